Context: an optimization exercise on an open-source flow, tuned for small area. The choices shown serve that exercise and are no tape-out recipe.
At most, simulation tests tie the RTL to the original design; equivalence was not proved.
Runs are listed by start time; runs that overlapped did not see each other's results, and the first one shown may already differ from the original design.
Some runs may be left out. An edit can pass the tests and still lose a function that they never use.
Only the layout flow was run in run 4; the RTL was not checked for function there.
No activity file was given, so power comes from the tool's default toggle rates.

$ cat flow/config.mk
export PLATFORM = sky130hd
export DESIGN_NAME = censor_rtl
export DESIGN_NICKNAME = censor_rtl
export VERILOG_FILES = /design/flow/design.v
export SDC_FILE = /design/flow/constraint.sdc
export NUM_CORES = 4
export LEC_CHECK = 0
export CAP_MARGIN = 20
export CORE_MARGIN = 2
export CORE_UTILIZATION = 45
export PLACE_DENSITY = 0.6
export SLEW_MARGIN = 20
$ cat flow/constraint.sdc
create_clock -name core_clock -period 10.0 [get_ports {clock}]
set_input_delay 2.0000 -clock core_clock [delete_from_list [all_inputs] [get_ports {clock}]]
set_output_delay 2.0000 -clock core_clock [all_outputs]
set_load 0.01 [all_outputs]
$ cat flow/design.v
`timescale 1ns / 1ps
module crc8_rtl(
    input clock,
    input reset,
    input enable,
    input init,
    input [7:0] char_in,
    output [7:0] crc_out);
    reg [7:0]   crc_reg;
    wire [7:0]  next_crc;
    assign crc_out = crc_reg;
    always @ (posedge clock)
    if(reset) begin
        crc_reg <= 8'h00;
    end
    else if(enable) begin
        if(init) begin
            crc_reg <= 8'h00;
        end
        else begin
            crc_reg <= next_crc;
        end
    end
    assign next_crc[0] = (char_in[2] ^ char_in[4] ^ char_in[5] ^ crc_reg[2] ^ crc_reg[4] ^ crc_reg[5]);
    assign next_crc[1] = (char_in[0] ^ char_in[3] ^ char_in[5] ^ char_in[6] ^ crc_reg[0] ^ crc_reg[3] ^ crc_reg[5] ^ crc_reg[6]);
    assign next_crc[2] = (char_in[0] ^ char_in[1] ^ char_in[4] ^ char_in[6] ^ char_in[7] ^ crc_reg[0] ^ crc_reg[1] ^ crc_reg[4] ^ crc_reg[6] ^ crc_reg[7]);
    assign next_crc[3] = (char_in[0] ^ char_in[1] ^ char_in[4] ^ char_in[7] ^ crc_reg[0] ^ crc_reg[1] ^ crc_reg[4] ^ crc_reg[7]);
    assign next_crc[4] = (char_in[0] ^ char_in[1] ^ char_in[4] ^ crc_reg[0] ^ crc_reg[1] ^ crc_reg[4]);
    assign next_crc[5] = (char_in[1] ^ char_in[2] ^ char_in[5] ^ crc_reg[1] ^ crc_reg[2] ^ crc_reg[5]);
    assign next_crc[6] = (char_in[0] ^ char_in[2] ^ char_in[3] ^ char_in[6] ^ crc_reg[0] ^ crc_reg[2] ^ crc_reg[3] ^ crc_reg[6]);
    assign next_crc[7] = (char_in[1] ^ char_in[3] ^ char_in[4] ^ char_in[7] ^ crc_reg[1] ^ crc_reg[3] ^ crc_reg[4] ^ crc_reg[7]);
endmodule
`timescale 1ns / 1ps
module pearson8_rtl(
    input clock,
    input reset,
    input enable,
    input init,
    input [7:0] char_in,
    output reg [7:0] hash_out
);
    localparam [2047:0] lut = {8'hd6, 8'h50, 8'h0f, 8'h0b, 8'h76, 8'hb5, 8'h5f, 8'h94, 8'h57, 8'h4a, 8'hef, 8'h25, 8'h8a, 8'h13, 8'hed, 8'h9b,
                            8'hbd, 8'haf, 8'hd2, 8'h6e, 8'h8f, 8'h74, 8'h0a, 8'had, 8'h23, 8'h92, 8'h7b, 8'h40, 8'hee, 8'h90, 8'h97, 8'h30,
                            8'h59, 8'h64, 8'hc8, 8'hb7, 8'h3d, 8'h8d, 8'h73, 8'hcc, 8'hd8, 8'hc7, 8'h00, 8'h85, 8'h14, 8'h2c, 8'h7c, 8'h81,
                            8'h1b, 8'hdd, 8'h55, 8'he3, 8'h93, 8'h87, 8'hab, 8'h19, 8'h16, 8'hf7, 8'h56, 8'h05, 8'hf0, 8'h39, 8'h04, 8'h0e,
                            8'hae, 8'h79, 8'h08, 8'h09, 8'h47, 8'h75, 8'h53, 8'he2, 8'h7d, 8'ha1, 8'h29, 8'h72, 8'hb4, 8'h5c, 8'h32, 8'h51,
                            8'hba, 8'hb9, 8'h4e, 8'h3f, 8'hc1, 8'h49, 8'h02, 8'h44, 8'hc4, 8'h4f, 8'h5a, 8'h70, 8'hec, 8'h5e, 8'h3a, 8'h67,
                            8'hf2, 8'h5d, 8'h95, 8'hac, 8'he6, 8'h83, 8'h9e, 8'h22, 8'h8c, 8'h99, 8'he9, 8'hb6, 8'h69, 8'ha4, 8'hd1, 8'hf9,
                            8'h9f, 8'h5b, 8'hbf, 8'h1c, 8'hc2, 8'h48, 8'h01, 8'h8e, 8'h06, 8'h86, 8'h63, 8'hb2, 8'h91, 8'haa, 8'he4, 8'hb3,
                            8'h7f, 8'ha8, 8'h2e, 8'hce, 8'hbb, 8'h4b, 8'h0c, 8'hda, 8'h6f, 8'hcf, 8'h36, 8'ha3, 8'h12, 8'h41, 8'hdb, 8'h28,
                            8'h80, 8'hf6, 8'hca, 8'h4d, 8'h66, 8'h0d, 8'h38, 8'hd0, 8'he7, 8'h78, 8'h34, 8'h1f, 8'h96, 8'h20, 8'hfb, 8'h27,
                            8'hff, 8'hbc, 8'hfa, 8'h26, 8'h3e, 8'h9c, 8'h7a, 8'h84, 8'h6b, 8'hc6, 8'h9d, 8'h54, 8'h2b, 8'hdf, 8'h6a, 8'hf4,
                            8'hf3, 8'hd5, 8'h07, 8'ha7, 8'hbe, 8'h68, 8'h15, 8'h42, 8'h52, 8'h24, 8'he0, 8'h77, 8'hf8, 8'hc9, 8'h37, 8'hb0,
                            8'hd9, 8'h2d, 8'h1d, 8'h60, 8'heb, 8'hd7, 8'h2f, 8'h03, 8'hcb, 8'h11, 8'h88, 8'h45, 8'h62, 8'h21, 8'h58, 8'hfc,
                            8'hb1, 8'hf1, 8'h6d, 8'ha2, 8'h6c, 8'h98, 8'h71, 8'h35, 8'hde, 8'ha9, 8'hfd, 8'ha0, 8'h7e, 8'h2a, 8'ha5, 8'h65,
                            8'hc5, 8'h31, 8'h46, 8'hd3, 8'h8b, 8'ha6, 8'hd4, 8'he8, 8'h1e, 8'h10, 8'h43, 8'h89, 8'hfe, 8'h33, 8'h61, 8'h1a,
                            8'h17, 8'hdc, 8'hc3, 8'h18, 8'he5, 8'hcd, 8'hb8, 8'h3c, 8'h4c, 8'hc0, 8'h3b, 8'hf5, 8'h9a, 8'he1, 8'h82, 8'hea};
    reg [7:0]   hash_reg;
    wire [7:0]  next_hash;
    assign hash_out = hash_reg;
    always @ (posedge clock)
    if(reset) begin
        hash_reg <= 8'h00;
    end
    else if(enable) begin
        if(init) begin
            hash_reg <= 8'h00;
        end
        else begin
            hash_reg <= next_hash;
        end
    end
    wire [7:0]  lut_index;
    assign lut_index = hash_reg ^ char_in;
    assign next_hash = lut[(8'd255 - lut_index)*8 +: 8];
endmodule
`timescale 1ns / 1ps
module bloom_filter_rtl(
    input clock, 
    input reset,
    input enable,
    input write,
    input check,
    input reg[7:0] hash1,
    input reg[7:0] hash2,
    output reg word_detected
);   
    reg [511:0] filter;
    always @(posedge clock)
    if(reset) begin
        filter <= 512'h0;
        word_detected <= 1'b0;
    end
    else if(enable) begin
        if(write) begin
            filter[hash1] <= 1'b1;
            filter[hash2 + 9'hff] <= 1'b1;
        end
        else if(check) begin
            if(filter[hash1] == 1'b1) begin
                if(filter[hash2 + 9'hff] == 1'b1) begin
                    word_detected <= 1'b1;
                end
                else begin
                word_detected <= 1'b0;
                end
            end
            else begin
                word_detected <= 1'b0;
            end
        end
        else begin
            word_detected <= 1'b0;
        end
    end
endmodule
`timescale 1ns / 1ps
module fifo_rtl(
    input clock, 
    input reset,
    input enable, 
    input write_en, 
    input read_en,
    input [7:0] data_in,
    output reg [7:0] data_out,
    output full, 
    output empty
);
  reg [5:0] wptr, rptr;  
  reg [7:0] memory [63:0];  
  assign full = ( (wptr == 6'b111111) & (rptr == 6'b000000) ? 1 : 0 );
  assign empty = (wptr == rptr) ? 1 : 0;
  always @(posedge clock)
    if (reset) begin
        memory[0] <= 0; memory[1] <= 0; memory[2] <= 0; memory[3] <= 0;
        memory[4] <= 0; memory[5] <= 0; memory[6] <= 0; memory[7] <= 0;
        memory[8] <= 0; memory[9] <= 0; memory[10] <= 0; memory[11] <= 0;
        memory[12] <= 0; memory[13] <= 0; memory[14] <= 0; memory[15] <= 0;
        memory[16] <= 0; memory[17] <= 0; memory[18] <= 0; memory[19] <= 0;
        memory[20] <= 0; memory[21] <= 0; memory[22] <= 0; memory[23] <= 0;
        memory[24] <= 0; memory[25] <= 0; memory[26] <= 0; memory[27] <= 0;
        memory[28] <= 0; memory[29] <= 0; memory[30] <= 0; memory[31] <= 0;
        memory[32] <= 0; memory[33] <= 0; memory[34] <= 0; memory[35] <= 0;
        memory[36] <= 0; memory[37] <= 0; memory[38] <= 0; memory[39] <= 0;
        memory[40] <= 0; memory[41] <= 0; memory[42] <= 0; memory[43] <= 0;
        memory[44] <= 0; memory[45] <= 0; memory[46] <= 0; memory[47] <= 0;
        memory[48] <= 0; memory[49] <= 0; memory[50] <= 0; memory[51] <= 0;
        memory[52] <= 0; memory[53] <= 0; memory[54] <= 0; memory[55] <= 0;
        memory[56] <= 0; memory[57] <= 0; memory[58] <= 0; memory[59] <= 0;
        memory[60] <= 0; memory[61] <= 0; memory[62] <= 0; memory[63] <= 0;
        data_out <= 0; wptr <= 0; rptr <= 0;
    end
    else begin
        if (write_en & !full & enable) begin
            memory[wptr] <= data_in;
            wptr <= wptr + 1;
        end
        if (read_en & !empty & enable) begin
            data_out <= memory[rptr];
            rptr <= rptr + 1;
        end
    end
endmodule
`timescale 1ns / 1ps
module censor_rtl(
    input clock,
    input reset,
    input enable,
    input bloom_write,
    input [7:0] char_in,
    output [7:0] char_out,
    output reg data_ready
    );
    reg prev_fifo_read;
    reg prev_space_detect_in;
    reg write;
    reg check;
    reg word_detected;
    reg space_detect_in;
    reg space_detect_out;
    reg censor_en;
    reg fifo_write;
    reg fifo_read;
    reg fifo2_read_int;
    reg [7:0] char_int;
    reg [7:0] crc_out;
    reg [7:0] hash_out;
    reg [7:0] crc_in;
    reg [7:0] hash_in;
    reg [7:0] char_in_count;
    reg [7:0] censor_in;
    reg [7:0] censor_out;
    wire fifo_full, fifo_empty, fifo2_full, fifo2_empty;
    wire [7:0] char_in_count_inc;
    wire [7:0] char_in_count_now;
    assign char_in_count_inc = char_in_count + 8'h01;
    assign char_in_count_now = fifo_write ? char_in_count_inc : char_in_count;
    assign space_detect_in = ~char_in[0] & ~char_in[1] & ~char_in[2] & ~char_in[3] & ~char_in[4] & char_in[5] & ~char_in[6] & ~char_in[7];
    assign space_detect_out = ~char_int[0] & ~char_int[1] & ~char_int[2] & ~char_int[3] & ~char_int[4] & char_int[5] & ~char_int[6] & ~char_int[7];
    assign write = bloom_write & space_detect_in;
    assign check = ~bloom_write & space_detect_in;
    assign fifo_write = ~bloom_write;
    assign crc_in = crc_out;
    assign hash_in = hash_out;
    assign censor_en = censor_out[0]&~space_detect_out;
    assign censor_in[0] = word_detected;
    assign censor_in[7:1] = 7'b0000000;
    assign char_out = ( (censor_en == 1'b1) ? 8'h2A : char_int );
    assign fifo2_read_int = ( (((prev_fifo_read == 1'b0) && (fifo_read==1'b1))|| space_detect_out) ? 1'b1 : 1'b0 );
    crc8_rtl crc8(clock, reset, enable, space_detect_in, char_in, crc_out);
    pearson8_rtl pearson8(clock, reset, enable, space_detect_in, char_in, hash_out);
    bloom_filter_rtl bloom_filter(clock, reset, enable, write, check, crc_in, hash_in, word_detected);
    fifo_rtl fifo(clock, reset, enable, fifo_write, fifo_read, char_in, char_int, fifo_full, fifo_empty);
    fifo_rtl fifo_to_censor(clock, reset, enable, prev_space_detect_in, fifo2_read_int, censor_in, censor_out, fifo2_full, fifo2_empty);         
    always @ (posedge clock) begin
        if(reset) begin
            data_ready <= 1'b0;
            fifo_read <= 1'b0;       
            char_in_count <= 8'h00;
            prev_fifo_read <= 1'b0;
            prev_space_detect_in <= 1'b0;
        end
        else if(enable) begin
            if(fifo_write) begin
                char_in_count <= char_in_count_inc;
            end
            else begin
                fifo_read <= 1'b0;
                data_ready <= 1'b0;
                char_in_count <= 8'h00;
            end
            if(char_in_count_now == 8'h2B) begin
                fifo_read <= 1'b1;
            end
            if(char_in_count_now == 8'h2C) begin
                data_ready <= 1'b1;
            end
            prev_fifo_read <= fifo_read;
            prev_space_detect_in <= (space_detect_in & ~bloom_write);
        end
    end
endmodule
$ cat flow/run.sh
#!/bin/bash
# synth_recipe.tcl (not shown) runs the flow's synth.tcl, then flattens the netlist and writes it again
# the make line also repeats each setting of config.mk as NAME=value (left out here)
make -C /OpenROAD-flow-scripts/flow DESIGN_CONFIG=/design/flow/config.mk WORK_HOME=/design/flow/orfs CLKGATE_MAP_FILE= SYNTH_SCRIPT=/design/flow/synth_recipe.tcl finish
==> results of run 1 <==
[metal layers]
metal	vias up	track usage [%]	part of all wire [%]
met5	-	0	0
met4	0	6.55	2.7
met3	281	3.74	6.8
met2	1495	38.9	47
met1	19113	33.8	43
li1	17449	-	-
[logic make-up (layout without fill, tap and decap cells)]
logic type      after synthesis  count (layout)  share of synthesized area, %
mux                         389             389                          14.4
fa+ha+maj                    27              27                         0.621
other cells                   0               1                             0
simple gates               1821            1821                          16.2
compound gates              974             974                          10.8
flops                      1149            1149                          52.9
xor+xnor                     81              81                          1.40
buf+inv                     484             357                          3.73
[path summary, 6_finish.rpt]
kind / start / slack (ns) / cells past startpoint / end
worst max register to register: pearson8.hash_reg[1]$_SDFFE_PP0P_ / 5.41 / 11 / pearson8.hash_reg[1]$_SDFFE_PP0P_
worst max-delay path: char_in[1] / 4.25 / 13 / pearson8.hash_reg[1]$_SDFFE_PP0P_
worst min register to register: bloom_filter.filter[125]$_SDFFE_PP0P_ / 0.46 / 2 / bloom_filter.filter[125]$_SDFFE_PP0P_
worst min-delay path: bloom_filter.filter[125]$_SDFFE_PP0P_ / 0.46 / 2 / bloom_filter.filter[125]$_SDFFE_PP0P_
[cell usage in the layout, fill, tap and decap left out, types with 32 or more instances in the layout]
cell type and instances:
dfxtp_1 561, nor2_1 811, or2_2 67, mux2i_1 71, clkbuf_16 120, edfxtp_1 576
o21bai_1 65, buf_4 85, o21ai_0 71, nand3_1 40, xnor2_1 41, and2_1 415
nor3_1 139, nand2_1 161, a21oi_1 579, clkbuf_1 32, mux4_2 314
[metrics by stage]
| stage | power, mW | instances |
|---|---|---|
| after floorplan | 7.61 | 4925 |
| after global routing | 13.7 | 6410 |
| final | 13.2 | 6411 |
| after detailed placement | 8.65 | 6191 |
| after global placement | 8.67 | 6191 |
| after CTS | 13.2 | 6408 |
[critical path: stages]
cell             delay [ns]
clkdlybuf4s50_1        0.46
buf_4                  0.23
xor2_2                 0.08
buf_4                  0.24
inv_2                  0.53
ha_1                   0.72
or2_2                  0.35
nor2_1                 0.10
o311a_1                0.32
a211oi_1               0.20
a211oi_1               0.08
a2111oi_0              0.88
a221o_1                0.20
[area by class of cell]
class,count,share of cell area [%]
repair buffers,107,1.46
clock buffers,161,5.45
multi-input cells,3292,39.9
flip-flops and latches,1149,48.3
well taps,1612,3.39
diodes,1,0.00420
clock inverters,56,1.23
inverters,33,0.208
[power breakdown]
part	internal, mW	total, mW	switching [mW]
combinational	1.09	3.41	2.32
sequential	5.07	5.27	0.195
clock	2.66	4.55	1.89
total	8.83	13.2	4.40
==> results.cfg, run 1 <==
[job]
drv_cap = 0

[yosys]
synth_area_um2 = 54400
synth_nets = 4964
synth_commonest_cells = nor2_1 (818), a21oi_1 (579), edfxtp_1 (576)
netlist_instances = 4925
ys_seq_area_share_pct = 52.9
synth_edf_count = 576
synthArstFlopShare_pct = 0
synth_area_leaders = edfxtp_1 (32%), dfxtp_1 (21%), mux4_2 (13%)
synth-seq-cells = 1149
yosys.area.top_type = edfxtp_1
postSynthAreaPerCell_um2 = 11.0
yosys_warnings = 17
dominantRegCellSynth = edfxtp_1
synth.distinct_cells = 85
synth.top_cell.area_share_pct = 31.8
synth_most_common_cell = nor2_1

[routing]
dr_total_vias = 38338
antenna_left = 0
wl_per_cell_um = 23.4
drtIter0Drc = 4306
routed_wl_um = 150000
via_per_inst = 5.98
drc = 0
drtPass1Iterations = 8

[clock_network]
cts_tree = done
post_cts_resized = 0
cts_buffer_depth = 3
insertion_delay_ns = 0.74
ctsRootBufferMaster = clkbuf_16
cts_buffers = 118
cts.sinks = 1149
htreeDepth = 3
post_cts_buffers = 0
clk_pin_slew_worst_paths_ns = 0.06
cts_hold_buf = 0

[timing]
setup_viol = 0
whs_ns = 0.458
rsz0062_at_grt = false
timing.final.max_slew_violations = 0
tns_ns = 0
slew-limit-headroom_pct = 20.7
post-route-period-util_pct = 57.5
finClkSkew_ns = 0.0229
hold_viol_final = 0
worst_slew_pin_slew_ns = 1.19
fin_crit_ns = 5.75
worst_slack_ns = 4.25
fmax_mhz = 174

[outcome]
status = no timing/DRC/antenna violations

[global_route]
grt_max_degree = 107
grt_pass1_wl_um = 230000
grt_use_total_pct = 24.1
antenna_found_initial = 0
grt_pass1_vias = 36558
grt-ovfl-total = 0

[finish]
seqCellArea_um2 = 28800
reg.largest.list = fifo.memory (512), bloom_filter.filter (511), fifo_to_censor.memory (64)
nets = 4740
multi_input_area_um2 = 23800
final_area_um2 = 59600
synthToLayoutAreaGrowth_pct = 9.48
regMostFlops = fifo.memory
post-route-util_pct = 49.6
drive_gt1_share_pct = 15.1
fillCellCount = 10646
largest_register_ff_count = 512

[worst_setup_path]
worstSetupStartpointType = input pin
path_class = input pin to register
arrival_ns = 6.41
path_max_fanout = 32
cp-end-kind = register
worstPathRequired_ns = 10.66

[hold_path]
hp-class = register to register

[floorplan]
coreArea_um2 = 120000
die-width_um = 352
die_area_um2 = 124000
io_pins = 21
die_y_um = 352
start_util_pct = 45.4
rows = 127

[place]
gp_congestion = 0.966
hpwl_um = 92200
placed_cell_area_um2 = 55500
port_buffers = 20
place_ws_ns = 3.67

[power_and_ir_drop]
peakVddDrop_mv = 0.197
powerDensity_nw_per_um2 = 222
p_leak_nw = 19.8
==> run 2: changes to the inputs <==
==> flow/design.v (replaced) <==
`timescale 1ns / 1ps
module crc8_rtl(
    input clock,
    input reset,
    input enable,
    input init,
    input [7:0] char_in,
    output [7:0] crc_out);
    reg [7:0]   crc_reg;
    wire [7:0]  next_crc;
    assign crc_out = crc_reg;
    always @ (posedge clock)
    if(reset) begin
        crc_reg <= 8'h00;
    end
    else if(enable) begin
        if(init) begin
            crc_reg <= 8'h00;
        end
        else begin
            crc_reg <= next_crc;
        end
    end
    assign next_crc[0] = (char_in[2] ^ char_in[4] ^ char_in[5] ^ crc_reg[2] ^ crc_reg[4] ^ crc_reg[5]);
    assign next_crc[1] = (char_in[0] ^ char_in[3] ^ char_in[5] ^ char_in[6] ^ crc_reg[0] ^ crc_reg[3] ^ crc_reg[5] ^ crc_reg[6]);
    assign next_crc[2] = (char_in[0] ^ char_in[1] ^ char_in[4] ^ char_in[6] ^ char_in[7] ^ crc_reg[0] ^ crc_reg[1] ^ crc_reg[4] ^ crc_reg[6] ^ crc_reg[7]);
    assign next_crc[3] = (char_in[0] ^ char_in[1] ^ char_in[4] ^ char_in[7] ^ crc_reg[0] ^ crc_reg[1] ^ crc_reg[4] ^ crc_reg[7]);
    assign next_crc[4] = (char_in[0] ^ char_in[1] ^ char_in[4] ^ crc_reg[0] ^ crc_reg[1] ^ crc_reg[4]);
    assign next_crc[5] = (char_in[1] ^ char_in[2] ^ char_in[5] ^ crc_reg[1] ^ crc_reg[2] ^ crc_reg[5]);
    assign next_crc[6] = (char_in[0] ^ char_in[2] ^ char_in[3] ^ char_in[6] ^ crc_reg[0] ^ crc_reg[2] ^ crc_reg[3] ^ crc_reg[6]);
    assign next_crc[7] = (char_in[1] ^ char_in[3] ^ char_in[4] ^ char_in[7] ^ crc_reg[1] ^ crc_reg[3] ^ crc_reg[4] ^ crc_reg[7]);
endmodule
`timescale 1ns / 1ps
module pearson8_rtl(
    input clock,
    input reset,
    input enable,
    input init,
    input [7:0] char_in,
    output reg [7:0] hash_out
);
    localparam [2047:0] lut = {8'hd6, 8'h50, 8'h0f, 8'h0b, 8'h76, 8'hb5, 8'h5f, 8'h94, 8'h57, 8'h4a, 8'hef, 8'h25, 8'h8a, 8'h13, 8'hed, 8'h9b,
                            8'hbd, 8'haf, 8'hd2, 8'h6e, 8'h8f, 8'h74, 8'h0a, 8'had, 8'h23, 8'h92, 8'h7b, 8'h40, 8'hee, 8'h90, 8'h97, 8'h30,
                            8'h59, 8'h64, 8'hc8, 8'hb7, 8'h3d, 8'h8d, 8'h73, 8'hcc, 8'hd8, 8'hc7, 8'h00, 8'h85, 8'h14, 8'h2c, 8'h7c, 8'h81,
                            8'h1b, 8'hdd, 8'h55, 8'he3, 8'h93, 8'h87, 8'hab, 8'h19, 8'h16, 8'hf7, 8'h56, 8'h05, 8'hf0, 8'h39, 8'h04, 8'h0e,
                            8'hae, 8'h79, 8'h08, 8'h09, 8'h47, 8'h75, 8'h53, 8'he2, 8'h7d, 8'ha1, 8'h29, 8'h72, 8'hb4, 8'h5c, 8'h32, 8'h51,
                            8'hba, 8'hb9, 8'h4e, 8'h3f, 8'hc1, 8'h49, 8'h02, 8'h44, 8'hc4, 8'h4f, 8'h5a, 8'h70, 8'hec, 8'h5e, 8'h3a, 8'h67,
                            8'hf2, 8'h5d, 8'h95, 8'hac, 8'he6, 8'h83, 8'h9e, 8'h22, 8'h8c, 8'h99, 8'he9, 8'hb6, 8'h69, 8'ha4, 8'hd1, 8'hf9,
                            8'h9f, 8'h5b, 8'hbf, 8'h1c, 8'hc2, 8'h48, 8'h01, 8'h8e, 8'h06, 8'h86, 8'h63, 8'hb2, 8'h91, 8'haa, 8'he4, 8'hb3,
                            8'h7f, 8'ha8, 8'h2e, 8'hce, 8'hbb, 8'h4b, 8'h0c, 8'hda, 8'h6f, 8'hcf, 8'h36, 8'ha3, 8'h12, 8'h41, 8'hdb, 8'h28,
                            8'h80, 8'hf6, 8'hca, 8'h4d, 8'h66, 8'h0d, 8'h38, 8'hd0, 8'he7, 8'h78, 8'h34, 8'h1f, 8'h96, 8'h20, 8'hfb, 8'h27,
                            8'hff, 8'hbc, 8'hfa, 8'h26, 8'h3e, 8'h9c, 8'h7a, 8'h84, 8'h6b, 8'hc6, 8'h9d, 8'h54, 8'h2b, 8'hdf, 8'h6a, 8'hf4,
                            8'hf3, 8'hd5, 8'h07, 8'ha7, 8'hbe, 8'h68, 8'h15, 8'h42, 8'h52, 8'h24, 8'he0, 8'h77, 8'hf8, 8'hc9, 8'h37, 8'hb0,
                            8'hd9, 8'h2d, 8'h1d, 8'h60, 8'heb, 8'hd7, 8'h2f, 8'h03, 8'hcb, 8'h11, 8'h88, 8'h45, 8'h62, 8'h21, 8'h58, 8'hfc,
                            8'hb1, 8'hf1, 8'h6d, 8'ha2, 8'h6c, 8'h98, 8'h71, 8'h35, 8'hde, 8'ha9, 8'hfd, 8'ha0, 8'h7e, 8'h2a, 8'ha5, 8'h65,
                            8'hc5, 8'h31, 8'h46, 8'hd3, 8'h8b, 8'ha6, 8'hd4, 8'he8, 8'h1e, 8'h10, 8'h43, 8'h89, 8'hfe, 8'h33, 8'h61, 8'h1a,
                            8'h17, 8'hdc, 8'hc3, 8'h18, 8'he5, 8'hcd, 8'hb8, 8'h3c, 8'h4c, 8'hc0, 8'h3b, 8'hf5, 8'h9a, 8'he1, 8'h82, 8'hea};
    reg [7:0]   hash_reg;
    wire [7:0]  next_hash;
    assign hash_out = hash_reg;
    always @ (posedge clock)
    if(reset) begin
        hash_reg <= 8'h00;
    end
    else if(enable) begin
        if(init) begin
            hash_reg <= 8'h00;
        end
        else begin
            hash_reg <= next_hash;
        end
    end
    wire [7:0]  lut_index;
    assign lut_index = hash_reg ^ char_in;
    assign next_hash = lut[(8'd255 - lut_index)*8 +: 8];
endmodule
`timescale 1ns / 1ps
module bloom_filter_rtl(
    input clock,
    input reset,
    input write,             
    input [7:0] hash1,       
    input [7:0] hash2,       
    output hit               
);
    reg  [254:0] fa;         
    reg  [255:1] fb;         
    reg          fs;         
    wire [15:0] a_lo, a_hi, b_lo, b_hi;
    genvar i;
    generate
        for (i = 0; i < 16; i = i + 1) begin : g_pre
            assign a_lo[i] = write & (hash1[3:0] == i);
            assign a_hi[i] = (hash1[7:4] == i);
            assign b_lo[i] = write & (hash2[3:0] == i);
            assign b_hi[i] = (hash2[7:4] == i);
        end
        for (i = 0; i < 255; i = i + 1) begin : g_a
            always @(posedge clock)
                fa[i] <= (fa[i] & ~reset) | (a_lo[i % 16] & a_hi[i / 16]);
        end
        for (i = 1; i < 256; i = i + 1) begin : g_b
            always @(posedge clock)
                fb[i] <= (fb[i] & ~reset) | (b_lo[i % 16] & b_hi[i / 16]);
        end
    endgenerate
    always @(posedge clock)
        fs <= (fs & ~reset) | (a_lo[15] & a_hi[15]) | (b_lo[0] & b_hi[0]);
    wire [255:0] va = {fs, fa};
    wire [255:0] vb = {fb, fs};
    assign hit = va[hash1] & vb[hash2];
endmodule
`timescale 1ns / 1ps
module fifo_rtl #(parameter DEPTH = 44) (
    input clock,
    input shift,
    input [7:0] data_in,
    output [7:0] q,
    output [7:0] q_next
);
    reg [8*DEPTH-1:0] line;
    always @(posedge clock)
        if (shift) line <= {line[8*DEPTH-9:0], data_in};
    assign q = line[8*DEPTH-1 -: 8];
    assign q_next = line[8*DEPTH-9 -: 8];
endmodule
`timescale 1ns / 1ps
module censor_rtl(
    input clock,
    input reset,
    input enable,
    input bloom_write,
    input [7:0] char_in,
    output [7:0] char_out,
    output data_ready
    );
    localparam NFLAG = 22;       
    wire space_in = (char_in == 8'h20);
    wire take_text = enable & ~bloom_write;
    wire [7:0] crc, hash;
    wire hit;
    wire [7:0] oldest, next_oldest;
    crc8_rtl crc8(clock, reset, enable, space_in, char_in, crc);
    pearson8_rtl pearson8(clock, reset, enable, space_in, char_in, hash);
    bloom_filter_rtl bloom_filter(clock, reset, ~reset & enable & bloom_write & space_in, crc, hash, hit);
    fifo_rtl #(.DEPTH(44)) line(clock, take_text, char_in, oldest, next_oldest);
    reg [5:0] count;
    assign data_ready = count[5] & count[3] & count[2];
    always @(posedge clock)
        if (reset) count <= 6'd0;
        else if (take_text & ~data_ready) count <= count + 6'd1;
    reg in_word;
    always @(posedge clock)
        if (reset) in_word <= 1'b0;
        else if (enable) in_word <= space_in ? 1'b0 : (in_word | ~bloom_write);
    wire push = take_text & space_in & in_word;
    wire out_space = (oldest == 8'h20);
    wire next_space = (next_oldest == 8'h20);
    wire pop = take_text & data_ready & ~out_space & next_space;
    reg [NFLAG-1:0] flags;
    reg [4:0] nflags;
    always @(posedge clock)
        if (push) flags <= {flags[NFLAG-2:0], hit};
    always @(posedge clock)
        if (reset) nflags <= 5'd0;
        else if (push & ~pop) nflags <= nflags + 5'd1;
        else if (pop & ~push) nflags <= nflags - 5'd1;
    wire [4:0] head_idx = nflags - 5'd1;
    wire head = flags[head_idx];
    wire censor = head & ~out_space;
    assign char_out = censor ? 8'h2A : oldest;
endmodule
==> run 2 against run 1 <==
Compared with the run above:
- worst setup slack worse by 0.0090 ns
- global-route usage down 2.0 points
- power down 23%
- sequential power down 23%
- register-to-register slack better by 0.59 ns
- clock skew up 0.012 ns
- cell count down 34%
- clock power down 25%
- sequential share of layout area up 5.6 points
- first-iteration DRC count down 42%
- via count down 35%
- largest cell class unchanged
==> results.cfg, run 2 <==
[global_route]
grt_pass1_wl_um = 146000
grt_max_degree = 272
grt_use_total_pct = 22.1
grt_pass1_vias = 24692
grt-ovfl-total = 0
antenna_found_initial = 3

[finish]
final_cell_mix = dfxtp_1 (533), inv_1 (523), o22ai_1 (518)
largest_register_ff_count = 352
final_area_um2 = 40800
post-route-util_pct = 50.5
synthToLayoutAreaGrowth_pct = 10.7
reg.largest.list = line.line (352), bloom_filter.fa (255), bloom_filter.fb (255)
nets = 3110
mostFrequentLayoutCell = dfxtp_1
fin_cells = 4218
drive_gt1_share_pct = 11.6
n_antenna_cell = 0
regMostFlops = line.line

[routing]
dr_total_vias = 24968
antenna_left = 0
drtIter0Drc = 2519
routed_wl_um = 94600
via_per_inst = 5.92
drtPass1Iterations = 6
drc = 0
wl_per_cell_um = 22.4

[timing]
tns_ns = 0
timing.final.max_slew_violations = 0
setup_viol = 0
post-route-period-util_pct = 57.6
whs_ns = 0.395
rsz0062_at_grt = false
hold_viol_final = 0
worst_slack_ns = 4.24
worst_slew_pin_slew_ns = 1.13
slew-limit-headroom_pct = 24.6
fmax_mhz = 174
finClkSkew_ns = 0.0353
fin_crit_ns = 5.76

[worst_setup_path]
cp-end-kind = output pin
path_class = register to output pin
rr_startpoint = pearson8.hash_reg[0]$_SDFFE_PP0P_
timing.rr.end = pearson8.hash_reg[2]$_SDFFE_PP0P_
ff2ff_setup_slack_ns = 6.00
path_max_fanout = 12
worstSetupStartpointType = register
arrival_ns = 3.76
r2r_cells = 10
crit_start = nflags[0]$_SDFFE_PP0P_
worstPathRequired_ns = 8.00

[job]
drv_cap = 0

[hold_path]
hp-class = register to register
whs_path_depth = 0
min_from = line.line[9]$_DFFE_PP_
hold_end = line.line[17]$_DFFE_PP_

[yosys]
yosys.area.top_type = edfxtp_1
synth_commonest_cells = dfxtp_1 (539), inv_1 (523), o22ai_1 (518)
synth.top_cell.area_share_pct = 30.5
synth_area_leaders = edfxtp_1 (30%), dfxtp_1 (29%), mux4_2 (9.3%)
synth-seq-cells = 913
netlist_instances = 3183
yosys_warnings = 6
synth_nets = 3213
postSynthAreaPerCell_um2 = 11.6
synth_area_um2 = 36900
ys_seq_area_share_pct = 59.7
synth_edf_count = 374
synth.distinct_cells = 75
dominantRegCellSynth = dfxtp_1
synthArstFlopShare_pct = 0
synth_most_common_cell = dfxtp_1

[power_and_ir_drop]
clkPwrFrac_pct = 33.6
power.share.switching_pct = 33.3
powerDensity_nw_per_um2 = 249
p_comb_share_pct = 26.2
power_mw = 10.1
p_int_mw = 6.77
p_leak_nw = 12.8
p_sw_mw = 3.38
peakVddDrop_mv = 0.140
share_seq_of_total_power_pct = 40.2

[floorplan]
coreArea_um2 = 80800
die_y_um = 290
start_util_pct = 45.6
die_area_um2 = 84200
io_pins = 21
rows = 104
die-width_um = 290

[clock_network]
ctsRootBufferMaster = clkbuf_16
clk_pin_slew_worst_paths_ns = 0.06
cts_buffer_depth = 3
insertion_delay_ns = 0.66
cts_buffers = 92
cts_tree = done
cts.sinks = 913
htreeDepth = 3
post_cts_buffers = 0
cts_hold_buf = 0
post_cts_resized = 0

[outcome]
status = no timing/DRC/antenna violations

[place]
gp_congestion = 0.911
placed_cells = 4045
port_buffers = 20
placed_cell_area_um2 = 37800
place_ws_ns = 3.98
hpwl_um = 55300
run 2: changes by cell type after synthesis, moves of 46 or more:
cell      change
mux2i_1      -46
edfxtp_1    -202
o22ai_1     +498
nor3_1      -109
a21oi_1     -519
and2_1      -399
inv_1       +498
clkbuf_1     -93
buf_2        -74
nor2_1      -736
or2_2        -66
mux4_2      -161
o21bai_1     -65
run 2: cells by family (layout without fill, tap and decap cells):
family | count (synthesis) | after routing | synth area share [%]
flops | 913 | 913 | 59.7
buf+inv | 790 | 765 | 8.37
compound gates | 820 | 820 | 14.5
xor+xnor | 55 | 55 | 1.42
simple gates | 406 | 406 | 5.27
fa+ha+maj | 18 | 18 | 0.611
mux | 181 | 181 | 10.1
run 2: cell type report:
type / instances / area [um2]
clock buffer: 127 / 2580
clock inverter: 45 / 450
fill: 6928 / 40000
inverter: 526 / 1980
multi-input combinational: 1480 / 11900
sequential: 913 / 22000
tap: 1060 / 1330
timing repair buffer: 67 / 594
run 2: layer usage:
layer / GRT usage [%] / routed length [um] / vias to the layer above
li1: - / - / 11440
met1: 29.9 / 40500 / 12347
met2: 34.9 / 44000 / 959
met3: 4.86 / 7080 / 216
met4: 7.96 / 2980 / 6
met5: 0 / 34 / -
run 2: worst max-delay path: stages (launching register included):
cell             delay (ns)
dfxtp_1                0.71
inv_1                  0.10
ha_1                   0.27
xor2_1                 0.38
mux4_2                 0.28
a21oi_1                0.07
o31ai_1                0.42
nand2_1                0.22
and2_1                 0.22
clkdlybuf4s50_1        0.47
run 2: worst max path at each step:
stage,slack (ns),cells after the start,end
after floorplan,0.22,7,nflags[2]$_SDFFE_PP0P_
after global placement,3.93,12,pearson8.hash_reg[3]$_SDFFE_PP0P_
after detailed placement,3.98,6,line.line[130]$_DFFE_PP_
after CTS,4.12,9,char_out[7]
after global routing,3.87,9,char_out[6]
final,4.24,9,char_out[7]
run 2: power groups by stage:
stage	combinational (mW)	clock (mW)	sequential [mW]
CTS	2.59	3.49	4.09
global route	2.81	3.64	4.10
floorplan	1.89	0	4.07
finish	2.66	3.41	4.08
global placement	2.64	0	4.17
detailed placement	2.58	0	4.17
==> run 3: changes to the inputs <==
==> flow/design.v (replaced) <==
`timescale 1ns / 1ps
module crc8_rtl(
    input clock,
    input reset,
    input enable,
    input init,
    input [7:0] char_in,
    output [7:0] crc_out);
    reg [7:0]   crc_reg;
    wire [7:0]  next_crc;
    assign crc_out = crc_reg;
    always @ (posedge clock)
    if(reset) begin
        crc_reg <= 8'h00;
    end
    else if(enable) begin
        if(init) begin
            crc_reg <= 8'h00;
        end
        else begin
            crc_reg <= next_crc;
        end
    end
    assign next_crc[0] = (char_in[2] ^ char_in[4] ^ char_in[5] ^ crc_reg[2] ^ crc_reg[4] ^ crc_reg[5]);
    assign next_crc[1] = (char_in[0] ^ char_in[3] ^ char_in[5] ^ char_in[6] ^ crc_reg[0] ^ crc_reg[3] ^ crc_reg[5] ^ crc_reg[6]);
    assign next_crc[2] = (char_in[0] ^ char_in[1] ^ char_in[4] ^ char_in[6] ^ char_in[7] ^ crc_reg[0] ^ crc_reg[1] ^ crc_reg[4] ^ crc_reg[6] ^ crc_reg[7]);
    assign next_crc[3] = (char_in[0] ^ char_in[1] ^ char_in[4] ^ char_in[7] ^ crc_reg[0] ^ crc_reg[1] ^ crc_reg[4] ^ crc_reg[7]);
    assign next_crc[4] = (char_in[0] ^ char_in[1] ^ char_in[4] ^ crc_reg[0] ^ crc_reg[1] ^ crc_reg[4]);
    assign next_crc[5] = (char_in[1] ^ char_in[2] ^ char_in[5] ^ crc_reg[1] ^ crc_reg[2] ^ crc_reg[5]);
    assign next_crc[6] = (char_in[0] ^ char_in[2] ^ char_in[3] ^ char_in[6] ^ crc_reg[0] ^ crc_reg[2] ^ crc_reg[3] ^ crc_reg[6]);
    assign next_crc[7] = (char_in[1] ^ char_in[3] ^ char_in[4] ^ char_in[7] ^ crc_reg[1] ^ crc_reg[3] ^ crc_reg[4] ^ crc_reg[7]);
endmodule
`timescale 1ns / 1ps
module pearson8_rtl(
    input clock,
    input reset,
    input enable,
    input init,
    input [7:0] char_in,
    output [7:0] hash_out
);
    reg  [7:0] hash_reg;
    wire [7:0] next_hash;
    assign hash_out = hash_reg;
    pearson8_lut lut(.x(hash_reg ^ char_in), .y(next_hash));
    always @(posedge clock)
        if (reset) hash_reg <= 8'h00;
        else if (enable) hash_reg <= init ? 8'h00 : next_hash;
endmodule
module pearson8_lut(x, y);
  input [7:0] x;
  wire [7:0] x;
  output [7:0] y;
  wire [7:0] y;
  wire _000_;
  wire _001_;
  wire _002_;
  wire _003_;
  wire _004_;
  wire _005_;
  wire _006_;
  wire _007_;
  wire _008_;
  wire _009_;
  wire _010_;
  wire _011_;
  wire _012_;
  wire _013_;
  wire _014_;
  wire _015_;
  wire _016_;
  wire _017_;
  wire _018_;
  wire _019_;
  wire _020_;
  wire _021_;
  wire _022_;
  wire _023_;
  wire _024_;
  wire _025_;
  wire _026_;
  wire _027_;
  wire _028_;
  wire _029_;
  wire _030_;
  wire _031_;
  wire _032_;
  wire _033_;
  wire _034_;
  wire _035_;
  wire _036_;
  wire _037_;
  wire _038_;
  wire _039_;
  wire _040_;
  wire _041_;
  wire _042_;
  wire _043_;
  wire _044_;
  wire _045_;
  wire _046_;
  wire _047_;
  wire _048_;
  wire _049_;
  wire _050_;
  wire _051_;
  wire _052_;
  wire _053_;
  wire _054_;
  wire _055_;
  wire _056_;
  wire _057_;
  wire _058_;
  wire _059_;
  wire _060_;
  wire _061_;
  wire _062_;
  wire _063_;
  wire _064_;
  wire _065_;
  wire _066_;
  wire _067_;
  wire _068_;
  wire _069_;
  wire _070_;
  wire _071_;
  wire _072_;
  wire _073_;
  wire _074_;
  wire _075_;
  wire _076_;
  wire _077_;
  wire _078_;
  wire _079_;
  wire _080_;
  wire _081_;
  wire _082_;
  wire _083_;
  wire _084_;
  wire _085_;
  wire _086_;
  wire _087_;
  wire _088_;
  wire _089_;
  wire _090_;
  wire _091_;
  wire _092_;
  wire _093_;
  wire _094_;
  wire _095_;
  wire _096_;
  wire _097_;
  wire _098_;
  wire _099_;
  wire _100_;
  wire _101_;
  wire _102_;
  wire _103_;
  wire _104_;
  wire _105_;
  wire _106_;
  wire _107_;
  wire _108_;
  wire _109_;
  wire _110_;
  wire _111_;
  wire _112_;
  wire _113_;
  wire _114_;
  wire _115_;
  wire _116_;
  wire _117_;
  wire _118_;
  wire _119_;
  wire _120_;
  wire _121_;
  wire _122_;
  wire _123_;
  wire _124_;
  wire _125_;
  wire _126_;
  wire _127_;
  wire _128_;
  wire _129_;
  wire _130_;
  wire _131_;
  wire _132_;
  wire _133_;
  wire _134_;
  wire _135_;
  wire _136_;
  wire _137_;
  wire _138_;
  wire _139_;
  wire _140_;
  wire _141_;
  wire _142_;
  wire _143_;
  wire _144_;
  wire _145_;
  wire _146_;
  wire _147_;
  wire _148_;
  wire _149_;
  wire _150_;
  wire _151_;
  wire _152_;
  wire _153_;
  wire _154_;
  wire _155_;
  wire _156_;
  wire _157_;
  wire _158_;
  wire _159_;
  wire _160_;
  wire _161_;
  wire _162_;
  wire _163_;
  wire _164_;
  wire _165_;
  wire _166_;
  wire _167_;
  wire _168_;
  wire _169_;
  wire _170_;
  wire _171_;
  wire _172_;
  wire _173_;
  wire _174_;
  wire _175_;
  wire _176_;
  wire _177_;
  wire _178_;
  wire _179_;
  wire _180_;
  wire _181_;
  wire _182_;
  wire _183_;
  wire _184_;
  wire _185_;
  wire _186_;
  wire _187_;
  wire _188_;
  wire _189_;
  wire _190_;
  wire _191_;
  wire _192_;
  wire _193_;
  wire _194_;
  wire _195_;
  wire _196_;
  wire _197_;
  wire _198_;
  wire _199_;
  wire _200_;
  wire _201_;
  wire _202_;
  wire _203_;
  wire _204_;
  wire _205_;
  wire _206_;
  wire _207_;
  wire _208_;
  wire _209_;
  wire _210_;
  wire _211_;
  wire _212_;
  wire _213_;
  wire _214_;
  wire _215_;
  wire _216_;
  wire _217_;
  wire _218_;
  wire _219_;
  wire _220_;
  wire _221_;
  wire _222_;
  wire _223_;
  wire _224_;
  wire _225_;
  wire _226_;
  wire _227_;
  wire _228_;
  wire _229_;
  wire _230_;
  wire _231_;
  wire _232_;
  wire _233_;
  wire _234_;
  wire _235_;
  wire _236_;
  wire _237_;
  wire _238_;
  wire _239_;
  wire _240_;
  wire _241_;
  wire _242_;
  wire _243_;
  wire _244_;
  wire _245_;
  wire _246_;
  wire _247_;
  wire _248_;
  wire _249_;
  wire _250_;
  wire _251_;
  wire _252_;
  wire _253_;
  wire _254_;
  wire _255_;
  wire _256_;
  wire _257_;
  wire _258_;
  wire _259_;
  wire _260_;
  wire _261_;
  wire _262_;
  wire _263_;
  wire _264_;
  wire _265_;
  wire _266_;
  wire _267_;
  wire _268_;
  wire _269_;
  wire _270_;
  wire _271_;
  wire _272_;
  wire _273_;
  wire _274_;
  wire _275_;
  wire _276_;
  wire _277_;
  wire _278_;
  wire _279_;
  wire _280_;
  wire _281_;
  wire _282_;
  wire _283_;
  wire _284_;
  wire _285_;
  wire _286_;
  wire _287_;
  wire _288_;
  wire _289_;
  wire _290_;
  wire _291_;
  wire _292_;
  wire _293_;
  wire _294_;
  wire _295_;
  wire _296_;
  wire _297_;
  wire _298_;
  wire _299_;
  wire _300_;
  wire _301_;
  wire _302_;
  wire _303_;
  wire _304_;
  wire _305_;
  wire _306_;
  wire _307_;
  wire _308_;
  wire _309_;
  wire _310_;
  wire _311_;
  wire _312_;
  wire _313_;
  wire _314_;
  wire _315_;
  wire _316_;
  wire _317_;
  wire _318_;
  wire _319_;
  wire _320_;
  wire _321_;
  wire _322_;
  wire _323_;
  wire _324_;
  wire _325_;
  wire _326_;
  wire _327_;
  wire _328_;
  wire _329_;
  wire _330_;
  wire _331_;
  wire _332_;
  wire _333_;
  wire _334_;
  wire _335_;
  wire _336_;
  wire _337_;
  wire _338_;
  wire _339_;
  wire _340_;
  wire _341_;
  wire _342_;
  wire _343_;
  wire _344_;
  wire _345_;
  wire _346_;
  wire _347_;
  wire _348_;
  wire _349_;
  wire _350_;
  wire _351_;
  wire _352_;
  wire _353_;
  wire _354_;
  wire _355_;
  wire _356_;
  wire _357_;
  wire _358_;
  wire _359_;
  wire _360_;
  wire _361_;
  wire _362_;
  wire _363_;
  wire _364_;
  wire _365_;
  wire _366_;
  wire _367_;
  wire _368_;
  wire _369_;
  wire _370_;
  wire _371_;
  wire _372_;
  wire _373_;
  wire _374_;
  wire _375_;
  wire _376_;
  wire _377_;
  wire _378_;
  wire _379_;
  wire _380_;
  wire _381_;
  wire _382_;
  wire _383_;
  wire _384_;
  wire _385_;
  wire _386_;
  wire _387_;
  wire _388_;
  wire _389_;
  wire _390_;
  wire _391_;
  wire _392_;
  wire _393_;
  wire _394_;
  wire _395_;
  wire _396_;
  wire _397_;
  wire _398_;
  wire _399_;
  wire _400_;
  wire _401_;
  wire _402_;
  wire _403_;
  wire _404_;
  wire _405_;
  wire _406_;
  wire _407_;
  wire _408_;
  wire _409_;
  wire _410_;
  wire _411_;
  wire _412_;
  wire _413_;
  wire _414_;
  wire _415_;
  wire _416_;
  wire _417_;
  wire _418_;
  wire _419_;
  wire _420_;
  wire _421_;
  wire _422_;
  wire _423_;
  wire _424_;
  wire _425_;
  wire _426_;
  wire _427_;
  wire _428_;
  wire _429_;
  wire _430_;
  wire _431_;
  wire _432_;
  c_inv _433_ (
    .A(x[6]),
    .Y(_069_)
  );
  c_inv _434_ (
    .A(x[5]),
    .Y(_080_)
  );
  c_inv _435_ (
    .A(x[4]),
    .Y(_091_)
  );
  c_inv _436_ (
    .A(x[2]),
    .Y(_101_)
  );
  c_inv _437_ (
    .A(x[0]),
    .Y(_112_)
  );
  c_nor2 _438_ (
    .A(_101_),
    .B(_112_),
    .Y(_123_)
  );
  c_inv _439_ (
    .A(_123_),
    .Y(_134_)
  );
  c_inv _440_ (
    .A(x[1]),
    .Y(_145_)
  );
  c_nor2 _441_ (
    .A(x[2]),
    .B(_145_),
    .Y(_156_)
  );
  c_nor2 _442_ (
    .A(x[3]),
    .B(_156_),
    .Y(_166_)
  );
  c_nand2 _443_ (
    .A(_166_),
    .B(_134_),
    .Y(_177_)
  );
  c_nor2 _444_ (
    .A(_145_),
    .B(_112_),
    .Y(_188_)
  );
  c_nor2 _445_ (
    .A(x[1]),
    .B(x[0]),
    .Y(_199_)
  );
  c_nor2 _446_ (
    .A(_199_),
    .B(_188_),
    .Y(_209_)
  );
  c_nor2 _447_ (
    .A(_101_),
    .B(_209_),
    .Y(_220_)
  );
  c_inv _448_ (
    .A(_220_),
    .Y(_231_)
  );
  c_nor2 _449_ (
    .A(x[1]),
    .B(x[2]),
    .Y(_242_)
  );
  c_nor2 _450_ (
    .A(x[3]),
    .B(_242_),
    .Y(_252_)
  );
  c_and2 _451_ (
    .A(_231_),
    .B(_252_),
    .X(_263_)
  );
  c_nand2 _452_ (
    .A(_263_),
    .B(_177_),
    .Y(_274_)
  );
  c_nor2 _453_ (
    .A(x[1]),
    .B(_101_),
    .Y(_285_)
  );
  c_nor2 _454_ (
    .A(_156_),
    .B(_285_),
    .Y(_295_)
  );
  c_inv _455_ (
    .A(_295_),
    .Y(_306_)
  );
  c_a31oi _456_ (
    .A1(_306_),
    .A2(x[3]),
    .A3(_134_),
    .B1(_091_),
    .Y(_317_)
  );
  c_inv _457_ (
    .A(_188_),
    .Y(_328_)
  );
  c_inv _458_ (
    .A(x[3]),
    .Y(_339_)
  );
  c_nor2 _459_ (
    .A(_339_),
    .B(_285_),
    .Y(_349_)
  );
  c_nand2 _460_ (
    .A(_349_),
    .B(_328_),
    .Y(_360_)
  );
  c_a32o _461_ (
    .A1(_091_),
    .A2(_177_),
    .A3(_360_),
    .B1(_274_),
    .B2(_317_),
    .X(_371_)
  );
  c_nand2 _462_ (
    .A(_371_),
    .B(_080_),
    .Y(_379_)
  );
  c_nor2 _463_ (
    .A(x[2]),
    .B(x[0]),
    .Y(_380_)
  );
  c_nor2 _464_ (
    .A(_242_),
    .B(_380_),
    .Y(_381_)
  );
  c_nor2 _465_ (
    .A(_199_),
    .B(_381_),
    .Y(_382_)
  );
  c_inv _466_ (
    .A(_199_),
    .Y(_383_)
  );
  c_nor2 _467_ (
    .A(_101_),
    .B(_383_),
    .Y(_384_)
  );
  c_nor2 _468_ (
    .A(_339_),
    .B(_384_),
    .Y(_385_)
  );
  c_inv _469_ (
    .A(_385_),
    .Y(_386_)
  );
  c_nor2 _470_ (
    .A(_382_),
    .B(_386_),
    .Y(_387_)
  );
  c_nor2 _471_ (
    .A(x[2]),
    .B(_112_),
    .Y(_388_)
  );
  c_nor2 _472_ (
    .A(x[3]),
    .B(_388_),
    .Y(_389_)
  );
  c_inv _473_ (
    .A(_389_),
    .Y(_390_)
  );
  c_nor2 _474_ (
    .A(_156_),
    .B(_390_),
    .Y(_391_)
  );
  c_nor2 _475_ (
    .A(_339_),
    .B(_188_),
    .Y(_392_)
  );
  c_nand2 _476_ (
    .A(_295_),
    .B(_392_),
    .Y(_393_)
  );
  c_nor2 _477_ (
    .A(x[3]),
    .B(_285_),
    .Y(_394_)
  );
  c_inv _478_ (
    .A(_394_),
    .Y(_395_)
  );
  c_inv _479_ (
    .A(_156_),
    .Y(_396_)
  );
  c_nor2 _480_ (
    .A(_112_),
    .B(_396_),
    .Y(_397_)
  );
  c_o21ai _481_ (
    .A1(_395_),
    .A2(_397_),
    .B1(_393_),
    .Y(_398_)
  );
  c_nand2 _482_ (
    .A(_398_),
    .B(_091_),
    .Y(_399_)
  );
  c_o311ai _483_ (
    .A1(_091_),
    .A2(_391_),
    .A3(_387_),
    .B1(x[5]),
    .C1(_399_),
    .Y(_400_)
  );
  c_nand3 _484_ (
    .A(_379_),
    .B(_069_),
    .C(_400_),
    .Y(_401_)
  );
  c_nor2 _485_ (
    .A(x[0]),
    .B(_145_),
    .Y(_402_)
  );
  c_nor2 _486_ (
    .A(_339_),
    .B(_402_),
    .Y(_403_)
  );
  c_nor2 _487_ (
    .A(x[1]),
    .B(_112_),
    .Y(_404_)
  );
  c_nor2 _488_ (
    .A(_404_),
    .B(_395_),
    .Y(_405_)
  );
  c_nor2 _489_ (
    .A(x[3]),
    .B(_123_),
    .Y(_406_)
  );
  c_inv _490_ (
    .A(_406_),
    .Y(_407_)
  );
  c_nor2 _491_ (
    .A(x[1]),
    .B(_407_),
    .Y(_408_)
  );
  c_nor2 _492_ (
    .A(_145_),
    .B(_101_),
    .Y(_409_)
  );
  c_inv _493_ (
    .A(_242_),
    .Y(_410_)
  );
  c_nand2 _494_ (
    .A(_410_),
    .B(_112_),
    .Y(_411_)
  );
  c_inv _495_ (
    .A(_411_),
    .Y(_412_)
  );
  c_nor2 _496_ (
    .A(_409_),
    .B(_412_),
    .Y(_413_)
  );
  c_nor2 _497_ (
    .A(_339_),
    .B(_413_),
    .Y(_414_)
  );
  c_o21ai _498_ (
    .A1(_408_),
    .A2(_414_),
    .B1(_091_),
    .Y(_415_)
  );
  c_o311ai _499_ (
    .A1(_091_),
    .A2(_403_),
    .A3(_405_),
    .B1(x[5]),
    .C1(_415_),
    .Y(_416_)
  );
  c_nor2 _500_ (
    .A(x[2]),
    .B(_383_),
    .Y(_417_)
  );
  c_inv _501_ (
    .A(_417_),
    .Y(_418_)
  );
  c_nor2 _502_ (
    .A(_339_),
    .B(_123_),
    .Y(_419_)
  );
  c_inv _503_ (
    .A(_419_),
    .Y(_420_)
  );
  c_nor2 _504_ (
    .A(_188_),
    .B(_420_),
    .Y(_421_)
  );
  c_nand2 _505_ (
    .A(_421_),
    .B(_418_),
    .Y(_422_)
  );
  c_inv _506_ (
    .A(_404_),
    .Y(_423_)
  );
  c_a31oi _507_ (
    .A1(_423_),
    .A2(_101_),
    .A3(_339_),
    .B1(x[4]),
    .Y(_424_)
  );
  c_nand2 _508_ (
    .A(_422_),
    .B(_424_),
    .Y(_425_)
  );
  c_inv _509_ (
    .A(_402_),
    .Y(_426_)
  );
  c_nor2 _510_ (
    .A(_101_),
    .B(_426_),
    .Y(_427_)
  );
  c_inv _511_ (
    .A(_427_),
    .Y(_428_)
  );
  c_a31oi _512_ (
    .A1(_426_),
    .A2(_101_),
    .A3(_339_),
    .B1(_091_),
    .Y(_429_)
  );
  c_nand2 _513_ (
    .A(_428_),
    .B(_429_),
    .Y(_430_)
  );
  c_nand3 _514_ (
    .A(_425_),
    .B(_080_),
    .C(_430_),
    .Y(_431_)
  );
  c_a31oi _515_ (
    .A1(_416_),
    .A2(x[6]),
    .A3(_431_),
    .B1(x[7]),
    .Y(_432_)
  );
  c_nor2 _516_ (
    .A(_382_),
    .B(_395_),
    .Y(_000_)
  );
  c_nor2 _517_ (
    .A(_339_),
    .B(_411_),
    .Y(_001_)
  );
  c_o21ai _518_ (
    .A1(_001_),
    .A2(_405_),
    .B1(_091_),
    .Y(_002_)
  );
  c_o311ai _519_ (
    .A1(_091_),
    .A2(_001_),
    .A3(_000_),
    .B1(x[5]),
    .C1(_002_),
    .Y(_003_)
  );
  c_nand2 _520_ (
    .A(_418_),
    .B(_406_),
    .Y(_004_)
  );
  c_inv _521_ (
    .A(_004_),
    .Y(_005_)
  );
  c_nand2 _522_ (
    .A(_005_),
    .B(_328_),
    .Y(_006_)
  );
  c_inv _523_ (
    .A(_285_),
    .Y(_007_)
  );
  c_nor2 _524_ (
    .A(_112_),
    .B(_007_),
    .Y(_008_)
  );
  c_inv _525_ (
    .A(_008_),
    .Y(_009_)
  );
  c_nor2 _526_ (
    .A(_339_),
    .B(_388_),
    .Y(_010_)
  );
  c_a31oi _527_ (
    .A1(_428_),
    .A2(_010_),
    .A3(_009_),
    .B1(_091_),
    .Y(_011_)
  );
  c_inv _528_ (
    .A(_382_),
    .Y(_012_)
  );
  c_nor2 _529_ (
    .A(x[3]),
    .B(_409_),
    .Y(_013_)
  );
  c_nand2 _530_ (
    .A(_012_),
    .B(_013_),
    .Y(_014_)
  );
  c_inv _531_ (
    .A(_209_),
    .Y(_015_)
  );
  c_o21ai _532_ (
    .A1(_409_),
    .A2(_015_),
    .B1(x[3]),
    .Y(_016_)
  );
  c_a32o _533_ (
    .A1(_091_),
    .A2(_014_),
    .A3(_016_),
    .B1(_011_),
    .B2(_006_),
    .X(_017_)
  );
  c_nand2 _534_ (
    .A(_017_),
    .B(_080_),
    .Y(_018_)
  );
  c_nand3 _535_ (
    .A(_018_),
    .B(x[6]),
    .C(_003_),
    .Y(_019_)
  );
  c_inv _536_ (
    .A(_166_),
    .Y(_020_)
  );
  c_nor2 _537_ (
    .A(x[0]),
    .B(_101_),
    .Y(_021_)
  );
  c_nor2 _538_ (
    .A(_021_),
    .B(_020_),
    .Y(_022_)
  );
  c_inv _539_ (
    .A(_380_),
    .Y(_023_)
  );
  c_a31oi _540_ (
    .A1(_396_),
    .A2(_023_),
    .A3(_007_),
    .B1(_339_),
    .Y(_024_)
  );
  c_o21ai _541_ (
    .A1(_024_),
    .A2(_022_),
    .B1(x[4]),
    .Y(_025_)
  );
  c_nand2 _542_ (
    .A(_421_),
    .B(_306_),
    .Y(_026_)
  );
  c_a31oi _543_ (
    .A1(_426_),
    .A2(_339_),
    .A3(_023_),
    .B1(x[4]),
    .Y(_027_)
  );
  c_nand2 _544_ (
    .A(_026_),
    .B(_027_),
    .Y(_028_)
  );
  c_nand3 _545_ (
    .A(_028_),
    .B(x[5]),
    .C(_025_),
    .Y(_029_)
  );
  c_nor2 _546_ (
    .A(_339_),
    .B(_242_),
    .Y(_030_)
  );
  c_inv _547_ (
    .A(_030_),
    .Y(_031_)
  );
  c_nor2 _548_ (
    .A(_031_),
    .B(_427_),
    .Y(_032_)
  );
  c_nand2 _549_ (
    .A(_032_),
    .B(_009_),
    .Y(_033_)
  );
  c_nand3 _550_ (
    .A(_006_),
    .B(_091_),
    .C(_033_),
    .Y(_034_)
  );
  c_and2 _551_ (
    .A(_231_),
    .B(_391_),
    .X(_035_)
  );
  c_o311ai _552_ (
    .A1(_091_),
    .A2(_032_),
    .A3(_035_),
    .B1(_080_),
    .C1(_034_),
    .Y(_036_)
  );
  c_nand3 _553_ (
    .A(_036_),
    .B(_069_),
    .C(_029_),
    .Y(_037_)
  );
  c_a32oi _554_ (
    .A1(_019_),
    .A2(x[7]),
    .A3(_037_),
    .B1(_401_),
    .B2(_432_),
    .Y(y[6])
  );
  c_a31oi _555_ (
    .A1(_406_),
    .A2(_328_),
    .A3(_023_),
    .B1(_091_),
    .Y(_038_)
  );
  c_o21ai _556_ (
    .A1(_397_),
    .A2(_386_),
    .B1(_038_),
    .Y(_039_)
  );
  c_nor2 _557_ (
    .A(x[3]),
    .B(_380_),
    .Y(_040_)
  );
  c_inv _558_ (
    .A(_040_),
    .Y(_041_)
  );
  c_nor2 _559_ (
    .A(_339_),
    .B(_380_),
    .Y(_042_)
  );
  c_inv _560_ (
    .A(_042_),
    .Y(_043_)
  );
  c_nand2 _561_ (
    .A(_383_),
    .B(_410_),
    .Y(_044_)
  );
  c_o22ai _562_ (
    .A1(_188_),
    .A2(_043_),
    .B1(_041_),
    .B2(_044_),
    .Y(_045_)
  );
  c_nand2 _563_ (
    .A(_045_),
    .B(_091_),
    .Y(_046_)
  );
  c_nand3 _564_ (
    .A(_039_),
    .B(_080_),
    .C(_046_),
    .Y(_047_)
  );
  c_nand2 _565_ (
    .A(_418_),
    .B(x[3]),
    .Y(_048_)
  );
  c_o21ai _566_ (
    .A1(_008_),
    .A2(_048_),
    .B1(_014_),
    .Y(_049_)
  );
  c_nor2 _567_ (
    .A(_091_),
    .B(_049_),
    .Y(_050_)
  );
  c_a311oi _568_ (
    .A1(_396_),
    .A2(_423_),
    .A3(x[3]),
    .B1(x[4]),
    .C1(_406_),
    .Y(_051_)
  );
  c_o311ai _569_ (
    .A1(_080_),
    .A2(_051_),
    .A3(_050_),
    .B1(_069_),
    .C1(_047_),
    .Y(_052_)
  );
  c_inv _570_ (
    .A(_388_),
    .Y(_053_)
  );
  c_nor2 _571_ (
    .A(x[1]),
    .B(_053_),
    .Y(_054_)
  );
  c_nor2 _572_ (
    .A(_054_),
    .B(_407_),
    .Y(_055_)
  );
  c_inv _573_ (
    .A(_021_),
    .Y(_056_)
  );
  c_nand2 _574_ (
    .A(_056_),
    .B(x[3]),
    .Y(_057_)
  );
  c_nor2 _575_ (
    .A(_285_),
    .B(_057_),
    .Y(_058_)
  );
  c_o21ai _576_ (
    .A1(_058_),
    .A2(_055_),
    .B1(_091_),
    .Y(_059_)
  );
  c_a31oi _577_ (
    .A1(_423_),
    .A2(x[2]),
    .A3(_339_),
    .B1(_091_),
    .Y(_060_)
  );
  c_nand2 _578_ (
    .A(_056_),
    .B(_030_),
    .Y(_061_)
  );
  c_nand2 _579_ (
    .A(_060_),
    .B(_061_),
    .Y(_062_)
  );
  c_nand3 _580_ (
    .A(_059_),
    .B(x[5]),
    .C(_062_),
    .Y(_063_)
  );
  c_nor2 _581_ (
    .A(_388_),
    .B(_021_),
    .Y(_064_)
  );
  c_o21ai _582_ (
    .A1(x[3]),
    .A2(_064_),
    .B1(_091_),
    .Y(_065_)
  );
  c_nor2 _583_ (
    .A(_285_),
    .B(_123_),
    .Y(_066_)
  );
  c_nor2 _584_ (
    .A(_339_),
    .B(_066_),
    .Y(_067_)
  );
  c_nor2 _585_ (
    .A(_067_),
    .B(_065_),
    .Y(_068_)
  );
  c_nand2 _586_ (
    .A(_009_),
    .B(_339_),
    .Y(_070_)
  );
  c_and2 _587_ (
    .A(_070_),
    .B(_048_),
    .X(_071_)
  );
  c_o311ai _588_ (
    .A1(x[5]),
    .A2(_068_),
    .A3(_071_),
    .B1(x[6]),
    .C1(_063_),
    .Y(_072_)
  );
  c_nand2 _589_ (
    .A(_041_),
    .B(x[4]),
    .Y(_073_)
  );
  c_nor2 _590_ (
    .A(x[3]),
    .B(_209_),
    .Y(_074_)
  );
  c_nor2 _591_ (
    .A(_074_),
    .B(_032_),
    .Y(_075_)
  );
  c_o22ai _592_ (
    .A1(_044_),
    .A2(_073_),
    .B1(x[4]),
    .B2(_075_),
    .Y(_076_)
  );
  c_nand2 _593_ (
    .A(_076_),
    .B(x[6]),
    .Y(_077_)
  );
  c_o21ai _594_ (
    .A1(_156_),
    .A2(_402_),
    .B1(_040_),
    .Y(_078_)
  );
  c_o21ai _595_ (
    .A1(x[1]),
    .A2(_043_),
    .B1(_078_),
    .Y(_079_)
  );
  c_nor2 _596_ (
    .A(_091_),
    .B(_079_),
    .Y(_081_)
  );
  c_nor2 _597_ (
    .A(_101_),
    .B(_015_),
    .Y(_082_)
  );
  c_inv _598_ (
    .A(_082_),
    .Y(_083_)
  );
  c_nor2 _599_ (
    .A(_339_),
    .B(_083_),
    .Y(_084_)
  );
  c_nor2 _600_ (
    .A(_065_),
    .B(_084_),
    .Y(_085_)
  );
  c_o311ai _601_ (
    .A1(x[6]),
    .A2(_081_),
    .A3(_085_),
    .B1(x[5]),
    .C1(_077_),
    .Y(_086_)
  );
  c_o21ai _602_ (
    .A1(x[3]),
    .A2(_412_),
    .B1(_011_),
    .Y(_087_)
  );
  c_inv _603_ (
    .A(_403_),
    .Y(_088_)
  );
  c_nor2 _604_ (
    .A(_156_),
    .B(_088_),
    .Y(_089_)
  );
  c_o21ai _605_ (
    .A1(_394_),
    .A2(_089_),
    .B1(_091_),
    .Y(_090_)
  );
  c_nand3 _606_ (
    .A(_087_),
    .B(_069_),
    .C(_090_),
    .Y(_092_)
  );
  c_inv _607_ (
    .A(_022_),
    .Y(_093_)
  );
  c_nor2 _608_ (
    .A(x[4]),
    .B(_419_),
    .Y(_094_)
  );
  c_nand2 _609_ (
    .A(_093_),
    .B(_094_),
    .Y(_095_)
  );
  c_o21ai _610_ (
    .A1(_404_),
    .A2(_043_),
    .B1(_429_),
    .Y(_096_)
  );
  c_nand3 _611_ (
    .A(_095_),
    .B(_096_),
    .C(x[6]),
    .Y(_097_)
  );
  c_a31oi _612_ (
    .A1(_092_),
    .A2(_080_),
    .A3(_097_),
    .B1(x[7]),
    .Y(_098_)
  );
  c_a32o _613_ (
    .A1(_052_),
    .A2(x[7]),
    .A3(_072_),
    .B1(_086_),
    .B2(_098_),
    .X(y[5])
  );
  c_inv _614_ (
    .A(x[7]),
    .Y(_099_)
  );
  c_inv _615_ (
    .A(_392_),
    .Y(_100_)
  );
  c_inv _616_ (
    .A(_397_),
    .Y(_102_)
  );
  c_a31oi _617_ (
    .A1(_083_),
    .A2(_339_),
    .A3(_102_),
    .B1(_091_),
    .Y(_103_)
  );
  c_o21a _618_ (
    .A1(_100_),
    .A2(_409_),
    .B1(_103_),
    .X(_104_)
  );
  c_nor2 _619_ (
    .A(_339_),
    .B(_199_),
    .Y(_105_)
  );
  c_nand2 _620_ (
    .A(_056_),
    .B(_105_),
    .Y(_106_)
  );
  c_a31oi _621_ (
    .A1(_012_),
    .A2(_134_),
    .A3(_106_),
    .B1(x[4]),
    .Y(_107_)
  );
  c_nor2 _622_ (
    .A(x[2]),
    .B(x[3]),
    .Y(_108_)
  );
  c_nor2 _623_ (
    .A(x[3]),
    .B(_188_),
    .Y(_109_)
  );
  c_nor2 _624_ (
    .A(_042_),
    .B(_109_),
    .Y(_110_)
  );
  c_o21ai _625_ (
    .A1(_285_),
    .A2(_110_),
    .B1(_091_),
    .Y(_111_)
  );
  c_nor2 _626_ (
    .A(_043_),
    .B(_209_),
    .Y(_113_)
  );
  c_o311ai _627_ (
    .A1(_091_),
    .A2(_108_),
    .A3(_113_),
    .B1(x[6]),
    .C1(_111_),
    .Y(_114_)
  );
  c_o311ai _628_ (
    .A1(x[6]),
    .A2(_107_),
    .A3(_104_),
    .B1(x[5]),
    .C1(_114_),
    .Y(_115_)
  );
  c_nor2 _629_ (
    .A(x[3]),
    .B(_404_),
    .Y(_116_)
  );
  c_nand2 _630_ (
    .A(_428_),
    .B(_116_),
    .Y(_117_)
  );
  c_o21ai _631_ (
    .A1(_339_),
    .A2(_012_),
    .B1(_117_),
    .Y(_118_)
  );
  c_nand2 _632_ (
    .A(_118_),
    .B(_091_),
    .Y(_119_)
  );
  c_o21ai _633_ (
    .A1(_031_),
    .A2(_220_),
    .B1(_429_),
    .Y(_120_)
  );
  c_nand3 _634_ (
    .A(_119_),
    .B(_120_),
    .C(x[6]),
    .Y(_121_)
  );
  c_nand2 _635_ (
    .A(_102_),
    .B(_105_),
    .Y(_122_)
  );
  c_inv _636_ (
    .A(_064_),
    .Y(_124_)
  );
  c_inv _637_ (
    .A(_109_),
    .Y(_125_)
  );
  c_nor2 _638_ (
    .A(_125_),
    .B(_124_),
    .Y(_126_)
  );
  c_nor2 _639_ (
    .A(_091_),
    .B(_126_),
    .Y(_127_)
  );
  c_nand2 _640_ (
    .A(_127_),
    .B(_122_),
    .Y(_128_)
  );
  c_nor2 _641_ (
    .A(_088_),
    .B(_124_),
    .Y(_129_)
  );
  c_o311ai _642_ (
    .A1(x[4]),
    .A2(_166_),
    .A3(_129_),
    .B1(_069_),
    .C1(_128_),
    .Y(_130_)
  );
  c_nand3 _643_ (
    .A(_130_),
    .B(_121_),
    .C(_080_),
    .Y(_131_)
  );
  c_nand3 _644_ (
    .A(_115_),
    .B(_099_),
    .C(_131_),
    .Y(_132_)
  );
  c_inv _645_ (
    .A(_013_),
    .Y(_133_)
  );
  c_o22ai _646_ (
    .A1(_088_),
    .A2(_124_),
    .B1(_133_),
    .B2(_054_),
    .Y(_135_)
  );
  c_nor2 _647_ (
    .A(_209_),
    .B(_390_),
    .Y(_136_)
  );
  c_o21ai _648_ (
    .A1(_001_),
    .A2(_136_),
    .B1(_091_),
    .Y(_137_)
  );
  c_o21ai _649_ (
    .A1(_091_),
    .A2(_135_),
    .B1(_137_),
    .Y(_138_)
  );
  c_nor2 _650_ (
    .A(x[6]),
    .B(_138_),
    .Y(_139_)
  );
  c_inv _651_ (
    .A(_409_),
    .Y(_140_)
  );
  c_a31oi _652_ (
    .A1(_140_),
    .A2(x[3]),
    .A3(_410_),
    .B1(x[4]),
    .Y(_141_)
  );
  c_o21ai _653_ (
    .A1(_042_),
    .A2(_126_),
    .B1(_141_),
    .Y(_142_)
  );
  c_o21ai _654_ (
    .A1(_199_),
    .A2(_380_),
    .B1(x[3]),
    .Y(_143_)
  );
  c_o21ai _655_ (
    .A1(_384_),
    .A2(_020_),
    .B1(_143_),
    .Y(_144_)
  );
  c_nand2 _656_ (
    .A(_144_),
    .B(x[4]),
    .Y(_146_)
  );
  c_a31oi _657_ (
    .A1(x[6]),
    .A2(_142_),
    .A3(_146_),
    .B1(_139_),
    .Y(_147_)
  );
  c_inv _658_ (
    .A(_089_),
    .Y(_148_)
  );
  c_nor2 _659_ (
    .A(_064_),
    .B(_395_),
    .Y(_149_)
  );
  c_nor2 _660_ (
    .A(x[4]),
    .B(_149_),
    .Y(_150_)
  );
  c_nand2 _661_ (
    .A(_150_),
    .B(_148_),
    .Y(_151_)
  );
  c_nor2 _662_ (
    .A(_145_),
    .B(_023_),
    .Y(_152_)
  );
  c_o21ai _663_ (
    .A1(_395_),
    .A2(_152_),
    .B1(_317_),
    .Y(_153_)
  );
  c_nand3 _664_ (
    .A(_151_),
    .B(x[6]),
    .C(_153_),
    .Y(_154_)
  );
  c_and2 _665_ (
    .A(_016_),
    .B(x[4]),
    .X(_155_)
  );
  c_nand2 _666_ (
    .A(_155_),
    .B(_177_),
    .Y(_157_)
  );
  c_nand3 _667_ (
    .A(_125_),
    .B(_091_),
    .C(_061_),
    .Y(_158_)
  );
  c_nand3 _668_ (
    .A(_157_),
    .B(_069_),
    .C(_158_),
    .Y(_159_)
  );
  c_a31oi _669_ (
    .A1(_159_),
    .A2(x[5]),
    .A3(_154_),
    .B1(_099_),
    .Y(_160_)
  );
  c_o21ai _670_ (
    .A1(x[5]),
    .A2(_147_),
    .B1(_160_),
    .Y(_161_)
  );
  c_nand2 _671_ (
    .A(_132_),
    .B(_161_),
    .Y(y[4])
  );
  c_o21ai _672_ (
    .A1(_152_),
    .A2(_070_),
    .B1(_026_),
    .Y(_162_)
  );
  c_nand2 _673_ (
    .A(_162_),
    .B(x[4]),
    .Y(_163_)
  );
  c_nand2 _674_ (
    .A(_166_),
    .B(_426_),
    .Y(_164_)
  );
  c_nand2 _675_ (
    .A(_102_),
    .B(_418_),
    .Y(_165_)
  );
  c_o21ai _676_ (
    .A1(_008_),
    .A2(_165_),
    .B1(x[3]),
    .Y(_167_)
  );
  c_nand3 _677_ (
    .A(_167_),
    .B(_091_),
    .C(_164_),
    .Y(_168_)
  );
  c_nand3 _678_ (
    .A(_168_),
    .B(_163_),
    .C(_080_),
    .Y(_169_)
  );
  c_o21ai _679_ (
    .A1(_082_),
    .A2(_048_),
    .B1(_150_),
    .Y(_170_)
  );
  c_nor2 _680_ (
    .A(x[3]),
    .B(_295_),
    .Y(_171_)
  );
  c_o311ai _681_ (
    .A1(_091_),
    .A2(_419_),
    .A3(_171_),
    .B1(x[5]),
    .C1(_170_),
    .Y(_172_)
  );
  c_inv _682_ (
    .A(_349_),
    .Y(_173_)
  );
  c_nor2 _683_ (
    .A(_112_),
    .B(_173_),
    .Y(_174_)
  );
  c_nand2 _684_ (
    .A(_174_),
    .B(_396_),
    .Y(_175_)
  );
  c_nand2 _685_ (
    .A(_175_),
    .B(_143_),
    .Y(_176_)
  );
  c_o21ai _686_ (
    .A1(_149_),
    .A2(_176_),
    .B1(_091_),
    .Y(_178_)
  );
  c_o311ai _687_ (
    .A1(_091_),
    .A2(_349_),
    .A3(_021_),
    .B1(x[5]),
    .C1(_178_),
    .Y(_179_)
  );
  c_nor2 _688_ (
    .A(x[3]),
    .B(_101_),
    .Y(_180_)
  );
  c_nor2 _689_ (
    .A(x[4]),
    .B(_180_),
    .Y(_181_)
  );
  c_o21ai _690_ (
    .A1(_043_),
    .A2(_008_),
    .B1(_181_),
    .Y(_182_)
  );
  c_o21ai _691_ (
    .A1(_057_),
    .A2(_209_),
    .B1(_060_),
    .Y(_183_)
  );
  c_a31oi _692_ (
    .A1(_183_),
    .A2(_080_),
    .A3(_182_),
    .B1(_069_),
    .Y(_184_)
  );
  c_a32oi _693_ (
    .A1(_169_),
    .A2(_069_),
    .A3(_172_),
    .B1(_179_),
    .B2(_184_),
    .Y(_185_)
  );
  c_o21ai _694_ (
    .A1(_199_),
    .A2(_041_),
    .B1(_011_),
    .Y(_186_)
  );
  c_o21ai _695_ (
    .A1(_108_),
    .A2(_209_),
    .B1(_091_),
    .Y(_187_)
  );
  c_nor2 _696_ (
    .A(x[1]),
    .B(_339_),
    .Y(_189_)
  );
  c_a31oi _697_ (
    .A1(_134_),
    .A2(_339_),
    .A3(_328_),
    .B1(x[4]),
    .Y(_190_)
  );
  c_o21ai _698_ (
    .A1(_173_),
    .A2(_388_),
    .B1(_190_),
    .Y(_191_)
  );
  c_nand2 _699_ (
    .A(_007_),
    .B(x[4]),
    .Y(_192_)
  );
  c_o311ai _700_ (
    .A1(_189_),
    .A2(_152_),
    .A3(_192_),
    .B1(_080_),
    .C1(_191_),
    .Y(_193_)
  );
  c_nand2 _701_ (
    .A(_193_),
    .B(x[6]),
    .Y(_194_)
  );
  c_a31oi _702_ (
    .A1(_186_),
    .A2(x[5]),
    .A3(_187_),
    .B1(_194_),
    .Y(_195_)
  );
  c_nor2 _703_ (
    .A(_064_),
    .B(_173_),
    .Y(_196_)
  );
  c_o21ai _704_ (
    .A1(_196_),
    .A2(_263_),
    .B1(x[4]),
    .Y(_197_)
  );
  c_nor2 _705_ (
    .A(x[5]),
    .B(_141_),
    .Y(_198_)
  );
  c_nand2 _706_ (
    .A(_388_),
    .B(x[3]),
    .Y(_200_)
  );
  c_nand3 _707_ (
    .A(_200_),
    .B(_328_),
    .C(_091_),
    .Y(_201_)
  );
  c_a32oi _708_ (
    .A1(x[5]),
    .A2(_007_),
    .A3(_201_),
    .B1(_197_),
    .B2(_198_),
    .Y(_202_)
  );
  c_o21ai _709_ (
    .A1(x[6]),
    .A2(_202_),
    .B1(x[7]),
    .Y(_203_)
  );
  c_o22ai _710_ (
    .A1(x[7]),
    .A2(_185_),
    .B1(_195_),
    .B2(_203_),
    .Y(y[3])
  );
  c_o311ai _711_ (
    .A1(_145_),
    .A2(x[3]),
    .A3(_021_),
    .B1(x[4]),
    .C1(_148_),
    .Y(_204_)
  );
  c_o311ai _712_ (
    .A1(x[4]),
    .A2(_285_),
    .A3(_417_),
    .B1(_080_),
    .C1(_204_),
    .Y(_205_)
  );
  c_nand3 _713_ (
    .A(_167_),
    .B(_091_),
    .C(_004_),
    .Y(_206_)
  );
  c_nand2 _714_ (
    .A(_116_),
    .B(_056_),
    .Y(_207_)
  );
  c_nand3 _715_ (
    .A(_393_),
    .B(x[4]),
    .C(_207_),
    .Y(_208_)
  );
  c_nand3 _716_ (
    .A(_206_),
    .B(x[5]),
    .C(_208_),
    .Y(_210_)
  );
  c_nand3 _717_ (
    .A(_210_),
    .B(x[6]),
    .C(_205_),
    .Y(_211_)
  );
  c_nor2 _718_ (
    .A(_285_),
    .B(_124_),
    .Y(_212_)
  );
  c_o21ai _719_ (
    .A1(_339_),
    .A2(_212_),
    .B1(_027_),
    .Y(_213_)
  );
  c_o311ai _720_ (
    .A1(x[3]),
    .A2(_409_),
    .A3(_015_),
    .B1(x[4]),
    .C1(_173_),
    .Y(_214_)
  );
  c_nand3 _721_ (
    .A(_213_),
    .B(_214_),
    .C(x[5]),
    .Y(_215_)
  );
  c_nand2 _722_ (
    .A(_402_),
    .B(_339_),
    .Y(_216_)
  );
  c_nand3 _723_ (
    .A(_057_),
    .B(x[4]),
    .C(_216_),
    .Y(_217_)
  );
  c_nor2 _724_ (
    .A(x[2]),
    .B(_404_),
    .Y(_218_)
  );
  c_nor2 _725_ (
    .A(_218_),
    .B(_088_),
    .Y(_219_)
  );
  c_o21ai _726_ (
    .A1(x[3]),
    .A2(_053_),
    .B1(_091_),
    .Y(_221_)
  );
  c_o21ai _727_ (
    .A1(_221_),
    .A2(_219_),
    .B1(_217_),
    .Y(_222_)
  );
  c_nand2 _728_ (
    .A(_222_),
    .B(_080_),
    .Y(_223_)
  );
  c_nand3 _729_ (
    .A(_215_),
    .B(_069_),
    .C(_223_),
    .Y(_224_)
  );
  c_a31oi _730_ (
    .A1(_231_),
    .A2(_339_),
    .A3(_053_),
    .B1(x[4]),
    .Y(_225_)
  );
  c_o21ai _731_ (
    .A1(_339_),
    .A2(_383_),
    .B1(_225_),
    .Y(_226_)
  );
  c_nand2 _732_ (
    .A(_403_),
    .B(_218_),
    .Y(_227_)
  );
  c_nand3 _733_ (
    .A(_227_),
    .B(_164_),
    .C(x[4]),
    .Y(_228_)
  );
  c_nand3 _734_ (
    .A(_226_),
    .B(x[5]),
    .C(_228_),
    .Y(_229_)
  );
  c_a31oi _735_ (
    .A1(_009_),
    .A2(x[3]),
    .A3(_053_),
    .B1(_091_),
    .Y(_230_)
  );
  c_nor2 _736_ (
    .A(_152_),
    .B(_220_),
    .Y(_232_)
  );
  c_nand2 _737_ (
    .A(_230_),
    .B(_232_),
    .Y(_233_)
  );
  c_o21ai _738_ (
    .A1(_392_),
    .A2(_074_),
    .B1(_091_),
    .Y(_234_)
  );
  c_nand3 _739_ (
    .A(_233_),
    .B(_080_),
    .C(_234_),
    .Y(_235_)
  );
  c_nand3 _740_ (
    .A(_229_),
    .B(x[6]),
    .C(_235_),
    .Y(_236_)
  );
  c_nand2 _741_ (
    .A(_392_),
    .B(_101_),
    .Y(_237_)
  );
  c_nand3 _742_ (
    .A(_424_),
    .B(_237_),
    .C(_216_),
    .Y(_238_)
  );
  c_nand2 _743_ (
    .A(_140_),
    .B(_040_),
    .Y(_239_)
  );
  c_o311ai _744_ (
    .A1(_339_),
    .A2(_404_),
    .A3(_427_),
    .B1(x[4]),
    .C1(_239_),
    .Y(_240_)
  );
  c_nand3 _745_ (
    .A(_240_),
    .B(_080_),
    .C(_238_),
    .Y(_241_)
  );
  c_nor2 _746_ (
    .A(x[3]),
    .B(_402_),
    .Y(_243_)
  );
  c_nor2 _747_ (
    .A(x[4]),
    .B(_243_),
    .Y(_244_)
  );
  c_nand2 _748_ (
    .A(_244_),
    .B(_106_),
    .Y(_245_)
  );
  c_o311ai _749_ (
    .A1(_091_),
    .A2(_196_),
    .A3(_005_),
    .B1(x[5]),
    .C1(_245_),
    .Y(_246_)
  );
  c_a31oi _750_ (
    .A1(_246_),
    .A2(_069_),
    .A3(_241_),
    .B1(_099_),
    .Y(_247_)
  );
  c_a32o _751_ (
    .A1(_211_),
    .A2(_099_),
    .A3(_224_),
    .B1(_236_),
    .B2(_247_),
    .X(y[2])
  );
  c_nor2 _752_ (
    .A(x[4]),
    .B(_055_),
    .Y(_248_)
  );
  c_o21ai _753_ (
    .A1(_145_),
    .A2(_021_),
    .B1(x[3]),
    .Y(_249_)
  );
  c_o21ai _754_ (
    .A1(_427_),
    .A2(_165_),
    .B1(x[3]),
    .Y(_250_)
  );
  c_a32oi _755_ (
    .A1(_250_),
    .A2(x[4]),
    .A3(_117_),
    .B1(_248_),
    .B2(_249_),
    .Y(_251_)
  );
  c_nand2 _756_ (
    .A(_428_),
    .B(_010_),
    .Y(_253_)
  );
  c_o21ai _757_ (
    .A1(x[3]),
    .A2(_295_),
    .B1(_253_),
    .Y(_254_)
  );
  c_nand2 _758_ (
    .A(_254_),
    .B(_091_),
    .Y(_255_)
  );
  c_nand2 _759_ (
    .A(_413_),
    .B(x[3]),
    .Y(_256_)
  );
  c_nand3 _760_ (
    .A(_256_),
    .B(x[4]),
    .C(_041_),
    .Y(_257_)
  );
  c_a31oi _761_ (
    .A1(_255_),
    .A2(x[6]),
    .A3(_257_),
    .B1(_080_),
    .Y(_258_)
  );
  c_o21ai _762_ (
    .A1(x[6]),
    .A2(_251_),
    .B1(_258_),
    .Y(_259_)
  );
  c_o21ai _763_ (
    .A1(_384_),
    .A2(_382_),
    .B1(_339_),
    .Y(_260_)
  );
  c_nand2 _764_ (
    .A(_056_),
    .B(_252_),
    .Y(_261_)
  );
  c_a32oi _765_ (
    .A1(_383_),
    .A2(_094_),
    .A3(_261_),
    .B1(_155_),
    .B2(_260_),
    .Y(_262_)
  );
  c_nor2 _766_ (
    .A(_180_),
    .B(_109_),
    .Y(_264_)
  );
  c_nand2 _767_ (
    .A(_007_),
    .B(_105_),
    .Y(_265_)
  );
  c_nand3 _768_ (
    .A(_264_),
    .B(x[4]),
    .C(_265_),
    .Y(_266_)
  );
  c_o311ai _769_ (
    .A1(x[4]),
    .A2(_108_),
    .A3(_105_),
    .B1(x[6]),
    .C1(_266_),
    .Y(_267_)
  );
  c_o21ai _770_ (
    .A1(x[6]),
    .A2(_262_),
    .B1(_267_),
    .Y(_268_)
  );
  c_o21ai _771_ (
    .A1(x[5]),
    .A2(_268_),
    .B1(_259_),
    .Y(_269_)
  );
  c_nor2 _772_ (
    .A(x[4]),
    .B(_079_),
    .Y(_270_)
  );
  c_o21ai _773_ (
    .A1(_112_),
    .A2(_306_),
    .B1(_339_),
    .Y(_271_)
  );
  c_o21ai _774_ (
    .A1(_145_),
    .A2(_064_),
    .B1(_349_),
    .Y(_272_)
  );
  c_o21a _775_ (
    .A1(_152_),
    .A2(_271_),
    .B1(_272_),
    .X(_273_)
  );
  c_o21ai _776_ (
    .A1(_145_),
    .A2(_064_),
    .B1(x[3]),
    .Y(_275_)
  );
  c_nand2 _777_ (
    .A(_248_),
    .B(_275_),
    .Y(_276_)
  );
  c_o311ai _778_ (
    .A1(_091_),
    .A2(_421_),
    .A3(_005_),
    .B1(_080_),
    .C1(_276_),
    .Y(_277_)
  );
  c_o311ai _779_ (
    .A1(_080_),
    .A2(_270_),
    .A3(_273_),
    .B1(_069_),
    .C1(_277_),
    .Y(_278_)
  );
  c_o21ai _780_ (
    .A1(_199_),
    .A2(_133_),
    .B1(_275_),
    .Y(_279_)
  );
  c_nand2 _781_ (
    .A(_279_),
    .B(_091_),
    .Y(_280_)
  );
  c_o21ai _782_ (
    .A1(_402_),
    .A2(_218_),
    .B1(_339_),
    .Y(_281_)
  );
  c_nand3 _783_ (
    .A(_122_),
    .B(x[4]),
    .C(_281_),
    .Y(_282_)
  );
  c_nand3 _784_ (
    .A(_280_),
    .B(_282_),
    .C(_080_),
    .Y(_283_)
  );
  c_nand2 _785_ (
    .A(_103_),
    .B(_057_),
    .Y(_284_)
  );
  c_nor2 _786_ (
    .A(x[4]),
    .B(_391_),
    .Y(_286_)
  );
  c_o21ai _787_ (
    .A1(_339_),
    .A2(_102_),
    .B1(_286_),
    .Y(_287_)
  );
  c_nand3 _788_ (
    .A(_284_),
    .B(x[5]),
    .C(_287_),
    .Y(_288_)
  );
  c_a31oi _789_ (
    .A1(_288_),
    .A2(x[6]),
    .A3(_283_),
    .B1(x[7]),
    .Y(_289_)
  );
  c_a22o _790_ (
    .A1(_278_),
    .A2(_289_),
    .B1(_269_),
    .B2(x[7]),
    .X(y[1])
  );
  c_nand2 _791_ (
    .A(_124_),
    .B(_189_),
    .Y(_290_)
  );
  c_nand2 _792_ (
    .A(_290_),
    .B(_091_),
    .Y(_291_)
  );
  c_nand2 _793_ (
    .A(_083_),
    .B(_166_),
    .Y(_292_)
  );
  c_nand2 _794_ (
    .A(_349_),
    .B(_112_),
    .Y(_293_)
  );
  c_nand3 _795_ (
    .A(_292_),
    .B(_291_),
    .C(_293_),
    .Y(_294_)
  );
  c_o21ai _796_ (
    .A1(_291_),
    .A2(_292_),
    .B1(_294_),
    .Y(_296_)
  );
  c_nand2 _797_ (
    .A(_296_),
    .B(_080_),
    .Y(_297_)
  );
  c_nor2 _798_ (
    .A(_152_),
    .B(_271_),
    .Y(_298_)
  );
  c_o21ai _799_ (
    .A1(_174_),
    .A2(_298_),
    .B1(_091_),
    .Y(_299_)
  );
  c_nand2 _800_ (
    .A(_299_),
    .B(x[5]),
    .Y(_300_)
  );
  c_o21ai _801_ (
    .A1(_230_),
    .A2(_300_),
    .B1(_297_),
    .Y(_301_)
  );
  c_nand2 _802_ (
    .A(_301_),
    .B(_069_),
    .Y(_302_)
  );
  c_o21ai _803_ (
    .A1(_145_),
    .A2(_023_),
    .B1(_116_),
    .Y(_303_)
  );
  c_nand2 _804_ (
    .A(_167_),
    .B(_303_),
    .Y(_304_)
  );
  c_nand2 _805_ (
    .A(_304_),
    .B(_091_),
    .Y(_305_)
  );
  c_a31oi _806_ (
    .A1(_328_),
    .A2(_339_),
    .A3(_007_),
    .B1(_091_),
    .Y(_307_)
  );
  c_o21ai _807_ (
    .A1(_339_),
    .A2(_232_),
    .B1(_307_),
    .Y(_308_)
  );
  c_nand3 _808_ (
    .A(_305_),
    .B(x[5]),
    .C(_308_),
    .Y(_309_)
  );
  c_nand3 _809_ (
    .A(_175_),
    .B(x[4]),
    .C(_239_),
    .Y(_310_)
  );
  c_inv _810_ (
    .A(_212_),
    .Y(_311_)
  );
  c_nand2 _811_ (
    .A(_311_),
    .B(_339_),
    .Y(_312_)
  );
  c_nand2 _812_ (
    .A(_312_),
    .B(_272_),
    .Y(_313_)
  );
  c_nand3 _813_ (
    .A(_313_),
    .B(_080_),
    .C(_310_),
    .Y(_314_)
  );
  c_a31oi _814_ (
    .A1(_309_),
    .A2(x[6]),
    .A3(_314_),
    .B1(x[7]),
    .Y(_315_)
  );
  c_inv _815_ (
    .A(_084_),
    .Y(_316_)
  );
  c_nand2 _816_ (
    .A(_389_),
    .B(_145_),
    .Y(_318_)
  );
  c_nand2 _817_ (
    .A(_403_),
    .B(_101_),
    .Y(_319_)
  );
  c_a31oi _818_ (
    .A1(_316_),
    .A2(_318_),
    .A3(_319_),
    .B1(x[4]),
    .Y(_320_)
  );
  c_nand2 _819_ (
    .A(_218_),
    .B(_426_),
    .Y(_321_)
  );
  c_o21ai _820_ (
    .A1(_008_),
    .A2(_264_),
    .B1(x[4]),
    .Y(_322_)
  );
  c_a31oi _821_ (
    .A1(x[3]),
    .A2(_140_),
    .A3(_321_),
    .B1(_322_),
    .Y(_323_)
  );
  c_o21ai _822_ (
    .A1(_323_),
    .A2(_320_),
    .B1(_080_),
    .Y(_324_)
  );
  c_nand2 _823_ (
    .A(_100_),
    .B(_066_),
    .Y(_325_)
  );
  c_nand3 _824_ (
    .A(_316_),
    .B(x[4]),
    .C(_325_),
    .Y(_326_)
  );
  c_nor2 _825_ (
    .A(_380_),
    .B(_285_),
    .Y(_327_)
  );
  c_o21ai _826_ (
    .A1(_252_),
    .A2(_327_),
    .B1(_091_),
    .Y(_329_)
  );
  c_nand3 _827_ (
    .A(_326_),
    .B(x[5]),
    .C(_329_),
    .Y(_330_)
  );
  c_nand3 _828_ (
    .A(_324_),
    .B(_069_),
    .C(_330_),
    .Y(_331_)
  );
  c_nand3 _829_ (
    .A(_256_),
    .B(_091_),
    .C(_264_),
    .Y(_332_)
  );
  c_nor2 _830_ (
    .A(_339_),
    .B(_383_),
    .Y(_333_)
  );
  c_nor2 _831_ (
    .A(_091_),
    .B(_409_),
    .Y(_334_)
  );
  c_o21ai _832_ (
    .A1(_381_),
    .A2(_333_),
    .B1(_334_),
    .Y(_335_)
  );
  c_nand2 _833_ (
    .A(_332_),
    .B(_335_),
    .Y(_336_)
  );
  c_o22ai _834_ (
    .A1(_402_),
    .A2(_407_),
    .B1(_031_),
    .B2(_220_),
    .Y(_337_)
  );
  c_nand2 _835_ (
    .A(_337_),
    .B(_091_),
    .Y(_338_)
  );
  c_nand2 _836_ (
    .A(_390_),
    .B(_061_),
    .Y(_340_)
  );
  c_a31oi _837_ (
    .A1(_340_),
    .A2(x[4]),
    .A3(_140_),
    .B1(_080_),
    .Y(_341_)
  );
  c_a22o _838_ (
    .A1(_338_),
    .A2(_341_),
    .B1(_336_),
    .B2(_080_),
    .X(_342_)
  );
  c_nand2 _839_ (
    .A(_342_),
    .B(x[6]),
    .Y(_343_)
  );
  c_a32o _840_ (
    .A1(_331_),
    .A2(x[7]),
    .A3(_343_),
    .B1(_302_),
    .B2(_315_),
    .X(y[0])
  );
  c_nand2 _841_ (
    .A(_311_),
    .B(_252_),
    .Y(_344_)
  );
  c_a32oi _842_ (
    .A1(_344_),
    .A2(x[4]),
    .A3(_106_),
    .B1(_253_),
    .B2(_225_),
    .Y(_345_)
  );
  c_nand4 _843_ (
    .A(_093_),
    .B(_091_),
    .C(_134_),
    .D(_012_),
    .Y(_346_)
  );
  c_o21ai _844_ (
    .A1(_152_),
    .A2(_406_),
    .B1(_216_),
    .Y(_347_)
  );
  c_nor2 _845_ (
    .A(_091_),
    .B(_067_),
    .Y(_348_)
  );
  c_nand2 _846_ (
    .A(_348_),
    .B(_347_),
    .Y(_350_)
  );
  c_a31oi _847_ (
    .A1(_346_),
    .A2(x[5]),
    .A3(_350_),
    .B1(x[6]),
    .Y(_351_)
  );
  c_o21ai _848_ (
    .A1(x[5]),
    .A2(_345_),
    .B1(_351_),
    .Y(_352_)
  );
  c_o21ai _849_ (
    .A1(_339_),
    .A2(_311_),
    .B1(_318_),
    .Y(_353_)
  );
  c_o21ai _850_ (
    .A1(x[2]),
    .A2(_402_),
    .B1(_116_),
    .Y(_354_)
  );
  c_a22o _851_ (
    .A1(_348_),
    .A2(_354_),
    .B1(_353_),
    .B2(_091_),
    .X(_355_)
  );
  c_nand2 _852_ (
    .A(_355_),
    .B(_080_),
    .Y(_356_)
  );
  c_nor2 _853_ (
    .A(_384_),
    .B(_397_),
    .Y(_357_)
  );
  c_nand2 _854_ (
    .A(_286_),
    .B(_357_),
    .Y(_358_)
  );
  c_o21ai _855_ (
    .A1(_417_),
    .A2(_110_),
    .B1(x[4]),
    .Y(_359_)
  );
  c_nand3 _856_ (
    .A(_358_),
    .B(x[5]),
    .C(_359_),
    .Y(_361_)
  );
  c_nand3 _857_ (
    .A(_356_),
    .B(x[6]),
    .C(_361_),
    .Y(_362_)
  );
  c_nor2 _858_ (
    .A(_390_),
    .B(_082_),
    .Y(_363_)
  );
  c_nand3 _859_ (
    .A(_271_),
    .B(_091_),
    .C(_386_),
    .Y(_364_)
  );
  c_o311ai _860_ (
    .A1(_091_),
    .A2(_042_),
    .A3(_363_),
    .B1(x[5]),
    .C1(_364_),
    .Y(_365_)
  );
  c_a21o _861_ (
    .A1(_166_),
    .A2(_212_),
    .B1(_291_),
    .X(_366_)
  );
  c_o311ai _862_ (
    .A1(_091_),
    .A2(_408_),
    .A3(_333_),
    .B1(_080_),
    .C1(_366_),
    .Y(_367_)
  );
  c_nand3 _863_ (
    .A(_365_),
    .B(_367_),
    .C(x[6]),
    .Y(_368_)
  );
  c_a31oi _864_ (
    .A1(_339_),
    .A2(_053_),
    .A3(_411_),
    .B1(_414_),
    .Y(_369_)
  );
  c_nand2 _865_ (
    .A(_369_),
    .B(_091_),
    .Y(_370_)
  );
  c_o21ai _866_ (
    .A1(_188_),
    .A2(_043_),
    .B1(_103_),
    .Y(_372_)
  );
  c_nand3 _867_ (
    .A(_372_),
    .B(_080_),
    .C(_370_),
    .Y(_373_)
  );
  c_nand3 _868_ (
    .A(_312_),
    .B(x[4]),
    .C(_290_),
    .Y(_374_)
  );
  c_nand2 _869_ (
    .A(_349_),
    .B(_426_),
    .Y(_375_)
  );
  c_nand3 _870_ (
    .A(_375_),
    .B(_091_),
    .C(_261_),
    .Y(_376_)
  );
  c_nand3 _871_ (
    .A(_374_),
    .B(x[5]),
    .C(_376_),
    .Y(_377_)
  );
  c_a31oi _872_ (
    .A1(_373_),
    .A2(_069_),
    .A3(_377_),
    .B1(x[7]),
    .Y(_378_)
  );
  c_a32o _873_ (
    .A1(_362_),
    .A2(x[7]),
    .A3(_352_),
    .B1(_368_),
    .B2(_378_),
    .X(y[7])
  );
endmodule
`timescale 1ns / 1ps
module bloom_filter_rtl(
    input clock,
    input reset,
    input write,             
    input [7:0] hash1,       
    input [7:0] hash2,       
    output hit               
);
    reg  [254:0] fa_n;       
    reg  [255:1] fb_n;       
    reg          fs_n;       
    wire [15:0] a_lo_n, a_hi_n, b_lo_n, b_hi_n;
    bf_dec4n da_lo(hash1[3:0], a_lo_n);
    bf_dec4n da_hi(hash1[7:4], a_hi_n);
    bf_dec4n db_lo(hash2[3:0], b_lo_n);
    bf_dec4n db_hi(hash2[7:4], b_hi_n);
    wire write_n;
    c_inv iw(write, write_n);
    wire [15:0] wa_lo_n, wb_lo_n;
    genvar i;
    generate
        for (i = 0; i < 16; i = i + 1) begin : g_w
            c_or2 ua(a_lo_n[i], write_n, wa_lo_n[i]);
            c_or2 ub(b_lo_n[i], write_n, wb_lo_n[i]);
        end
    endgenerate
    wire [254:0] fa_d;
    wire [255:1] fb_d;
    generate
        for (i = 0; i < 255; i = i + 1) begin : g_a
            c_o22a u(fa_n[i], reset, wa_lo_n[i % 16], a_hi_n[i / 16], fa_d[i]);
        end
        for (i = 1; i < 256; i = i + 1) begin : g_b
            c_o22a u(fb_n[i], reset, wb_lo_n[i % 16], b_hi_n[i / 16], fb_d[i]);
        end
    endgenerate
    wire fs_a, fs_d;
    c_o22a us0(fs_n, reset, wa_lo_n[15], a_hi_n[15], fs_a);
    c_o21a us1(wb_lo_n[0], b_hi_n[0], fs_a, fs_d);
    always @(posedge clock) begin
        fa_n <= fa_d;
        fb_n <= fb_d;
        fs_n <= fs_d;
    end
    wire ha, hb;
    bf_rd256 ra({fs_n, fa_n}, a_lo_n, a_hi_n, ha);
    bf_rd256 rb({fb_n, fs_n}, b_lo_n, b_hi_n, hb);
    c_and2 uh(ha, hb, hit);
endmodule
module bf_dec4n(input [3:0] x, output [15:0] y);
    wire [3:0] xn;
    genvar i;
    generate
        for (i = 0; i < 4; i = i + 1) begin : g_n
            c_inv u(x[i], xn[i]);
        end
        for (i = 0; i < 16; i = i + 1) begin : g
            c_nand4 u(i & 1 ? x[0] : xn[0], i & 2 ? x[1] : xn[1],
                      i & 4 ? x[2] : xn[2], i & 8 ? x[3] : xn[3], y[i]);
        end
    endgenerate
endmodule
module bf_ao16n(input [15:0] v_n, input [15:0] sel_n, output y_n);
    wire [7:0] p;        
    wire [3:0] q;
    genvar i;
    generate
        for (i = 0; i < 8; i = i + 1) begin : g_p
            c_o22ai u(v_n[2*i], sel_n[2*i], v_n[2*i+1], sel_n[2*i+1], p[i]);
        end
        for (i = 0; i < 4; i = i + 1) begin : g_q
            c_nor2 u(p[2*i], p[2*i+1], q[i]);
        end
    endgenerate
    c_and4 ua(q[0], q[1], q[2], q[3], y_n);
endmodule
module bf_rd256(input [255:0] v_n, input [15:0] lo_n, input [15:0] hi_n, output y);
    wire [15:0] g_n;
    genvar k;
    generate
        for (k = 0; k < 16; k = k + 1) begin : g_grp
            bf_ao16n u(v_n[16*k +: 16], lo_n, g_n[k]);
        end
    endgenerate
    wire y_n;
    bf_ao16n top(g_n, hi_n, y_n);
    c_inv ui(y_n, y);
endmodule
module c_inv(input A, output Y); assign Y = ~A; endmodule
module c_and2(input A, input B, output X); assign X = A & B; endmodule
module c_or2(input A, input B, output X); assign X = A | B; endmodule
module c_nand2(input A, input B, output Y); assign Y = ~(A & B); endmodule
module c_nor2(input A, input B, output Y); assign Y = ~(A | B); endmodule
module c_nand3(input A, input B, input C, output Y); assign Y = ~(A & B & C); endmodule
module c_nand4(input A, input B, input C, input D, output Y); assign Y = ~(A & B & C & D); endmodule
module c_and4(input A, input B, input C, input D, output X); assign X = A & B & C & D; endmodule
module c_xor2(input A, input B, output X); assign X = A ^ B; endmodule
module c_a21o(input A1, input A2, input B1, output X); assign X = (A1 & A2) | B1; endmodule
module c_a22o(input A1, input A2, input B1, input B2, output X); assign X = (A1 & A2) | (B1 & B2); endmodule
module c_a31oi(input A1, input A2, input A3, input B1, output Y); assign Y = ~((A1 & A2 & A3) | B1); endmodule
module c_a32o(input A1, input A2, input A3, input B1, input B2, output X); assign X = (A1 & A2 & A3) | (B1 & B2); endmodule
module c_a32oi(input A1, input A2, input A3, input B1, input B2, output Y); assign Y = ~((A1 & A2 & A3) | (B1 & B2)); endmodule
module c_a311oi(input A1, input A2, input A3, input B1, input C1, output Y); assign Y = ~((A1 & A2 & A3) | B1 | C1); endmodule
module c_o21a(input A1, input A2, input B1, output X); assign X = (A1 | A2) & B1; endmodule
module c_o21ai(input A1, input A2, input B1, output Y); assign Y = ~((A1 | A2) & B1); endmodule
module c_o22a(input A1, input A2, input B1, input B2, output X); assign X = (A1 | A2) & (B1 | B2); endmodule
module c_o22ai(input A1, input A2, input B1, input B2, output Y); assign Y = ~((A1 | A2) & (B1 | B2)); endmodule
module c_o311ai(input A1, input A2, input A3, input B1, input C1, output Y); assign Y = ~((A1 | A2 | A3) & B1 & C1); endmodule
`timescale 1ns / 1ps
module fifo_rtl #(parameter DEPTH = 44) (
    input clock,
    input shift,
    input [7:0] data_in,
    output [7:0] q,
    output [7:0] q_next
);
    reg [8*DEPTH-1:0] line;
    always @(posedge clock)
        if (shift) line <= {line[8*DEPTH-9:0], data_in};
    assign q = line[8*DEPTH-1 -: 8];
    assign q_next = line[8*DEPTH-9 -: 8];
endmodule
`timescale 1ns / 1ps
module censor_rtl(
    input clock,
    input reset,
    input enable,
    input bloom_write,
    input [7:0] char_in,
    output [7:0] char_out,
    output data_ready
    );
    localparam NFLAG = 22;       
    wire space_in = (char_in == 8'h20);
    wire take_text = enable & ~bloom_write;
    wire [7:0] crc, hash;
    wire hit;
    wire [7:0] oldest, next_oldest;
    crc8_rtl crc8(clock, reset, enable, space_in, char_in, crc);
    pearson8_rtl pearson8(clock, reset, enable, space_in, char_in, hash);
    bloom_filter_rtl bloom_filter(clock, reset, ~reset & enable & bloom_write & space_in, crc, hash, hit);
    fifo_rtl #(.DEPTH(44)) line(clock, take_text, char_in, oldest, next_oldest);
    reg [5:0] count;
    assign data_ready = count[5] & count[3] & count[2];
    always @(posedge clock)
        if (reset) count <= 6'd0;
        else if (take_text & ~data_ready) count <= count + 6'd1;
    reg in_word;
    always @(posedge clock)
        if (reset) in_word <= 1'b0;
        else if (enable) in_word <= space_in ? 1'b0 : (in_word | ~bloom_write);
    wire push = take_text & space_in & in_word;
    wire out_space = (oldest == 8'h20);
    wire next_space = (next_oldest == 8'h20);
    wire pop = take_text & data_ready & ~out_space & next_space;
    reg [NFLAG-1:0] flags;
    reg [4:0] nflags;
    always @(posedge clock)
        if (push) flags <= {flags[NFLAG-2:0], hit};
    always @(posedge clock)
        if (reset) nflags <= 5'd0;
        else if (push & ~pop) nflags <= nflags + 5'd1;
        else if (pop & ~push) nflags <= nflags - 5'd1;
    wire [4:0] head_idx = nflags - 5'd1;
    wire head = flags[head_idx];
    wire censor = head & ~out_space;
    assign char_out = censor ? 8'h2A : oldest;
endmodule
--- a/flow/config.mk
+++ b/flow/config.mk
@@ -8,5 +8,8 @@
 export CAP_MARGIN = 20
 export CORE_MARGIN = 2
-export CORE_UTILIZATION = 45
-export PLACE_DENSITY = 0.6
+export CORE_UTILIZATION = 70
+export CTS_CLUSTER_DIAMETER = 100
+export CTS_CLUSTER_SIZE = 20
+export PLACE_DENSITY = 0.8
 export SLEW_MARGIN = 20
+export SYNTH_HIERARCHICAL = 1
==> run 3 against run 2 <==
Compared with the run above:
- largest power group unchanged
- register-to-register slack lost 0.59 ns
- synthesized cell count is 18% lower
- clock skew grew 0.013 ns
- sequential share of layout area rose by 6.9 points
- die area down 41%
- final area shrank 11%
- area after synthesis decreased by 9.4%
- non-clock buffer count grew 7
- core utilization rose by 26 points
- combinational power fell by 36%
- hold slack lost 0.0062 ns
==> results.cfg, run 3 <==
[outcome]
status = no timing/DRC/antenna violations

[finish]
mostFrequentLayoutCell = dfxtp_1
drive_gt1_share_pct = 4.73
synthToLayoutAreaGrowth_pct = 8.35
final_area_um2 = 36200
largest_register_ff_count = 352
final_cell_mix = dfxtp_1 (539), o22a_1 (511), edfxtp_1 (374)
regMostFlops = line.line
nets = 2735
reg.largest.list = line.line (352), bloom_filter.fa_n (255), bloom_filter.fb_n (255)

[timing]
whs_ns = 0.389
worst_slew_pin_slew_ns = 1.33
timing.final.max_slew_violations = 0
fmax_mhz = 171
setup_viol = 0
tns_ns = 0
rsz0062_at_grt = false
slew-limit-headroom_pct = 11.1
finClkSkew_ns = 0.0484
post-route-period-util_pct = 58.6
hold_viol_final = 0
fin_crit_ns = 5.86

[floorplan]
coreArea_um2 = 47400
rows = 80
die_area_um2 = 49500
start_util_pct = 70.4
die-width_um = 222
die_y_um = 222
io_pins = 21

[place]
port_buffers = 20
gp_congestion = 0.983
hpwl_um = 61800
placed_cell_area_um2 = 34700

[global_route]
gr-usage-met2_pct = 66.5
grt.met3_usage_pct = 12.4
grt-busiest-layer = met2
grt_use_total_pct = 43.2
antenna_found_initial = 18
grt.met1_usage_pct = 54.4
grt_max_degree = 230
grt_pass1_vias = 25201
grt_pass1_wl_um = 159000
grt-ovfl-total = 0

[clock_network]
cts_hold_buf = 0
post_cts_resized = 0
insertion_delay_ns = 0.67
cts_buffers = 51
cts.sinks = 913
cts_tree = done
ctsRootBufferMaster = clkbuf_16
clk_pin_slew_worst_paths_ns = 0.09
htreeDepth = 2
post_cts_buffers = 0
cts_buffer_depth = 3

[worst_setup_path]
ff2ff_setup_slack_ns = 5.41
r2r_cells = 14
cp-end-kind = output pin
rr_startpoint = pearson8.hash_reg[2]$_SDFFE_PP0P_
worstSetupStartpointType = register
worstPathRequired_ns = 8.00
path_max_fanout = 12
arrival_ns = 3.86
timing.rr.end = pearson8.hash_reg[2]$_SDFFE_PP0P_
path_class = register to output pin

[yosys]
postSynthAreaPerCell_um2 = 12.8
synth_most_common_cell = dfxtp_1
synthMuxAreaShare_pct = 0.524
synthArstFlopShare_pct = 0
synthXorXnorAreaFrac_pct = 1.33
synth-seq-cells = 913
netlist_instances = 2616
synth_nets = 2632
synth.top_cell.area_share_pct = 33.6
synth_top_family_by_area = compound AO/OA/AOI/OAI gates
synth_area_um2 = 33400
yosys_warnings = 11
ys_seq_area_share_pct = 65.9
dominantRegCellSynth = dfxtp_1
synth_edf_count = 374
synth_area_leaders = edfxtp_1 (34%), dfxtp_1 (32%), o22a_1 (13%)
yosys.area.top_type = edfxtp_1
synthAdderAreaFrac_pct = 0.150
synth_compound_area_share_pct = 21.8
yosys.area_share.simple_pct = 8.98
synth_commonest_cells = dfxtp_1 (539), o22a_1 (511), edfxtp_1 (374)
synth.distinct_cells = 59

[routing]
via_per_inst = 7.86
antenna_left = 0
drc = 0
drtPass1Iterations = 12
drtIter0Drc = 4455
routed_wl_um = 108000
wl_per_cell_um = 32.1
dr_total_vias = 26533

[hold_path]
hold_end = line.line[30]$_DFFE_PP_
hp-class = register to register
min_from = line.line[22]$_DFFE_PP_
whs_path_depth = 0

[power_and_ir_drop]
p_leak_nw = 11.2
power_mw = 7.97
powerDensity_nw_per_um2 = 220
peakVddDrop_mv = 0.147

[job]
drv_cap = 0
==> run 3: cell count changes after synthesis, sizes merged, moves of 34 or more <==
| cell | change |
|---|---|
| and4 | +34 |
| nor2 | +170 |
| buf | -58 |
| o22a | +511 |
| inv | -452 |
| mux4 | -148 |
| nand2 | -45 |
| a21oi | -47 |
| o22ai | -241 |
| nand4 | +53 |
| clkbuf | -182 |
==> run 3: worst max-delay path, stage by stage, from the launching register on <==
cell and delay, ns:
dfxtp_1 0.73, inv_1 0.11, ha_1 0.30, xor2_2 0.30, mux4_2 0.36, a211oi_1 0.41
nor4_4 0.15, nor2b_1 0.24, clkdlybuf4s50_1 0.59
==> run 3: final cells by class <==
cell class                 instances  area [um2]
antenna                            8        20.0
clock buffer                      83        1430
clock inverter                     2        36.3
multi-input combinational       1606       11000
sequential                       913       22000
timing repair buffer              74         651
tap                              615         769
inverter                          73         274
fill                            2583       11300
==> run 3: cells by family (layout without fill, tap and decap cells) <==
| logic type | Yosys count | after routing |
|---|---|---|
| buffers and inverters | 97 | 232 |
| muxes | 10 | 10 |
| other | 0 | 8 |
| xor gates and xnor gates | 36 | 36 |
| AOI/OAI and AO/OA | 955 | 955 |
| adders and majority gates | 4 | 4 |
| and+or+nand+nor | 601 | 601 |
| DFF | 913 | 913 |
==> run 3: worst max path at each step <==
stage | startpoint | end | slack, ns | depth (start not counted)
2_1_floorplan | enable | nflags[2]$_SDFFE_PP0P_ | 0.69 | 5
3_3_place_gp | char_in[2] | pearson8.hash_reg[2]$_SDFFE_PP0P_ | 3.64 | 15
3_5_place_dp | char_in[2] | pearson8.hash_reg[2]$_SDFFE_PP0P_ | 3.79 | 15
4_1_cts | nflags[0]$_SDFFE_PP0P_ | char_out[6] | 4.22 | 8
5_1_grt | char_in[2] | pearson8.hash_reg[2]$_SDFFE_PP0P_ | 4.00 | 15
6_report | nflags[0]$_SDFFE_PP0P_ | char_out[6] | 4.14 | 8
==> run 3: report_power, final <==
part | total, mW | internal, mW | switching (mW)
Sequential | 4.07 | 3.95 | 0.119
Combinational | 1.70 | 0.448 | 1.25
Clock | 2.20 | 0.983 | 1.22
==> run 3: metrics by stage <==
stage          utilization [%]  std cells  setup WS, ns
6_report                  76.3       3374          4.14
3_3_place_gp              73.1       3278          3.64
3_5_place_dp              73.1       3278          3.79
4_1_cts                   76.2       3363          4.22
5_1_grt                   76.2       3367          4.00
2_1_floorplan                -       2616         0.694
==> run 3: metal layers <==
metal  up-vias  part of all wire [%]
met5         -                 0.082
met4        12                   8.5
met3       758                    13
met2      2519                    44
met1     12554                    34
li1      10690                     -
==> run 3: Yosys stat by module (local to each module, per instance), a selection <==
module | flops+latches | cells
c_o311ai | 0 | 1
c_inv | 0 | 1
censor_rtl | 34 | 126
c_nand4 | 0 | 1
c_nand3 | 0 | 1
c_a22o | 0 | 1
c_a311oi | 0 | 1
c_or2 | 0 | 1
c_a21o | 0 | 1
c_o22ai | 0 | 1
c_o21ai | 0 | 1
c_a32o | 0 | 1
==> run 4: changes to the inputs <==
--- a/flow/design.v
+++ b/flow/design.v
@@ -2,49 +2,63 @@
 module crc8_rtl(
     input clock,
-    input reset,
-    input enable,
-    input init,
+    input load,
+    input hold,
     input [7:0] char_in,
     output [7:0] crc_out);
-    reg [7:0]   crc_reg;
-    wire [7:0]  next_crc;
+    reg  [7:0] crc_reg;
+    wire [7:0] x, n, d;
     assign crc_out = crc_reg;
-    always @ (posedge clock)
-    if(reset) begin
-        crc_reg <= 8'h00;
-    end
-    else if(enable) begin
-        if(init) begin
-            crc_reg <= 8'h00;
+    genvar i;
+    generate
+        for (i = 0; i < 8; i = i + 1) begin : g_x
+            c_xor2 u(crc_reg[i], char_in[i], x[i]);
         end
-        else begin
-            crc_reg <= next_crc;
+    endgenerate
+    wire x01, x47, x13, x25, x36, x036;
+    c_xor2 s0(x[0], x[1], x01);
+    c_xor2 s1(x[4], x[7], x47);
+    c_xor2 s2(x[1], x[3], x13);
+    c_xor2 s3(x[2], x[5], x25);
+    c_xor2 s4(x[3], x[6], x36);
+    c_xor2 s5(x36, x[0], x036);
+    c_xor2 o0(x25, x[4], n[0]);          
+    c_xor2 o1(x036, x[5], n[1]);         
+    c_xor2 o2(n[3], x[6], n[2]);         
+    c_xor2 o3(x01, x47, n[3]);           
+    c_xor2 o4(x01, x[4], n[4]);          
+    c_xor2 o5(x25, x[1], n[5]);          
+    c_xor2 o6(x036, x[2], n[6]);         
+    c_xor2 o7(x13, x47, n[7]);           
+    generate
+        for (i = 0; i < 8; i = i + 1) begin : g_d
+            c_a22o u(n[i], load, crc_reg[i], hold, d[i]);
         end
-    end
-    assign next_crc[0] = (char_in[2] ^ char_in[4] ^ char_in[5] ^ crc_reg[2] ^ crc_reg[4] ^ crc_reg[5]);
-    assign next_crc[1] = (char_in[0] ^ char_in[3] ^ char_in[5] ^ char_in[6] ^ crc_reg[0] ^ crc_reg[3] ^ crc_reg[5] ^ crc_reg[6]);
-    assign next_crc[2] = (char_in[0] ^ char_in[1] ^ char_in[4] ^ char_in[6] ^ char_in[7] ^ crc_reg[0] ^ crc_reg[1] ^ crc_reg[4] ^ crc_reg[6] ^ crc_reg[7]);
-    assign next_crc[3] = (char_in[0] ^ char_in[1] ^ char_in[4] ^ char_in[7] ^ crc_reg[0] ^ crc_reg[1] ^ crc_reg[4] ^ crc_reg[7]);
-    assign next_crc[4] = (char_in[0] ^ char_in[1] ^ char_in[4] ^ crc_reg[0] ^ crc_reg[1] ^ crc_reg[4]);
-    assign next_crc[5] = (char_in[1] ^ char_in[2] ^ char_in[5] ^ crc_reg[1] ^ crc_reg[2] ^ crc_reg[5]);
-    assign next_crc[6] = (char_in[0] ^ char_in[2] ^ char_in[3] ^ char_in[6] ^ crc_reg[0] ^ crc_reg[2] ^ crc_reg[3] ^ crc_reg[6]);
-    assign next_crc[7] = (char_in[1] ^ char_in[3] ^ char_in[4] ^ char_in[7] ^ crc_reg[1] ^ crc_reg[3] ^ crc_reg[4] ^ crc_reg[7]);
+    endgenerate
+    always @(posedge clock) crc_reg <= d;
 endmodule
 `timescale 1ns / 1ps
 module pearson8_rtl(
     input clock,
-    input reset,
-    input enable,
-    input init,
+    input load,              
+    input hold,              
     input [7:0] char_in,
     output [7:0] hash_out
 );
     reg  [7:0] hash_reg;
-    wire [7:0] next_hash;
+    wire [7:0] x, next_hash, d;
     assign hash_out = hash_reg;
-    pearson8_lut lut(.x(hash_reg ^ char_in), .y(next_hash));
-    always @(posedge clock)
-        if (reset) hash_reg <= 8'h00;
-        else if (enable) hash_reg <= init ? 8'h00 : next_hash;
+    genvar i;
+    generate
+        for (i = 0; i < 8; i = i + 1) begin : g_x
+            c_xor2 u(hash_reg[i], char_in[i], x[i]);
+        end
+    endgenerate
+    pearson8_lut lut(.x(x), .y(next_hash));
+    generate
+        for (i = 0; i < 8; i = i + 1) begin : g_d
+            c_a22o u(next_hash[i], load, hash_reg[i], hold, d[i]);
+        end
+    endgenerate
+    always @(posedge clock) hash_reg <= d;
 endmodule
 module pearson8_lut(x, y);
@@ -3093,6 +3107,8 @@
     wire hit;
     wire [7:0] oldest, next_oldest;
-    crc8_rtl crc8(clock, reset, enable, space_in, char_in, crc);
-    pearson8_rtl pearson8(clock, reset, enable, space_in, char_in, hash);
+    wire hash_load = enable & ~reset & ~space_in;
+    wire hash_hold = ~enable & ~reset;
+    crc8_rtl crc8(clock, hash_load, hash_hold, char_in, crc);
+    pearson8_rtl pearson8(clock, hash_load, hash_hold, char_in, hash);
     bloom_filter_rtl bloom_filter(clock, reset, ~reset & enable & bloom_write & space_in, crc, hash, hit);
     fifo_rtl #(.DEPTH(44)) line(clock, take_text, char_in, oldest, next_oldest);
--- a/flow/config.mk
+++ b/flow/config.mk
@@ -8,8 +8,8 @@
 export CAP_MARGIN = 20
 export CORE_MARGIN = 2
-export CORE_UTILIZATION = 70
+export CORE_UTILIZATION = 60
 export CTS_CLUSTER_DIAMETER = 100
 export CTS_CLUSTER_SIZE = 20
-export PLACE_DENSITY = 0.8
+export PLACE_DENSITY = 0.75
 export SLEW_MARGIN = 20
 export SYNTH_HIERARCHICAL = 1
==> run 4 against run 3 <==
Compared with the run above:
- flip-flop and latch count stayed put
- worst setup slack worse by 0.27 ns
- power increased by 3.8%
- combinational power is 19% higher
==> results.cfg, run 4 <==
[yosys]
synth_edf_count = 374
synth_area_leaders = edfxtp_1 (34%), dfxtp_1 (33%), o22a_1 (14%)
synth.top_cell.area_share_pct = 33.9
synthArstFlopShare_pct = 0
yosys_warnings = 11
synth_nets = 2596
dominantRegCellSynth = dfxtp_1
postSynthAreaPerCell_um2 = 12.8
ys_seq_area_share_pct = 66.6
synth_area_um2 = 33100
synth_commonest_cells = dfxtp_1 (539), o22a_1 (511), edfxtp_1 (374)
synth.distinct_cells = 50
netlist_instances = 2580
synth_most_common_cell = dfxtp_1
yosys.area.top_type = edfxtp_1
synth-seq-cells = 913

[floorplan]
rows = 86
start_util_pct = 60.4
die_y_um = 239
io_pins = 21
coreArea_um2 = 54800
die-width_um = 239
die_area_um2 = 57000

[clock_network]
ctsRootBufferMaster = clkbuf_16
insertion_delay_ns = 0.65
cts_hold_buf = 0
cts.sinks = 913
post_cts_buffers = 0
clk_pin_slew_worst_paths_ns = 0.08
cts_buffers = 52
htreeDepth = 2
cts_buffer_depth = 3
post_cts_resized = 0
cts_tree = done

[place]
placed_cell_area_um2 = 34300
gp_congestion = 0.964
place_ws_ns = 3.47
hpwl_um = 55700
port_buffers = 20

[power_and_ir_drop]
powerDensity_nw_per_um2 = 231
power_mw = 8.27
peakVddDrop_mv = 0.186
p_leak_nw = 11.0

[routing]
dr_wl_met2_um = 41000
antenna_left = 0
drtIter0Drc = 2746
drc = 0
wirelength_met1_um = 37800
wl_per_cell_um = 26.2
routed_wl_um = 89100
highest_layer = met5
dr_total_vias = 23547
drtPass1Iterations = 7
via_per_inst = 6.93
wl_met3_um = 6550

[global_route]
grt_max_degree = 269
grt_pass1_wl_um = 135000
grt_pass1_vias = 22224
grt_use_total_pct = 30.7
antenna_found_initial = 2
grt-ovfl-total = 0

[worst_setup_path]
cpMostUsedCell = inv_1
r2r_cells = 12
cp_slowest_cell = nor2_1
path_class = input pin to register
worstPathRequired_ns = 10.52
ff2ff_setup_slack_ns = 5.13
path_max_fanout = 13
crit_end = pearson8.hash_reg[3]$_DFF_P_
rr_startpoint = pearson8.hash_reg[2]$_DFF_P_
arrival_ns = 6.64
cp-end-kind = register
timing.rr.end = pearson8.hash_reg[3]$_DFF_P_
worstSetupStartpointType = input pin
worstPathCellList = clkdlybuf4s50_1 -> xor2_1 -> buf_4 -> inv_1 -> nor2_1 -> inv_1 -> nor2_1 -> inv_1 -> a31oi_1 -> o21ai_1 -> a31oi_1 -> o22ai_1 -> a22o_1
max_stage_delay_ns = 1.08
crit_start = char_in[2]

[finish]
final_area_um2 = 35900
largest_register_ff_count = 352
drive_gt1_share_pct = 3.93
mostFrequentLayoutCell = dfxtp_1
regMostFlops = line.line
synthToLayoutAreaGrowth_pct = 8.43
reg.largest.list = line.line (352), bloom_filter.fa_n (255), bloom_filter.fb_n (255)
final_cell_mix = dfxtp_1 (539), o22a_1 (511), edfxtp_1 (374)
nets = 2679
post-route-util_pct = 65.5

[outcome]
status = no timing/DRC/antenna violations

[job]
drv_cap = 0

[timing]
timing.final.max_slew_violations = 0
fmax_mhz = 163
finClkSkew_ns = 0.0359
setup_viol = 0
rsz0062_at_grt = false
tns_ns = 0
worst_slew_pin_slew_ns = 1.30
slew-limit-headroom_pct = 13.0
worst_slack_ns = 3.88
fin_crit_ns = 6.12
post-route-period-util_pct = 61.2
hold_viol_final = 0

[hold_path]
hp-class = register to register
## run 4: cell type report
cell class	instances	area [um2]
Sequential cell	913	22000
Fill cell	4016	18900
Multi-Input combinational cell	1574	10700
Clock buffer	80	1410
Tap cell	704	881
Timing Repair Buffer	50	483
Inverter	72	270
Clock inverter	6	81.3
Antenna cell	1	2.50
## run 4: worst min path at each step
stage | startpoint | end | slack (ns) | cells after the start
detailed placement | line.line[92]$_DFFE_PP_ | line.line[100]$_DFFE_PP_ | 0.40 | 0
finish | line.line[57]$_DFFE_PP_ | line.line[65]$_DFFE_PP_ | 0.40 | 0
floorplan | line.line[92]$_DFFE_PP_ | line.line[100]$_DFFE_PP_ | 0.40 | 0
global placement | line.line[74]$_DFFE_PP_ | line.line[82]$_DFFE_PP_ | 0.40 | 0
CTS | line.line[57]$_DFFE_PP_ | line.line[65]$_DFFE_PP_ | 0.42 | 0
global route | line.line[322]$_DFFE_PP_ | line.line[330]$_DFFE_PP_ | 0.43 | 0
## run 4: cells by family (layout without fill, tap and decap cells)
| family | Yosys count | in the layout | share of synthesized area [%] |
|---|---|---|---|
| flip-flops | 913 | 913 | 66.6 |
| adder cells (fa/ha/maj) | 4 | 4 | 0.151 |
| multiplexers | 10 | 10 | 0.529 |
| buffers and inverters | 93 | 208 | 1.26 |
| AO/OA/AOI/OAI | 955 | 955 | 22.1 |
| XOR/XNOR | 41 | 41 | 1.11 |
| AND/OR/NAND/NOR | 564 | 564 | 8.28 |
| other | 0 | 1 | 0 |
## run 4: Yosys stat by module (local to each module, per instance), excerpt
module	copies in the design	flops+latches	cell area, um2	cells inside
c_xor2	30	0	8.76	1
c_o22ai	277	0	6.26	1
c_and4	34	0	8.76	1
c_nand2	85	0	3.75	1
c_a32oi	6	0	8.76	1
c_o21ai	68	0	5.00	1
c_o311ai	23	0	8.76	1
c_inv	69	0	3.75	1
c_a31oi	31	0	6.26	1
bloom_filter_rtl	1	511	10200	511
## run 4: worst max-delay path, delay by kind of cell
family	cells	cell delay (ns)
and+or+nand+nor	2	1.50
buffers and inverters	5	1.72
xor gates and xnor gates	1	0.18
AOI/OAI and AO/OA	5	1.22
## run 4: metrics by stage
step	hold WS, ns	cells
after floorplan	0.400	2580
after global placement	0.400	3311
after detailed placement	0.405	3311
after CTS	0.416	3397
after global routing	0.428	3400
final	0.402	3400
## run 4: metal layers
layer	vias up	global-route usage (%)
li1	10522	-
met1	11792	42.9
met2	1015	48.4
met3	216	4.33
met4	2	12.5
met5	-	0
## run 4: report_power, final
part	switching, mW	internal, mW	total [mW]
sequential	0.129	3.95	4.08
combinational	1.53	0.494	2.02
clock	1.19	0.982	2.17
==> run 5: changes to the inputs <==
--- a/flow/design.v
+++ b/flow/design.v
@@ -3013,8 +3013,8 @@
         fs_n <= fs_d;
     end
-    wire ha, hb;
-    bf_rd256 ra({fs_n, fa_n}, a_lo_n, a_hi_n, ha);
-    bf_rd256 rb({fb_n, fs_n}, b_lo_n, b_hi_n, hb);
-    c_and2 uh(ha, hb, hit);
+    wire ha_n, hb_n;
+    bf_rd256 ra({fs_n, fa_n}, a_lo_n, a_hi_n, ha_n);
+    bf_rd256 rb({fb_n, fs_n}, b_lo_n, b_hi_n, hb_n);
+    c_nor2 uh(ha_n, hb_n, hit);
 endmodule
 module bf_dec4n(input [3:0] x, output [15:0] y);
@@ -3033,5 +3033,5 @@
 module bf_ao16n(input [15:0] v_n, input [15:0] sel_n, output y_n);
     wire [7:0] p;        
-    wire [3:0] q;
+    wire [1:0] q;
     genvar i;
     generate
@@ -3039,11 +3039,10 @@
             c_o22ai u(v_n[2*i], sel_n[2*i], v_n[2*i+1], sel_n[2*i+1], p[i]);
         end
-        for (i = 0; i < 4; i = i + 1) begin : g_q
-            c_nor2 u(p[2*i], p[2*i+1], q[i]);
-        end
     endgenerate
-    c_and4 ua(q[0], q[1], q[2], q[3], y_n);
+    c_or4 u0(p[0], p[1], p[2], p[3], q[0]);
+    c_or4 u1(p[4], p[5], p[6], p[7], q[1]);
+    c_nor2 un(q[0], q[1], y_n);
 endmodule
-module bf_rd256(input [255:0] v_n, input [15:0] lo_n, input [15:0] hi_n, output y);
+module bf_rd256(input [255:0] v_n, input [15:0] lo_n, input [15:0] hi_n, output y_n);
     wire [15:0] g_n;
     genvar k;
@@ -3053,7 +3052,5 @@
         end
     endgenerate
-    wire y_n;
     bf_ao16n top(g_n, hi_n, y_n);
-    c_inv ui(y_n, y);
 endmodule
 module c_inv(input A, output Y); assign Y = ~A; endmodule
@@ -3062,4 +3059,5 @@
 module c_nand2(input A, input B, output Y); assign Y = ~(A & B); endmodule
 module c_nor2(input A, input B, output Y); assign Y = ~(A | B); endmodule
+module c_or4(input A, input B, input C, input D, output X); assign X = A | B | C | D; endmodule
 module c_nand3(input A, input B, input C, output Y); assign Y = ~(A & B & C); endmodule
 module c_nand4(input A, input B, input C, input D, output Y); assign Y = ~(A & B & C & D); endmodule
--- a/flow/config.mk
+++ b/flow/config.mk
@@ -8,8 +8,9 @@
 export CAP_MARGIN = 20
 export CORE_MARGIN = 2
-export CORE_UTILIZATION = 60
-export CTS_CLUSTER_DIAMETER = 100
-export CTS_CLUSTER_SIZE = 20
-export PLACE_DENSITY = 0.75
+export CORE_UTILIZATION = 70
+export CTS_BUF_LIST = sky130_fd_sc_hd__clkbuf_8
+export CTS_CLUSTER_DIAMETER = 80
+export CTS_CLUSTER_SIZE = 16
+export PLACE_DENSITY = 0.8
 export SLEW_MARGIN = 20
 export SYNTH_HIERARCHICAL = 1
==> run 5 against run 4 <==
Compared with the run above:
- still clean on timing, DRC and antenna
- maximum frequency grew 2.2%
- sequential power is essentially flat
- power shrank 3.6%
- flip-flop and latch count is the same
- combinational power is essentially flat
- clock power shrank 15%
- register-to-register slack gained 0.21 ns
- sequential share of layout area grew 1.1 points
- worst setup slack gained 0.13 ns
- clock skew grew 0.011 ns
- first-iteration DRC count grew 41%
- largest cell class unchanged
==> results.cfg, run 5 <==
[yosys]
synth.distinct_cells = 49
synthArstFlopShare_pct = 0
yosys.area.top_type = edfxtp_1
dominantRegCellSynth = dfxtp_1
postSynthAreaPerCell_um2 = 13.1
synth_edf_count = 374
yosys_warnings = 11
ys_seq_area_share_pct = 66.9
synth_area_leaders = edfxtp_1 (34%), dfxtp_1 (33%), o22a_1 (14%)
netlist_instances = 2510
synth_most_common_cell = dfxtp_1
synth_nets = 2526
synth_commonest_cells = dfxtp_1 (539), o22a_1 (511), edfxtp_1 (374)
synth.top_cell.area_share_pct = 34.1
synth_area_um2 = 32900
synth-seq-cells = 913

[job]
drv_cap = 0

[finish]
synthToLayoutAreaGrowth_pct = 7.06
regMostFlops = line.line
reg.largest.list = line.line (352), bloom_filter.fa_n (255), bloom_filter.fb_n (255)
n_antenna_cell = 0
mostFrequentLayoutCell = dfxtp_1
largest_register_ff_count = 352
final_cell_mix = dfxtp_1 (539), o22a_1 (511), edfxtp_1 (374)
nets = 2624
drive_gt1_share_pct = 4.60
fillCellCount = 2697

[clock_network]
cts_buffers = 68
htreeDepth = 3
post_cts_buffers = 0
cts_tree = done
post_cts_resized = 0
cts_hold_buf = 0
clk_pin_slew_worst_paths_ns = 0.10
ctsRootBufferMaster = clkbuf_8
cts.sinks = 913
insertion_delay_ns = 0.69
cts_buffer_depth = 3

[routing]
wl_per_cell_um = 28.1
drc = 0
drtPass1Iterations = 8
routed_wl_um = 91500
drtIter0Drc = 3881
dr_total_vias = 24451
via_per_inst = 7.50
antenna_left = 0

[timing]
worst_slew_pin_slew_ns = 1.17
setup_viol = 0
post-route-period-util_pct = 59.9
finClkSkew_ns = 0.0470
slew-limit-headroom_pct = 22.2
hold_viol_final = 0
timing.final.max_slew_violations = 0
fin_crit_ns = 5.99
tns_ns = 0
fmax_mhz = 167
rsz0062_at_grt = false

[power_and_ir_drop]
p_int_mw = 5.14
power.share.switching_pct = 35.5
share_seq_of_total_power_pct = 51.4
p_comb_share_pct = 25.5
peakVddDrop_mv = 0.243
clkPwrFrac_pct = 23.2
p_leak_nw = 11.4
power_mw = 7.97
powerDensity_nw_per_um2 = 226
p_sw_mw = 2.83

[floorplan]
coreArea_um2 = 46500
rows = 79
start_util_pct = 70.8
die-width_um = 221
die_y_um = 221
io_pins = 21
die_area_um2 = 48800

[worst_setup_path]
ff2ff_setup_slack_ns = 5.34
cp-end-kind = output pin
worstPathRequired_ns = 8.00
cp_slowest_cell = dfxtp_1
path_max_fanout = 12
arrival_ns = 3.99
worstPathCellList = inv_1 -> ha_1 -> xor2_2 -> mux4_2 -> a211oi_1 -> nor4_4 -> or2_1 -> clkdlybuf4s50_1
path_class = register to output pin
max_stage_delay_ns = 0.78
worstSetupStartpointType = register

[place]
hpwl_um = 55800
port_buffers = 20
gp_congestion = 0.955

[global_route]
grt_max_degree = 182
antenna_found_initial = 0
grt-ovfl-total = 0
grt_pass1_wl_um = 138000
grt_pass1_vias = 23437
grt_use_total_pct = 36.3

[outcome]
status = no timing/DRC/antenna violations

[hold_path]
hp-class = register to register
==> run 5: final timing paths <==
kind / endpoint / cells past startpoint / startpoint
max reg2reg: pearson8.hash_reg[5]$_DFF_P_ / 13 / pearson8.hash_reg[2]$_DFF_P_
max: char_out[3] / 8 / nflags[0]$_SDFFE_PP0P_
min: line.line[91]$_DFFE_PP_ / 0 / line.line[83]$_DFFE_PP_
min reg2reg: line.line[91]$_DFFE_PP_ / 0 / line.line[83]$_DFFE_PP_
==> run 5: metrics by stage <==
step	cells	hold slack (ns)	area, um2	worst slack [ns]	utilization [%]
3_5_place_dp	3142	0.405	34000	3.76	73.1
5_1_grt	3259	0.426	35200	3.80	75.8
2_1_floorplan	2510	0.400	32900	0.694	-
6_report	3259	0.412	35200	4.01	75.8
3_3_place_gp	3142	0.400	34000	3.75	73.1
4_1_cts	3256	0.419	35200	3.94	75.7
==> run 5: kinds of logic (layout without fill, tap and decap cells) <==
kind of cell | after synthesis | count (layout) | share of synthesized area [%]
flip-flops | 913 | 913 | 66.9
multiplexers | 10 | 10 | 0.532
AO/OA/AOI/OAI | 955 | 955 | 22.2
XOR/XNOR | 41 | 41 | 1.11
buffers and inverters | 91 | 233 | 1.25
AND/OR/NAND/NOR | 496 | 496 | 7.80
adder cells (fa/ha/maj) | 4 | 4 | 0.152
==> run 5: per-layer routing <==
metal	share of wire [%]	global-route usage (%)	vias up
li1	-	-	10417
met1	38	50.0	11884
met2	46	57.4	1748
met3	10	5.60	402
met4	5.0	17.1	0
met5	0	0	-
==> run 5: cell type report <==
class / count / area, um2 / area share (%)
Timing Repair Buffer: 49 / 474 / 1.35
Inverter: 70 / 263 / 0.746
Multi-Input combinational cell: 1506 / 10500 / 29.8
Sequential cell: 913 / 22000 / 62.5
Clock inverter: 41 / 198 / 0.561
Tap cell: 607 / 759 / 2.16
Clock buffer: 73 / 1000 / 2.85
==> run 5: modules after synthesis, one instance, submodules excluded, a selection <==
module | times used | cells inside
c_o22ai | 277 | 1
c_a32o | 6 | 1
crc8_rtl | 1 | 8
c_a32oi | 6 | 1
c_nand3 | 53 | 1
c_nand4 | 65 | 1
==> run 5: power groups by stage <==
stage	sequential (mW)	clock, mW	combinational, mW
final	4.09	1.85	2.03
after CTS	4.08	1.84	1.91
after global routing	4.10	1.98	2.12
after detailed placement	4.17	0	1.91
after floorplan	4.11	0	1.18
after global placement	4.16	0	1.94
==> run 5: worst max-delay path: cells and delay by family (launching register included) <==
kind	cells	cell delay, ns
and+or+nand+nor	2	0.39
buffers and inverters	2	0.62
DFF	1	0.78
AOI/OAI and AO/OA	1	0.43
muxes	1	0.40
xor gates and xnor gates	1	0.36
adders and majority gates	1	0.32
==> run 6: changes to the inputs <==
==> flow/flow/run.sh (new file) <==
#!/bin/bash
# The standard layout (standard.sh: ORFS synthesis through finish), with
# two changes passed to ORFS through its own variables:
#  - clock tree synthesis with clkbuf_8 buffers, clusters of at most 16 sinks
#    within 80 um, and no dummy loads;
#  - input and output ports are buffered with buf_1 cells (repair may still
#    resize them).
# make's full output goes to standard.log here; ORFS writes each step's log
# under orfs/logs/.
set -euo pipefail
export CTS_ARGS="-sink_clustering_enable -repair_clock_nets -sink_clustering_size 16 -sink_clustering_max_diameter 80 -buf_list sky130_fd_sc_hd__clkbuf_8 -dont_use_dummy_load"
export BUFFER_PORTS_ARGS="-buffer_cell sky130_fd_sc_hd__buf_1"
bash standard.sh > standard.log 2>&1
==> flow/standard.sh (new file) <==
#!/bin/bash
# synth_recipe.tcl (not shown) runs the flow's synth.tcl, then flattens the netlist and writes it again
# the make line also repeats each setting of config.mk as NAME=value (left out here)
make -C /OpenROAD-flow-scripts/flow DESIGN_CONFIG=/design/flow/config.mk WORK_HOME=/design/flow/orfs CLKGATE_MAP_FILE= SYNTH_SCRIPT=/design/flow/synth_recipe.tcl "${@:-finish}"
--- a/flow/config.mk
+++ b/flow/config.mk
@@ -8,9 +8,9 @@
 export CAP_MARGIN = 20
 export CORE_MARGIN = 2
-export CORE_UTILIZATION = 70
+export CORE_UTILIZATION = 55
 export CTS_BUF_LIST = sky130_fd_sc_hd__clkbuf_8
 export CTS_CLUSTER_DIAMETER = 80
 export CTS_CLUSTER_SIZE = 16
-export PLACE_DENSITY = 0.8
+export PLACE_DENSITY = 0.7
 export SLEW_MARGIN = 20
 export SYNTH_HIERARCHICAL = 1
removed: flow/run.sh
==> run 6 against run 5 <==
Compared with the run above:
- sequential power is essentially flat
- still clean
- maximum frequency up 11%
- flip-flop and latch count unchanged
- first-iteration DRC count down 33%
- non-clock buffer count grew 1
- critical path depth is 5 higher
==> results.cfg, run 6 <==
[worst_setup_path]
cp_num_buf_inv = 4
cp_slowest_cell = xor2_1
arrival_ns = 5.91
worstPathCellList = buf_1 -> xor2_1 -> inv_1 -> nor2_1 -> inv_1 -> nor2_1 -> inv_1 -> a31oi_1 -> o21ai_1 -> nand3_1 -> a31oi_1 -> a32o_1 -> a22o_1
path_max_fanout = 13
max_stage_delay_ns = 0.76
crit_family = buffers and inverters
ff2ff_setup_slack_ns = 5.69
cpMostUsedCell = inv_1
cp-end-kind = register
worstPathRequired_ns = 10.53
path_class = input pin to register
worstSetupStartpointType = input pin

[floorplan]
die_y_um = 249
die-width_um = 249
coreArea_um2 = 59100
io_pins = 21
rows = 89
start_util_pct = 55.7
die_area_um2 = 61800

[timing]
fmax_mhz = 186
fin_crit_ns = 5.38
whs_ns = 0.348
hold_viol_final = 0
rsz0062_at_grt = false
worst_slew_pin_slew_ns = 1.23
slew-limit-headroom_pct = 17.8
post-route-period-util_pct = 53.8
setup_viol = 0
worst_slack_ns = 4.62
tns_ns = 0
finClkSkew_ns = 0.0755
timing.final.max_slew_violations = 0

[yosys]
synth_nets = 2526
synth-seq-cells = 913
synth.distinct_cells = 49
synthArstFlopShare_pct = 0
yosys_warnings = 11
synth_area_um2 = 32900
postSynthAreaPerCell_um2 = 13.1
synth_commonest_cells = dfxtp_1 (539), o22a_1 (511), edfxtp_1 (374)
dominantRegCellSynth = dfxtp_1
synth.top_cell.area_share_pct = 34.1
synth_edf_count = 374
yosys.area.top_type = edfxtp_1
synth_area_leaders = edfxtp_1 (34%), dfxtp_1 (33%), o22a_1 (14%)
ys_seq_area_share_pct = 66.9
synth_most_common_cell = dfxtp_1
netlist_instances = 2510

[place]
placed_cell_area_um2 = 34100
place_ws_ns = 4.19
hpwl_um = 51400
placed_cells = 3309
gp_congestion = 0.974
port_buffers = 20

[finish]
n_antenna_cell = 0
final_cell_mix = dfxtp_1 (539), o22a_1 (511), edfxtp_1 (374)
multi_input_area_um2 = 10500
final_area_um2 = 35000
synthToLayoutAreaGrowth_pct = 6.51
reg.largest.list = line.line (352), bloom_filter.fa_n (255), bloom_filter.fb_n (255)
regMostFlops = line.line
fin_cells = 3379
post-route-util_pct = 59.3
drive_gt1_share_pct = 4.30
seqCellArea_um2 = 22000
fillCellCount = 4805
largest_register_ff_count = 352
mostFrequentLayoutCell = dfxtp_1
nets = 2624

[clock_network]
post_cts_resized = 0
htreeDepth = 3
cts_buffer_depth = 3
cts_tree = done
ctsRootBufferMaster = clkbuf_8
cts.sinks = 913
cts_buffers = 67
clk_pin_slew_worst_paths_ns = 0.10
cts_hold_buf = 0
insertion_delay_ns = 0.68
post_cts_buffers = 0

[routing]
antenna_left = 0
drtPass1Iterations = 6
dr_total_vias = 22877
routed_wl_um = 83900
via_per_inst = 6.77
drc = 0
drtIter0Drc = 2586
wl_per_cell_um = 24.8

[outcome]
status = no timing/DRC/antenna violations

[global_route]
grt_pass1_vias = 22255
antenna_found_initial = 0
grt_max_degree = 233
grt_use_total_pct = 26.6
grt-ovfl-total = 0
grt_pass1_wl_um = 129000

[power_and_ir_drop]
power_mw = 7.76
p_leak_nw = 11.1
powerDensity_nw_per_um2 = 221
peakVddDrop_mv = 0.153

[hold_path]
hp-class = register to register

[job]
drv_cap = 0
run 6: cell counts after synthesis:
Identical to the previous run, type by type.
run 6: final cells by class:
cell class                      count  share of cell area, %
Timing Repair Buffer               50                  0.982
Inverter                           70                  0.750
Clock buffer                       67                   2.63
Sequential cell                   913                   62.8
Multi-Input combinational cell   1506                   30.0
Tap cell                          773                   2.76
run 6: modules after synthesis, one instance, submodules excluded, excerpt:
module / flip-flops and latches / cell area (um2) / cells
crc8_rtl: 8 / 160 / 8
c_a22o: 0 / 8.76 / 1
c_or4: 0 / 7.51 / 1
c_and2: 0 / 6.26 / 1
c_o21ai: 0 / 5.00 / 1
c_nor2: 0 / 3.75 / 1
run 6: path summary, 6_finish.rpt:
| check | start | cells after the start | to |
|---|---|---|---|
| hold reg to reg | line.line[161]$_DFFE_PP_ | 0 | line.line[169]$_DFFE_PP_ |
| setup reg to reg | pearson8.hash_reg[2]$_DFF_P_ | 12 | pearson8.hash_reg[5]$_DFF_P_ |
| setup / recovery | char_in[2] | 13 | pearson8.hash_reg[5]$_DFF_P_ |
| hold / removal | line.line[161]$_DFFE_PP_ | 0 | line.line[169]$_DFFE_PP_ |
run 6: power by group:
part	switching (mW)	leakage [nW]	internal [mW]
Combinational	1.53	2.70	0.490
Sequential	0.105	7.87	3.95
Clock	1.07	0.482	0.604
Total	2.71	11.1	5.05
run 6: cells by family after synthesis:
logic type                 after synthesis  synth area share (%)
AOI/OAI and AO/OA                      955                  22.2
xor gates and xnor gates                41                  1.11
adders and majority gates                4                 0.152
buffers and inverters                   91                  1.25
DFF                                    913                  66.9
muxes                                   10                 0.532
and+or+nand+nor                        496                  7.80
run 6: routing by layer:
| layer | vias to the layer above | global-route usage, % | share of wire [%] |
|---|---|---|---|
| met5 | - | 0 | 0 |
| met2 | 865 | 41.3 | 46 |
| met4 | 0 | 10.8 | 3.8 |
| met1 | 11458 | 37.1 | 43 |
| li1 | 10339 | - | - |
| met3 | 215 | 4.84 | 7.0 |
==> run 7: changes to the inputs <==
--- a/flow/design.v
+++ b/flow/design.v
@@ -2981,18 +2981,8 @@
     reg          fs_n;       
     wire [15:0] a_lo_n, a_hi_n, b_lo_n, b_hi_n;
-    bf_dec4n da_lo(hash1[3:0], a_lo_n);
-    bf_dec4n da_hi(hash1[7:4], a_hi_n);
-    bf_dec4n db_lo(hash2[3:0], b_lo_n);
-    bf_dec4n db_hi(hash2[7:4], b_hi_n);
-    wire write_n;
-    c_inv iw(write, write_n);
     wire [15:0] wa_lo_n, wb_lo_n;
+    bf_dec8n da(hash1, write, a_lo_n, wa_lo_n, a_hi_n);
+    bf_dec8n db(hash2, write, b_lo_n, wb_lo_n, b_hi_n);
     genvar i;
-    generate
-        for (i = 0; i < 16; i = i + 1) begin : g_w
-            c_or2 ua(a_lo_n[i], write_n, wa_lo_n[i]);
-            c_or2 ub(b_lo_n[i], write_n, wb_lo_n[i]);
-        end
-    endgenerate
     wire [254:0] fa_d;
     wire [255:1] fb_d;
@@ -3018,14 +3008,23 @@
     c_nor2 uh(ha_n, hb_n, hit);
 endmodule
-module bf_dec4n(input [3:0] x, output [15:0] y);
-    wire [3:0] xn;
+module bf_dec8n(input [7:0] x, input w, output [15:0] lo_n, output [15:0] wlo_n, output [15:0] hi_n);
+    wire [7:0] xn;
+    wire [3:0] p, q, wq, r, s;       
     genvar i;
     generate
-        for (i = 0; i < 4; i = i + 1) begin : g_n
+        for (i = 0; i < 8; i = i + 1) begin : g_n
             c_inv u(x[i], xn[i]);
         end
-        for (i = 0; i < 16; i = i + 1) begin : g
-            c_nand4 u(i & 1 ? x[0] : xn[0], i & 2 ? x[1] : xn[1],
-                      i & 4 ? x[2] : xn[2], i & 8 ? x[3] : xn[3], y[i]);
+        for (i = 0; i < 4; i = i + 1) begin : g_p
+            c_nor2 up(i & 1 ? xn[0] : x[0], i & 2 ? xn[1] : x[1], p[i]);
+            c_nor2 uq(i & 1 ? xn[2] : x[2], i & 2 ? xn[3] : x[3], q[i]);
+            c_and3 uw(w, i & 1 ? x[2] : xn[2], i & 2 ? x[3] : xn[3], wq[i]);
+            c_nor2 ur(i & 1 ? xn[4] : x[4], i & 2 ? xn[5] : x[5], r[i]);
+            c_nor2 us(i & 1 ? xn[6] : x[6], i & 2 ? xn[7] : x[7], s[i]);
+        end
+        for (i = 0; i < 16; i = i + 1) begin : g_o
+            c_nand2 ul(p[i % 4], q[i / 4], lo_n[i]);
+            c_nand2 uw(p[i % 4], wq[i / 4], wlo_n[i]);
+            c_nand2 uh(r[i % 4], s[i / 4], hi_n[i]);
         end
     endgenerate
@@ -3060,4 +3059,5 @@
 module c_nor2(input A, input B, output Y); assign Y = ~(A | B); endmodule
 module c_or4(input A, input B, input C, input D, output X); assign X = A | B | C | D; endmodule
+module c_and3(input A, input B, input C, output X); assign X = A & B & C; endmodule
 module c_nand3(input A, input B, input C, output Y); assign Y = ~(A & B & C); endmodule
 module c_nand4(input A, input B, input C, input D, output Y); assign Y = ~(A & B & C & D); endmodule
==> flow/run.sh (new file) <==
#!/bin/bash
# synth_recipe.tcl (not shown) runs the flow's synth.tcl, then flattens the netlist and writes it again
# the make line also repeats each setting of config.mk as NAME=value (left out here)
make -C /OpenROAD-flow-scripts/flow DESIGN_CONFIG=/design/flow/config.mk WORK_HOME=/design/flow/orfs CLKGATE_MAP_FILE= SYNTH_SCRIPT=/design/flow/synth_recipe.tcl finish
removed: flow/flow/run.sh
removed: flow/standard.sh
==> run 7 against run 6 <==
Compared with the run above:
- area after synthesis shrank 0.22%
- die area fell by 0.22%
- sequential share of layout area shrank 0.37 points
- worst setup slack got worse by 0.28 ns
- combinational power about the same
- clock skew decreased by 0.044 ns
- highest routed layer unchanged
==> results.cfg, run 7 <==
[hold_path]
hp-class = register to register

[outcome]
status = no timing/DRC/antenna violations

[floorplan]
start_util_pct = 55.6
rows = 89
io_pins = 21
die-width_um = 248
die_area_um2 = 61700
coreArea_um2 = 59000
die_y_um = 248

[clock_network]
cts_tree = done
post_cts_buffers = 0
cts_buffers = 67
clk_pin_slew_worst_paths_ns = 0.10
ctsRootBufferMaster = clkbuf_8
insertion_delay_ns = 0.68
post_cts_resized = 0
cts.sinks = 913
cts_hold_buf = 0
htreeDepth = 3
cts_buffer_depth = 3

[global_route]
grt_max_degree = 206
antenna_found_initial = 1
grt-ovfl-total = 0
grt_use_total_pct = 27.1
grt_pass1_wl_um = 128000
grt_pass1_vias = 22146

[finish]
reg.largest.list = line.line (352), bloom_filter.fa_n (255), bloom_filter.fb_n (255)
fin_cells = 3452
largest_register_ff_count = 352
final_cell_mix = dfxtp_1 (539), o22a_1 (511), edfxtp_1 (374)
synthToLayoutAreaGrowth_pct = 7.37
regMostFlops = line.line
mostFrequentLayoutCell = dfxtp_1
nets = 2660
drive_gt1_share_pct = 4.33

[yosys]
synth_compound_area_share_pct = 22.3
synth_most_common_cell = dfxtp_1
synthAdderAreaFrac_pct = 0.152
synth.top_cell.area_share_pct = 34.2
ys_seq_area_share_pct = 67.1
yosys_warnings = 11
synth_top_family_by_area = compound AO/OA/AOI/OAI gates
synth_nets = 2565
synth.distinct_cells = 49
netlist_instances = 2549
synthMuxAreaShare_pct = 0.534
yosys.area.top_type = edfxtp_1
synth-seq-cells = 913
synth_edf_count = 374
yosys.area_share.simple_pct = 7.61
postSynthAreaPerCell_um2 = 12.9
dominantRegCellSynth = dfxtp_1
synthXorXnorAreaFrac_pct = 1.12
synth_commonest_cells = dfxtp_1 (539), o22a_1 (511), edfxtp_1 (374)
synthArstFlopShare_pct = 0
synth_area_um2 = 32800
synth_area_leaders = edfxtp_1 (34%), dfxtp_1 (33%), o22a_1 (14%)

[power_and_ir_drop]
powerDensity_nw_per_um2 = 222
peakVddDrop_mv = 0.154
p_leak_nw = 11.4

[routing]
via_per_inst = 6.63
wl_per_cell_um = 24.8
antenna_left = 0
drc = 0
drtIter0Drc = 2396
drtPass1Iterations = 6
dr_total_vias = 22878
routed_wl_um = 85500

[worst_setup_path]
worstPathRequired_ns = 8.00
arrival_ns = 3.67
worstSetupStartpointType = register
path_max_fanout = 12
path_class = register to output pin
cp-end-kind = output pin

[timing]
hold_viol_final = 0
post-route-period-util_pct = 56.7
slew-limit-headroom_pct = 26.7
fin_crit_ns = 5.67
worst_slew_pin_slew_ns = 1.10
finClkSkew_ns = 0.0320
rsz0062_at_grt = false
setup_viol = 0
fmax_mhz = 176
tns_ns = 0
timing.final.max_slew_violations = 0

[job]
drv_cap = 0

[place]
gp_congestion = 0.972
placed_cells = 3348
hpwl_um = 52500
port_buffers = 20
-- run 7: path summary, 6_finish.rpt --
path / start / end / slack, ns / depth (start not counted)
worst max-delay path: nflags[0]$_SDFFE_PP0P_ / char_out[7] / 4.33 / 8
worst min-delay path: line.line[55]$_DFFE_PP_ / line.line[63]$_DFFE_PP_ / 0.41 / 0
worst max register to register: pearson8.hash_reg[2]$_DFF_P_ / pearson8.hash_reg[5]$_DFF_P_ / 5.69 / 12
worst min register to register: line.line[55]$_DFFE_PP_ / line.line[63]$_DFFE_PP_ / 0.41 / 0
-- run 7: cell families (layout without fill, tap and decap cells) --
group                      after synthesis  count (layout)
and+or+nand+nor                        536             536
other                                    0               1
adders and majority gates                4               4
xor gates and xnor gates                41              41
muxes                                   10              10
AOI/OAI and AO/OA                      955             955
buffers and inverters                   90             219
DFF                                    913             913
-- run 7: routing by layer --
layer | GRT usage, % | part of all wire (%) | wire length (um)
met1 | 36.3 | 43 | 36400
met2 | 42.9 | 46 | 39600
met3 | 4.33 | 6.3 | 5370
met4 | 14.0 | 4.8 | 4070
met5 | 0 | 0 | 0
-- run 7: cell type report --
class                      count  area (um2)
fill                        4692       23800
sequential                   913       22000
multi-input combinational   1546       10500
tap                          773         967
clock buffer                  68         936
timing repair buffer          47         437
inverter                      69         259
clock inverter                35         169
antenna                        1        2.50
-- run 7: power by group --
part / total [mW] / switching [mW] / internal, mW / leakage (nW)
combinational: 2.03 / 1.53 / 0.503 / 2.85
sequential: 4.04 / 0.0864 / 3.95 / 7.87
clock: 1.77 / 1.13 / 0.641 / 0.671
-- run 7: stage by stage --
stage | hold slack (ns) | setup WS (ns) | instance area, um2 | util, % | total power, mW
3_5_place_dp | 0.405 | 3.94 | 34100 | 57.9 | 6.07
5_1_grt | 0.416 | 4.06 | 35300 | 59.7 | 8.15
2_1_floorplan | 0.400 | 0.694 | 32800 | - | 5.28
3_3_place_gp | 0.401 | 3.89 | 34100 | 57.9 | 6.14
6_report | 0.406 | 4.33 | 35300 | 59.7 | 7.84
4_1_cts | 0.403 | 4.26 | 35200 | 59.7 | 7.82
-- run 7: per-module statistics from Yosys (local to each module, per instance), excerpt --
module / copies in the design / cells inside
bloom_filter_rtl: 1 / 511
c_a21o: 1 / 1
c_a22o: 19 / 1
c_a311oi: 1 / 1
c_a31oi: 31 / 1
c_a32o: 6 / 1
c_a32oi: 6 / 1
c_and2: 4 / 1
c_and3: 8 / 1
c_inv: 66 / 1
c_nand2: 181 / 1
c_o22ai: 277 / 1
c_o311ai: 23 / 1
censor_rtl: 1 / 128
pearson8_rtl: 1 / 8
-- run 7: critical path, stage by stage (launching register included) --
cell             delay (ns)
dfxtp_1                0.70
inv_1                  0.10
ha_1                   0.28
xor2_2                 0.29
mux4_2                 0.36
a211oi_1               0.39
nor4_4                 0.14
nor2b_1                0.18
clkdlybuf4s50_1        0.56
==> run 8: changes to the inputs <==
==> flow/flow/run.sh (new file) <==
#!/bin/bash
# The standard layout (standard.sh: ORFS synthesis through finish), with
# two changes passed to ORFS through its own variables:
#  - clock tree synthesis with clkbuf_8 buffers, clusters of at most 16 sinks
#    within 80 um, and no dummy loads;
#  - input and output ports are buffered with buf_1 cells (repair may still
#    resize them).
# make's full output goes to standard.log here; ORFS writes each step's log
# under orfs/logs/.
set -euo pipefail
export CTS_ARGS="-sink_clustering_enable -repair_clock_nets -sink_clustering_size 16 -sink_clustering_max_diameter 80 -buf_list sky130_fd_sc_hd__clkbuf_8 -dont_use_dummy_load"
export BUFFER_PORTS_ARGS="-buffer_cell sky130_fd_sc_hd__buf_1"
bash standard.sh > standard.log 2>&1
==> flow/standard.sh (new file) <==
#!/bin/bash
# synth_recipe.tcl (not shown) runs the flow's synth.tcl, then flattens the netlist and writes it again
# the make line also repeats each setting of config.mk as NAME=value (left out here)
make -C /OpenROAD-flow-scripts/flow DESIGN_CONFIG=/design/flow/config.mk WORK_HOME=/design/flow/orfs CLKGATE_MAP_FILE= SYNTH_SCRIPT=/design/flow/synth_recipe.tcl "${@:-finish}"
removed: flow/run.sh
==> run 8 against run 7 <==
Compared with the run above:
- synthesized cell count stayed put
- worst setup slack improved by 0.35 ns
- register-to-register slack improved by 0.25 ns
- count of clock-buffer cells in the layout shrank 1
- the layout now fails its checks (max-slew violations)
==> results.cfg, run 8 <==
[worst_setup_path]
crit_start = nflags[0]$_SDFFE_PP0P_
max_stage_delay_ns = 0.70
worstPathRequired_ns = 8.00
arrival_ns = 3.32
path_class = register to output pin
cp-end-kind = output pin
ff2ff_setup_slack_ns = 5.94
timing.rr.end = pearson8.hash_reg[3]$_DFF_P_
cp_slowest_cell = dfxtp_1
r2r_cells = 14
worstSetupStartpointType = register
path_max_fanout = 12
worstPathCellList = inv_1 -> ha_1 -> xor2_2 -> mux4_2 -> a211oi_1 -> nor4_4 -> or2_1 -> buf_1
rr_startpoint = pearson8.hash_reg[3]$_DFF_P_

[yosys]
yosys.area.top_type = edfxtp_1
synthArstFlopShare_pct = 0
synthMuxAreaShare_pct = 0.534
synthXorXnorAreaFrac_pct = 1.12
synth_commonest_cells = dfxtp_1 (539), o22a_1 (511), edfxtp_1 (374)
yosys.area_share.simple_pct = 7.61
dominantRegCellSynth = dfxtp_1
synth_edf_count = 374
synth.top_cell.area_share_pct = 34.2
netlist_instances = 2549
ys_seq_area_share_pct = 67.1
synth.distinct_cells = 49
synth_compound_area_share_pct = 22.3
synth-seq-cells = 913
synth_area_um2 = 32800
synth_top_family_by_area = compound AO/OA/AOI/OAI gates
postSynthAreaPerCell_um2 = 12.9
synth_area_leaders = edfxtp_1 (34%), dfxtp_1 (33%), o22a_1 (14%)
synthAdderAreaFrac_pct = 0.152
yosys_warnings = 11
synth_nets = 2565
synth_most_common_cell = dfxtp_1

[timing]
worst_slack_ns = 4.68
finClkSkew_ns = 0.0858
fmax_mhz = 188
hold_viol_final = 0
worst_slew_pin_slew_ns = 1.53
whs_ns = 0.369
tns_ns = 0
setup_viol = 0
post-route-period-util_pct = 53.2
rsz0062_at_grt = false
timing.final.max_slew_violations = 61
fin_crit_ns = 5.32
slew-limit-headroom_pct = -1.81

[floorplan]
die_area_um2 = 61700
coreArea_um2 = 59000
rows = 89
start_util_pct = 55.6
io_pins = 21
die_y_um = 248
die-width_um = 248

[routing]
via_per_inst = 6.72
drc = 0
drtIter0Drc = 2344
wl_per_cell_um = 25.0
dr_total_vias = 22972
antenna_left = 0
routed_wl_um = 85400
drtPass1Iterations = 8

[power_and_ir_drop]
p_comb_share_pct = 25.9
p_int_mw = 5.05
share_seq_of_total_power_pct = 52.3
p_leak_nw = 11.1
power.share.switching_pct = 34.6
clkPwrFrac_pct = 21.8
peakVddDrop_mv = 0.152
powerDensity_nw_per_um2 = 221
p_sw_mw = 2.67

[global_route]
grt_max_degree = 259
grt_pass1_vias = 22302
grt_pass1_wl_um = 129000
grt_use_total_pct = 27.4
antenna_found_initial = 3
grt-ovfl-total = 0

[finish]
largest_register_ff_count = 352
fin_cells = 3416
regMostFlops = line.line
mostFrequentLayoutCell = dfxtp_1
multi_input_area_um2 = 10500
nets = 2659
synthToLayoutAreaGrowth_pct = 6.38
drive_gt1_share_pct = 4.09
fillCellCount = 4721
post-route-util_pct = 59.2
reg.largest.list = line.line (352), bloom_filter.fa_n (255), bloom_filter.fb_n (255)
final_cell_mix = dfxtp_1 (539), o22a_1 (511), edfxtp_1 (374)
seqCellArea_um2 = 22000

[place]
hpwl_um = 51800
port_buffers = 20
gp_congestion = 0.944
place_ws_ns = 4.26
placed_cells = 3347

[clock_network]
cts_tree = done
cts_buffer_depth = 3
post_cts_resized = 0
ctsRootBufferMaster = clkbuf_8
cts.sinks = 913
clk_pin_slew_worst_paths_ns = 0.10
cts_buffers = 67
post_cts_buffers = 0
cts_hold_buf = 0
htreeDepth = 3
insertion_delay_ns = 0.67

[hold_path]
hold_end = line.line[56]$_DFFE_PP_
whs_path_depth = 0
hp-class = register to register
min_from = line.line[48]$_DFFE_PP_

[outcome]
status = finished with violations
check.faults = max-slew violations

[job]
drv_cap = 0
==> run 8: cell counts after synthesis <==
No cell type changed its count.
==> run 8: worst max-delay path, delay by kind of cell, from the launching register on <==
kind,cells,cell delay (ns)
buffers and inverters,2,0.23
flip-flops,1,0.70
XOR/XNOR,1,0.31
AND/OR/NAND/NOR,2,0.38
multiplexers,1,0.37
adder cells (fa/ha/maj),1,0.28
AO/OA/AOI/OAI,1,0.40
==> run 8: stage by stage <==
step | power [mW] | cell area (um2)
global route | 8.03 | 34900
finish | 7.72 | 34900
CTS | 7.70 | 34900
global placement | 6.11 | 34000
floorplan | 5.28 | 32800
detailed placement | 6.04 | 34000
==> run 8: power groups by stage <==
stage / combinational, mW / clock (mW) / sequential (mW)
2_1_floorplan: 1.20 / 0 / 4.08
4_1_cts: 1.92 / 1.74 / 4.04
5_1_grt: 2.11 / 1.87 / 4.05
6_report: 2.00 / 1.68 / 4.04
3_5_place_dp: 1.91 / 0 / 4.12
3_3_place_gp: 1.99 / 0 / 4.12
==> run 8: area by class of cell <==
type / instances / share of cell area [%]
clock buffer: 67 / 2.64
antenna: 2 / 0.0143
tap: 773 / 2.77
sequential: 913 / 63.0
inverter: 69 / 0.742
timing repair buffer: 46 / 0.831
multi-input combinational: 1546 / 30.0
==> run 8: per-module statistics from Yosys (local to each module, per instance), excerpt <==
module	cells	flops+latches	area (um2)	times used
c_a21o	1	0	7.51	1
c_a22o	1	0	8.76	19
c_a32o	1	0	10.0	6
c_a32oi	1	0	8.76	6
c_and3	1	0	6.26	8
c_inv	1	0	3.75	66
==> run 8: logic make-up (layout without fill, tap and decap cells) <==
logic type | Yosys count | count (layout)
AOI/OAI and AO/OA | 955 | 955
DFF | 913 | 913
and+or+nand+nor | 536 | 536
buffers and inverters | 90 | 182
xor gates and xnor gates | 41 | 41
muxes | 10 | 10
adders and majority gates | 4 | 4
other | 0 | 2
==> run 8: worst max-delay path by stage <==
stage,slack [ns],end
after global placement,4.06,pearson8.hash_reg[3]$_DFF_P_
after floorplan,0.69,nflags[2]$_SDFFE_PP0P_
after detailed placement,4.26,pearson8.hash_reg[3]$_DFF_P_
after CTS,4.61,char_out[3]
final,4.68,char_out[3]
after global routing,4.50,char_out[3]
==> run 8: layer usage <==
layer	part of all wire [%]	track usage, %	vias up
li1	-	-	10328
met3	6.5	3.91	233
met1	42	36.7	11445
met5	0.018	0	-
met4	4.7	14.0	2
met2	47	43.5	964
==> run 9: changes to the inputs <==
--- a/flow/config.mk
+++ b/flow/config.mk
@@ -13,4 +13,4 @@
 export CTS_CLUSTER_SIZE = 16
 export PLACE_DENSITY = 0.7
-export SLEW_MARGIN = 20
+export SLEW_MARGIN = 40
 export SYNTH_HIERARCHICAL = 1
==> run 9 against run 8 <==
Compared with the run above:
- the run now finishes clean
- non-clock buffer count grew 3
- global-route usage is essentially flat
- sequential power is essentially flat
- die area is the same
- worst setup slack gained 0.032 ns
- routed wire length grew 0.48%
- power grew 0.24%
- via count grew 0.55%
- flip-flop and latch count is the same
- area after synthesis is the same
- first-iteration DRC count grew 6.8%
- largest cell class unchanged
==> results.cfg, run 9 <==
[yosys]
synth.distinct_cells = 49
netlist_instances = 2549
synth_area_um2 = 32800
synth.top_cell.area_share_pct = 34.2
synth_most_common_cell = dfxtp_1
synth_edf_count = 374
dominantRegCellSynth = dfxtp_1
ys_seq_area_share_pct = 67.1
synth_commonest_cells = dfxtp_1 (539), o22a_1 (511), edfxtp_1 (374)
postSynthAreaPerCell_um2 = 12.9
synth-seq-cells = 913
yosys.area.top_type = edfxtp_1
yosys_warnings = 11
synth_area_leaders = edfxtp_1 (34%), dfxtp_1 (33%), o22a_1 (14%)
synthArstFlopShare_pct = 0
synth_nets = 2565

[clock_network]
clk_pin_slew_worst_paths_ns = 0.09
cts_buffers = 67
cts_buffer_depth = 3
cts.sinks = 913
post_cts_buffers = 0
htreeDepth = 3
cts_hold_buf = 0
ctsRootBufferMaster = clkbuf_8
insertion_delay_ns = 0.69
cts_tree = done
post_cts_resized = 0

[power_and_ir_drop]
peakVddDrop_mv = 0.143
p_leak_nw = 11.2
power_mw = 7.74
powerDensity_nw_per_um2 = 221

[floorplan]
die-width_um = 248
die_y_um = 248
rows = 89
die_area_um2 = 61700
start_util_pct = 55.6
io_pins = 21
coreArea_um2 = 59000

[place]
hpwl_um = 52200
gp_congestion = 0.944
place_ws_ns = 4.29
port_buffers = 20

[worst_setup_path]
cp-end-kind = output pin
r2r_cells = 14
rr_startpoint = pearson8.hash_reg[3]$_DFF_P_
worstPathRequired_ns = 8.00
ff2ff_setup_slack_ns = 5.98
worstSetupStartpointType = register
crit_family = flip-flops
path_max_fanout = 12
timing.rr.end = pearson8.hash_reg[3]$_DFF_P_
cp_slowest_cell = dfxtp_1
path_class = register to output pin
worstPathCellList = inv_1 -> ha_1 -> mux4_1 -> mux2_4 -> nor3b_4 -> nor4_4 -> or2_1 -> buf_1
cp_num_buf_inv = 2
max_stage_delay_ns = 0.69
arrival_ns = 3.29

[timing]
finClkSkew_ns = 0.0751
fin_crit_ns = 5.29
hold_viol_final = 0
timing.final.max_slew_violations = 0
rsz0062_at_grt = false
setup_viol = 0
worst_slew_pin_slew_ns = 0.904
whs_ns = 0.369
slew-limit-headroom_pct = 39.5
worst_slack_ns = 4.71
fmax_mhz = 189
post-route-period-util_pct = 52.9
tns_ns = 0

[routing]
dr_total_vias = 23099
wl_per_cell_um = 25.1
antenna_left = 0
drtIter0Drc = 2504
drc = 0
via_per_inst = 6.76
routed_wl_um = 85800
drtPass1Iterations = 8

[finish]
reg.largest.list = line.line (352), bloom_filter.fa_n (255), bloom_filter.fb_n (255)
final_cell_mix = dfxtp_1 (539), o22a_1 (511), edfxtp_1 (374)
largest_register_ff_count = 352
post-route-util_pct = 59.3
nets = 2662
regMostFlops = line.line
drive_gt1_share_pct = 4.39
synthToLayoutAreaGrowth_pct = 6.68
mostFrequentLayoutCell = dfxtp_1
fillCellCount = 4701

[global_route]
grt_pass1_wl_um = 130000
grt_use_total_pct = 27.4
antenna_found_initial = 3
grt_max_degree = 156
grt-ovfl-total = 0
grt_pass1_vias = 22371

[hold_path]
min_from = line.line[31]$_DFFE_PP_
hp-class = register to register
hold_end = line.line[39]$_DFFE_PP_
whs_path_depth = 0

[outcome]
status = no timing/DRC/antenna violations

[job]
drv_cap = 0
run 9: cell count changes in the layout (fill, tap and decap cells not counted):
cell,delta
buf_12,+1
buf_16,+2
buf_4,-3
buf_6,+2
clkbuf_8,+1
diode_2,-1
nand2_1,-5
nand2_2,+5
run 9: logic make-up after synthesis:
group / after synthesis / synth area share [%]
buffers and inverters: 90 / 1.24
muxes: 10 / 0.533
xor gates and xnor gates: 41 / 1.12
and+or+nand+nor: 536 / 7.61
DFF: 913 / 67.1
adders and majority gates: 4 / 0.152
AOI/OAI and AO/OA: 955 / 22.3
run 9: report_power, final:
| group | switching (mW) | internal, mW |
|---|---|---|
| clock network | 1.09 | 0.604 |
| registers | 0.0858 | 3.95 |
| logic | 1.52 | 0.494 |
| total | 2.69 | 5.05 |
run 9: per-module statistics from Yosys (local to each module, per instance), excerpt:
module,flops+latches,copies in the design,cells,area [um2]
c_o21ai,0,68,1,5.00
pearson8_rtl,8,1,8,160
c_nand4,0,1,1,6.26
bloom_filter_rtl,511,1,511,10200
c_o21a,0,3,1,7.51
c_or4,0,68,1,7.51
c_a31oi,0,31,1,6.26
censor_rtl,34,1,128,1650
c_a22o,0,19,1,8.76
c_o311ai,0,23,1,8.76
c_inv,0,66,1,3.75
c_nand3,0,53,1,5.00
c_a32oi,0,6,1,8.76
c_nor2,0,169,1,3.75
c_a32o,0,6,1,10.0
run 9: how the worst max path moves through the flow:
| stage | start | endpoint | depth (start not counted) |
|---|---|---|---|
| finish | nflags[0]$_SDFFE_PP0P_ | char_out[3] | 8 |
| global route | nflags[0]$_SDFFE_PP0P_ | char_out[3] | 8 |
| CTS | nflags[0]$_SDFFE_PP0P_ | char_out[3] | 8 |
| detailed placement | char_in[3] | pearson8.hash_reg[3]$_DFF_P_ | 15 |
| global placement | char_in[3] | pearson8.hash_reg[3]$_DFF_P_ | 15 |
| floorplan | enable | nflags[2]$_SDFFE_PP0P_ | 5 |
run 9: area by class of cell:
type                       count  area [um2]  area share, %
sequential                   913       22000           62.9
multi-input combinational   1546       10500           29.9
tap                          773         967           2.76
clock buffer                  67         922           2.63
timing repair buffer          49         379           1.08
inverter                      69         259          0.739
antenna                        1        2.50        0.00714
run 9: stage by stage:
| stage | std cells | cell area, um2 |
|---|---|---|
| 2_1_floorplan | 2549 | 32800 |
| 3_3_place_gp | 3347 | 34000 |
| 3_5_place_dp | 3350 | 34100 |
| 4_1_cts | 3417 | 35000 |
| 5_1_grt | 3418 | 35000 |
| 6_report | 3418 | 35000 |
run 9: metal layers:
layer / vias up / share of wire [%] / track usage [%]
li1: 10354 / - / -
met1: 11487 / 41 / 36.4
met2: 984 / 47 / 43.9
met3: 272 / 6.7 / 4.34
met4: 2 / 5.1 / 13.5
met5: - / 0.016 / 0
==> run 10: changes to the inputs <==
--- a/flow/config.mk
+++ b/flow/config.mk
@@ -8,9 +8,9 @@
 export CAP_MARGIN = 20
 export CORE_MARGIN = 2
-export CORE_UTILIZATION = 55
+export CORE_UTILIZATION = 60
 export CTS_BUF_LIST = sky130_fd_sc_hd__clkbuf_8
 export CTS_CLUSTER_DIAMETER = 80
 export CTS_CLUSTER_SIZE = 16
-export PLACE_DENSITY = 0.7
+export PLACE_DENSITY = 0.75
 export SLEW_MARGIN = 40
 export SYNTH_HIERARCHICAL = 1
==> run 10 against run 9 <==
Compared with the run above:
- clock power barely moved
- combinational power barely moved
- cell count fell by 2.3%
- area after synthesis did not move
- power fell by 0.43%
- clock skew barely moved
- sequential power barely moved
- maximum frequency fell by 4.5%
- synthesized cell count did not move
- count of clock-buffer cells in the layout did not move
- critical endpoint is now pearson8.hash_reg[5]$_DFF_P_
==> results.cfg, run 10 <==
[outcome]
status = no timing/DRC/antenna violations

[yosys]
synth_nets = 2565
yosys.area.top_type = edfxtp_1
synth.distinct_cells = 49
ys_seq_area_share_pct = 67.1
synth_commonest_cells = dfxtp_1 (539), o22a_1 (511), edfxtp_1 (374)
yosys_warnings = 11
synth_area_um2 = 32800
synth.top_cell.area_share_pct = 34.2
synthArstFlopShare_pct = 0
postSynthAreaPerCell_um2 = 12.9
synth_edf_count = 374
synth-seq-cells = 913
synth_most_common_cell = dfxtp_1
synth_area_leaders = edfxtp_1 (34%), dfxtp_1 (33%), o22a_1 (14%)
dominantRegCellSynth = dfxtp_1
netlist_instances = 2549

[timing]
timing.final.max_slew_violations = 0
worst_slack_ns = 4.47
setup_viol = 0
worst_slew_pin_slew_ns = 0.930
rsz0062_at_grt = false
tns_ns = 0
hold_viol_final = 0
finClkSkew_ns = 0.0749
whs_ns = 0.384
slew-limit-headroom_pct = 37.8
post-route-period-util_pct = 55.3
fmax_mhz = 181
fin_crit_ns = 5.53

[clock_network]
cts_hold_buf = 0
ctsRootBufferMaster = clkbuf_8
htreeDepth = 3
insertion_delay_ns = 0.67
post_cts_resized = 0
cts.sinks = 913
cts_buffers = 67
clk_pin_slew_worst_paths_ns = 0.09
cts_buffer_depth = 3
cts_tree = done
post_cts_buffers = 0

[worst_setup_path]
worstPathCellList = buf_1 -> xor2_1 -> inv_1 -> nor2_1 -> inv_1 -> nor2_1 -> inv_1 -> a31oi_1 -> o21ai_1 -> nand3_1 -> a31oi_1 -> a32o_1 -> a22o_1
cp_slowest_cell = nor2_1
cpMostUsedCell = inv_1
worstPathRequired_ns = 10.49
path_max_fanout = 13
crit_family = simple AND/OR/NAND/NOR gates
path_class = input pin to register
max_stage_delay_ns = 0.68
cp-end-kind = register
arrival_ns = 6.02
r2r_cells = 12
rr_startpoint = pearson8.hash_reg[2]$_DFF_P_
cp_num_buf_inv = 4
timing.rr.end = pearson8.hash_reg[5]$_DFF_P_
worstSetupStartpointType = input pin
ff2ff_setup_slack_ns = 5.45

[place]
port_buffers = 20
gp_congestion = 0.954
placed_cell_area_um2 = 33900
hpwl_um = 50200
place_ws_ns = 4.00

[power_and_ir_drop]
power_mw = 7.71
power.share.switching_pct = 34.5
share_seq_of_total_power_pct = 52.3
powerDensity_nw_per_um2 = 221
peakVddDrop_mv = 0.130
clkPwrFrac_pct = 21.7
p_leak_nw = 11.1
p_comb_share_pct = 26.0
p_int_mw = 5.05
p_sw_mw = 2.66

[global_route]
grt_pass1_vias = 22084
grt_max_degree = 110
grt_pass1_wl_um = 125000
grt-ovfl-total = 0
grt_use_total_pct = 28.3
antenna_found_initial = 2

[floorplan]
start_util_pct = 60.9
io_pins = 21
coreArea_um2 = 53900
die_y_um = 238
die_area_um2 = 56600
rows = 85
die-width_um = 238

[hold_path]
hold_end = line.line[27]$_DFFE_PP_
hp-class = register to register
min_from = line.line[19]$_DFFE_PP_
whs_path_depth = 0

[finish]
final_area_um2 = 34900
mostFrequentLayoutCell = dfxtp_1
synthToLayoutAreaGrowth_pct = 6.17
nets = 2659
regMostFlops = line.line
final_cell_mix = dfxtp_1 (539), o22a_1 (511), edfxtp_1 (374)
drive_gt1_share_pct = 4.13
fillCellCount = 4086
largest_register_ff_count = 352
reg.largest.list = line.line (352), bloom_filter.fa_n (255), bloom_filter.fb_n (255)

[routing]
drtIter0Drc = 2680
routed_wl_um = 81000
drtPass1Iterations = 8
antenna_left = 0
wl_per_cell_um = 24.3
drc = 0
via_per_inst = 6.90
dr_total_vias = 23018

[job]
drv_cap = 0
[run 10: layer usage]
layer / track usage (%) / share of wire [%] / vias up
met5: 0 / 0.014 / -
met4: 12.4 / 4.1 / 2
met3: 5.02 / 7.7 / 242
met2: 43.4 / 45 / 1021
met1: 39.9 / 43 / 11409
li1: - / - / 10344
[run 10: worst max path at each step]
stage | cells after the start | endpoint | from
3_5_place_dp | 13 | pearson8.hash_reg[2]$_DFF_P_ | char_in[2]
3_3_place_gp | 13 | pearson8.hash_reg[5]$_DFF_P_ | char_in[2]
6_report | 13 | pearson8.hash_reg[5]$_DFF_P_ | char_in[2]
4_1_cts | 8 | char_out[1] | nflags[0]$_SDFFE_PP0P_
2_1_floorplan | 5 | nflags[2]$_SDFFE_PP0P_ | enable
5_1_grt | 13 | pearson8.hash_reg[5]$_DFF_P_ | char_in[2]
[run 10: kinds of logic after synthesis]
family	count (synthesis)	synth area share, %
compound gates	955	22.3
fa+ha+maj	4	0.152
xor+xnor	41	1.12
buf+inv	90	1.24
flops	913	67.1
mux	10	0.533
simple gates	536	7.61
[run 10: power by group through the flow]
stage               Clock [mW]  Combinational [mW]  Sequential (mW)
finish                    1.67                2.00             4.03
detailed placement           0                1.90             4.12
global route              1.85                2.10             4.04
floorplan                    0                1.20             4.08
global placement             0                1.96             4.12
CTS                       1.73                1.90             4.03
[run 10: cell type report]
class,instances,area (um2),share of cell area (%)
Sequential cell,913,22000,63.2
Antenna cell,1,2.50,0.00718
Inverter,69,259,0.743
Tap cell,696,871,2.50
Timing Repair Buffer,46,318,0.912
Clock buffer,67,922,2.65
Multi-Input combinational cell,1546,10500,30.0
[run 10: stage by stage]
step / cells / utilization [%]
after global routing: 3338 / 64.6
after CTS: 3337 / 64.6
after floorplan: 2549 / -
final: 3338 / 64.6
after detailed placement: 3270 / 62.9
after global placement: 3269 / 62.8
[run 10: modules after synthesis, one instance, submodules excluded, a selection]
module	copies in the design	cells inside	flops+latches	cell area, um2
c_a311oi	1	1	0	8.76
c_nand3	53	1	0	5.00
c_o22ai	277	1	0	6.26
c_a31oi	31	1	0	6.26
c_and3	8	1	0	6.26
c_a22o	19	1	0	8.76
bloom_filter_rtl	1	511	511	10200
c_or4	68	1	0	7.51
c_and2	4	1	0	6.26
censor_rtl	1	128	34	1650
crc8_rtl	1	8	8	160
c_o22a	511	1	0	8.76
c_o21ai	68	1	0	5.00
c_o311ai	23	1	0	8.76
==> run 11: changes to the inputs <==
==> flow/flow/run.sh (replaced) <==
#!/bin/bash
# The standard layout (standard.sh: ORFS synthesis through finish), with
# two changes passed to ORFS through its own variables:
#  - clock tree synthesis with clkbuf_8 buffers, clusters of at most 18 sinks
#    within 80 um, and no dummy loads;
#  - input and output ports are buffered with buf_1 cells (repair may still
#    resize them).
# make's full output goes to standard.log here; ORFS writes each step's log
# under orfs/logs/.
set -euo pipefail
export CTS_ARGS="-sink_clustering_enable -repair_clock_nets -sink_clustering_size 18 -sink_clustering_max_diameter 80 -buf_list sky130_fd_sc_hd__clkbuf_8 -dont_use_dummy_load"
export BUFFER_PORTS_ARGS="-buffer_cell sky130_fd_sc_hd__buf_1"
bash standard.sh > standard.log 2>&1
--- a/flow/config.mk
+++ b/flow/config.mk
@@ -8,9 +8,9 @@
 export CAP_MARGIN = 20
 export CORE_MARGIN = 2
-export CORE_UTILIZATION = 60
+export CORE_UTILIZATION = 55
 export CTS_BUF_LIST = sky130_fd_sc_hd__clkbuf_8
 export CTS_CLUSTER_DIAMETER = 80
-export CTS_CLUSTER_SIZE = 16
-export PLACE_DENSITY = 0.75
+export CTS_CLUSTER_SIZE = 18
+export PLACE_DENSITY = 0.7
 export SLEW_MARGIN = 40
 export SYNTH_HIERARCHICAL = 1
==> run 11 against run 10 <==
Compared with the run above:
- clock skew is 0.029 ns higher
- maximum frequency is 4.3% higher
- global-route usage is 1.2 points lower
- via count stayed put
- count of clock-buffer cells in the layout is 10 lower
- highest routed layer unchanged
- clock power is 7% lower
- worst setup slack better by 0.23 ns
- hold slack worse by 0.036 ns
- die area is 8.9% higher
- critical path depth is 5 lower
- core utilization is 5.5 points lower
==> results.cfg, run 11 <==
[global_route]
grt_pass1_vias = 22338
grt_use_total_pct = 27.1
antenna_found_initial = 2
grt-ovfl-total = 0
grt_max_degree = 156
grt_pass1_wl_um = 129000

[clock_network]
cts.sinks = 913
cts_tree = done
clk_pin_slew_worst_paths_ns = 0.11
insertion_delay_ns = 0.72
cts_buffer_depth = 3
post_cts_resized = 0
htreeDepth = 2
post_cts_buffers = 0
cts_buffers = 57
cts_hold_buf = 0
ctsRootBufferMaster = clkbuf_8

[worst_setup_path]
worstPathCellList = inv_1 -> ha_1 -> mux4_1 -> mux2_4 -> nor3b_4 -> nor4_4 -> or2_1 -> buf_1
worstSetupStartpointType = register
arrival_ns = 3.31
timing.rr.end = pearson8.hash_reg[3]$_DFF_P_
worstPathRequired_ns = 8.00
r2r_cells = 14
path_class = register to output pin
path_max_fanout = 12
cp_slowest_cell = dfxtp_1
crit_start = nflags[0]$_SDFFE_PP0P_
ff2ff_setup_slack_ns = 5.98
crit_end = char_out[3]
rr_startpoint = pearson8.hash_reg[3]$_DFF_P_
cp-end-kind = output pin
max_stage_delay_ns = 0.69

[timing]
rsz0062_at_grt = false
fin_crit_ns = 5.31
fmax_mhz = 188
post-route-period-util_pct = 53.1
slew-limit-headroom_pct = 40.9
whs_ns = 0.348
tns_ns = 0
timing.final.max_slew_violations = 0
hold_viol_final = 0
setup_viol = 0
finClkSkew_ns = 0.104
worst_slew_pin_slew_ns = 0.884

[power_and_ir_drop]
clkPwrFrac_pct = 20.5
p_int_mw = 4.96
peakVddDrop_mv = 0.153
p_leak_nw = 11.1
powerDensity_nw_per_um2 = 218
power.share.switching_pct = 34.9
p_sw_mw = 2.66
share_seq_of_total_power_pct = 53.0
p_comb_share_pct = 26.4

[finish]
largest_register_ff_count = 352
nets = 2652
synthToLayoutAreaGrowth_pct = 6.27
fin_cells = 3408
final_cell_mix = dfxtp_1 (539), o22a_1 (511), edfxtp_1 (374)
reg.largest.list = line.line (352), bloom_filter.fa_n (255), bloom_filter.fb_n (255)
regMostFlops = line.line
mostFrequentLayoutCell = dfxtp_1
final_area_um2 = 34900
drive_gt1_share_pct = 4.06

[yosys]
synth.top_cell.area_share_pct = 34.2
synthXorXnorAreaFrac_pct = 1.12
yosys.area.top_type = edfxtp_1
netlist_instances = 2549
synth_nets = 2565
synth_most_common_cell = dfxtp_1
synth_compound_area_share_pct = 22.3
yosys.area_share.simple_pct = 7.61
dominantRegCellSynth = dfxtp_1
synth.distinct_cells = 49
postSynthAreaPerCell_um2 = 12.9
synthArstFlopShare_pct = 0
yosys_warnings = 11
ys_seq_area_share_pct = 67.1
synth_area_leaders = edfxtp_1 (34%), dfxtp_1 (33%), o22a_1 (14%)
synth_area_um2 = 32800
synth_top_family_by_area = compound AO/OA/AOI/OAI gates
synthMuxAreaShare_pct = 0.534
synth_commonest_cells = dfxtp_1 (539), o22a_1 (511), edfxtp_1 (374)
synth_edf_count = 374
synthAdderAreaFrac_pct = 0.152
synth-seq-cells = 913

[place]
port_buffers = 20
placed_cells = 3350
gp_congestion = 0.944
hpwl_um = 52200
placed_cell_area_um2 = 34100

[floorplan]
coreArea_um2 = 59000
start_util_pct = 55.6
rows = 89
die_area_um2 = 61700
io_pins = 21
die-width_um = 248
die_y_um = 248

[routing]
dr_total_vias = 23018
dr_wl_met2_um = 39900
wl_per_cell_um = 25.0
via_per_inst = 6.75
highest_layer = met5
wirelength_met1_um = 35200
drtIter0Drc = 2332
antenna_left = 0
drtPass1Iterations = 8
drc = 0
wl_met3_um = 6000
routed_wl_um = 85300

[hold_path]
hp-class = register to register
min_from = line.line[21]$_DFFE_PP_

[outcome]
status = no timing/DRC/antenna violations

[job]
drv_cap = 0
[run 11: cell count changes in the layout (fill, tap and decap cells not counted), sizes merged]
cell    delta
buf        +2
clkbuf     -9
[run 11: modules after synthesis (local to each module, per instance), a selection]
module,times used,area [um2]
c_nor2,169,3.75
bloom_filter_rtl,1,10200
c_nand2,181,3.75
c_and2,4,6.26
c_xor2,30,8.76
censor_rtl,1,1650
c_a22o,19,8.76
c_a311oi,1,8.76
c_a31oi,31,6.26
c_o22a,511,8.76
c_and3,8,6.26
c_nand4,1,6.26
c_o21a,3,7.51
crc8_rtl,1,160
[run 11: per-layer routing]
layer / GRT usage [%] / vias to the layer above
li1: - / 10319
met1: 36.2 / 11424
met2: 44.0 / 1001
met3: 3.76 / 272
met4: 13.0 / 2
met5: 0 / -
[run 11: per-stage QoR]
| stage | setup slack [ns] | utilization, % | total power, mW |
|---|---|---|---|
| global placement | 4.06 | 57.6 | 6.11 |
| detailed placement | 4.29 | 57.7 | 6.04 |
| global route | 4.48 | 59.1 | 7.90 |
| floorplan | 0.694 | - | 5.28 |
| CTS | 4.61 | 59.1 | 7.58 |
| finish | 4.69 | 59.1 | 7.61 |
[run 11: area by class of cell]
cell class	count	area, um2
antenna	1	2.50
clock buffer	57	785
fill	4713	24100
inverter	69	259
multi-input combinational	1546	10500
sequential	913	22000
tap	773	967
timing repair buffer	49	379
[run 11: critical path: cells and delay by family, from the launching register on]
kind	cells	cell delay, ns
multiplexers	2	0.67
flip-flops	1	0.69
adder cells (fa/ha/maj)	1	0.47
buffers and inverters	2	0.23
AND/OR/NAND/NOR	3	0.56
[run 11: cells by family after synthesis]
| family | after synthesis |
|---|---|
| AOI/OAI and AO/OA | 955 |
| DFF | 913 |
| and+or+nand+nor | 536 |
| buffers and inverters | 90 |
| xor gates and xnor gates | 41 |
| muxes | 10 |
| adders and majority gates | 4 |
[run 11: worst min path at each step]
stage                     cells past startpoint                  endpoint  slack, ns
after floorplan                               0  line.line[100]$_DFFE_PP_       0.40
after global placement                        0  line.line[174]$_DFFE_PP_       0.40
after detailed placement                      0  line.line[111]$_DFFE_PP_       0.40
after CTS                                     0   line.line[29]$_DFFE_PP_       0.35
after global routing                          0   line.line[98]$_DFFE_PP_       0.35
final                                         0   line.line[29]$_DFFE_PP_       0.35
[run 11: power by group through the flow]
stage / Clock [mW] / Combinational [mW] / Sequential, mW
2_1_floorplan: 0 / 1.20 / 4.08
3_3_place_gp: 0 / 1.99 / 4.12
3_5_place_dp: 0 / 1.92 / 4.12
4_1_cts: 1.61 / 1.93 / 4.04
5_1_grt: 1.74 / 2.12 / 4.05
6_report: 1.56 / 2.01 / 4.04
==> run 12: changes to the inputs <==
--- a/flow/config.mk
+++ b/flow/config.mk
@@ -8,9 +8,9 @@
 export CAP_MARGIN = 20
 export CORE_MARGIN = 2
-export CORE_UTILIZATION = 55
+export CORE_UTILIZATION = 60
 export CTS_BUF_LIST = sky130_fd_sc_hd__clkbuf_8
 export CTS_CLUSTER_DIAMETER = 80
 export CTS_CLUSTER_SIZE = 18
-export PLACE_DENSITY = 0.7
+export PLACE_DENSITY = 0.75
 export SLEW_MARGIN = 40
 export SYNTH_HIERARCHICAL = 1
==> run 12 against run 11 <==
Compared with the run above:
- combinational power about the same
- via count fell by 0.37%
- synthesized cell count did not move
- die area fell by 8.2%
- hold slack improved by 0.013 ns
- power fell by 0.53%
- core utilization rose by 5.3 points
- maximum frequency fell by 4.0%
- final area down 0.52%
- worst setup slack got worse by 0.22 ns
- first-iteration DRC count increased by 14%
- critical path type is now input pin to register
- critical endpoint is now pearson8.hash_reg[2]$_DFF_P_
- largest cell class unchanged
==> results.cfg, run 12 <==
[timing]
finClkSkew_ns = 0.0963
worst_slew_pin_slew_ns = 0.894
post-route-period-util_pct = 55.3
rsz0062_at_grt = false
setup_viol = 0
timing.final.max_slew_violations = 0
tns_ns = 0
hold_viol_final = 0
slew-limit-headroom_pct = 40.2
fin_crit_ns = 5.53
fmax_mhz = 181

[routing]
drtPass1Iterations = 6
dr_total_vias = 22933
wl_per_cell_um = 24.3
drc = 0
drtIter0Drc = 2656
antenna_left = 0
routed_wl_um = 80700
via_per_inst = 6.89

[yosys]
dominantRegCellSynth = dfxtp_1
yosys.area.top_type = edfxtp_1
yosys_warnings = 11
synth.top_cell.area_share_pct = 34.2
synth_most_common_cell = dfxtp_1
netlist_instances = 2549
synth.distinct_cells = 49
synth_edf_count = 374
synth_area_leaders = edfxtp_1 (34%), dfxtp_1 (33%), o22a_1 (14%)
synthArstFlopShare_pct = 0
synth-seq-cells = 913
synth_commonest_cells = dfxtp_1 (539), o22a_1 (511), edfxtp_1 (374)
postSynthAreaPerCell_um2 = 12.9
synth_area_um2 = 32800
synth_nets = 2565
ys_seq_area_share_pct = 67.1

[floorplan]
die_area_um2 = 56600
die-width_um = 238
start_util_pct = 60.9
io_pins = 21
coreArea_um2 = 53900
die_y_um = 238
rows = 85

[worst_setup_path]
cp_num_buf_inv = 4
worstSetupStartpointType = input pin
crit_family = simple AND/OR/NAND/NOR gates
worstPathRequired_ns = 10.55
path_class = input pin to register
cp_slowest_cell = nor2_1
cpMostUsedCell = inv_1
max_stage_delay_ns = 0.70
cp-end-kind = register
path_max_fanout = 13
arrival_ns = 6.08
worstPathCellList = buf_1 -> xor2_1 -> inv_1 -> nor2_1 -> inv_1 -> nor2_1 -> inv_1 -> a31oi_1 -> nand2_1 -> nand3_1 -> nand3_1 -> a32o_1 -> a22o_1

[outcome]
status = no timing/DRC/antenna violations

[clock_network]
post_cts_buffers = 0
clk_pin_slew_worst_paths_ns = 0.11
cts_buffers = 56
cts_tree = done
insertion_delay_ns = 0.72
ctsRootBufferMaster = clkbuf_8
cts_buffer_depth = 3
htreeDepth = 2
cts.sinks = 913
cts_hold_buf = 0
post_cts_resized = 0

[power_and_ir_drop]
powerDensity_nw_per_um2 = 218
p_leak_nw = 11.1
power_mw = 7.57
peakVddDrop_mv = 0.130

[global_route]
antenna_found_initial = 2
grt_max_degree = 110
grt_pass1_vias = 22085
grt_pass1_wl_um = 124000
grt_use_total_pct = 28.1
grt-ovfl-total = 0

[place]
port_buffers = 20
gp_congestion = 0.954
hpwl_um = 50200

[finish]
regMostFlops = line.line
final_cell_mix = dfxtp_1 (539), o22a_1 (511), edfxtp_1 (374)
synthToLayoutAreaGrowth_pct = 5.72
nets = 2648
multi_input_area_um2 = 10500
seqCellArea_um2 = 22000
fillCellCount = 4118
drive_gt1_share_pct = 3.76
mostFrequentLayoutCell = dfxtp_1
post-route-util_pct = 64.4
reg.largest.list = line.line (352), bloom_filter.fa_n (255), bloom_filter.fb_n (255)
largest_register_ff_count = 352

[job]
drv_cap = 0

[hold_path]
hp-class = register to register
run 12: per-stage QoR:
step	area [um2]	instances	setup slack [ns]	hold slack [ns]
2_1_floorplan	32800	2549	0.694	0.400
3_3_place_gp	33900	3269	4.12	0.401
3_5_place_dp	33900	3270	4.00	0.405
4_1_cts	34700	3326	4.55	0.367
5_1_grt	34700	3327	4.22	0.382
6_report	34700	3327	4.47	0.361
run 12: layer usage:
| metal | vias up | part of all wire (%) | GRT usage, % |
|---|---|---|---|
| met3 | 254 | 7.7 | 4.48 |
| met2 | 987 | 45 | 43.3 |
| li1 | 10324 | - | - |
| met1 | 11366 | 43 | 39.7 |
| met4 | 2 | 4.3 | 12.4 |
| met5 | - | 0.016 | 0 |
run 12: modules after synthesis, one instance, submodules excluded, a selection:
module | copies in the design | cells inside
pearson8_rtl | 1 | 8
c_a32o | 6 | 1
c_nor2 | 169 | 1
c_or4 | 68 | 1
c_o21ai | 68 | 1
c_and2 | 4 | 1
censor_rtl | 1 | 128
c_a21o | 1 | 1
c_nand3 | 53 | 1
c_nand4 | 1 | 1
crc8_rtl | 1 | 8
c_o311ai | 23 | 1
c_nand2 | 181 | 1
c_and3 | 8 | 1
run 12: worst paths after layout:
check                               startpoint  slack [ns]  cells after the start                            to
setup / recovery                    char_in[2]        4.47                     13  pearson8.hash_reg[2]$_DFF_P_
hold / removal        line.line[132]$_DFFE_PP_        0.36                      0      line.line[140]$_DFFE_PP_
setup reg to reg  pearson8.hash_reg[2]$_DFF_P_        5.46                     12  pearson8.hash_reg[2]$_DFF_P_
hold reg to reg       line.line[132]$_DFFE_PP_        0.36                      0      line.line[140]$_DFFE_PP_
run 12: layout make-up:
class                      instances  area share, %
inverter                          69          0.746
multi-input combinational       1546           30.2
tap                              696           2.51
antenna                            1        0.00721
sequential                       913           63.4
timing repair buffer              46          0.916
clock buffer                      56           2.22
run 12: cell families after synthesis:
logic type | after synthesis | share of synthesized area, %
AOI/OAI and AO/OA | 955 | 22.3
xor gates and xnor gates | 41 | 1.12
adders and majority gates | 4 | 0.152
buffers and inverters | 90 | 1.24
DFF | 913 | 67.1
muxes | 10 | 0.533
and+or+nand+nor | 536 | 7.61
run 12: power by group:
| part | switching (mW) | internal, mW | leakage, nW | total (mW) |
|---|---|---|---|---|
| Clock | 1.04 | 0.502 | 0.403 | 1.54 |
| Combinational | 1.51 | 0.489 | 2.80 | 2.00 |
| Sequential | 0.0821 | 3.95 | 7.87 | 4.03 |
==> run 13: changes to the inputs <==
==> flow/flow/run.sh (replaced) <==
#!/bin/bash
# The standard layout (standard.sh: ORFS synthesis through finish), with
# two changes passed to ORFS through its own variables:
#  - clock tree synthesis with clkbuf_8 buffers, clusters of at most 16 sinks
#    within 80 um, and no dummy loads;
#  - input and output ports are buffered with buf_1 cells (repair may still
#    resize them).
# make's full output goes to standard.log here; ORFS writes each step's log
# under orfs/logs/.
set -euo pipefail
export CTS_ARGS="-sink_clustering_enable -repair_clock_nets -sink_clustering_size 16 -sink_clustering_max_diameter 80 -buf_list sky130_fd_sc_hd__clkbuf_8 -dont_use_dummy_load"
export BUFFER_PORTS_ARGS="-buffer_cell sky130_fd_sc_hd__buf_1"
bash standard.sh > standard.log 2>&1
--- a/flow/config.mk
+++ b/flow/config.mk
@@ -8,9 +8,9 @@
 export CAP_MARGIN = 20
 export CORE_MARGIN = 2
-export CORE_UTILIZATION = 60
+export CORE_UTILIZATION = 65
 export CTS_BUF_LIST = sky130_fd_sc_hd__clkbuf_8
 export CTS_CLUSTER_DIAMETER = 80
-export CTS_CLUSTER_SIZE = 18
-export PLACE_DENSITY = 0.75
+export CTS_CLUSTER_SIZE = 16
+export PLACE_DENSITY = 0.8
 export SLEW_MARGIN = 40
 export SYNTH_HIERARCHICAL = 1
==> run 13 against run 12 <==
Compared with the run above:
- non-clock buffer count increased by 2
- flip-flop and latch count unchanged
- global-route usage increased by 3.5 points
- area after synthesis unchanged
- highest routed layer is now met4
- largest power group unchanged
==> results.cfg, run 13 <==
[yosys]
postSynthAreaPerCell_um2 = 12.9
synthMuxAreaShare_pct = 0.534
synth_area_um2 = 32800
synth_area_leaders = edfxtp_1 (34%), dfxtp_1 (33%), o22a_1 (14%)
ys_seq_area_share_pct = 67.1
synth_commonest_cells = dfxtp_1 (539), o22a_1 (511), edfxtp_1 (374)
synthAdderAreaFrac_pct = 0.152
yosys.area_share.simple_pct = 7.61
dominantRegCellSynth = dfxtp_1
yosys_warnings = 11
synth.top_cell.area_share_pct = 34.2
synth-seq-cells = 913
synthXorXnorAreaFrac_pct = 1.12
synthArstFlopShare_pct = 0
netlist_instances = 2549
synth_top_family_by_area = compound AO/OA/AOI/OAI gates
synth_nets = 2565
synth_compound_area_share_pct = 22.3
synth.distinct_cells = 49
synth_most_common_cell = dfxtp_1
yosys.area.top_type = edfxtp_1
synth_edf_count = 374

[power_and_ir_drop]
peakVddDrop_mv = 0.141
powerDensity_nw_per_um2 = 223
p_leak_nw = 11.2

[floorplan]
die_y_um = 229
die-width_um = 229
rows = 82
io_pins = 21
die_area_um2 = 52300
start_util_pct = 65.7
coreArea_um2 = 50000

[clock_network]
clk_pin_slew_worst_paths_ns = 0.10
cts.sinks = 913
insertion_delay_ns = 0.70
cts_buffer_depth = 3
htreeDepth = 3
cts_buffers = 68
cts_hold_buf = 0
post_cts_resized = 0
cts_tree = done
ctsRootBufferMaster = clkbuf_8
post_cts_buffers = 0

[timing]
worst_slew_pin_slew_ns = 0.922
hold_viol_final = 0
tns_ns = 0
setup_viol = 0
fin_crit_ns = 5.58
slew-limit-headroom_pct = 38.3
timing.final.max_slew_violations = 0
fmax_mhz = 179
rsz0062_at_grt = false
finClkSkew_ns = 0.0971
post-route-period-util_pct = 55.8

[finish]
synthToLayoutAreaGrowth_pct = 6.28
drive_gt1_share_pct = 4.27
largest_register_ff_count = 352
fillCellCount = 3408
final_cell_mix = dfxtp_1 (539), o22a_1 (511), edfxtp_1 (374)
regMostFlops = line.line
n_antenna_cell = 0
fin_cells = 3316
mostFrequentLayoutCell = dfxtp_1
reg.largest.list = line.line (352), bloom_filter.fa_n (255), bloom_filter.fb_n (255)
nets = 2662

[worst_setup_path]
arrival_ns = 6.13
worstPathCellList = buf_1 -> xor2_1 -> inv_1 -> nor2_1 -> inv_1 -> nor2_1 -> inv_1 -> a31oi_1 -> o21ai_1 -> nand3_1 -> a31oi_1 -> a32o_1 -> a22o_1
worstSetupStartpointType = input pin
cp-end-kind = register
crit_family = buffers and inverters
max_stage_delay_ns = 0.70
cpMostUsedCell = inv_1
cp_slowest_cell = nor2_1
path_max_fanout = 13
path_class = input pin to register
worstPathRequired_ns = 10.55
cp_num_buf_inv = 4

[global_route]
grt-ovfl-total = 0
grt_pass1_wl_um = 128000
grt_max_degree = 178
grt_pass1_vias = 22699
antenna_found_initial = 0
grt_use_total_pct = 31.6

[routing]
dr_total_vias = 23381
routed_wl_um = 84600
wl_per_cell_um = 25.5
drc = 0
drtIter0Drc = 2915
antenna_left = 0
drtPass1Iterations = 7
via_per_inst = 7.05

[hold_path]
hp-class = register to register

[job]
drv_cap = 0

[place]
hpwl_um = 53200
placed_cells = 3246
port_buffers = 20
gp_congestion = 0.973

[outcome]
status = no timing/DRC/antenna violations
-- run 13: cell counts after synthesis --
No cell type changed its count.
-- run 13: cell type report --
class	instances	area [um2]	share of cell area, %
Sequential cell	913	22000	63.1
Tap cell	672	841	2.41
Multi-Input combinational cell	1546	10500	30.0
Inverter	69	259	0.742
Clock buffer	68	936	2.68
Timing Repair Buffer	48	369	1.06
-- run 13: cells by family after synthesis --
family | count (synthesis)
DFF | 913
AOI/OAI and AO/OA | 955
adders and majority gates | 4
and+or+nand+nor | 536
xor gates and xnor gates | 41
muxes | 10
buffers and inverters | 90
-- run 13: final timing paths --
check                               startpoint                            to  slack (ns)  depth (start not counted)
setup / recovery                    char_in[2]  pearson8.hash_reg[5]$_DFF_P_        4.42                         13
hold / removal         line.line[31]$_DFFE_PP_       line.line[39]$_DFFE_PP_        0.35                          0
setup reg to reg  pearson8.hash_reg[2]$_DFF_P_  pearson8.hash_reg[5]$_DFF_P_        5.41                         12
hold reg to reg        line.line[31]$_DFFE_PP_       line.line[39]$_DFFE_PP_        0.35                          0
-- run 13: per-module statistics from Yosys, one instance, submodules excluded, excerpt --
module    cells  times used  area [um2]  flip-flops and latches
crc8_rtl      8           1         160                       8
c_o22ai       1         277        6.26                       0
c_nand4       1           1        6.26                       0
c_a22o        1          19        8.76                       0
c_a31oi       1          31        6.26                       0
c_a32oi       1           6        8.76                       0
c_inv         1          66        3.75                       0
c_xor2        1          30        8.76                       0
c_nand3       1          53        5.00                       0
c_and3        1           8        6.26                       0
c_o21a        1           3        7.51                       0
c_nor2        1         169        3.75                       0
-- run 13: per-layer routing --
metal  routed length (um)  vias up  part of all wire [%]  track usage, %
met5                    0        -                     0               0
met3                 7310      272                   8.6            5.99
met1                34600    11481                    41            43.3
met4                 3850        0                   4.6            14.6
li1                     -    10343                     -               -
met2                38800     1285                    46            49.3
-- run 13: power breakdown --
group | internal (mW) | total [mW] | switching [mW] | leakage, nW
clock network | 0.612 | 1.68 | 1.06 | 0.489
logic | 0.501 | 2.05 | 1.55 | 2.82
registers | 3.95 | 4.04 | 0.0909 | 7.87
total | 5.06 | 7.77 | 2.70 | 11.2
-- run 13: stage by stage --
step	setup WS [ns]	hold WS, ns	area (um2)	util, %	total power [mW]
after floorplan	0.694	0.400	32800	-	5.28
after global placement	3.93	0.400	33900	67.8	6.13
after detailed placement	3.92	0.405	33900	67.8	6.07
after CTS	4.48	0.355	34800	69.7	7.71
after global routing	4.24	0.353	34900	69.8	8.04
final	4.42	0.346	34900	69.8	7.77
==> run 14: changes to the inputs <==
==> flow/design.v (replaced) <==
`timescale 1ns / 1ps
module crc8_rtl(
    input clock,
    input load,
    input hold,
    input [7:0] char_in,
    output [7:0] crc_out);
    reg  [7:0] crc_reg;
    wire [7:0] x, n, d;
    assign crc_out = crc_reg;
    genvar i;
    generate
        for (i = 0; i < 8; i = i + 1) begin : g_x
            c_xor2 u(crc_reg[i], char_in[i], x[i]);
        end
    endgenerate
    wire x01, x47, x13, x25, x36, x036;
    c_xor2 s0(x[0], x[1], x01);
    c_xor2 s1(x[4], x[7], x47);
    c_xor2 s2(x[1], x[3], x13);
    c_xor2 s3(x[2], x[5], x25);
    c_xor2 s4(x[3], x[6], x36);
    c_xor2 s5(x36, x[0], x036);
    c_xor2 o0(x25, x[4], n[0]);          
    c_xor2 o1(x036, x[5], n[1]);         
    c_xor2 o2(n[3], x[6], n[2]);         
    c_xor2 o3(x01, x47, n[3]);           
    c_xor2 o4(x01, x[4], n[4]);          
    c_xor2 o5(x25, x[1], n[5]);          
    c_xor2 o6(x036, x[2], n[6]);         
    c_xor2 o7(x13, x47, n[7]);           
    generate
        for (i = 0; i < 8; i = i + 1) begin : g_d
            c_a22o u(n[i], load, crc_reg[i], hold, d[i]);
        end
    endgenerate
    always @(posedge clock) crc_reg <= d;
endmodule
`timescale 1ns / 1ps
module pearson8_rtl(
    input clock,
    input load,              
    input hold,              
    input [7:0] char_in,
    output [7:0] hash_out
);
    reg  [7:0] hash_reg;
    wire [7:0] x, next_hash, d;
    assign hash_out = hash_reg;
    genvar i;
    generate
        for (i = 0; i < 8; i = i + 1) begin : g_x
            c_xor2 u(hash_reg[i], char_in[i], x[i]);
        end
    endgenerate
    pearson8_lut lut(.x(x), .y(next_hash));
    generate
        for (i = 0; i < 8; i = i + 1) begin : g_d
            c_a22o u(next_hash[i], load, hash_reg[i], hold, d[i]);
        end
    endgenerate
    always @(posedge clock) hash_reg <= d;
endmodule
module pearson8_lut(input [7:0] x, output [7:0] y);
    pearson8_lut_p u(.x({x[3], x[4], x[6], x[1], x[2], x[7], x[5], x[0]}), .y(y));
endmodule
module pearson8_lut_p(x, y);
  input [7:0] x;
  wire [7:0] x;
  output [7:0] y;
  wire [7:0] y;
  wire _000_;
  wire _001_;
  wire _002_;
  wire _003_;
  wire _004_;
  wire _005_;
  wire _006_;
  wire _007_;
  wire _008_;
  wire _009_;
  wire _010_;
  wire _011_;
  wire _012_;
  wire _013_;
  wire _014_;
  wire _015_;
  wire _016_;
  wire _017_;
  wire _018_;
  wire _019_;
  wire _020_;
  wire _021_;
  wire _022_;
  wire _023_;
  wire _024_;
  wire _025_;
  wire _026_;
  wire _027_;
  wire _028_;
  wire _029_;
  wire _030_;
  wire _031_;
  wire _032_;
  wire _033_;
  wire _034_;
  wire _035_;
  wire _036_;
  wire _037_;
  wire _038_;
  wire _039_;
  wire _040_;
  wire _041_;
  wire _042_;
  wire _043_;
  wire _044_;
  wire _045_;
  wire _046_;
  wire _047_;
  wire _048_;
  wire _049_;
  wire _050_;
  wire _051_;
  wire _052_;
  wire _053_;
  wire _054_;
  wire _055_;
  wire _056_;
  wire _057_;
  wire _058_;
  wire _059_;
  wire _060_;
  wire _061_;
  wire _062_;
  wire _063_;
  wire _064_;
  wire _065_;
  wire _066_;
  wire _067_;
  wire _068_;
  wire _069_;
  wire _070_;
  wire _071_;
  wire _072_;
  wire _073_;
  wire _074_;
  wire _075_;
  wire _076_;
  wire _077_;
  wire _078_;
  wire _079_;
  wire _080_;
  wire _081_;
  wire _082_;
  wire _083_;
  wire _084_;
  wire _085_;
  wire _086_;
  wire _087_;
  wire _088_;
  wire _089_;
  wire _090_;
  wire _091_;
  wire _092_;
  wire _093_;
  wire _094_;
  wire _095_;
  wire _096_;
  wire _097_;
  wire _098_;
  wire _099_;
  wire _100_;
  wire _101_;
  wire _102_;
  wire _103_;
  wire _104_;
  wire _105_;
  wire _106_;
  wire _107_;
  wire _108_;
  wire _109_;
  wire _110_;
  wire _111_;
  wire _112_;
  wire _113_;
  wire _114_;
  wire _115_;
  wire _116_;
  wire _117_;
  wire _118_;
  wire _119_;
  wire _120_;
  wire _121_;
  wire _122_;
  wire _123_;
  wire _124_;
  wire _125_;
  wire _126_;
  wire _127_;
  wire _128_;
  wire _129_;
  wire _130_;
  wire _131_;
  wire _132_;
  wire _133_;
  wire _134_;
  wire _135_;
  wire _136_;
  wire _137_;
  wire _138_;
  wire _139_;
  wire _140_;
  wire _141_;
  wire _142_;
  wire _143_;
  wire _144_;
  wire _145_;
  wire _146_;
  wire _147_;
  wire _148_;
  wire _149_;
  wire _150_;
  wire _151_;
  wire _152_;
  wire _153_;
  wire _154_;
  wire _155_;
  wire _156_;
  wire _157_;
  wire _158_;
  wire _159_;
  wire _160_;
  wire _161_;
  wire _162_;
  wire _163_;
  wire _164_;
  wire _165_;
  wire _166_;
  wire _167_;
  wire _168_;
  wire _169_;
  wire _170_;
  wire _171_;
  wire _172_;
  wire _173_;
  wire _174_;
  wire _175_;
  wire _176_;
  wire _177_;
  wire _178_;
  wire _179_;
  wire _180_;
  wire _181_;
  wire _182_;
  wire _183_;
  wire _184_;
  wire _185_;
  wire _186_;
  wire _187_;
  wire _188_;
  wire _189_;
  wire _190_;
  wire _191_;
  wire _192_;
  wire _193_;
  wire _194_;
  wire _195_;
  wire _196_;
  wire _197_;
  wire _198_;
  wire _199_;
  wire _200_;
  wire _201_;
  wire _202_;
  wire _203_;
  wire _204_;
  wire _205_;
  wire _206_;
  wire _207_;
  wire _208_;
  wire _209_;
  wire _210_;
  wire _211_;
  wire _212_;
  wire _213_;
  wire _214_;
  wire _215_;
  wire _216_;
  wire _217_;
  wire _218_;
  wire _219_;
  wire _220_;
  wire _221_;
  wire _222_;
  wire _223_;
  wire _224_;
  wire _225_;
  wire _226_;
  wire _227_;
  wire _228_;
  wire _229_;
  wire _230_;
  wire _231_;
  wire _232_;
  wire _233_;
  wire _234_;
  wire _235_;
  wire _236_;
  wire _237_;
  wire _238_;
  wire _239_;
  wire _240_;
  wire _241_;
  wire _242_;
  wire _243_;
  wire _244_;
  wire _245_;
  wire _246_;
  wire _247_;
  wire _248_;
  wire _249_;
  wire _250_;
  wire _251_;
  wire _252_;
  wire _253_;
  wire _254_;
  wire _255_;
  wire _256_;
  wire _257_;
  wire _258_;
  wire _259_;
  wire _260_;
  wire _261_;
  wire _262_;
  wire _263_;
  wire _264_;
  wire _265_;
  wire _266_;
  wire _267_;
  wire _268_;
  wire _269_;
  wire _270_;
  wire _271_;
  wire _272_;
  wire _273_;
  wire _274_;
  wire _275_;
  wire _276_;
  wire _277_;
  wire _278_;
  wire _279_;
  wire _280_;
  wire _281_;
  wire _282_;
  wire _283_;
  wire _284_;
  wire _285_;
  wire _286_;
  wire _287_;
  wire _288_;
  wire _289_;
  wire _290_;
  wire _291_;
  wire _292_;
  wire _293_;
  wire _294_;
  wire _295_;
  wire _296_;
  wire _297_;
  wire _298_;
  wire _299_;
  wire _300_;
  wire _301_;
  wire _302_;
  wire _303_;
  wire _304_;
  wire _305_;
  wire _306_;
  wire _307_;
  wire _308_;
  wire _309_;
  wire _310_;
  wire _311_;
  wire _312_;
  wire _313_;
  wire _314_;
  wire _315_;
  wire _316_;
  wire _317_;
  wire _318_;
  wire _319_;
  wire _320_;
  wire _321_;
  wire _322_;
  wire _323_;
  wire _324_;
  wire _325_;
  wire _326_;
  wire _327_;
  wire _328_;
  wire _329_;
  wire _330_;
  wire _331_;
  wire _332_;
  wire _333_;
  wire _334_;
  wire _335_;
  wire _336_;
  wire _337_;
  wire _338_;
  wire _339_;
  wire _340_;
  wire _341_;
  wire _342_;
  wire _343_;
  wire _344_;
  wire _345_;
  wire _346_;
  wire _347_;
  wire _348_;
  wire _349_;
  wire _350_;
  wire _351_;
  wire _352_;
  wire _353_;
  wire _354_;
  wire _355_;
  wire _356_;
  wire _357_;
  wire _358_;
  wire _359_;
  wire _360_;
  wire _361_;
  wire _362_;
  wire _363_;
  wire _364_;
  wire _365_;
  wire _366_;
  wire _367_;
  wire _368_;
  wire _369_;
  wire _370_;
  wire _371_;
  wire _372_;
  wire _373_;
  wire _374_;
  wire _375_;
  wire _376_;
  wire _377_;
  wire _378_;
  wire _379_;
  wire _380_;
  wire _381_;
  wire _382_;
  wire _383_;
  wire _384_;
  wire _385_;
  wire _386_;
  wire _387_;
  wire _388_;
  wire _389_;
  wire _390_;
  wire _391_;
  wire _392_;
  wire _393_;
  wire _394_;
  wire _395_;
  wire _396_;
  wire _397_;
  wire _398_;
  wire _399_;
  wire _400_;
  wire _401_;
  wire _402_;
  wire _403_;
  wire _404_;
  wire _405_;
  wire _406_;
  wire _407_;
  wire _408_;
  wire _409_;
  wire _410_;
  wire _411_;
  wire _412_;
  wire _413_;
  wire _414_;
  wire _415_;
  wire _416_;
  wire _417_;
  wire _418_;
  wire _419_;
  wire _420_;
  wire _421_;
  wire _422_;
  wire _423_;
  wire _424_;
  wire _425_;
  wire _426_;
  wire _427_;
  wire _428_;
  wire _429_;
  wire _430_;
  wire _431_;
  wire _432_;
  wire _433_;
  wire _434_;
  wire _435_;
  wire _436_;
  wire _437_;
  wire _438_;
  wire _439_;
  wire _440_;
  wire _441_;
  wire _442_;
  c_inv _443_ (
    .A(x[5]),
    .Y(_069_)
  );
  c_inv _444_ (
    .A(x[6]),
    .Y(_080_)
  );
  c_inv _445_ (
    .A(x[3]),
    .Y(_091_)
  );
  c_nor2 _446_ (
    .A(x[0]),
    .B(x[3]),
    .Y(_101_)
  );
  c_inv _447_ (
    .A(_101_),
    .Y(_112_)
  );
  c_nor2 _448_ (
    .A(x[2]),
    .B(x[3]),
    .Y(_123_)
  );
  c_nor2 _449_ (
    .A(x[4]),
    .B(_123_),
    .Y(_134_)
  );
  c_inv _450_ (
    .A(x[0]),
    .Y(_145_)
  );
  c_inv _451_ (
    .A(x[2]),
    .Y(_156_)
  );
  c_nor2 _452_ (
    .A(_145_),
    .B(_156_),
    .Y(_166_)
  );
  c_nor2 _453_ (
    .A(x[0]),
    .B(x[2]),
    .Y(_177_)
  );
  c_nor2 _454_ (
    .A(_177_),
    .B(_166_),
    .Y(_188_)
  );
  c_o311ai _455_ (
    .A1(x[1]),
    .A2(_091_),
    .A3(_188_),
    .B1(_112_),
    .C1(_134_),
    .Y(_199_)
  );
  c_nor2 _456_ (
    .A(x[1]),
    .B(x[0]),
    .Y(_210_)
  );
  c_inv _457_ (
    .A(x[1]),
    .Y(_220_)
  );
  c_nor2 _458_ (
    .A(_220_),
    .B(_145_),
    .Y(_231_)
  );
  c_nor2 _459_ (
    .A(_210_),
    .B(_231_),
    .Y(_242_)
  );
  c_nor2 _460_ (
    .A(_156_),
    .B(_242_),
    .Y(_253_)
  );
  c_nor2 _461_ (
    .A(x[2]),
    .B(_145_),
    .Y(_263_)
  );
  c_nor2 _462_ (
    .A(_091_),
    .B(_263_),
    .Y(_274_)
  );
  c_nor2 _463_ (
    .A(_220_),
    .B(_091_),
    .Y(_285_)
  );
  c_nor2 _464_ (
    .A(_285_),
    .B(_274_),
    .Y(_296_)
  );
  c_nor2 _465_ (
    .A(_296_),
    .B(_253_),
    .Y(_307_)
  );
  c_inv _466_ (
    .A(_242_),
    .Y(_317_)
  );
  c_nor2 _467_ (
    .A(x[1]),
    .B(x[2]),
    .Y(_328_)
  );
  c_nor2 _468_ (
    .A(x[3]),
    .B(_328_),
    .Y(_339_)
  );
  c_inv _469_ (
    .A(_339_),
    .Y(_350_)
  );
  c_o21ai _470_ (
    .A1(_350_),
    .A2(_317_),
    .B1(x[4]),
    .Y(_360_)
  );
  c_o21ai _471_ (
    .A1(_307_),
    .A2(_360_),
    .B1(_199_),
    .Y(_371_)
  );
  c_nand2 _472_ (
    .A(_371_),
    .B(_080_),
    .Y(_382_)
  );
  c_nor2 _473_ (
    .A(x[1]),
    .B(x[3]),
    .Y(_390_)
  );
  c_nor2 _474_ (
    .A(_123_),
    .B(_390_),
    .Y(_391_)
  );
  c_inv _475_ (
    .A(_328_),
    .Y(_392_)
  );
  c_nand2 _476_ (
    .A(_392_),
    .B(x[0]),
    .Y(_393_)
  );
  c_inv _477_ (
    .A(_393_),
    .Y(_394_)
  );
  c_nor2 _478_ (
    .A(_391_),
    .B(_394_),
    .Y(_395_)
  );
  c_inv _479_ (
    .A(x[4]),
    .Y(_396_)
  );
  c_nor2 _480_ (
    .A(_091_),
    .B(_166_),
    .Y(_397_)
  );
  c_nor2 _481_ (
    .A(x[3]),
    .B(_156_),
    .Y(_398_)
  );
  c_inv _482_ (
    .A(_398_),
    .Y(_399_)
  );
  c_nor2 _483_ (
    .A(_220_),
    .B(_399_),
    .Y(_400_)
  );
  c_or3 _484_ (
    .A(_396_),
    .B(_397_),
    .C(_400_),
    .X(_401_)
  );
  c_o311ai _485_ (
    .A1(x[4]),
    .A2(_395_),
    .A3(_307_),
    .B1(x[6]),
    .C1(_401_),
    .Y(_402_)
  );
  c_nor2 _486_ (
    .A(x[2]),
    .B(_220_),
    .Y(_403_)
  );
  c_nor2 _487_ (
    .A(_403_),
    .B(_112_),
    .Y(_404_)
  );
  c_and3 _488_ (
    .A(_188_),
    .B(_220_),
    .C(x[3]),
    .X(_405_)
  );
  c_o21ai _489_ (
    .A1(_404_),
    .A2(_405_),
    .B1(x[4]),
    .Y(_406_)
  );
  c_o21ai _490_ (
    .A1(_285_),
    .A2(_397_),
    .B1(_396_),
    .Y(_407_)
  );
  c_a31oi _491_ (
    .A1(_339_),
    .A2(x[0]),
    .A3(_396_),
    .B1(_080_),
    .Y(_408_)
  );
  c_inv _492_ (
    .A(_210_),
    .Y(_409_)
  );
  c_nor2 _493_ (
    .A(x[1]),
    .B(_156_),
    .Y(_410_)
  );
  c_nor2 _494_ (
    .A(_091_),
    .B(_410_),
    .Y(_411_)
  );
  c_inv _495_ (
    .A(_411_),
    .Y(_412_)
  );
  c_nor2 _496_ (
    .A(_403_),
    .B(_412_),
    .Y(_413_)
  );
  c_a31oi _497_ (
    .A1(x[2]),
    .A2(_091_),
    .A3(_409_),
    .B1(_413_),
    .Y(_414_)
  );
  c_inv _498_ (
    .A(_403_),
    .Y(_415_)
  );
  c_nor2 _499_ (
    .A(x[3]),
    .B(_188_),
    .Y(_416_)
  );
  c_nand2 _500_ (
    .A(_416_),
    .B(_415_),
    .Y(_417_)
  );
  c_inv _501_ (
    .A(_177_),
    .Y(_418_)
  );
  c_nand2 _502_ (
    .A(_285_),
    .B(_418_),
    .Y(_419_)
  );
  c_nand3 _503_ (
    .A(_417_),
    .B(_396_),
    .C(_419_),
    .Y(_420_)
  );
  c_o21ai _504_ (
    .A1(_396_),
    .A2(_414_),
    .B1(_420_),
    .Y(_421_)
  );
  c_o21ai _505_ (
    .A1(x[6]),
    .A2(_421_),
    .B1(x[5]),
    .Y(_422_)
  );
  c_a31oi _506_ (
    .A1(_406_),
    .A2(_407_),
    .A3(_408_),
    .B1(_422_),
    .Y(_423_)
  );
  c_a31oi _507_ (
    .A1(_069_),
    .A2(_382_),
    .A3(_402_),
    .B1(_423_),
    .Y(_424_)
  );
  c_inv _508_ (
    .A(_397_),
    .Y(_425_)
  );
  c_nor2 _509_ (
    .A(x[0]),
    .B(_220_),
    .Y(_426_)
  );
  c_nor2 _510_ (
    .A(_177_),
    .B(_403_),
    .Y(_427_)
  );
  c_nor2 _511_ (
    .A(_426_),
    .B(_427_),
    .Y(_428_)
  );
  c_nor2 _512_ (
    .A(_425_),
    .B(_428_),
    .Y(_429_)
  );
  c_inv _513_ (
    .A(_390_),
    .Y(_430_)
  );
  c_nor2 _514_ (
    .A(x[0]),
    .B(_430_),
    .Y(_431_)
  );
  c_o21ai _515_ (
    .A1(_431_),
    .A2(_429_),
    .B1(_396_),
    .Y(_432_)
  );
  c_nor2 _516_ (
    .A(_156_),
    .B(_231_),
    .Y(_433_)
  );
  c_inv _517_ (
    .A(_433_),
    .Y(_434_)
  );
  c_nand2 _518_ (
    .A(_409_),
    .B(_156_),
    .Y(_435_)
  );
  c_nand2 _519_ (
    .A(_434_),
    .B(_435_),
    .Y(_436_)
  );
  c_nor2 _520_ (
    .A(x[3]),
    .B(_242_),
    .Y(_437_)
  );
  c_nor2 _521_ (
    .A(_396_),
    .B(_437_),
    .Y(_438_)
  );
  c_o21ai _522_ (
    .A1(_091_),
    .A2(_436_),
    .B1(_438_),
    .Y(_439_)
  );
  c_nand2 _523_ (
    .A(_432_),
    .B(_439_),
    .Y(_440_)
  );
  c_nand2 _524_ (
    .A(_440_),
    .B(_080_),
    .Y(_441_)
  );
  c_nand2 _525_ (
    .A(_415_),
    .B(_430_),
    .Y(_442_)
  );
  c_nand2 _526_ (
    .A(_394_),
    .B(_442_),
    .Y(_000_)
  );
  c_o21ai _527_ (
    .A1(x[0]),
    .A2(_442_),
    .B1(_000_),
    .Y(_001_)
  );
  c_nand2 _528_ (
    .A(_001_),
    .B(x[4]),
    .Y(_002_)
  );
  c_inv _529_ (
    .A(_253_),
    .Y(_003_)
  );
  c_nor2 _530_ (
    .A(_156_),
    .B(_112_),
    .Y(_004_)
  );
  c_nor2 _531_ (
    .A(x[4]),
    .B(_004_),
    .Y(_005_)
  );
  c_nand3 _532_ (
    .A(_003_),
    .B(_392_),
    .C(_005_),
    .Y(_006_)
  );
  c_nand3 _533_ (
    .A(_002_),
    .B(x[6]),
    .C(_006_),
    .Y(_007_)
  );
  c_nand3 _534_ (
    .A(_441_),
    .B(x[5]),
    .C(_007_),
    .Y(_008_)
  );
  c_nor2 _535_ (
    .A(_145_),
    .B(_415_),
    .Y(_009_)
  );
  c_inv _536_ (
    .A(_009_),
    .Y(_010_)
  );
  c_nor2 _537_ (
    .A(_220_),
    .B(_156_),
    .Y(_011_)
  );
  c_nor2 _538_ (
    .A(_091_),
    .B(_011_),
    .Y(_012_)
  );
  c_inv _539_ (
    .A(_012_),
    .Y(_013_)
  );
  c_nor2 _540_ (
    .A(_177_),
    .B(_013_),
    .Y(_014_)
  );
  c_a31oi _541_ (
    .A1(_010_),
    .A2(_091_),
    .A3(_434_),
    .B1(_014_),
    .Y(_015_)
  );
  c_nor2 _542_ (
    .A(x[3]),
    .B(_410_),
    .Y(_016_)
  );
  c_nand2 _543_ (
    .A(_010_),
    .B(_016_),
    .Y(_017_)
  );
  c_nor2 _544_ (
    .A(_091_),
    .B(_409_),
    .Y(_018_)
  );
  c_nand2 _545_ (
    .A(_018_),
    .B(x[2]),
    .Y(_019_)
  );
  c_a31oi _546_ (
    .A1(_017_),
    .A2(x[4]),
    .A3(_019_),
    .B1(_080_),
    .Y(_020_)
  );
  c_o21ai _547_ (
    .A1(x[4]),
    .A2(_015_),
    .B1(_020_),
    .Y(_021_)
  );
  c_nand2 _548_ (
    .A(_392_),
    .B(_101_),
    .Y(_022_)
  );
  c_nor2 _549_ (
    .A(x[1]),
    .B(_145_),
    .Y(_023_)
  );
  c_nor2 _550_ (
    .A(_263_),
    .B(_023_),
    .Y(_024_)
  );
  c_nand3 _551_ (
    .A(_024_),
    .B(x[4]),
    .C(_022_),
    .Y(_025_)
  );
  c_o21ai _552_ (
    .A1(x[4]),
    .A2(_397_),
    .B1(_025_),
    .Y(_026_)
  );
  c_nand2 _553_ (
    .A(_026_),
    .B(_080_),
    .Y(_027_)
  );
  c_nand3 _554_ (
    .A(_021_),
    .B(_069_),
    .C(_027_),
    .Y(_028_)
  );
  c_nand3 _555_ (
    .A(_008_),
    .B(x[7]),
    .C(_028_),
    .Y(_029_)
  );
  c_o21ai _556_ (
    .A1(x[7]),
    .A2(_424_),
    .B1(_029_),
    .Y(y[6])
  );
  c_nand2 _557_ (
    .A(_242_),
    .B(_156_),
    .Y(_030_)
  );
  c_nand2 _558_ (
    .A(_003_),
    .B(_030_),
    .Y(_031_)
  );
  c_nand2 _559_ (
    .A(_031_),
    .B(x[3]),
    .Y(_032_)
  );
  c_inv _560_ (
    .A(_296_),
    .Y(_033_)
  );
  c_nor2 _561_ (
    .A(x[2]),
    .B(_430_),
    .Y(_034_)
  );
  c_o21ai _562_ (
    .A1(_034_),
    .A2(_033_),
    .B1(_396_),
    .Y(_035_)
  );
  c_nand2 _563_ (
    .A(_035_),
    .B(x[5]),
    .Y(_036_)
  );
  c_a31oi _564_ (
    .A1(_032_),
    .A2(x[4]),
    .A3(_399_),
    .B1(_036_),
    .Y(_037_)
  );
  c_inv _565_ (
    .A(_004_),
    .Y(_038_)
  );
  c_nand2 _566_ (
    .A(_038_),
    .B(_396_),
    .Y(_039_)
  );
  c_inv _567_ (
    .A(_188_),
    .Y(_040_)
  );
  c_inv _568_ (
    .A(_285_),
    .Y(_041_)
  );
  c_nor2 _569_ (
    .A(_041_),
    .B(_040_),
    .Y(_042_)
  );
  c_o21ai _570_ (
    .A1(_274_),
    .A2(_390_),
    .B1(_019_),
    .Y(_043_)
  );
  c_nand2 _571_ (
    .A(_043_),
    .B(x[4]),
    .Y(_044_)
  );
  c_o21a _572_ (
    .A1(_039_),
    .A2(_042_),
    .B1(_044_),
    .X(_045_)
  );
  c_nor2 _573_ (
    .A(x[5]),
    .B(_045_),
    .Y(_046_)
  );
  c_o21ai _574_ (
    .A1(_046_),
    .A2(_037_),
    .B1(_080_),
    .Y(_047_)
  );
  c_inv _575_ (
    .A(_307_),
    .Y(_048_)
  );
  c_o21ai _576_ (
    .A1(_210_),
    .A2(_394_),
    .B1(_091_),
    .Y(_049_)
  );
  c_nand3 _577_ (
    .A(_048_),
    .B(_396_),
    .C(_049_),
    .Y(_050_)
  );
  c_nor2 _578_ (
    .A(_396_),
    .B(_431_),
    .Y(_051_)
  );
  c_o21ai _579_ (
    .A1(_177_),
    .A2(_442_),
    .B1(_051_),
    .Y(_052_)
  );
  c_nand3 _580_ (
    .A(_050_),
    .B(_069_),
    .C(_052_),
    .Y(_053_)
  );
  c_nor2 _581_ (
    .A(_145_),
    .B(_091_),
    .Y(_054_)
  );
  c_inv _582_ (
    .A(_054_),
    .Y(_055_)
  );
  c_nor2 _583_ (
    .A(_328_),
    .B(_055_),
    .Y(_056_)
  );
  c_inv _584_ (
    .A(_166_),
    .Y(_057_)
  );
  c_o21ai _585_ (
    .A1(_430_),
    .A2(_057_),
    .B1(_396_),
    .Y(_058_)
  );
  c_nor2 _586_ (
    .A(x[0]),
    .B(_392_),
    .Y(_059_)
  );
  c_nor2 _587_ (
    .A(_054_),
    .B(_012_),
    .Y(_060_)
  );
  c_o21ai _588_ (
    .A1(x[3]),
    .A2(_059_),
    .B1(_060_),
    .Y(_061_)
  );
  c_o311ai _589_ (
    .A1(_018_),
    .A2(_056_),
    .A3(_058_),
    .B1(x[5]),
    .C1(_061_),
    .Y(_062_)
  );
  c_nand3 _590_ (
    .A(_053_),
    .B(x[6]),
    .C(_062_),
    .Y(_063_)
  );
  c_inv _591_ (
    .A(_416_),
    .Y(_064_)
  );
  c_nand3 _592_ (
    .A(_032_),
    .B(_396_),
    .C(_064_),
    .Y(_065_)
  );
  c_nor2 _593_ (
    .A(_285_),
    .B(_397_),
    .Y(_066_)
  );
  c_nor2 _594_ (
    .A(_426_),
    .B(_066_),
    .Y(_067_)
  );
  c_nand2 _595_ (
    .A(_067_),
    .B(_418_),
    .Y(_068_)
  );
  c_a31oi _596_ (
    .A1(_068_),
    .A2(x[4]),
    .A3(_000_),
    .B1(_069_),
    .Y(_070_)
  );
  c_o21ai _597_ (
    .A1(_034_),
    .A2(_065_),
    .B1(_070_),
    .Y(_071_)
  );
  c_inv _598_ (
    .A(_056_),
    .Y(_072_)
  );
  c_nand2 _599_ (
    .A(_112_),
    .B(_430_),
    .Y(_073_)
  );
  c_nand2 _600_ (
    .A(_073_),
    .B(_156_),
    .Y(_074_)
  );
  c_nand3 _601_ (
    .A(_038_),
    .B(_220_),
    .C(x[4]),
    .Y(_075_)
  );
  c_nand4 _602_ (
    .A(_075_),
    .B(_069_),
    .C(_072_),
    .D(_074_),
    .Y(_076_)
  );
  c_nand3 _603_ (
    .A(_071_),
    .B(_080_),
    .C(_076_),
    .Y(_077_)
  );
  c_o21ai _604_ (
    .A1(_156_),
    .A2(_023_),
    .B1(_033_),
    .Y(_078_)
  );
  c_o21ai _605_ (
    .A1(_156_),
    .A2(_317_),
    .B1(_339_),
    .Y(_079_)
  );
  c_nand2 _606_ (
    .A(_078_),
    .B(_079_),
    .Y(_081_)
  );
  c_nand2 _607_ (
    .A(_081_),
    .B(_396_),
    .Y(_082_)
  );
  c_o21ai _608_ (
    .A1(_156_),
    .A2(_210_),
    .B1(x[3]),
    .Y(_083_)
  );
  c_inv _609_ (
    .A(_410_),
    .Y(_084_)
  );
  c_a31oi _610_ (
    .A1(_084_),
    .A2(x[0]),
    .A3(_091_),
    .B1(_396_),
    .Y(_085_)
  );
  c_o21ai _611_ (
    .A1(_083_),
    .A2(_428_),
    .B1(_085_),
    .Y(_086_)
  );
  c_nand3 _612_ (
    .A(_082_),
    .B(_069_),
    .C(_086_),
    .Y(_087_)
  );
  c_nor2 _613_ (
    .A(_156_),
    .B(_091_),
    .Y(_088_)
  );
  c_nor2 _614_ (
    .A(_396_),
    .B(_088_),
    .Y(_089_)
  );
  c_o21ai _615_ (
    .A1(_391_),
    .A2(_428_),
    .B1(_089_),
    .Y(_090_)
  );
  c_nor2 _616_ (
    .A(x[0]),
    .B(_156_),
    .Y(_092_)
  );
  c_nand2 _617_ (
    .A(_092_),
    .B(x[3]),
    .Y(_093_)
  );
  c_nand3 _618_ (
    .A(_093_),
    .B(_396_),
    .C(_430_),
    .Y(_094_)
  );
  c_nand3 _619_ (
    .A(_090_),
    .B(x[5]),
    .C(_094_),
    .Y(_095_)
  );
  c_a31oi _620_ (
    .A1(_087_),
    .A2(x[6]),
    .A3(_095_),
    .B1(x[7]),
    .Y(_096_)
  );
  c_a32o _621_ (
    .A1(_047_),
    .A2(x[7]),
    .A3(_063_),
    .B1(_077_),
    .B2(_096_),
    .X(y[5])
  );
  c_inv _622_ (
    .A(x[7]),
    .Y(_097_)
  );
  c_inv _623_ (
    .A(_092_),
    .Y(_098_)
  );
  c_a31oi _624_ (
    .A1(_010_),
    .A2(_098_),
    .A3(_084_),
    .B1(_091_),
    .Y(_099_)
  );
  c_nor2 _625_ (
    .A(x[3]),
    .B(_418_),
    .Y(_100_)
  );
  c_nor2 _626_ (
    .A(x[4]),
    .B(_100_),
    .Y(_102_)
  );
  c_nand2 _627_ (
    .A(_242_),
    .B(_411_),
    .Y(_103_)
  );
  c_nand2 _628_ (
    .A(_339_),
    .B(_409_),
    .Y(_104_)
  );
  c_nand3 _629_ (
    .A(_102_),
    .B(_103_),
    .C(_104_),
    .Y(_105_)
  );
  c_o311ai _630_ (
    .A1(_396_),
    .A2(_100_),
    .A3(_099_),
    .B1(_069_),
    .C1(_105_),
    .Y(_106_)
  );
  c_nand2 _631_ (
    .A(_016_),
    .B(_098_),
    .Y(_107_)
  );
  c_o21ai _632_ (
    .A1(_210_),
    .A2(_107_),
    .B1(_089_),
    .Y(_108_)
  );
  c_nand3 _633_ (
    .A(_108_),
    .B(x[5]),
    .C(_407_),
    .Y(_109_)
  );
  c_nand3 _634_ (
    .A(_106_),
    .B(x[6]),
    .C(_109_),
    .Y(_110_)
  );
  c_nor2 _635_ (
    .A(_399_),
    .B(_317_),
    .Y(_111_)
  );
  c_inv _636_ (
    .A(_111_),
    .Y(_113_)
  );
  c_o21ai _637_ (
    .A1(_023_),
    .A2(_339_),
    .B1(_113_),
    .Y(_114_)
  );
  c_inv _638_ (
    .A(_426_),
    .Y(_115_)
  );
  c_nor2 _639_ (
    .A(_091_),
    .B(_177_),
    .Y(_116_)
  );
  c_nand2 _640_ (
    .A(_115_),
    .B(_116_),
    .Y(_117_)
  );
  c_inv _641_ (
    .A(_123_),
    .Y(_118_)
  );
  c_nor2 _642_ (
    .A(_426_),
    .B(_118_),
    .Y(_119_)
  );
  c_nor2 _643_ (
    .A(_396_),
    .B(_119_),
    .Y(_120_)
  );
  c_a31oi _644_ (
    .A1(_113_),
    .A2(_117_),
    .A3(_120_),
    .B1(_069_),
    .Y(_121_)
  );
  c_o21ai _645_ (
    .A1(x[4]),
    .A2(_114_),
    .B1(_121_),
    .Y(_122_)
  );
  c_nor2 _646_ (
    .A(_011_),
    .B(_393_),
    .Y(_124_)
  );
  c_nor2 _647_ (
    .A(x[4]),
    .B(_124_),
    .Y(_125_)
  );
  c_nand2 _648_ (
    .A(_317_),
    .B(_116_),
    .Y(_126_)
  );
  c_nand4 _649_ (
    .A(_064_),
    .B(_126_),
    .C(x[4]),
    .D(_430_),
    .Y(_127_)
  );
  c_nand2 _650_ (
    .A(_127_),
    .B(_069_),
    .Y(_128_)
  );
  c_o21ai _651_ (
    .A1(_125_),
    .A2(_128_),
    .B1(_122_),
    .Y(_129_)
  );
  c_nand2 _652_ (
    .A(_129_),
    .B(_080_),
    .Y(_130_)
  );
  c_inv _653_ (
    .A(_016_),
    .Y(_131_)
  );
  c_o21ai _654_ (
    .A1(_131_),
    .A2(_040_),
    .B1(x[4]),
    .Y(_132_)
  );
  c_nand2 _655_ (
    .A(_409_),
    .B(_392_),
    .Y(_133_)
  );
  c_nor2 _656_ (
    .A(_133_),
    .B(_013_),
    .Y(_135_)
  );
  c_nor2 _657_ (
    .A(_135_),
    .B(_132_),
    .Y(_136_)
  );
  c_a31oi _658_ (
    .A1(_113_),
    .A2(_435_),
    .A3(_093_),
    .B1(x[4]),
    .Y(_137_)
  );
  c_o21ai _659_ (
    .A1(_136_),
    .A2(_137_),
    .B1(_069_),
    .Y(_138_)
  );
  c_nor2 _660_ (
    .A(_156_),
    .B(_409_),
    .Y(_139_)
  );
  c_nand2 _661_ (
    .A(_428_),
    .B(x[3]),
    .Y(_140_)
  );
  c_nor2 _662_ (
    .A(_023_),
    .B(_399_),
    .Y(_141_)
  );
  c_inv _663_ (
    .A(_141_),
    .Y(_142_)
  );
  c_nand3 _664_ (
    .A(_140_),
    .B(_120_),
    .C(_142_),
    .Y(_143_)
  );
  c_o311ai _665_ (
    .A1(x[4]),
    .A2(_139_),
    .A3(_429_),
    .B1(x[5]),
    .C1(_143_),
    .Y(_144_)
  );
  c_nand3 _666_ (
    .A(_138_),
    .B(x[6]),
    .C(_144_),
    .Y(_146_)
  );
  c_inv _667_ (
    .A(_263_),
    .Y(_147_)
  );
  c_nor2 _668_ (
    .A(_396_),
    .B(_054_),
    .Y(_148_)
  );
  c_nand3 _669_ (
    .A(_013_),
    .B(_147_),
    .C(_148_),
    .Y(_149_)
  );
  c_nor2 _670_ (
    .A(x[4]),
    .B(_317_),
    .Y(_150_)
  );
  c_o21ai _671_ (
    .A1(_134_),
    .A2(_150_),
    .B1(_414_),
    .Y(_151_)
  );
  c_nand3 _672_ (
    .A(_151_),
    .B(x[5]),
    .C(_149_),
    .Y(_152_)
  );
  c_nor2 _673_ (
    .A(_396_),
    .B(_141_),
    .Y(_153_)
  );
  c_o21ai _674_ (
    .A1(_153_),
    .A2(_102_),
    .B1(_032_),
    .Y(_154_)
  );
  c_nand2 _675_ (
    .A(_154_),
    .B(_069_),
    .Y(_155_)
  );
  c_a31oi _676_ (
    .A1(_155_),
    .A2(_080_),
    .A3(_152_),
    .B1(_097_),
    .Y(_157_)
  );
  c_a32o _677_ (
    .A1(_130_),
    .A2(_097_),
    .A3(_110_),
    .B1(_146_),
    .B2(_157_),
    .X(y[4])
  );
  c_o21ai _678_ (
    .A1(_433_),
    .A2(_428_),
    .B1(x[3]),
    .Y(_158_)
  );
  c_a31oi _679_ (
    .A1(_158_),
    .A2(_112_),
    .A3(_430_),
    .B1(_396_),
    .Y(_159_)
  );
  c_nor2 _680_ (
    .A(_145_),
    .B(_118_),
    .Y(_160_)
  );
  c_nor2 _681_ (
    .A(x[4]),
    .B(_160_),
    .Y(_161_)
  );
  c_and2 _682_ (
    .A(_161_),
    .B(_392_),
    .X(_162_)
  );
  c_o21ai _683_ (
    .A1(_162_),
    .A2(_159_),
    .B1(_069_),
    .Y(_163_)
  );
  c_nand2 _684_ (
    .A(_253_),
    .B(x[3]),
    .Y(_164_)
  );
  c_nand2 _685_ (
    .A(_285_),
    .B(_177_),
    .Y(_165_)
  );
  c_nand3 _686_ (
    .A(_164_),
    .B(_051_),
    .C(_165_),
    .Y(_167_)
  );
  c_nand3 _687_ (
    .A(_167_),
    .B(x[5]),
    .C(_094_),
    .Y(_168_)
  );
  c_nand2 _688_ (
    .A(_160_),
    .B(x[5]),
    .Y(_169_)
  );
  c_nand4 _689_ (
    .A(_163_),
    .B(_080_),
    .C(_168_),
    .D(_169_),
    .Y(_170_)
  );
  c_nand3 _690_ (
    .A(_107_),
    .B(_396_),
    .C(_117_),
    .Y(_171_)
  );
  c_nand3 _691_ (
    .A(_438_),
    .B(_118_),
    .C(_419_),
    .Y(_172_)
  );
  c_nand3 _692_ (
    .A(_172_),
    .B(x[5]),
    .C(_171_),
    .Y(_173_)
  );
  c_inv _693_ (
    .A(_139_),
    .Y(_174_)
  );
  c_nand3 _694_ (
    .A(_174_),
    .B(x[3]),
    .C(_435_),
    .Y(_175_)
  );
  c_nand2 _695_ (
    .A(_175_),
    .B(_134_),
    .Y(_176_)
  );
  c_nand2 _696_ (
    .A(_418_),
    .B(_390_),
    .Y(_178_)
  );
  c_nand3 _697_ (
    .A(_178_),
    .B(_083_),
    .C(x[4]),
    .Y(_179_)
  );
  c_nand3 _698_ (
    .A(_176_),
    .B(_069_),
    .C(_179_),
    .Y(_180_)
  );
  c_a31oi _699_ (
    .A1(_173_),
    .A2(x[6]),
    .A3(_180_),
    .B1(x[7]),
    .Y(_181_)
  );
  c_nor2 _700_ (
    .A(x[3]),
    .B(_166_),
    .Y(_182_)
  );
  c_inv _701_ (
    .A(_023_),
    .Y(_183_)
  );
  c_nand2 _702_ (
    .A(_182_),
    .B(_183_),
    .Y(_184_)
  );
  c_nand3 _703_ (
    .A(_103_),
    .B(_184_),
    .C(_396_),
    .Y(_185_)
  );
  c_nand2 _704_ (
    .A(_418_),
    .B(_091_),
    .Y(_186_)
  );
  c_o21ai _705_ (
    .A1(_231_),
    .A2(_412_),
    .B1(_186_),
    .Y(_187_)
  );
  c_a31oi _706_ (
    .A1(_115_),
    .A2(_398_),
    .A3(_183_),
    .B1(_396_),
    .Y(_189_)
  );
  c_nand2 _707_ (
    .A(_187_),
    .B(_189_),
    .Y(_190_)
  );
  c_nand3 _708_ (
    .A(_190_),
    .B(x[5]),
    .C(_185_),
    .Y(_191_)
  );
  c_nand2 _709_ (
    .A(_030_),
    .B(_411_),
    .Y(_192_)
  );
  c_o311ai _710_ (
    .A1(x[3]),
    .A2(_231_),
    .A3(_059_),
    .B1(_396_),
    .C1(_192_),
    .Y(_193_)
  );
  c_nand2 _711_ (
    .A(_186_),
    .B(_220_),
    .Y(_194_)
  );
  c_nand2 _712_ (
    .A(_118_),
    .B(_426_),
    .Y(_195_)
  );
  c_nand3 _713_ (
    .A(_194_),
    .B(x[4]),
    .C(_195_),
    .Y(_196_)
  );
  c_nand3 _714_ (
    .A(_193_),
    .B(_069_),
    .C(_196_),
    .Y(_197_)
  );
  c_nand3 _715_ (
    .A(_197_),
    .B(_191_),
    .C(_080_),
    .Y(_198_)
  );
  c_nor2 _716_ (
    .A(_091_),
    .B(_436_),
    .Y(_200_)
  );
  c_o21ai _717_ (
    .A1(_404_),
    .A2(_200_),
    .B1(x[4]),
    .Y(_201_)
  );
  c_nand2 _718_ (
    .A(_231_),
    .B(_091_),
    .Y(_202_)
  );
  c_o21ai _719_ (
    .A1(_041_),
    .A2(_188_),
    .B1(_396_),
    .Y(_203_)
  );
  c_nor2 _720_ (
    .A(_100_),
    .B(_203_),
    .Y(_204_)
  );
  c_nand2 _721_ (
    .A(_204_),
    .B(_202_),
    .Y(_205_)
  );
  c_nand2 _722_ (
    .A(_201_),
    .B(_205_),
    .Y(_206_)
  );
  c_nand2 _723_ (
    .A(_206_),
    .B(x[5]),
    .Y(_207_)
  );
  c_nand2 _724_ (
    .A(_416_),
    .B(_220_),
    .Y(_208_)
  );
  c_o21ai _725_ (
    .A1(_139_),
    .A2(_009_),
    .B1(x[3]),
    .Y(_209_)
  );
  c_nand3 _726_ (
    .A(_209_),
    .B(_208_),
    .C(_058_),
    .Y(_211_)
  );
  c_nand2b _727_ (
    .A_N(_058_),
    .B(_192_),
    .Y(_212_)
  );
  c_nand3 _728_ (
    .A(_211_),
    .B(_069_),
    .C(_212_),
    .Y(_213_)
  );
  c_nand3 _729_ (
    .A(_207_),
    .B(x[6]),
    .C(_213_),
    .Y(_214_)
  );
  c_a32o _730_ (
    .A1(_214_),
    .A2(x[7]),
    .A3(_198_),
    .B1(_170_),
    .B2(_181_),
    .X(y[3])
  );
  c_nor2 _731_ (
    .A(x[3]),
    .B(_031_),
    .Y(_215_)
  );
  c_a31oi _732_ (
    .A1(x[3]),
    .A2(_098_),
    .A3(_010_),
    .B1(_215_),
    .Y(_216_)
  );
  c_nor2 _733_ (
    .A(x[4]),
    .B(_216_),
    .Y(_217_)
  );
  c_and3 _734_ (
    .A(_148_),
    .B(_057_),
    .C(_392_),
    .X(_218_)
  );
  c_o21ai _735_ (
    .A1(_218_),
    .A2(_217_),
    .B1(x[5]),
    .Y(_219_)
  );
  c_nand2 _736_ (
    .A(_049_),
    .B(x[4]),
    .Y(_221_)
  );
  c_nand2 _737_ (
    .A(_186_),
    .B(_430_),
    .Y(_222_)
  );
  c_nand2 _738_ (
    .A(_222_),
    .B(_183_),
    .Y(_223_)
  );
  c_a31oi _739_ (
    .A1(_223_),
    .A2(_396_),
    .A3(_412_),
    .B1(x[5]),
    .Y(_224_)
  );
  c_o21ai _740_ (
    .A1(_067_),
    .A2(_221_),
    .B1(_224_),
    .Y(_225_)
  );
  c_nand3 _741_ (
    .A(_219_),
    .B(_080_),
    .C(_225_),
    .Y(_226_)
  );
  c_inv _742_ (
    .A(_203_),
    .Y(_227_)
  );
  c_nand2 _743_ (
    .A(_060_),
    .B(_147_),
    .Y(_228_)
  );
  c_nand2 _744_ (
    .A(_228_),
    .B(_392_),
    .Y(_229_)
  );
  c_a32o _745_ (
    .A1(_229_),
    .A2(x[4]),
    .A3(_409_),
    .B1(_022_),
    .B2(_227_),
    .X(_230_)
  );
  c_nand2 _746_ (
    .A(_230_),
    .B(_069_),
    .Y(_232_)
  );
  c_nand2 _747_ (
    .A(_183_),
    .B(_088_),
    .Y(_233_)
  );
  c_o21ai _748_ (
    .A1(_426_),
    .A2(_011_),
    .B1(_091_),
    .Y(_234_)
  );
  c_nand3 _749_ (
    .A(_234_),
    .B(_233_),
    .C(_396_),
    .Y(_235_)
  );
  c_o21ai _750_ (
    .A1(_166_),
    .A2(_391_),
    .B1(_148_),
    .Y(_236_)
  );
  c_nand3 _751_ (
    .A(_235_),
    .B(x[5]),
    .C(_236_),
    .Y(_237_)
  );
  c_a31oi _752_ (
    .A1(_232_),
    .A2(x[6]),
    .A3(_237_),
    .B1(x[7]),
    .Y(_238_)
  );
  c_nand3 _753_ (
    .A(_066_),
    .B(x[4]),
    .C(_124_),
    .Y(_239_)
  );
  c_nand4 _754_ (
    .A(_161_),
    .B(_057_),
    .C(_084_),
    .D(_165_),
    .Y(_240_)
  );
  c_nand2 _755_ (
    .A(_240_),
    .B(_239_),
    .Y(_241_)
  );
  c_nand2 _756_ (
    .A(_241_),
    .B(x[5]),
    .Y(_243_)
  );
  c_nand2 _757_ (
    .A(_339_),
    .B(x[0]),
    .Y(_244_)
  );
  c_inv _758_ (
    .A(_431_),
    .Y(_245_)
  );
  c_nand2 _759_ (
    .A(_098_),
    .B(_285_),
    .Y(_246_)
  );
  c_a31oi _760_ (
    .A1(_245_),
    .A2(_244_),
    .A3(_246_),
    .B1(x[4]),
    .Y(_247_)
  );
  c_inv _761_ (
    .A(_119_),
    .Y(_248_)
  );
  c_nand2 _762_ (
    .A(_434_),
    .B(_274_),
    .Y(_249_)
  );
  c_a31oi _763_ (
    .A1(_249_),
    .A2(_248_),
    .A3(_142_),
    .B1(_396_),
    .Y(_250_)
  );
  c_o21ai _764_ (
    .A1(_247_),
    .A2(_250_),
    .B1(_069_),
    .Y(_251_)
  );
  c_nand3 _765_ (
    .A(_251_),
    .B(_080_),
    .C(_243_),
    .Y(_252_)
  );
  c_nor2 _766_ (
    .A(x[4]),
    .B(_018_),
    .Y(_254_)
  );
  c_inv _767_ (
    .A(_254_),
    .Y(_255_)
  );
  c_inv _768_ (
    .A(_079_),
    .Y(_256_)
  );
  c_o21ai _769_ (
    .A1(_156_),
    .A2(_115_),
    .B1(_339_),
    .Y(_257_)
  );
  c_a31oi _770_ (
    .A1(_048_),
    .A2(x[4]),
    .A3(_257_),
    .B1(x[5]),
    .Y(_258_)
  );
  c_o21ai _771_ (
    .A1(_255_),
    .A2(_256_),
    .B1(_258_),
    .Y(_259_)
  );
  c_o21ai _772_ (
    .A1(_013_),
    .A2(_428_),
    .B1(_189_),
    .Y(_260_)
  );
  c_o311ai _773_ (
    .A1(x[4]),
    .A2(_182_),
    .A3(_133_),
    .B1(x[5]),
    .C1(_260_),
    .Y(_261_)
  );
  c_nand3 _774_ (
    .A(_259_),
    .B(x[6]),
    .C(_261_),
    .Y(_262_)
  );
  c_a32o _775_ (
    .A1(x[7]),
    .A2(_252_),
    .A3(_262_),
    .B1(_226_),
    .B2(_238_),
    .X(y[2])
  );
  c_o21ai _776_ (
    .A1(_403_),
    .A2(_055_),
    .B1(_396_),
    .Y(_264_)
  );
  c_nor2 _777_ (
    .A(_437_),
    .B(_264_),
    .Y(_265_)
  );
  c_o21ai _778_ (
    .A1(_265_),
    .A2(_250_),
    .B1(_069_),
    .Y(_266_)
  );
  c_nand2 _779_ (
    .A(_174_),
    .B(_073_),
    .Y(_267_)
  );
  c_nand3 _780_ (
    .A(_140_),
    .B(x[4]),
    .C(_267_),
    .Y(_268_)
  );
  c_nand2 _781_ (
    .A(_427_),
    .B(_115_),
    .Y(_269_)
  );
  c_nand2 _782_ (
    .A(_269_),
    .B(_091_),
    .Y(_270_)
  );
  c_nand3 _783_ (
    .A(_270_),
    .B(_396_),
    .C(_165_),
    .Y(_271_)
  );
  c_nand3 _784_ (
    .A(_268_),
    .B(x[5]),
    .C(_271_),
    .Y(_272_)
  );
  c_nand3 _785_ (
    .A(_266_),
    .B(x[6]),
    .C(_272_),
    .Y(_273_)
  );
  c_nand2 _786_ (
    .A(_397_),
    .B(_427_),
    .Y(_275_)
  );
  c_nand2 _787_ (
    .A(_147_),
    .B(_390_),
    .Y(_276_)
  );
  c_nand3 _788_ (
    .A(_275_),
    .B(x[4]),
    .C(_276_),
    .Y(_277_)
  );
  c_inv _789_ (
    .A(_222_),
    .Y(_278_)
  );
  c_o21ai _790_ (
    .A1(_403_),
    .A2(_066_),
    .B1(_278_),
    .Y(_279_)
  );
  c_nand3 _791_ (
    .A(_279_),
    .B(_069_),
    .C(_277_),
    .Y(_280_)
  );
  c_a31oi _792_ (
    .A1(_038_),
    .A2(_396_),
    .A3(_233_),
    .B1(_069_),
    .Y(_281_)
  );
  c_o21ai _793_ (
    .A1(_132_),
    .A2(_200_),
    .B1(_281_),
    .Y(_282_)
  );
  c_nand3 _794_ (
    .A(_282_),
    .B(_080_),
    .C(_280_),
    .Y(_283_)
  );
  c_nor2 _795_ (
    .A(x[2]),
    .B(_115_),
    .Y(_284_)
  );
  c_nor2 _796_ (
    .A(_412_),
    .B(_284_),
    .Y(_286_)
  );
  c_inv _797_ (
    .A(_286_),
    .Y(_287_)
  );
  c_nand2 _798_ (
    .A(_287_),
    .B(_270_),
    .Y(_288_)
  );
  c_nand2 _799_ (
    .A(_288_),
    .B(x[4]),
    .Y(_289_)
  );
  c_a31oi _800_ (
    .A1(_174_),
    .A2(_091_),
    .A3(_435_),
    .B1(x[4]),
    .Y(_290_)
  );
  c_nand2 _801_ (
    .A(_290_),
    .B(_249_),
    .Y(_291_)
  );
  c_nand3 _802_ (
    .A(_289_),
    .B(_291_),
    .C(x[5]),
    .Y(_292_)
  );
  c_nand3 _803_ (
    .A(_158_),
    .B(x[4]),
    .C(_064_),
    .Y(_293_)
  );
  c_o21ai _804_ (
    .A1(_182_),
    .A2(_255_),
    .B1(_293_),
    .Y(_294_)
  );
  c_nand2 _805_ (
    .A(_294_),
    .B(_069_),
    .Y(_295_)
  );
  c_nand2 _806_ (
    .A(_295_),
    .B(_292_),
    .Y(_297_)
  );
  c_nand2 _807_ (
    .A(_297_),
    .B(x[6]),
    .Y(_298_)
  );
  c_nand2 _808_ (
    .A(_003_),
    .B(_274_),
    .Y(_299_)
  );
  c_nand3 _809_ (
    .A(_299_),
    .B(x[4]),
    .C(_278_),
    .Y(_300_)
  );
  c_nor2 _810_ (
    .A(x[4]),
    .B(_404_),
    .Y(_301_)
  );
  c_nor2 _811_ (
    .A(x[1]),
    .B(_263_),
    .Y(_302_)
  );
  c_o21ai _812_ (
    .A1(_092_),
    .A2(_302_),
    .B1(x[3]),
    .Y(_303_)
  );
  c_nand2 _813_ (
    .A(_303_),
    .B(_301_),
    .Y(_304_)
  );
  c_nand3 _814_ (
    .A(_300_),
    .B(_069_),
    .C(_304_),
    .Y(_305_)
  );
  c_nand2 _815_ (
    .A(_102_),
    .B(_296_),
    .Y(_306_)
  );
  c_o311ai _816_ (
    .A1(_396_),
    .A2(_012_),
    .A3(_400_),
    .B1(x[5]),
    .C1(_306_),
    .Y(_308_)
  );
  c_a31oi _817_ (
    .A1(_305_),
    .A2(_080_),
    .A3(_308_),
    .B1(x[7]),
    .Y(_309_)
  );
  c_a32o _818_ (
    .A1(_298_),
    .A2(x[7]),
    .A3(_283_),
    .B1(_273_),
    .B2(_309_),
    .X(y[1])
  );
  c_nand3 _819_ (
    .A(_030_),
    .B(_091_),
    .C(_098_),
    .Y(_310_)
  );
  c_nand3 _820_ (
    .A(_310_),
    .B(x[4]),
    .C(_303_),
    .Y(_311_)
  );
  c_nand2 _821_ (
    .A(_399_),
    .B(_231_),
    .Y(_312_)
  );
  c_nand3 _822_ (
    .A(_245_),
    .B(_396_),
    .C(_312_),
    .Y(_313_)
  );
  c_nand3 _823_ (
    .A(_311_),
    .B(x[6]),
    .C(_313_),
    .Y(_314_)
  );
  c_o22ai _824_ (
    .A1(_023_),
    .A2(_013_),
    .B1(_107_),
    .B2(_428_),
    .Y(_315_)
  );
  c_nand2 _825_ (
    .A(_315_),
    .B(_396_),
    .Y(_316_)
  );
  c_nand2 _826_ (
    .A(_397_),
    .B(_115_),
    .Y(_318_)
  );
  c_nand3 _827_ (
    .A(_113_),
    .B(_120_),
    .C(_318_),
    .Y(_319_)
  );
  c_nand3 _828_ (
    .A(_319_),
    .B(_080_),
    .C(_316_),
    .Y(_320_)
  );
  c_a31oi _829_ (
    .A1(_091_),
    .A2(_392_),
    .A3(_024_),
    .B1(_014_),
    .Y(_321_)
  );
  c_nand2 _830_ (
    .A(_321_),
    .B(x[4]),
    .Y(_322_)
  );
  c_o21ai _831_ (
    .A1(_145_),
    .A2(_430_),
    .B1(_227_),
    .Y(_323_)
  );
  c_nand3 _832_ (
    .A(_322_),
    .B(x[6]),
    .C(_323_),
    .Y(_324_)
  );
  c_o21ai _833_ (
    .A1(_101_),
    .A2(_398_),
    .B1(_174_),
    .Y(_325_)
  );
  c_nand2 _834_ (
    .A(_397_),
    .B(_409_),
    .Y(_326_)
  );
  c_nand3 _835_ (
    .A(_325_),
    .B(x[4]),
    .C(_326_),
    .Y(_327_)
  );
  c_o21ai _836_ (
    .A1(_284_),
    .A2(_425_),
    .B1(_234_),
    .Y(_329_)
  );
  c_nand2 _837_ (
    .A(_329_),
    .B(_396_),
    .Y(_330_)
  );
  c_a31oi _838_ (
    .A1(_330_),
    .A2(_080_),
    .A3(_327_),
    .B1(_069_),
    .Y(_331_)
  );
  c_a32oi _839_ (
    .A1(_320_),
    .A2(_069_),
    .A3(_314_),
    .B1(_324_),
    .B2(_331_),
    .Y(_332_)
  );
  c_nor2 _840_ (
    .A(_097_),
    .B(_332_),
    .Y(_333_)
  );
  c_nand3 _841_ (
    .A(_326_),
    .B(x[4]),
    .C(_104_),
    .Y(_334_)
  );
  c_nand2 _842_ (
    .A(_334_),
    .B(x[6]),
    .Y(_335_)
  );
  c_a31oi _843_ (
    .A1(_078_),
    .A2(_396_),
    .A3(_131_),
    .B1(_335_),
    .Y(_336_)
  );
  c_o21ai _844_ (
    .A1(_091_),
    .A2(_418_),
    .B1(_120_),
    .Y(_337_)
  );
  c_nor2 _845_ (
    .A(_101_),
    .B(_012_),
    .Y(_338_)
  );
  c_o21ai _846_ (
    .A1(_059_),
    .A2(_338_),
    .B1(_396_),
    .Y(_340_)
  );
  c_and3 _847_ (
    .A(_340_),
    .B(_080_),
    .C(_337_),
    .X(_341_)
  );
  c_o21ai _848_ (
    .A1(_341_),
    .A2(_336_),
    .B1(_069_),
    .Y(_342_)
  );
  c_o21ai _849_ (
    .A1(_091_),
    .A2(_302_),
    .B1(x[4]),
    .Y(_343_)
  );
  c_nor2 _850_ (
    .A(_343_),
    .B(_215_),
    .Y(_344_)
  );
  c_inv _851_ (
    .A(_436_),
    .Y(_345_)
  );
  c_nor2 _852_ (
    .A(x[3]),
    .B(_345_),
    .Y(_346_)
  );
  c_o21ai _853_ (
    .A1(_413_),
    .A2(_346_),
    .B1(_396_),
    .Y(_347_)
  );
  c_nand3 _854_ (
    .A(_287_),
    .B(x[4]),
    .C(_310_),
    .Y(_348_)
  );
  c_nand3 _855_ (
    .A(_347_),
    .B(x[6]),
    .C(_348_),
    .Y(_349_)
  );
  c_o311ai _856_ (
    .A1(x[6]),
    .A2(_204_),
    .A3(_344_),
    .B1(x[5]),
    .C1(_349_),
    .Y(_351_)
  );
  c_a31oi _857_ (
    .A1(_097_),
    .A2(_342_),
    .A3(_351_),
    .B1(_333_),
    .Y(y[0])
  );
  c_o21ai _858_ (
    .A1(_067_),
    .A2(_215_),
    .B1(x[4]),
    .Y(_352_)
  );
  c_o21ai _859_ (
    .A1(_339_),
    .A2(_345_),
    .B1(_301_),
    .Y(_353_)
  );
  c_nand3 _860_ (
    .A(_352_),
    .B(_069_),
    .C(_353_),
    .Y(_354_)
  );
  c_nor2 _861_ (
    .A(x[4]),
    .B(_088_),
    .Y(_355_)
  );
  c_nand2 _862_ (
    .A(_355_),
    .B(_302_),
    .Y(_356_)
  );
  c_nand2 _863_ (
    .A(_148_),
    .B(_410_),
    .Y(_357_)
  );
  c_nand2 _864_ (
    .A(_112_),
    .B(x[1]),
    .Y(_358_)
  );
  c_nand4 _865_ (
    .A(_356_),
    .B(_357_),
    .C(x[5]),
    .D(_358_),
    .Y(_359_)
  );
  c_nand2 _866_ (
    .A(_400_),
    .B(_145_),
    .Y(_361_)
  );
  c_nand2 _867_ (
    .A(_072_),
    .B(_396_),
    .Y(_362_)
  );
  c_nand2 _868_ (
    .A(_317_),
    .B(_274_),
    .Y(_363_)
  );
  c_nand3 _869_ (
    .A(_362_),
    .B(_361_),
    .C(_363_),
    .Y(_364_)
  );
  c_o21ai _870_ (
    .A1(x[4]),
    .A2(_325_),
    .B1(_364_),
    .Y(_365_)
  );
  c_nand2 _871_ (
    .A(_365_),
    .B(_069_),
    .Y(_366_)
  );
  c_o21ai _872_ (
    .A1(_135_),
    .A2(_256_),
    .B1(x[4]),
    .Y(_367_)
  );
  c_o21ai _873_ (
    .A1(_428_),
    .A2(_060_),
    .B1(_290_),
    .Y(_368_)
  );
  c_a31oi _874_ (
    .A1(_367_),
    .A2(x[5]),
    .A3(_368_),
    .B1(x[6]),
    .Y(_369_)
  );
  c_a32oi _875_ (
    .A1(x[6]),
    .A2(_359_),
    .A3(_366_),
    .B1(_354_),
    .B2(_369_),
    .Y(_370_)
  );
  c_nand2 _876_ (
    .A(_068_),
    .B(_290_),
    .Y(_372_)
  );
  c_o21ai _877_ (
    .A1(_350_),
    .A2(_253_),
    .B1(_148_),
    .Y(_373_)
  );
  c_o21ai _878_ (
    .A1(_220_),
    .A2(_263_),
    .B1(_033_),
    .Y(_374_)
  );
  c_a31oi _879_ (
    .A1(_374_),
    .A2(_430_),
    .A3(_038_),
    .B1(_396_),
    .Y(_375_)
  );
  c_nand3 _880_ (
    .A(_355_),
    .B(_112_),
    .C(_041_),
    .Y(_376_)
  );
  c_nand2 _881_ (
    .A(_376_),
    .B(x[5]),
    .Y(_377_)
  );
  c_o21ai _882_ (
    .A1(_377_),
    .A2(_375_),
    .B1(_080_),
    .Y(_378_)
  );
  c_a31oi _883_ (
    .A1(_069_),
    .A2(_372_),
    .A3(_373_),
    .B1(_378_),
    .Y(_379_)
  );
  c_a31oi _884_ (
    .A1(_043_),
    .A2(_396_),
    .A3(_064_),
    .B1(_069_),
    .Y(_380_)
  );
  c_o21ai _885_ (
    .A1(_360_),
    .A2(_042_),
    .B1(_380_),
    .Y(_381_)
  );
  c_nand3 _886_ (
    .A(_242_),
    .B(x[3]),
    .C(_098_),
    .Y(_383_)
  );
  c_nand2 _887_ (
    .A(_438_),
    .B(_383_),
    .Y(_384_)
  );
  c_nand2 _888_ (
    .A(_269_),
    .B(x[3]),
    .Y(_385_)
  );
  c_nand3 _889_ (
    .A(_385_),
    .B(_396_),
    .C(_278_),
    .Y(_386_)
  );
  c_nand3 _890_ (
    .A(_384_),
    .B(_069_),
    .C(_386_),
    .Y(_387_)
  );
  c_nand3 _891_ (
    .A(_381_),
    .B(x[6]),
    .C(_387_),
    .Y(_388_)
  );
  c_nand2 _892_ (
    .A(_388_),
    .B(_097_),
    .Y(_389_)
  );
  c_o22ai _893_ (
    .A1(_379_),
    .A2(_389_),
    .B1(_097_),
    .B2(_370_),
    .Y(y[7])
  );
endmodule
`timescale 1ns / 1ps
module bloom_filter_rtl(
    input clock,
    input reset,
    input write,             
    input [7:0] hash1,       
    input [7:0] hash2,       
    output hit               
);
    reg  [254:0] fa_n;       
    reg  [255:1] fb_n;       
    reg          fs_n;       
    wire [15:0] a_lo_n, a_hi_n, b_lo_n, b_hi_n;
    wire [15:0] wa_lo_n, wb_lo_n;
    bf_dec8n da(hash1, write, a_lo_n, wa_lo_n, a_hi_n);
    bf_dec8n db(hash2, write, b_lo_n, wb_lo_n, b_hi_n);
    genvar i;
    wire [254:0] fa_d;
    wire [255:1] fb_d;
    generate
        for (i = 0; i < 255; i = i + 1) begin : g_a
            c_o22a u(fa_n[i], reset, wa_lo_n[i % 16], a_hi_n[i / 16], fa_d[i]);
        end
        for (i = 1; i < 256; i = i + 1) begin : g_b
            c_o22a u(fb_n[i], reset, wb_lo_n[i % 16], b_hi_n[i / 16], fb_d[i]);
        end
    endgenerate
    wire fs_a, fs_d;
    c_o22a us0(fs_n, reset, wa_lo_n[15], a_hi_n[15], fs_a);
    c_o21a us1(wb_lo_n[0], b_hi_n[0], fs_a, fs_d);
    always @(posedge clock) begin
        fa_n <= fa_d;
        fb_n <= fb_d;
        fs_n <= fs_d;
    end
    wire ha_n, hb_n;
    bf_rd256 ra({fs_n, fa_n}, a_lo_n, a_hi_n, ha_n);
    bf_rd256 rb({fb_n, fs_n}, b_lo_n, b_hi_n, hb_n);
    c_nor2 uh(ha_n, hb_n, hit);
endmodule
module bf_dec8n(input [7:0] x, input w, output [15:0] lo_n, output [15:0] wlo_n, output [15:0] hi_n);
    wire [7:0] xn;
    wire [3:0] p, q, wq, r, s;       
    genvar i;
    generate
        for (i = 0; i < 8; i = i + 1) begin : g_n
            c_inv u(x[i], xn[i]);
        end
        for (i = 0; i < 4; i = i + 1) begin : g_p
            c_nor2 up(i & 1 ? xn[0] : x[0], i & 2 ? xn[1] : x[1], p[i]);
            c_nor2 uq(i & 1 ? xn[2] : x[2], i & 2 ? xn[3] : x[3], q[i]);
            c_and3 uw(w, i & 1 ? x[2] : xn[2], i & 2 ? x[3] : xn[3], wq[i]);
            c_nor2 ur(i & 1 ? xn[4] : x[4], i & 2 ? xn[5] : x[5], r[i]);
            c_nor2 us(i & 1 ? xn[6] : x[6], i & 2 ? xn[7] : x[7], s[i]);
        end
        for (i = 0; i < 16; i = i + 1) begin : g_o
            c_nand2 ul(p[i % 4], q[i / 4], lo_n[i]);
            c_nand2 uw(p[i % 4], wq[i / 4], wlo_n[i]);
            c_nand2 uh(r[i % 4], s[i / 4], hi_n[i]);
        end
    endgenerate
endmodule
module bf_ao16n(input [15:0] v_n, input [15:0] sel_n, output y_n);
    wire [7:0] p;        
    wire [1:0] q;
    genvar i;
    generate
        for (i = 0; i < 8; i = i + 1) begin : g_p
            c_o22ai u(v_n[2*i], sel_n[2*i], v_n[2*i+1], sel_n[2*i+1], p[i]);
        end
    endgenerate
    c_or4 u0(p[0], p[1], p[2], p[3], q[0]);
    c_or4 u1(p[4], p[5], p[6], p[7], q[1]);
    c_nor2 un(q[0], q[1], y_n);
endmodule
module bf_rd256(input [255:0] v_n, input [15:0] lo_n, input [15:0] hi_n, output y_n);
    wire [15:0] g_n;
    genvar k;
    generate
        for (k = 0; k < 16; k = k + 1) begin : g_grp
            bf_ao16n u(v_n[16*k +: 16], lo_n, g_n[k]);
        end
    endgenerate
    bf_ao16n top(g_n, hi_n, y_n);
endmodule
module c_inv(input A, output Y); assign Y = ~A; endmodule
module c_and2(input A, input B, output X); assign X = A & B; endmodule
module c_or2(input A, input B, output X); assign X = A | B; endmodule
module c_nand2(input A, input B, output Y); assign Y = ~(A & B); endmodule
module c_nor2(input A, input B, output Y); assign Y = ~(A | B); endmodule
module c_or4(input A, input B, input C, input D, output X); assign X = A | B | C | D; endmodule
module c_and3(input A, input B, input C, output X); assign X = A & B & C; endmodule
module c_or3(input A, input B, input C, output X); assign X = A | B | C; endmodule
module c_nand2b(input A_N, input B, output Y); assign Y = ~(~A_N & B); endmodule
module c_nand3(input A, input B, input C, output Y); assign Y = ~(A & B & C); endmodule
module c_nand4(input A, input B, input C, input D, output Y); assign Y = ~(A & B & C & D); endmodule
module c_and4(input A, input B, input C, input D, output X); assign X = A & B & C & D; endmodule
module c_xor2(input A, input B, output X); assign X = A ^ B; endmodule
module c_a21o(input A1, input A2, input B1, output X); assign X = (A1 & A2) | B1; endmodule
module c_a22o(input A1, input A2, input B1, input B2, output X); assign X = (A1 & A2) | (B1 & B2); endmodule
module c_a31oi(input A1, input A2, input A3, input B1, output Y); assign Y = ~((A1 & A2 & A3) | B1); endmodule
module c_a32o(input A1, input A2, input A3, input B1, input B2, output X); assign X = (A1 & A2 & A3) | (B1 & B2); endmodule
module c_a32oi(input A1, input A2, input A3, input B1, input B2, output Y); assign Y = ~((A1 & A2 & A3) | (B1 & B2)); endmodule
module c_a311oi(input A1, input A2, input A3, input B1, input C1, output Y); assign Y = ~((A1 & A2 & A3) | B1 | C1); endmodule
module c_o21a(input A1, input A2, input B1, output X); assign X = (A1 | A2) & B1; endmodule
module c_o21ai(input A1, input A2, input B1, output Y); assign Y = ~((A1 | A2) & B1); endmodule
module c_o22a(input A1, input A2, input B1, input B2, output X); assign X = (A1 | A2) & (B1 | B2); endmodule
module c_o22ai(input A1, input A2, input B1, input B2, output Y); assign Y = ~((A1 | A2) & (B1 | B2)); endmodule
module c_o311ai(input A1, input A2, input A3, input B1, input C1, output Y); assign Y = ~((A1 | A2 | A3) & B1 & C1); endmodule
`timescale 1ns / 1ps
module fifo_rtl #(parameter DEPTH = 44) (
    input clock,
    input shift,
    input [7:0] data_in,
    output [7:0] q,
    output [7:0] q_next
);
    reg [8*DEPTH-1:0] line;
    always @(posedge clock)
        if (shift) line <= {line[8*DEPTH-9:0], data_in};
    assign q = line[8*DEPTH-1 -: 8];
    assign q_next = line[8*DEPTH-9 -: 8];
endmodule
`timescale 1ns / 1ps
module censor_rtl(
    input clock,
    input reset,
    input enable,
    input bloom_write,
    input [7:0] char_in,
    output [7:0] char_out,
    output data_ready
    );
    localparam NFLAG = 22;       
    wire space_in = (char_in == 8'h20);
    wire take_text = enable & ~bloom_write;
    wire [7:0] crc, hash;
    wire hit;
    wire [7:0] oldest, next_oldest;
    wire hash_load = enable & ~reset & ~space_in;
    wire hash_hold = ~enable & ~reset;
    crc8_rtl crc8(clock, hash_load, hash_hold, char_in, crc);
    pearson8_rtl pearson8(clock, hash_load, hash_hold, char_in, hash);
    bloom_filter_rtl bloom_filter(clock, reset, ~reset & enable & bloom_write & space_in, crc, hash, hit);
    fifo_rtl #(.DEPTH(44)) line(clock, take_text, char_in, oldest, next_oldest);
    reg [5:0] count;
    assign data_ready = count[5] & count[3] & count[2];
    always @(posedge clock)
        if (reset) count <= 6'd0;
        else if (take_text & ~data_ready) count <= count + 6'd1;
    reg in_word;
    always @(posedge clock)
        if (reset) in_word <= 1'b0;
        else if (enable) in_word <= space_in ? 1'b0 : (in_word | ~bloom_write);
    wire push = take_text & space_in & in_word;
    wire out_space = (oldest == 8'h20);
    wire next_space = (next_oldest == 8'h20);
    wire pop = take_text & data_ready & ~out_space & next_space;
    reg [NFLAG-1:0] flags;
    reg [4:0] nflags;
    always @(posedge clock)
        if (push) flags <= {flags[NFLAG-2:0], hit};
    always @(posedge clock)
        if (reset) nflags <= 5'd0;
        else if (push & ~pop) nflags <= nflags + 5'd1;
        else if (pop & ~push) nflags <= nflags - 5'd1;
    wire [4:0] head_idx = nflags - 5'd1;
    wire head = flags[head_idx];
    wire censor = head & ~out_space;
    assign char_out = censor ? 8'h2A : oldest;
endmodule
==> flow/flow/run.sh (replaced) <==
#!/bin/bash
# The standard layout (standard.sh: ORFS synthesis through finish), with
# two changes passed to ORFS through its own variables:
#  - clock tree synthesis with clkbuf_8 buffers, clusters of at most 18 sinks
#    within 80 um, and no dummy loads;
#  - input and output ports are buffered with buf_1 cells (repair may still
#    resize them).
# make's full output goes to standard.log here; ORFS writes each step's log
# under orfs/logs/.
set -euo pipefail
export CTS_ARGS="-sink_clustering_enable -repair_clock_nets -sink_clustering_size 18 -sink_clustering_max_diameter 80 -buf_list sky130_fd_sc_hd__clkbuf_8 -dont_use_dummy_load"
export BUFFER_PORTS_ARGS="-buffer_cell sky130_fd_sc_hd__buf_1"
bash standard.sh > standard.log 2>&1
--- a/flow/config.mk
+++ b/flow/config.mk
@@ -8,9 +8,9 @@
 export CAP_MARGIN = 20
 export CORE_MARGIN = 2
-export CORE_UTILIZATION = 65
+export CORE_UTILIZATION = 60
 export CTS_BUF_LIST = sky130_fd_sc_hd__clkbuf_8
 export CTS_CLUSTER_DIAMETER = 80
-export CTS_CLUSTER_SIZE = 16
-export PLACE_DENSITY = 0.8
+export CTS_CLUSTER_SIZE = 18
+export PLACE_DENSITY = 0.75
 export SLEW_MARGIN = 40
 export SYNTH_HIERARCHICAL = 1
==> run 14 against run 13 <==
Compared with the run above:
- global-route usage down 2.9 points
- sequential share of layout area rose by 0.30 points
- hold slack gained 0.036 ns
- cell count increased by 0.69%
- via count shrank 1.3%
- first-iteration DRC count is 5.1% lower
- worst setup slack improved by 0.18 ns
- largest power group unchanged
- sequential power barely moved
==> results.cfg, run 14 <==
[outcome]
status = no timing/DRC/antenna violations

[hold_path]
hp-class = register to register

[worst_setup_path]
cp-end-kind = output pin
path_class = register to output pin
arrival_ns = 3.40
path_max_fanout = 12
worstSetupStartpointType = register
worstPathRequired_ns = 8.00

[global_route]
grt-busiest-layer = met2
grt_pass1_wl_um = 126000
antenna_found_initial = 2
grt_max_degree = 156
grt_use_total_pct = 28.7
grt_pass1_vias = 22205
grt.met1_usage_pct = 39.2
grt-ovfl-total = 0
grt.met3_usage_pct = 4.83
gr-usage-met2_pct = 44.2

[yosys]
synth_nets = 2575
synth.top_cell.area_share_pct = 34.2
postSynthAreaPerCell_um2 = 12.8
synth_area_leaders = edfxtp_1 (34%), dfxtp_1 (33%), o22a_1 (14%)
synthArstFlopShare_pct = 0
yosys_warnings = 11
dominantRegCellSynth = dfxtp_1
synth_commonest_cells = dfxtp_1 (539), o22a_1 (511), edfxtp_1 (374)
synth_edf_count = 374
yosys.area.top_type = edfxtp_1
netlist_instances = 2559
synth_area_um2 = 32800
synth.distinct_cells = 47
ys_seq_area_share_pct = 67.1
synth-seq-cells = 913
synth_most_common_cell = dfxtp_1

[finish]
largest_register_ff_count = 352
reg.largest.list = line.line (352), bloom_filter.fa_n (255), bloom_filter.fb_n (255)
synthToLayoutAreaGrowth_pct = 5.89
mostFrequentLayoutCell = dfxtp_1
nets = 2660
multi_input_area_um2 = 10400
regMostFlops = line.line
drive_gt1_share_pct = 3.79
final_cell_mix = dfxtp_1 (539), o22a_1 (511), edfxtp_1 (374)
fillCellCount = 4078
post-route-util_pct = 64.4
seqCellArea_um2 = 22000

[floorplan]
coreArea_um2 = 53900
start_util_pct = 60.8
die_area_um2 = 56500
die-width_um = 238
rows = 85
die_y_um = 238
io_pins = 21

[timing]
fmax_mhz = 185
tns_ns = 0
timing.final.max_slew_violations = 0
slew-limit-headroom_pct = 37.8
finClkSkew_ns = 0.0916
worst_slew_pin_slew_ns = 0.930
setup_viol = 0
fin_crit_ns = 5.40
worst_slack_ns = 4.60
hold_viol_final = 0
post-route-period-util_pct = 54.0
rsz0062_at_grt = false

[routing]
wl_per_cell_um = 24.7
drtIter0Drc = 2767
drtPass1Iterations = 6
drc = 0
routed_wl_um = 82500
antenna_left = 0
via_per_inst = 6.91
dr_total_vias = 23066

[job]
drv_cap = 0

[place]
port_buffers = 20
hpwl_um = 50500
place_ws_ns = 4.46
gp_congestion = 1.05

[power_and_ir_drop]
peakVddDrop_mv = 0.143
p_int_mw = 4.94
p_sw_mw = 2.63
powerDensity_nw_per_um2 = 218
share_seq_of_total_power_pct = 53.4
power.share.switching_pct = 34.7
p_leak_nw = 11.1
clkPwrFrac_pct = 20.5
p_comb_share_pct = 26.1

[clock_network]
clk_pin_slew_worst_paths_ns = 0.10
cts.sinks = 913
cts_buffers = 57
insertion_delay_ns = 0.72
cts_tree = done
post_cts_buffers = 0
htreeDepth = 2
ctsRootBufferMaster = clkbuf_8
post_cts_resized = 0
cts_buffer_depth = 3
cts_hold_buf = 0
==> run 14: per-module statistics from Yosys (local to each module, per instance), a selection <==
| module | copies in the design | cells inside |
|---|---|---|
| c_inv | 67 | 1 |
| c_and2 | 1 | 1 |
| c_o22ai | 274 | 1 |
| crc8_rtl | 1 | 8 |
| c_xor2 | 30 | 1 |
| c_a31oi | 34 | 1 |
| c_or4 | 68 | 1 |
| c_a32o | 6 | 1 |
| c_o311ai | 9 | 1 |
| c_nor2 | 160 | 1 |
| c_and3 | 11 | 1 |
==> run 14: cells by family after synthesis <==
group	synth area share [%]
buffers and inverters	1.25
XOR/XNOR	1.12
multiplexers	0.534
AND/OR/NAND/NOR	8.10
flip-flops	67.1
adder cells (fa/ha/maj)	0.153
AO/OA/AOI/OAI	21.7
==> run 14: power by group through the flow <==
stage | Combinational, mW | Clock (mW) | Sequential, mW
3_5_place_dp | 1.86 | 0 | 4.12
4_1_cts | 1.87 | 1.60 | 4.04
5_1_grt | 2.07 | 1.72 | 4.05
3_3_place_gp | 1.91 | 0 | 4.12
6_report | 1.97 | 1.55 | 4.04
2_1_floorplan | 1.18 | 0 | 4.08
==> run 14: critical path, cell delays in order (launching register included) <==
cell,delay [ns]
dfxtp_1,0.73
inv_1,0.10
ha_1,0.29
xor2_2,0.28
mux4_2,0.36
a211oi_1,0.40
nor4_4,0.15
or2_1,0.25
buf_1,0.13
==> run 14: layout make-up <==
| cell class | count | share of cell area [%] |
|---|---|---|
| inverters | 70 | 0.757 |
| clock buffers | 57 | 2.26 |
| flip-flops and latches | 913 | 63.4 |
| diodes | 1 | 0.00721 |
| well taps | 696 | 2.51 |
| repair buffers | 47 | 1.09 |
| multi-input cells | 1555 | 30.0 |
==> run 14: worst paths after layout <==
kind	start	end	slack (ns)	depth (start not counted)
min reg2reg	line.line[85]$_DFFE_PP_	line.line[93]$_DFFE_PP_	0.38	0
max	nflags[0]$_SDFFE_PP0P_	char_out[1]	4.60	8
max reg2reg	pearson8.hash_reg[0]$_DFF_P_	pearson8.hash_reg[2]$_DFF_P_	5.98	15
min	line.line[85]$_DFFE_PP_	line.line[93]$_DFFE_PP_	0.38	0
==> run 14: metal layers <==
metal	up-vias	share of wire, %
met4	0	4.9
met1	11387	42
met3	279	7.8
li1	10315	-
met2	1085	45
met5	-	0
==> run 14: through the flow <==
step	total power [mW]	hold WS (ns)	std cells	instance area, um2
after global routing	7.84	0.367	3338	34700
after floorplan	5.26	0.400	2559	32800
final	7.57	0.382	3339	34700
after global placement	6.04	0.401	3278	33800
after detailed placement	5.99	0.405	3281	33900
after CTS	7.51	0.339	3338	34700

-- separate check: timing with driven ports --
The flow's constraints put no driver on any port. The routed layouts listed below were extracted and timed again, unchanged, in two steps. Step 1: set_driving_cell puts a clkbuf_16 on clock and a buf_2 on each other input, an assumption about the parent block. Step 2 moves the port delays by t, midway between the first and last clock arrival at a register: inputs arrive t later, outputs are due t later. That takes back most of the time a late clock gives input paths. Three values: ideal, step 1, step 2; two values: the first two.
run	t (ns)	setup WS [ns]	latest minus earliest clock arrival (ns)	cell pins on the clock port's net
run 1	0.798	4.250 / 4.299 / 3.501	0.024 / 0.024	1
run 2	0.706	4.241 / 4.173 / 3.858	0.041 / 0.041	1
run 3	0.716	4.144 / 4.078 / 3.542	0.066 / 0.066	1
run 4	0.690	3.875 / 3.890 / 3.201	0.041 / 0.041	1
run 5	0.726	4.009 / 3.951 / 3.569	0.055 / 0.055	1
run 6	0.702	4.615 / 4.652 / 3.950	0.076 / 0.076	1
run 7	0.720	4.334 / 4.278 / 3.688	0.041 / 0.041	1
run 8	0.689	4.682 / 4.627 / 4.048	0.095 / 0.095	1
run 9	0.711	4.714 / 4.659 / 4.084	0.075 / 0.076	1
run 10	0.682	4.465 / 4.494 / 3.811	0.081 / 0.081	1
run 11	0.728	4.691 / 4.636 / 4.093	0.120 / 0.120	1
run 12	0.726	4.470 / 4.499 / 3.773	0.097 / 0.097	1
run 13	0.715	4.419 / 4.459 / 3.745	0.098 / 0.097	1
run 14	0.728	4.600 / 4.545 / 4.260	0.095 / 0.095	1
For run 1, which loses most, drivers alone change the setup slack by +0.049 ns; drivers and shift together by -0.749 ns.
